Context: an optimization exercise on an open-source flow, tuned for small area. The choices shown serve that exercise and are no tape-out recipe.
The RTL was checked by simulation tests, not by an equivalence proof against the original design.
Runs are listed by start time; runs that overlapped did not see each other's results, and the first one shown may already differ from the original design.
The series may have gaps, and a smaller design here may also do less where the tests do not look.

==> design/flow/design.v <==
module keyboard_inner_driver(keyboard_clk, keyboard_data, clock50, reset, read, scan_ready, scan_code);
input keyboard_clk;
input keyboard_data;
input clock50;  
input reset;
input read;
output scan_ready;
output [7:0] scan_code;
reg [7:0] scan_code;
reg scan_ready;
reg read_char;
reg clock;  
reg [3:0] incnt;
reg [8:0] shiftin;
reg [7:0] filter;
reg keyboard_clk_filtered;
reg keyboard_clk_filtered_d;
wire kclk_rise = keyboard_clk_filtered & ~keyboard_clk_filtered_d;
always @(posedge clock50)
    if (reset) clock <= 1'b0;
    else clock <= ~clock;
always @(posedge clock50)
begin
   if (reset)
   begin
      filter <= 8'hff;
      keyboard_clk_filtered <= 1'b1;
      keyboard_clk_filtered_d <= 1'b1;
   end
   else
   begin
      keyboard_clk_filtered_d <= keyboard_clk_filtered;
      if (clock)
      begin
         filter <= {keyboard_clk, filter[7:1]};
         if (filter==8'b1111_1111) keyboard_clk_filtered <= 1;
         else if (filter==8'b0000_0000) keyboard_clk_filtered <= 0;
      end
   end
end
always @(posedge clock50)
begin
   if (reset==1)
   begin
      incnt <= 4'b0000;
      read_char <= 0;
      scan_ready <= 0;
   end
   else
   begin
      if (read) scan_ready <= 0;
      if (kclk_rise)
      begin
         if (keyboard_data==0 && read_char==0)
         begin
            read_char <= 1;
         end
         else
         begin
            if (read_char == 1)
            begin
               if (incnt < 9)
               begin
                  incnt <= incnt + 1'b1;
                  shiftin <= { keyboard_data, shiftin[8:1]};
               end
               else
               begin
                  incnt <= 0;
                  scan_code <= shiftin[7:0];
                  read_char <= 0;
                  if (!read) scan_ready <= 1;
               end
            end
         end
      end
   end
end
endmodule
module keyboard_press_driver(
  input  CLOCK_50, 
  output reg valid, makeBreak,
  output reg [7:0] outCode,
  input    PS2DAT,  
  input    PS2CLK,  
  input reset
);
parameter FIRST = 1'b0, SEENF0 = 1'b1;
reg state;
reg [1:0] count;
wire [7:0] scan_code;
reg [7:0] filter_scan;
wire scan_ready;
reg read;
parameter NULL = 8'h00;
keyboard_inner_driver kbd(
  .keyboard_clk(PS2CLK),
  .keyboard_data(PS2DAT),
  .clock50(CLOCK_50),
  .reset(reset),
  .read(read),
  .scan_ready(scan_ready),
  .scan_code(scan_code)
);
always @(posedge CLOCK_50)
	if (reset)
	begin
		state <= FIRST;
		filter_scan <= NULL;
		read <= 1'b0;
		count <= 2'b00;
		valid <= 1'b0;
		makeBreak <= 1'b0;
		outCode <= NULL;
	end
	else
	case(count)
		2'b00:
			if(scan_ready)
				count <= 2'b01;
		2'b01:
			if(scan_ready)
				count <= 2'b10;
		2'b10:
			begin
				read <= 1'b1;
				count <= 2'b11;
				valid <= 0;
				outCode <= scan_code;
				case(state)
					FIRST:
						case(scan_code)
							8'hF0:
								begin
									state <= SEENF0;
								end
							8'hE0:
								begin
									state <= FIRST;
								end
							default:
								begin
									filter_scan <= scan_code;
									if(filter_scan != scan_code)
										begin
											valid <= 1'b1;
											makeBreak <= 1'b1;
										end
								end
						endcase
					SEENF0:
						begin
							state <= FIRST;
							if(filter_scan == scan_code)
								begin
									filter_scan <= NULL;
								end
							valid <= 1'b1;
							makeBreak <= 1'b0;
						end
				endcase
			end
		2'b11:
			begin
				read <= 1'b0;
				count <= 2'b00;
				valid <= 0;
			end
	endcase
endmodule 
module whac_a_mole(
	input        CLOCK_50,
	input        resetn,    
	input        restart,   
	input        PS2_DAT,
	input        PS2_CLK,
	output [6:0] HEX0,
	output [6:0] HEX1,
	output       plot,
	output [7:0] x,
	output [6:0] y,
	output [2:0] colour
	);
	wire go;
	wire [1:0]difficulty;
	wire writeEn;
	wire [2:0] rgb;
	assign plot = writeEn;
	assign colour = rgb;
	wire valid, makeBreak;
	wire [7:0]outCode;
	keyboard_press_driver KEYBOARD(
		.CLOCK_50(CLOCK_50),
		.valid(valid),  
		.makeBreak(makeBreak),
		.outCode(outCode[7:0]),  
		.PS2DAT(PS2_DAT),  
		.PS2CLK(PS2_CLK),  
		.reset(~resetn)
		);
	keyboard_converter k0(
	.clk(CLOCK_50),
	.resetn(resetn),
	.valid(valid),
	.outCode(outCode[7:0]),
	.difficulty(difficulty[1:0]),
	.go(go)
);
	wire  draw_mole, draw_hammer, draw_n, clear, erase, update, count, clear_end;
	wire m;			 
	wire f_en, f;  
	wire compare;
	wire finish;
	assign writeEn = draw_mole || draw_hammer || clear || erase || draw_n || clear_end;
	wire move;			 
	wire [1:0] mole_id;
	wire [5:0] current_state;
	wire [5:0] frame;
	wire [3:0] id;
	wire [7:0] score, highscore;
	wire [3:0] num_id;
	wire [19:0] segment_0,segment_1,segment_2,segment_3,segment_4, segment_5, segment_h1, segment_h2;
        datapath d0(
			.resetn(resetn),
			.restart(restart),
		   .clk(CLOCK_50),
			.h(4'b0000),     
			.update(update),
			.erase(erase),
			.clear(clear),
			.valid(valid),  
			.outCode(outCode[7:0]),  
			.clear_end(clear_end),
			.id(id),
			.draw_mole(draw_mole),
			.draw_hammer(draw_hammer),
			.draw_n(draw_n),     
			.mole_id(mole_id),
			.compare(compare),
			.segment_0(segment_0),
			.segment_1(segment_1),
			.segment_2(segment_2),
			.segment_3(segment_3),
			.segment_4(segment_4),
			.segment_5(segment_5),
			.segment_h1(segment_h1),
			.segment_h2(segment_h2),
			.num_id(num_id),
			.m(m),
			.x(x),
			.y(y),
			.move(move),
			.rgb(rgb),
			.score(score[7:0]),
			.highscore(highscore[7:0])
		);
    number_top n0(
	.CLOCK_50(CLOCK_50),
	.resetn(resetn),
	.go(go),
	.score(score),
	.highscore(highscore),
	.difficulty(difficulty),
	.restart(restart),
	.finish(finish),
	.segment_0(segment_0),
	.segment_1(segment_1),
	.segment_2(segment_2),
	.segment_3(segment_3),
	.segment_4(segment_4),
	.segment_5(segment_5),
	.segment_h1(segment_h1),
	.segment_h2(segment_h2)
);
        control c0(
			.resetn(resetn),
		   .clk(CLOCK_50),
			.go(go),
			.move(move),
			.count(count),
			.difficulty(difficulty),
			.id(id),
			.num_id(num_id),
			.frame(frame),
			.f(f),
			.m(m),
			.restart(restart),
			.finish(finish),
			.update(update),
			.compare(compare),
			.mole_id(mole_id),
			.erase(erase),
			.clear(clear),
			.clear_end(clear_end),
			.draw_mole(draw_mole),
			.draw_hammer(draw_hammer),
			.draw_n(draw_n),
			.current_state(current_state)
		);
  delaycounter u0(
    .clock(CLOCK_50),
    .resetn(count),
    .enable(1'b1),
    .en(f_en)
);
  framecounter u1(
    .clock(CLOCK_50),
    .resetn(count),
	 .frame(frame),
    .enable(f_en),
    .en(f)
);
hex_decoder h0(
	.hex_digit(score[3:0]),
	.segments(HEX0)
	);
hex_decoder h1(
	.hex_digit(score[7:4]),
	.segments(HEX1)
);
endmodule
module keyboard_converter(clk, resetn, valid, outCode, difficulty, go);
	 input clk;
	 input resetn;
	 input valid;
	 input [7:0]outCode;
	 output reg [1:0] difficulty;
	 output reg go;
	 always@(*) begin
		go = 1'b0;
		if(valid == 1) begin
		  if (outCode[7:0] == 8'h16 || outCode[7:0] == 8'h1e || outCode[7:0] == 8'h26)
		     go = 1'b1;
		end
	 end
	 always@(posedge clk) begin
	   if(resetn == 0)begin
		  difficulty <= 2'b00;
		end
		else begin
		  if(valid) begin
			if (outCode[7:0] == 8'h16)
		    difficulty <= 2'b01;
			else if(outCode[7:0] == 8'h1e)
			difficulty <= 2'b10;
			else if(outCode[7:0] == 8'h1e)
			difficulty <= 2'b11;
		  end
		end
	 end
endmodule
module control(
    input clk,
    input resetn,
    input go,
    input move, f,
	 input finish, restart,
	 input [1:0]difficulty,
    output reg  draw_mole,draw_hammer, clear, erase, update, count, m, draw_n, clear_end, compare,
	 output reg [5:0]frame,
	 output reg [3:0] id,
    output reg [1:0]mole_id,
	 output reg [3:0]num_id,
    output reg [5:0]current_state
    );
    reg [5:0]  next_state; 
    localparam  CLEAR = 6'd0,
		D_MOLE_1 = 6'd1,
		D_MOLE_2 = 6'd2,
		D_MOLE_3 = 6'd3,
		D_MOLE_4 = 6'd4,
		D_HAMMER_1 = 6'd5,
		D_HAMMER_2 = 6'd6,
		D_HAMMER_3 = 6'd7,
		D_HAMMER_4 = 6'd8,
		ERASE_1 = 6'd9,
		ERASE_2 = 6'd10,
		ERASE_3 = 6'd11,
		ERASE_4 = 6'd12,
		WAIT = 6'd13,
		UPDATE = 6'd14,
		COUNT_TIME = 6'd15,
		WAIT1 = 6'd16,
		WAIT2 = 6'd17,
		WAIT3 = 6'd18,
		WAIT4= 6'd19,
		EWAIT1= 6'd20,
		EWAIT2= 6'd21,
		EWAIT3= 6'd22,
		EWAIT4= 6'd23,
		HWAIT1= 6'd24,
		HWAIT2= 6'd25,
		HWAIT3= 6'd26,
		HWAIT4= 6'd27,
		COUNT_WAIT= 6'd28,
		D_NUM_1 = 6'd29,
		D_NUM_2 = 6'd30,
		D_NUM_3 = 6'd31,
		D_NUM_4 = 6'd32,
		D_NUM_5 = 6'd33,
		D_NUM_6 = 6'd34,
		WAIT1N = 6'd35,
		WAIT2N = 6'd36,
		WAIT3N = 6'd37,
		WAIT4N= 6'd38,
		WAIT5N= 6'd39,
		WAIT6N= 6'd40,
		ENDGAME = 6'd41,
		CLEAR_END = 6'd42,
		ENDWAIT = 6'd43,
		D_ENDNUM_1 = 6'd44,
		D_ENDNUM_2 = 6'd45,
		D_ENDNUM_3 = 6'd46,
		D_ENDNUM_4 = 6'd47,
		ENDWAIT1 = 6'd48,
		ENDWAIT2 = 6'd49,
		ENDWAIT3 = 6'd50,
		ENDWAIT4 = 6'd51,
		RESTART = 6'd52;
	always@(*)
	begin
	 case(difficulty)
	   2'd1: frame = 6'd14;
		2'd2: frame = 6'd9;
		2'd3: frame = 6'd4;
		default: frame = 6'd14;
	endcase
	end
    always@(*)
    begin: state_table 
            case (current_state)
		CLEAR: next_state = move ? WAIT : CLEAR; 
		WAIT: next_state = go ? D_NUM_1 : WAIT;
		D_NUM_1: next_state = move ? WAIT1N : D_NUM_1;
		WAIT1N:  next_state = D_NUM_2;
		D_NUM_2: next_state = move ? WAIT2N : D_NUM_2;
		WAIT2N:  next_state = D_NUM_3;
		D_NUM_3: next_state = move ? WAIT3N : D_NUM_3;
		WAIT3N:  next_state = D_NUM_4;
		D_NUM_4: next_state = move ? WAIT4N : D_NUM_4;
		WAIT4N:  next_state = D_NUM_5;
		D_NUM_5: next_state = move ? WAIT5N : D_NUM_5;
		WAIT5N:  next_state = D_NUM_6;
		D_NUM_6: next_state = move ? WAIT6N : D_NUM_6;
		WAIT6N:  next_state = D_MOLE_1;
		D_MOLE_1: next_state = move ? WAIT1 : D_MOLE_1;
		WAIT1: next_state = D_MOLE_2;
		D_MOLE_2: next_state = move ? WAIT2 : D_MOLE_2;
		WAIT2: next_state = D_MOLE_3;
		D_MOLE_3: next_state = move ? WAIT3 : D_MOLE_3;
		WAIT3: next_state = D_MOLE_4;
		D_MOLE_4: next_state = move ? WAIT4 : D_MOLE_4;
		WAIT4:next_state = COUNT_TIME;
		COUNT_TIME :  next_state = f ? COUNT_WAIT : COUNT_TIME;
		COUNT_WAIT: next_state = finish ? CLEAR_END : ERASE_1;
		ERASE_1: next_state = move? EWAIT1 : ERASE_1;
		EWAIT1: next_state = ERASE_2;
		ERASE_2: next_state = move? EWAIT2 : ERASE_2;
		EWAIT2: next_state = ERASE_3;
		ERASE_3: next_state = move? EWAIT3 : ERASE_3;
		EWAIT3: next_state = ERASE_4;
		ERASE_4: next_state = move? EWAIT4 : ERASE_4;
		EWAIT4: next_state = UPDATE;
		UPDATE: next_state = D_HAMMER_1;
		D_HAMMER_1 : next_state = move ? HWAIT1 : D_HAMMER_1;
		HWAIT1: next_state = D_HAMMER_2;
		D_HAMMER_2 : next_state = move ? HWAIT2 : D_HAMMER_2;
		HWAIT2: next_state = D_HAMMER_3;
		D_HAMMER_3 : next_state = move ? HWAIT3 : D_HAMMER_3;
		HWAIT3: next_state = D_HAMMER_4;
		D_HAMMER_4 : next_state = move ? HWAIT4 : D_HAMMER_4;
		HWAIT4: next_state = D_NUM_1;
		CLEAR_END: next_state = move ? ENDWAIT : CLEAR_END;
		ENDWAIT: next_state = D_ENDNUM_1;
		D_ENDNUM_1: next_state = move ? ENDWAIT1 : D_ENDNUM_1;
		ENDWAIT1:  next_state = D_ENDNUM_2;
		D_ENDNUM_2: next_state = move ? ENDWAIT2 : D_ENDNUM_2;
		ENDWAIT2:  next_state = D_ENDNUM_3;
		D_ENDNUM_3: next_state = move ? ENDWAIT3 : D_ENDNUM_3;
		ENDWAIT3:  next_state = D_ENDNUM_4;
		D_ENDNUM_4: next_state = move ? ENDWAIT4 : D_ENDNUM_4;
		ENDWAIT4:  next_state = restart ? ENDWAIT4 : RESTART;   
		RESTART: next_state = CLEAR;
      default:     next_state = CLEAR;
      endcase
    end  
    always @(*)
    begin: enable_signals
	clear_end = 1'b0;
	erase = 1'b0;
   draw_mole = 1'b0;
	draw_hammer = 1'b0;
	draw_n = 1'b0;
	clear = 1'b0;
	update = 1'b0;
	count = 1'b0;
	m = 1'b1;     
	num_id = 4'd1;
	mole_id = 2'd0;
	id = 4'd0;
	compare = 1'b0;
        case (current_state)
            CLEAR: begin
		clear = 1'b1;
		m = 1'b0;
                end
            D_MOLE_1: begin
		draw_mole = 1'b1;
				m = 1'b0;
                end
            D_MOLE_2: begin
		draw_mole = 1'b1;
		mole_id = 2'd1;
		id = 4'd1;
				m = 1'b0;
                end
            D_MOLE_3: begin
		draw_mole = 1'b1;
		mole_id = 2'd2;
				id = 4'd2;
				m = 1'b0;
                end
            D_MOLE_4: begin
		draw_mole = 1'b1;
		mole_id = 2'd3;
				id = 4'd3;
				m = 1'b0;
                end
	    D_HAMMER_1: begin
		draw_hammer = 1'b1;
				m = 1'b0;
                end
            D_HAMMER_2: begin
		draw_hammer = 1'b1;
		mole_id = 2'd1;
				id = 4'd1;
				m = 1'b0;
                end
            D_HAMMER_3: begin
		draw_hammer = 1'b1;
		mole_id = 2'd2;
				id = 4'd2;
				m = 1'b0;
                end
            D_HAMMER_4: begin
		draw_hammer = 1'b1;
		mole_id = 2'd3;
				id = 4'd3;
				m = 1'b0;
						end
	    ERASE_1: begin
		erase = 1'b1;
				m = 1'b0;
		end
	    ERASE_2: begin
		erase = 1'b1;
		mole_id = 2'd1;
				id = 4'd1;
				m = 1'b0;
                end
            ERASE_3: begin
		erase = 1'b1;
		mole_id = 2'd2;
				id = 4'd2;
				m = 1'b0;
                end
            ERASE_4: begin
		erase = 1'b1;
		mole_id = 2'd3;
				id = 4'd3;
				m = 1'b0;
                end
	    UPDATE: begin
		update = 1'b1;
		m = 1'b0;
		end
	    COUNT_TIME: begin
		count = 1'b1;
				m = 1'b0;
		end
	    D_NUM_1: begin
		draw_n = 1'b1;
		num_id = 4'd1;
				id = 4'd4;
				m = 1'b0;
                end
	    D_NUM_2: begin
		draw_n = 1'b1;
		num_id = 4'd2;
				id = 4'd5;
				m = 1'b0;
                end
	    D_NUM_3: begin
		draw_n = 1'b1;
		num_id = 4'd3;
				id = 4'd6;
				m = 1'b0;
                end
	    D_NUM_4: begin
		draw_n = 1'b1;
		num_id = 4'd4;
				id = 4'd7;
				m = 1'b0;
                end
	    D_NUM_5: begin
		draw_n = 1'b1;
		num_id = 4'd5;
				id = 4'd8;
				m = 1'b0;
                end
	    D_NUM_6: begin
		draw_n = 1'b1;
		num_id = 4'd6;
				id = 4'd9;
				m = 1'b0;
                end
		CLEAR_END: begin
			clear_end = 1'b1;
			m = 1'b0;
		end
		D_ENDNUM_1: begin
			draw_n = 1'b1;
			num_id = 4'd7;     
				id = 4'd10; 
			m = 1'b0;
		end
		D_ENDNUM_2: begin
			draw_n = 1'b1;
			num_id = 4'd8;
				id = 4'd11;
			m = 1'b0;
		end
		D_ENDNUM_3: begin
			draw_n = 1'b1;
			num_id = 4'd9;
				id = 4'd10;
			m = 1'b0;
		end
		D_ENDNUM_4: begin
			draw_n = 1'b1;
			num_id = 4'd10;
				id = 4'd11;
			m = 1'b0;
		end
		ENDWAIT: begin
			compare = 1'b1;
		end
        endcase
    end  
   always@(posedge clk)
    begin:state_FFs 
        if(resetn == 0)
            current_state <= CLEAR;
        else
            current_state <= next_state;
    end  
endmodule
module datapath(
    input clk,
    input resetn, restart,
	 input valid,
	 input [7:0]outCode,
    input draw_mole, draw_hammer, erase, clear, update, m, draw_n, clear_end, compare,
    input [1:0]mole_id,
    input [3:0] h,id,
	 input [3:0] num_id,
    input [19:0] segment_0,segment_1,segment_2,segment_3,segment_4, segment_5, segment_h1, segment_h2,
    output reg [7:0] x,  
    output reg [6:0] y,
    output reg move,
    output reg [2:0]rgb,
    output reg [7:0]score,
	 output reg [7:0]highscore
    );
    reg [7:0] x_counter;  
    reg [6:0] y_counter;
    reg [7:0] counter;   
    reg [19:0] seq_20;
    reg [7:0] x_posi;
    reg [6:0] y_posi;
    reg [7:0] mole_1, mole_2, mole_3, mole_4;  
    reg [3:0] score_reg;
    reg [3:0] hammer, hammer_to_draw, hammer_up, h_state;
    reg [31:0] sequence1, sequence2, sequence3, sequence4;
    reg [3:0] direction;
	 reg [4:0] i;
    localparam  M_X_1 = 8'd19,  
		M_X_2 = 8'd43,  
		M_X_3 = 8'd67,  
		M_X_4 = 8'd91,  
		M_Y_S = 7'd59,  
		M_Y_E = 7'd51,  
		M_Y_H = 7'd45,  
		M_Y_H_2 = 7'd48,  
 		S1 = 24'b110000111100101100110000,
		S2 = 24'b110011000110011110110011,
		S3 = 24'b000110011011000111001100,
		S4 = 24'b001101100110110011011011,
		NUM_Y = 7'd13,
		END_NUM_Y_1 = 7'd45,
		END_NUM_Y_2 = 7'd59,
		NUM_X_1 = 8'd32,
		NUM_X_2 = 8'd38,
		NUM_X_3 = 8'd74,
		NUM_X_4 = 8'd80,
		NUM_X_5 = 8'd86,
		NUM_X_6 = 8'd134,
		END_NUM_X_1 = 8'd95,
		END_NUM_X_2 = 8'd101;
   always @(*) begin
	case (id)
	  4'd0: x_posi = M_X_1;
	  4'd1: x_posi = M_X_2;
	  4'd2: x_posi = M_X_3;
	  4'd3: x_posi = M_X_4;
	  4'd4: x_posi = NUM_X_1;
	  4'd5: x_posi = NUM_X_2;
	  4'd6: x_posi = NUM_X_3;
	  4'd7: x_posi = NUM_X_4;
	  4'd8: x_posi = NUM_X_5;
	  4'd9: x_posi = NUM_X_6;
	  4'd10: x_posi = END_NUM_X_1;
	  4'd11: x_posi = END_NUM_X_2;
     default: x_posi = M_X_1;
	endcase
   end
	always @(*)begin
		case (num_id)
			4'd1: seq_20 = segment_0;
			4'd2: seq_20 = segment_1;
			4'd3: seq_20 = segment_2;
			4'd4: seq_20 = segment_3;
			4'd5: seq_20 = segment_4;
			4'd6: seq_20 = segment_5;
			4'd7: seq_20 = segment_0;
			4'd8: seq_20 = segment_1;
			4'd9: seq_20 = segment_h1;
			4'd10: seq_20 = segment_h2;
			default: seq_20 = segment_0;
	  endcase
	end
   always @(*) begin
	if(draw_hammer)begin
	   if (h_state[mole_id] ==0)begin
	   	y_posi = M_Y_H;		
	   end
	   else begin
	   	y_posi = M_Y_H_2;
	   end
	end
	else if (erase) begin
			y_posi = M_Y_H;
	end
	else if (draw_n) begin
		  case (num_id)
			4'd7:y_posi = END_NUM_Y_1;
			4'd8:y_posi = END_NUM_Y_1;
			4'd9: y_posi = END_NUM_Y_2;
			4'd10: y_posi = END_NUM_Y_2;
			default: y_posi = NUM_Y;
		  endcase
		  end
    else if(draw_mole) begin
			case (mole_id)
	  			2'd0: y_posi = mole_1;
	  			2'd1: y_posi = mole_2;
	  			2'd2: y_posi = mole_3;
	  			2'd3: y_posi = mole_4;
				default: y_posi = mole_1;
			endcase
		end
	else y_posi = mole_1;
	end 
    always @ (posedge clk) begin
        if (resetn == 0) begin
	    x <= 8'd0; 		 
	    y <= 7'd0;	 	 
       move <= 1'b0;  	 
	    rgb <= 3'd0;
	    score <= 8'd0;
		 highscore <= 8'd0;
	    x_counter <= 8'd0;  
 	    y_counter <= 7'd25;
    	   counter <= 8'd0;   
		 i <= 5'd0;
       mole_1 <= M_Y_S;
 	    mole_2 <= M_Y_S;
	    mole_3 <= M_Y_S;
	    mole_4 <= M_Y_S;
	    hammer <= 4'b0000;
	    hammer_to_draw <= 4'b0000;
		 hammer_up <= 4'b0000;
		 h_state <= 4'b0000;
	    score_reg <= 4'b0000;
	    sequence1 <= S1;
	    sequence2 <= S2;
	    sequence3 <= S3;
	    sequence4 <= S4;
	    direction <= 4'b0000;
        end
        else begin
		 if(restart == 0) begin
	    x <= 8'd0;		
	    y <= 7'd0;	
       move <= 1'b0; 
	    rgb <= 3'd0;
	    score <= 8'd0;  
	    x_counter <= 8'd0;  
 	    y_counter <= 7'd25;
    	   counter <= 8'd0;   
		 i <= 5'd0;
       mole_1 <= M_Y_S;
 	    mole_2 <= M_Y_S;
	    mole_3 <= M_Y_S;
	    mole_4 <= M_Y_S;
	    hammer <= 4'b0000;
	    hammer_to_draw <= 4'b0000;
		 hammer_up <= 4'b0000;
		 h_state <= 4'b0000;
	    score_reg <= 4'b0000;
	    sequence1 <= S1;
	    sequence2 <= S2;
	    sequence3 <= S3;
	    sequence4 <= S4;
	    direction <= 4'b0000;
		 end
		 if (m) begin
		     move<= 1'b0;
			  counter <= 8'd0;		
		 end
		 if(compare) begin
		     if(score > highscore) begin
					highscore <= score;
				end
			end
	    if (update)begin   
		   x_counter <= 8'd0; 
 	      y_counter <= 7'd25;
			move <= 1'b0;
	    	hammer_to_draw <= hammer;
			hammer <= 4'd0;
			hammer_up <= hammer_to_draw;
			score <= score + score_reg[0] + score_reg[1] + score_reg[2] + score_reg[3];
			score_reg <= 4'd0;
		if(mole_1 == M_Y_S)begin
			direction[0] <= sequence1[23];
			sequence1 <= {sequence1[22 : 0], sequence1[23]};
		end
		else begin
			if(mole_1 == M_Y_E)
			    direction[0] <= 1'b0;
		end
		if(mole_2 == M_Y_S)begin
			direction[1] <= sequence2[23];
			sequence2 <= {sequence2[22 : 0], sequence2[23]};
		end
		else begin
			if(mole_2 == M_Y_E)
			    direction[1] <= 1'b0;
		end
		if(mole_3 == M_Y_S)begin
			direction[2] <= sequence3[23];
			sequence3 <= {sequence3[22 : 0], sequence3[23]};
		end
		else begin
			if(mole_3 == M_Y_E)
			    direction[2] <= 1'b0;
		end
		if(mole_4 == M_Y_S)begin
			direction[3] <= sequence4[23];
			sequence4 <= {sequence4[22 : 0], sequence4[23]};
		end
		else begin
			if(mole_4 == M_Y_E)
			    direction[3] <= 1'b0;
		end
		if(direction[0] == 1) begin
			if(mole_1 > M_Y_E)
				mole_1 <= mole_1 -1'b1;
		end
		else if(direction[0] == 0)begin
			if(mole_1 < M_Y_S)
				mole_1 <= mole_1 + 1'b1;
		end
		if(direction[1] == 1) begin
			if(mole_2 > M_Y_E)
				mole_2 <= mole_2 -1'b1;
		end
		else if(direction[1] == 0)begin
			if(mole_2 < M_Y_S)
				mole_2 <= mole_2 + 1'b1;
		end
		if(direction[2] == 1) begin
			if(mole_3 > M_Y_E)
				mole_3 <= mole_3 -1'b1;
		end
		else if(direction[2] == 0) begin
			if(mole_3 < M_Y_S)
				mole_3 <= mole_3 + 1'b1;
		end
		if(direction[3] == 1) begin
			if(mole_4 > M_Y_E)
				mole_4 <= mole_4 - 1'b1;
		end
		else if(direction[3] == 0) begin
			if(mole_4 < M_Y_S)
				mole_4 <= mole_4 + 1'b1;
		end 
		if(hammer_up[0] == 1) begin
			h_state[0] <= 1'b1;
		end else h_state[0] <= 1'b0;
		if(hammer_up[1] == 1) begin
			h_state[1] <= 1'b1;
		end else h_state[1] <= 1'b0;
	   if(hammer_up[2] == 1) begin
			h_state[2] <= 1'b1;
		end else h_state[2] <= 1'b0;
		if(hammer_up[3] == 1) begin
			h_state[3] <= 1'b1;
		end else h_state[3] <= 1'b0;
		end
		if(update == 0)begin
			if(valid == 1 && outCode[7:0] == 8'h1b) begin
				hammer[0] <= 1'b1;
				if(mole_1 == 7'd51 || (mole_1 == 7'd52 && direction[0] == 1)) 
					score_reg[0] <= 1'b1;
	    	end
	    	if(valid == 1 && outCode[7:0] == 8'h23) begin
				hammer[1] <= 1'b1;
				if(mole_2 == 7'd51 || (mole_2 == 7'd52 && direction[1] == 1))
					score_reg[1] <= 1'b1;
	    	end
	    	if(valid == 1 && outCode[7:0] == 8'h2b) begin
				hammer[2] <= 1'b1;
				if(mole_3 == 7'd51 || (mole_3 == 7'd52 && direction[2] == 1))
					score_reg[2] <= 1'b1;
	    	end
	    	if(valid == 1 && outCode[7:0] == 8'h34) begin
				hammer[3] <= 1'b1;
				if(mole_4 == 7'd51 || (mole_4 == 7'd52 && direction[3] == 1))
					score_reg[3] <= 1'b1;
	    	end
		end
	    if (clear) begin  
		if (y_counter < 60) begin 
			rgb<= 3'b111;
		end 
		else begin
			rgb <= 3'b000;
		end
		x_counter <= x_counter + 8'd1;
		if (x_counter == 159)begin
			x_counter <= 0;
			y_counter <= y_counter+ 7'd1;
		end
		if (x_counter == 159 & y_counter == 119)begin
			y_counter <= 7'd25;
			move <= 1'b1;
		end
		x<= x_counter;
		y<= y_counter;
	    end
		if(clear_end) begin
		if (y_counter < 76) begin 
			rgb <= 3'b111;  
			if (y_counter == 28)begin
				rgb<= 3'b111;
				if ( x_counter >54 &&  x_counter <59)begin
					rgb <= 3'b000;
				end
				if ( x_counter ==61 || x_counter ==62 || x_counter ==69 || x_counter ==70|| x_counter ==74|| x_counter ==75|| x_counter ==87|| x_counter ==91)begin
					rgb <= 3'b000;
				end
				if ( x_counter ==65|| x_counter ==66 ||x_counter ==67 ||x_counter ==94 ||x_counter ==95 ||x_counter ==98 ||x_counter ==100 )begin
					rgb <= 3'b000;
				end
				if ( x_counter >81 &&  x_counter <85)begin
					rgb <= 3'b000;
				end
			end 
			if (y_counter == 29)begin
				if ( x_counter ==54 ||  x_counter ==58 ||  x_counter ==63)begin
					rgb <= 3'b000;
				end
				if ( x_counter ==71 || x_counter ==73 || x_counter ==76 || x_counter ==81|| x_counter ==85|| x_counter ==88|| x_counter ==90|| x_counter ==93)begin
					rgb <= 3'b000;
				end
				if ( x_counter ==65|| x_counter ==68 ||x_counter ==96 ||x_counter ==98 ||x_counter ==99 )begin
					rgb <= 3'b000;
				end
			end 
			if (y_counter == 30)begin
				if ( x_counter ==54 ||  x_counter ==58 ||  x_counter ==63 ||x_counter ==61 || x_counter ==62||x_counter ==74 || x_counter ==75)begin
					rgb <= 3'b000;
				end
				if ( x_counter ==71 || x_counter ==73 || x_counter ==76 || x_counter ==81|| x_counter ==85|| x_counter ==88|| x_counter ==90|| x_counter ==93)begin
					rgb <= 3'b000;
				end
				if ( x_counter ==65|| x_counter ==68  ||x_counter ==98 ||x_counter ==94 ||x_counter ==95)begin
					rgb <= 3'b000;
				end
			end 
			if (y_counter == 31)begin
				if ( x_counter ==54 ||  x_counter ==58 ||  x_counter ==63 ||x_counter ==60)begin
					rgb <= 3'b000;
				end
				if ( x_counter ==71 || x_counter ==73 || x_counter ==81|| x_counter ==85|| x_counter ==88|| x_counter ==90|| x_counter ==93)begin
					rgb <= 3'b000;
				end
				if ( x_counter ==65|| x_counter ==68 ||x_counter ==96 ||x_counter ==98  )begin
					rgb <= 3'b000;
				end
			end 
			if (y_counter == 32)begin
				if ( x_counter >54 &&  x_counter <59)begin
					rgb <= 3'b000;
				end
				if ( x_counter >60 &&  x_counter <64)begin
					rgb <= 3'b000;
				end
				if ( x_counter ==71 || x_counter ==74 || x_counter ==74|| x_counter ==75|| x_counter ==76|| x_counter ==89|| x_counter ==94)begin
					rgb <= 3'b000;
				end
				if ( x_counter ==65|| x_counter ==68 ||x_counter ==82 ||x_counter ==83|| x_counter ==84 ||x_counter ==96 ||x_counter ==98 ||x_counter ==95)begin
					rgb <= 3'b000;
				end
			end 
			if (y_counter == 33 && x_counter == 58)begin
					rgb <= 3'b000;
			end
			if (y_counter == 34)begin
				if ( x_counter >54 &&  x_counter <58)begin
					rgb <= 3'b000;
				end
			end  
			if (y_counter == 45)begin
				if ( x_counter >48 &&  x_counter <52)begin
					rgb <= 3'b000;
				end
				if ( x_counter ==42 || x_counter ==46 || x_counter ==54|| x_counter ==58|| x_counter ==60|| x_counter ==62)begin
					rgb <= 3'b000;
				end
				if ( x_counter >66 &&  x_counter <70)begin
					rgb <= 3'b000;
				end
				if ( x_counter >71 &&  x_counter <75)begin
					rgb <= 3'b000;
				end
				if ( x_counter >76 &&  x_counter <80)begin
					rgb <= 3'b000;
				end
				if ( x_counter ==82|| x_counter ==84 ||x_counter ==87 ||x_counter ==88|| x_counter ==92)begin
					rgb <= 3'b000;
				end
			end 
			if (y_counter == 46)begin
				if ( x_counter ==43 || x_counter ==45 || x_counter ==48|| x_counter ==52|| x_counter ==54|| x_counter ==58|| x_counter ==60|| x_counter ==61 )begin
					rgb <= 3'b000;
				end
				if ( x_counter ==86 ||  x_counter ==89 || x_counter ==92)begin
					rgb <= 3'b000;
				end
				if ( x_counter ==67|| x_counter ==71 ||x_counter ==76 ||x_counter ==80|| x_counter ==82|| x_counter ==83)begin
					rgb <= 3'b000;
				end
			end 	
			if (y_counter == 47)begin
				if ( x_counter ==43 || x_counter ==45 || x_counter ==48|| x_counter ==52|| x_counter ==54|| x_counter ==58|| x_counter ==60)begin
					rgb <= 3'b000;
				end
				if ( x_counter ==86 ||  x_counter ==89 || x_counter ==87 || x_counter ==88)begin
					rgb <= 3'b000;
				end
				if ( x_counter ==68|| x_counter ==71 ||x_counter ==76 ||x_counter ==80|| x_counter ==82)begin
					rgb <= 3'b000;
				end
			end 		
			if (y_counter == 48)begin
				if ( x_counter ==43 || x_counter ==45 || x_counter ==48|| x_counter ==52|| x_counter ==54|| x_counter ==58|| x_counter ==60)begin
					rgb <= 3'b000;
				end
				if ( x_counter ==86 ||  x_counter ==92)begin
					rgb <= 3'b000;
				end
				if ( x_counter ==69|| x_counter ==71 ||x_counter ==76 ||x_counter ==80|| x_counter ==82)begin
					rgb <= 3'b000;
				end
			end 		
			if (y_counter == 49)begin
				if ( x_counter >54 &&  x_counter <59)begin
					rgb <= 3'b000;
				end
				if ( x_counter ==44 || x_counter ==49 || x_counter ==50|| x_counter ==51|| x_counter ==60)begin
					rgb <= 3'b000;
				end
				if ( x_counter >71 &&  x_counter <75)begin
					rgb <= 3'b000;
				end
				if ( x_counter >66 &&  x_counter <70)begin
					rgb <= 3'b000;
				end
				if ( x_counter >76 &&  x_counter <80)begin
					rgb <= 3'b000;
				end
				if ( x_counter ==82 ||  x_counter ==87 ||  x_counter ==88||  x_counter ==89||  x_counter ==92)begin
					rgb <= 3'b000;
				end
			end 	
			if (y_counter == 50 && x_counter == 44)begin
					rgb <= 3'b000;
			end 	
			if (y_counter == 51 && x_counter == 43)begin
					rgb <= 3'b000;
			end 	
			if (y_counter == 56)begin
				if ( x_counter ==32 || x_counter ==46)begin
					rgb <= 3'b000;
				end
			end 	
			if (y_counter == 57)begin
				if ( x_counter ==32 || x_counter ==46 ||x_counter ==38 || x_counter ==61)begin
					rgb <= 3'b000;
				end
			end 	
			if (y_counter == 58)begin
				if ( x_counter ==32 || x_counter ==46 || x_counter ==61)begin
					rgb <= 3'b000;
				end
			end 
			if (y_counter == 59)begin
				if ( x_counter >31 &&  x_counter <36)begin
					rgb <= 3'b000;
				end
				if ( x_counter >40 &&  x_counter <45)begin
					rgb <= 3'b000;
				end
				if ( x_counter >45 &&  x_counter <50)begin
					rgb <= 3'b000;
				end
				if ( x_counter >56 &&  x_counter <60)begin
					rgb <= 3'b000;
				end
				if ( x_counter ==38 || x_counter ==53 || x_counter ==54|| x_counter ==61|| x_counter ==62)begin
					rgb <= 3'b000;
				end
				if ( x_counter >66 &&  x_counter <70)begin
					rgb <= 3'b000;
				end
				if ( x_counter >71 &&  x_counter <75)begin
					rgb <= 3'b000;
				end
				if ( x_counter >76 &&  x_counter <80)begin
					rgb <= 3'b000;
				end
				if ( x_counter ==82|| x_counter ==84 ||x_counter ==87 ||x_counter ==88|| x_counter ==92)begin
					rgb <= 3'b000;
				end
			end 
			if (y_counter == 60)begin
				if ( x_counter ==32 || x_counter ==36 || x_counter ==38|| x_counter ==40|| x_counter ==44)begin
					rgb <= 3'b000;
				end
				if ( x_counter ==46 || x_counter ==50 || x_counter ==52|| x_counter ==55|| x_counter ==57 || x_counter ==61)begin
					rgb <= 3'b000;
				end
				if ( x_counter ==86 ||  x_counter ==89 || x_counter ==92)begin
					rgb <= 3'b000;
				end
				if ( x_counter ==67|| x_counter ==71 ||x_counter ==76 ||x_counter ==80|| x_counter ==82|| x_counter ==83)begin
					rgb <= 3'b000;
				end
			end 	
			if (y_counter == 61)begin
				if ( x_counter ==32 || x_counter ==36 || x_counter ==38|| x_counter ==40|| x_counter ==44|| x_counter ==53|| x_counter ==54)begin
					rgb <= 3'b000;
				end
				if ( x_counter ==46 || x_counter ==50 || x_counter ==52|| x_counter ==55|| x_counter ==58 || x_counter ==61)begin
					rgb <= 3'b000;
				end
				if ( x_counter ==86 ||  x_counter ==89 || x_counter ==87 || x_counter ==88)begin
					rgb <= 3'b000;
				end
				if ( x_counter ==68|| x_counter ==71 ||x_counter ==76 ||x_counter ==80|| x_counter ==82)begin
					rgb <= 3'b000;
				end
			end 		
			if (y_counter == 62)begin
				if ( x_counter ==32 || x_counter ==36 || x_counter ==38|| x_counter ==40|| x_counter ==44)begin
					rgb <= 3'b000;
				end
				if ( x_counter ==46 || x_counter ==50 || x_counter ==52|| x_counter ==59 || x_counter ==61)begin
					rgb <= 3'b000;
				end
				if ( x_counter ==86 ||  x_counter ==92)begin
					rgb <= 3'b000;
				end
				if ( x_counter ==69|| x_counter ==71 ||x_counter ==76 ||x_counter ==80|| x_counter ==82)begin
					rgb <= 3'b000;
				end
			end 		
			if (y_counter == 63)begin
				if ( x_counter ==32 || x_counter ==36 || x_counter ==38|| x_counter ==41|| x_counter ==44|| x_counter ==42|| x_counter ==43)begin
					rgb <= 3'b000;
				end
				if ( x_counter >52 &&  x_counter <56)begin
					rgb <= 3'b000;
				end
				if ( x_counter >56 &&  x_counter <60)begin
					rgb <= 3'b000;
				end
				if ( x_counter ==46 || x_counter ==50 ||  x_counter ==59 || x_counter ==62)begin
					rgb <= 3'b000;
				end
				if ( x_counter >71 &&  x_counter <75)begin
					rgb <= 3'b000;
				end
				if ( x_counter >66 &&  x_counter <70)begin
					rgb <= 3'b000;
				end
				if ( x_counter >76 &&  x_counter <80)begin
					rgb <= 3'b000;
				end
				if ( x_counter ==82 ||  x_counter ==87 ||  x_counter ==88||  x_counter ==89||  x_counter ==92)begin
					rgb <= 3'b000;
				end
			end 	
			if (y_counter == 64 && x_counter == 44)begin
					rgb <= 3'b000;
			end
			if (y_counter == 65)begin
				if ( x_counter >40 &&  x_counter <44)begin
					rgb <= 3'b000;
				end
			end
		end 
		else begin
			rgb <= 3'b000;
		end
		x_counter <= x_counter + 8'd1;
		if (x_counter == 159)begin
			x_counter <= 0;
			y_counter <= y_counter+ 7'd1;
		end
		if (x_counter == 159 & y_counter == 119)begin
			y_counter <= 7'd25;
			move <= 1'b1;
		end
		x<= x_counter;
		y<= y_counter;
	    end
	    if (draw_n) begin   
	        if (counter[4:0] == 5'd19)begin
				move <= 1'b1;
				counter <= 8'd0;
				end
		i <= counter[4:0];
		if (i < 5'd20 && seq_20[i] == 1'b1) begin  
			rgb <= 3'b000;
		end else rgb<= 3'b111;
		counter <= counter +8'd1;
		x <= x_posi + counter[1:0];
		y <= y_posi + counter [4:2];	
	   end
	    if (draw_mole) begin   
	    if (counter[5:0] == 6'b111111)begin
			move <= 1'b1;
			counter <= 8'd0;
		 end
		 rgb <= 3'b110;  
		 if (counter[2:0] == 3'd0)begin  
			if (counter[5:3] == 3'd0 ||counter[5:3] == 3'd3 ||counter[5:3] == 3'd4 ||counter[5:3] == 3'd7)
				rgb <= 3'b111;   	
		 end
		 if (counter[2:0] == 3'd2 || counter[2:0] == 3'd3)begin  
			if (counter[5:3] == 3'd2 ||counter[5:3] == 3'd5)
				rgb <= 3'b000;   	
		 end
		 if (counter[2:0] == 3'd5)begin  
			if (counter[5:3] == 3'd3 ||counter[5:3] == 3'd4)
				rgb <= 3'b100;   	
		 end
		 if (counter[2:0] == 3'd6 ||counter[2:0] == 3'd7)begin  
				rgb <= 3'b000;   	
		 end
	    counter <= counter +8'd1;
		 x <= x_posi + counter[5:3];
		 y <= y_posi + counter [2:0];
	    end
		 if (draw_hammer) begin   
	        if (counter[4:0] == 5'b11111)begin
				move <= 1'b1;
				counter <= 8'd0;
			end
				if(hammer_to_draw[mole_id] == 1'b1 || hammer_up[mole_id] == 1'b1) begin
				 rgb <= 3'b011;  
				 if (counter[4:2] == 3'd4 || counter[4:2]==3'd5|| counter[4:2]==3'd6|| counter[4:2]==3'd7)begin
					if (counter[1:0] == 2'd0 || counter[1:0] == 2'd3)begin
						rgb <= 3'b111;
					end
					if (counter[1:0] == 2'd1 || counter[1:0] == 2'd2)begin
						rgb <= 3'b101;
					end
				end
				end else rgb <= 3'b111;
				counter <= counter +8'd1;
				x <= x_posi + counter[4:2];
				y <= y_posi + counter [1:0];
	    end
	    if(erase) begin
			if(counter[7:0] == 8'd159)begin
				move <= 1'b1;
				counter <= 8'd0;
			end
			if (counter[7:3] < 5'd16) begin 
				rgb<= 3'b111;
			end
			else begin
			rgb <= 3'b000;
			end
			counter <= counter + 8'd1;
			x <= x_posi + counter[2:0];
			y <= y_posi + counter[7:3];
			end
        end
      end
endmodule
module delaycounter(clock, resetn, enable, en);
input clock, resetn, enable;
output en;
reg [20:0]q;
localparam DELAY = 21'd99;
assign en = ((q == DELAY) && enable) ? 1:0;
always @(posedge clock)
begin
  if(resetn == 1'b0)
    q<= 0;
  else if(enable == 1'b1)
  begin
    if(q == DELAY)
      q<= 0;
    else
      q<= q + 1'b1;
  end
end
endmodule
module framecounter(clock, resetn, frame, enable, en);
input clock, resetn, enable;
input [5:0] frame;
output en;
reg [5:0]q;
assign en = ((q == frame) && enable) ? 1:0;  
always @(posedge clock)
begin
  if(resetn == 1'b0)
    q<= 0;
  else if(enable == 1'b1)
  begin
    if(q == frame)  
      q<= 0;
    else
      q<= q + 1'b1;
  end
end
endmodule
module number_display(digit, segments);
    input [3:0] digit;
    output reg [19:0] segments;
    always @(*)
        case (digit)
            4'd0: segments = 20'b0111_0101_0101_0101_0111;
            4'd1: segments = 20'b0100_0100_0100_0100_0100;
            4'd2: segments = 20'b0111_0001_0111_0100_0111;
            4'd3: segments = 20'b0111_0100_0111_0100_0111;
            4'd4: segments = 20'b0100_0100_0111_0101_0101;
            4'd5: segments = 20'b0111_0100_0111_0001_0111;
            4'd6: segments = 20'b0111_0101_0111_0001_0111;
            4'd7: segments = 20'b0100_0100_0100_0100_0111;
            4'd8: segments = 20'b0111_0101_0111_0101_0111;
            4'd9: segments = 20'b0111_0100_0111_0101_0111;
            default: segments = 20'b0111_0101_0101_0101_0111;
        endcase
endmodule
module number_top(CLOCK_50, resetn, restart, go, score, highscore, difficulty, finish, segment_0,segment_1,segment_2,segment_3,segment_4, segment_5, segment_h1, segment_h2);
	input CLOCK_50, resetn, restart, go;
	input [1:0] difficulty;
	input [7:0]score, highscore;
   output[19:0] segment_0,segment_1,segment_2,segment_3,segment_4, segment_5, segment_h1, segment_h2;
	output reg finish;
	reg [7:0] timer;
	reg watch;
	wire [3:0] decade, unit, minute, second1, second2, decade_h, unit_h;
	wire en, frame_en;
delaycounter t1(
	.clock(CLOCK_50), 
	.resetn(resetn), 
	.enable(watch), 
	.en(frame_en)
);
framecounter t2(
	.clock(CLOCK_50), 
	.resetn(resetn), 
	.frame(6'd59), 
	.enable(frame_en),
	.en(en)
);
number_display n0(
	.digit(decade),
	.segments(segment_0)
);
number_display n1(
	.digit(unit),
	.segments(segment_1)
);
number_display n2(
	.digit(minute),
	.segments(segment_2)
);
number_display n3(
	.digit(second1),
	.segments(segment_3)
);
number_display n4(
	.digit(second2),
	.segments(segment_4)
);
number_display n5(
	.digit({2'b00, difficulty[1:0]}),
	.segments(segment_5)
);
number_display h1(
	.digit(decade_h),
	.segments(segment_h1)
);
number_display h2(
	.digit(unit_h),
	.segments(segment_h2)
);
always @(posedge CLOCK_50) begin
	if(resetn == 0 || restart == 0) begin
		timer <= 30;
		finish <= 1'b0;
		watch <= 1'b0;
	end
	else begin
	   if(go == 1) begin
			watch <= 1'b1;
		end
		if(watch == 1)begin 
			if(timer == 0) begin
				timer <= 30;
				finish <= 1'b1;
				watch <= 1'b0;
			end
			else begin
				if(en == 1)
					timer <= timer - 1'b1;
			end
		end
	end
end
assign	 decade = score / 10;
assign	 unit = score % 10;
assign	 minute = timer / 60;
assign	 second1 = (timer % 60) / 10;
assign    second2 = (timer % 60) % 10;
assign	 decade_h = highscore / 10;
assign 	 unit_h = highscore % 10;
endmodule
module hex_decoder(hex_digit, segments);
    input [3:0] hex_digit;
    output reg [6:0] segments;
    always @(*)
        case (hex_digit)
            4'h0: segments = 7'b100_0000;
            4'h1: segments = 7'b111_1001;
            4'h2: segments = 7'b010_0100;
            4'h3: segments = 7'b011_0000;
            4'h4: segments = 7'b001_1001;
            4'h5: segments = 7'b001_0010;
            4'h6: segments = 7'b000_0010;
            4'h7: segments = 7'b111_1000;
            4'h8: segments = 7'b000_0000;
            4'h9: segments = 7'b001_1000;
            4'hA: segments = 7'b000_1000;
            4'hB: segments = 7'b000_0011;
            4'hC: segments = 7'b100_0110;
            4'hD: segments = 7'b010_0001;
            4'hE: segments = 7'b000_0110;
            4'hF: segments = 7'b000_1110;   
            default: segments = 7'h7f;
        endcase
endmodule
==> design/flow/run.sh <==
#!/bin/bash
# synth_recipe.tcl (not shown) runs the flow's synth.tcl, then flattens the netlist and writes it again
# the make line also repeats each setting of config.mk as NAME=value (left out here)
make -C /OpenROAD-flow-scripts/flow DESIGN_CONFIG=/design/flow/config.mk WORK_HOME=/design/flow/orfs CLKGATE_MAP_FILE= SYNTH_SCRIPT=/design/flow/synth_recipe.tcl finish
==> design/flow/config.mk <==
export PLATFORM = sky130hd
export DESIGN_NAME = whac_a_mole
export DESIGN_NICKNAME = whac_a_mole
export VERILOG_FILES = /design/flow/design.v
export SDC_FILE = /design/flow/constraint.sdc
export NUM_CORES = 4
export LEC_CHECK = 0
export CAP_MARGIN = 20
export CORE_MARGIN = 2
export CORE_UTILIZATION = 40
export SLEW_MARGIN = 20
==> design/flow/constraint.sdc <==
create_clock -name core_clock -period 10.0 [get_ports {CLOCK_50}]
set_input_delay 2.0000 -clock core_clock [delete_from_list [all_inputs] [get_ports {CLOCK_50}]]
set_output_delay 2.0000 -clock core_clock [all_outputs]
set_load 0.01 [all_outputs]
==> results.ini, run 1 <==
[sta]
rsz_0062_raised_after_global_routing=no
final.setup_skew_ns=0.01055
final_min_period_over_clock_period_pct=62.96
setup_viol=0
max_clock_freq_mhz=158.8
worst_slew_margin_rel_pct=22.49
setup_tns_ns=0
fin_crit_ns=6.296
fin_worst_hold_slack_ns=0.4257
worst_slew_pin_slew_ns=1.146
final-hold-violation-count=0
drv_slew=0

[cts]
cts.hold.buffers_added=0
clockRootBuffer=sky130_fd_sc_hd__clkbuf_16
cts-resized-gates=0
htree_depth=2
tritoncts=built
clkTransAtPathRegs_ns=0.06
post_cts_setup_repair_buffer_count=0
cts.sinks=381
max-clock-path-buffers=3
numCtsBuffers=45
clock_latency_ns=0.58

[drt]
ant_nets=0
route.detailed.wl_per_inst_um=17.07
drt-initial-drc-count=2523
drt-vias-per-instance=5.831
drc=0
dr_total_vias=24890
detailedRoute.firstPassIterationCount=6
drt_wl_total_um=72870

[worst_hold_path]
hold_path_depth=0
worst_hold_startpoint=KEYBOARD.kbd.shiftin[0]$_DFFE_PP_
worst_hold_path.endpoint=KEYBOARD.kbd.scan_code[0]$_DFFE_PP_
holdCritPathClass=reg2reg

[place]
gp_routability_congestion=0.9491
port_buffers=37
detailedPlacementHpwl_um=50990

[setup_path]
worst-path-buf-inv=2
max_stage_delay_ns=0.73
crit_path_top_delay_cell=sky130_fd_sc_hd__dfxtp_1
cp_data_arrival_time_ns=6.78
timing.critical_path.required_ns=10.49
r2r_start=d0.highscore[5]$_SDFFE_PN0P_
timing.critical_path.cells=or2_1 -> ha_1 -> and2b_1 -> a21boi_0 -> nor4_2 -> nor4b_1 -> or2_2 -> nand2_1 -> inv_1 -> a22oi_1 -> o21ai_0 -> inv_1 -> ha_1 -> o311ai_0 -> o211a_1 -> o221ai_1 -> a31oi_1 -> o211ai_1 -> a211oi_1 -> nand3_1 -> a311oi_1
path_delay_family=compound AO/OA/AOI/OAI gates
r2r-end=d0.rgb[2]$_SDFFE_PN0P_
timing.critical_path.from=d0.highscore[5]$_SDFFE_PN0P_
crit_path_category=reg2reg
startpoint_type=flip-flop
reg2reg_depth=21
critPathCaptureType=flip-flop
r2r_slack_ns=3.70
cp_max_fo=21

[cells_and_area]
syn2layout_area_growth_pct=8.716
design.final.nets=3519
post-route-util_pct=43.94
layout_fillers=6554
drive_gt1_share_pct=4.807

[synthesis]
synth.area.top_cells=sky130_fd_sc_hd__dfxtp_1 28%, sky130_fd_sc_hd__ha_1 6.1%, sky130_fd_sc_hd__nand2_1 6.0%
netlist_instances=3493
synth_edf_count=17
post-synth-top-area-cell=sky130_fd_sc_hd__dfxtp_1
syn-mean-instance-area_sq_um=7.446
synth.distinct_cells=102
synth.yosys.seq_area_share_pct=29.98
netlist_area_sq_um=26010
postSynthRegisterBits=381
ys_async_sr_fraction_pct=0
synth.yosys.warnings=10
synthesis.nets=3634
dominantRegCellSynth=sky130_fd_sc_hd__dfxtp_1
synth_top_cell_area_share_pct=28.02

[global_route]
met3_routing_resource_usage_after_global_routing_pct=3.613
grt.overflow.total=0
grt.busiest_layer=met2
grt_util_met1_pct=28.77
via_count_of_the_first_global_routing_pass=22930
global_route.usage.met2_pct=34.03
grt_max_degree=74
track_usage_pct=21.18
grt_pass1_wl_um=119400
antenna_found_initial=1

[floorplan]
num_rows=93
floorplan.die_area_sq_um=67080
floorplan.die.width_um=259
core_sq_um=64350
die_h_um=259
io_pins=38
start_util_pct=40.42

[status]
status=finished clean

[job]
cap_violations=0

## cells in the final DEF, fill, tap and decap left out, types with 15 or more instances in the layout
cell / netlist / final
sky130_fd_sc_hd__a211oi_1: 38 / 38
sky130_fd_sc_hd__a21o_1: 24 / 24
sky130_fd_sc_hd__a21oi_1: 266 / 266
sky130_fd_sc_hd__a221oi_1: 24 / 24
sky130_fd_sc_hd__a22o_1: 22 / 22
sky130_fd_sc_hd__a22oi_1: 33 / 33
sky130_fd_sc_hd__a31oi_1: 59 / 59
sky130_fd_sc_hd__and2_1: 24 / 24
sky130_fd_sc_hd__and3_1: 30 / 30
sky130_fd_sc_hd__buf_4: 1 / 30
sky130_fd_sc_hd__clkbuf_16: 0 / 45
sky130_fd_sc_hd__clkdlybuf4s50_1: 0 / 35
sky130_fd_sc_hd__dfxtp_1: 364 / 363
sky130_fd_sc_hd__edfxtp_1: 17 / 17
sky130_fd_sc_hd__ha_1: 127 / 127
sky130_fd_sc_hd__inv_1: 114 / 112
sky130_fd_sc_hd__mux2i_1: 51 / 51
sky130_fd_sc_hd__nand2_1: 419 / 419
sky130_fd_sc_hd__nand2b_1: 57 / 57
sky130_fd_sc_hd__nand3_1: 183 / 183
sky130_fd_sc_hd__nand3b_1: 17 / 17
sky130_fd_sc_hd__nand4_1: 39 / 39
sky130_fd_sc_hd__nor2_1: 331 / 330
sky130_fd_sc_hd__nor2b_1: 48 / 48
sky130_fd_sc_hd__nor3_1: 94 / 94
sky130_fd_sc_hd__nor4_1: 31 / 30
sky130_fd_sc_hd__o211ai_1: 22 / 22
sky130_fd_sc_hd__o21a_1: 15 / 15
sky130_fd_sc_hd__o21ai_0: 250 / 250
sky130_fd_sc_hd__o22ai_1: 40 / 40
sky130_fd_sc_hd__o31ai_1: 25 / 25
sky130_fd_sc_hd__or2_2: 18 / 18
sky130_fd_sc_hd__or3_1: 86 / 86
sky130_fd_sc_hd__xnor2_1: 55 / 55
sky130_fd_sc_hd__xor2_1: 65 / 65
## final cells by class
| type | count | area, sq um | area share (%) |
|---|---|---|---|
| antenna | 1 | 2.502 | 0.008850 |
| clock buffer | 53 | 1196 | 4.230 |
| clock inverter | 28 | 272.8 | 0.9646 |
| inverter | 119 | 449.2 | 1.588 |
| multi-input combinational | 2765 | 16910 | 59.79 |
| sequential | 381 | 7799 | 27.58 |
| tap | 855 | 1070 | 3.783 |
| timing repair buffer | 66 | 580.6 | 2.053 |
## metrics by stage
step	cell area, sq um	setup WS [ns]	instances
floorplan	26010	4.620	3493
global placement	26790	3.897	4186
detailed placement	26790	3.805	4186
CTS	28260	3.806	4267
global route	28270	2.993	4267
finish	28280	3.704	4268
## Yosys cell counts, types with 33 or more instances
master / count
sky130_fd_sc_hd__nand2_1: 419
sky130_fd_sc_hd__inv_1: 114
sky130_fd_sc_hd__or3_1: 86
sky130_fd_sc_hd__xnor2_1: 55
sky130_fd_sc_hd__nand3_1: 183
sky130_fd_sc_hd__buf_1: 34
sky130_fd_sc_hd__mux2i_1: 51
sky130_fd_sc_hd__o21ai_0: 250
sky130_fd_sc_hd__a21oi_1: 266
sky130_fd_sc_hd__a22oi_1: 33
sky130_fd_sc_hd__clkbuf_1: 178
sky130_fd_sc_hd__a211oi_1: 38
sky130_fd_sc_hd__nor2_1: 331
sky130_fd_sc_hd__nor2b_1: 48
sky130_fd_sc_hd__ha_1: 127
sky130_fd_sc_hd__nand2b_1: 57
sky130_fd_sc_hd__nand4_1: 39
sky130_fd_sc_hd__o22ai_1: 40
sky130_fd_sc_hd__dfxtp_1: 364
sky130_fd_sc_hd__a31oi_1: 59
sky130_fd_sc_hd__xor2_1: 65
sky130_fd_sc_hd__nor3_1: 94
## metal layers
| layer | vias to the layer above | wire, um | share of wire, % |
|---|---|---|---|
| met3 | 152 | 4215 | 5.8 |
| met1 | 11570 | 33720 | 46 |
| met2 | 710 | 32750 | 45 |
| met4 | 0 | 2175 | 3.0 |
| li1 | 12460 | - | - |
| met5 | - | 0 | 0 |
## logic make-up (layout without fill, tap and decap cells)
kind of cell             after synthesis  after routing  share of synthesized area (%)
AND/OR/NAND/NOR                     1442           1442                          26.83
buffers and inverters                347            266                          5.118
other                                  0              1                              0
flip-flops                           381            381                          29.98
multiplexers                          59             59                          2.352
AO/OA/AOI/OAI                       1007           1007                          24.84
XOR/XNOR                             120            120                          4.041
adder cells (fa/ha/maj)              137            137                          6.840
## worst max-delay path by stage
stage | endpoint | slack [ns] | cells after the start
final | d0.rgb[2]$_SDFFE_PN0P_ | 3.70 | 21
after global routing | d0.rgb[2]$_SDFFE_PN0P_ | 2.99 | 21
after CTS | d0.rgb[1]$_SDFFE_PN0P_ | 3.81 | 20
after detailed placement | d0.rgb[1]$_SDFFE_PN0P_ | 3.80 | 20
after global placement | d0.rgb[1]$_SDFFE_PN0P_ | 3.90 | 20
after floorplan | d0.rgb[1]$_SDFFE_PN0P_ | 4.62 | 23
Power of run 1 is not shown: the default activity estimate is doubtful for this run.
==> inputs of run 2 (changes only) <==
==> design/flow/design.v (replaced) <==
module keyboard_inner_driver(keyboard_clk, keyboard_data, clock50, reset, strobe, scan_code);
input keyboard_clk;
input keyboard_data;
input clock50;
input reset;
output strobe;        
output [7:0] scan_code;
reg clock;            
reg fb;               
reg [2:0] fc;         
reg kf, kfd;          
reg read_char;
reg [3:0] incnt;
reg [7:0] shiftin;
wire kclk_rise = kf & ~kfd;
wire full = (fc == 3'd7);
assign strobe = (incnt == 4'd12);
assign scan_code = shiftin;
always @(posedge clock50)
    if (reset) clock <= 1'b0;
    else clock <= ~clock;
always @(posedge clock50)
begin
   if (reset)
   begin
      fb <= 1'b1;
      fc <= 3'd7;
      kf <= 1'b1;
      kfd <= 1'b1;
   end
   else
   begin
      kfd <= kf;
      if (clock)
      begin
         if (full) kf <= fb;
         if (keyboard_clk == fb) begin
            if (!full) fc <= fc + 3'd1;
         end else begin
            fb <= keyboard_clk;
            fc <= 3'd0;
         end
      end
   end
end
always @(posedge clock50)
begin
   if (reset)
   begin
      incnt <= 4'd0;
      read_char <= 1'b0;
   end
   else if (incnt[3] & (incnt[2] | incnt[1]))
   begin
      incnt <= strobe ? 4'd0 : incnt + 4'd1;
   end
   else if (kclk_rise)
   begin
      if (keyboard_data == 1'b0 && read_char == 1'b0)
         read_char <= 1'b1;
      else if (read_char)
      begin
         if (incnt == 4'd9)
         begin
            incnt <= 4'd10;
            read_char <= 1'b0;
         end
         else
         begin
            incnt <= incnt + 4'd1;
            if (!incnt[3]) shiftin <= {keyboard_data, shiftin[7:1]};
         end
      end
   end
end
endmodule
module keyboard_press_driver(
  input  CLOCK_50,
  output reg [2:0] ev,
  input    PS2DAT,  
  input    PS2CLK,  
  input reset
);
reg state;            
reg [2:0] fs;         
wire strobe;
wire [7:0] scan_code;
reg [2:0] k;
keyboard_inner_driver kbd(
  .keyboard_clk(PS2CLK),
  .keyboard_data(PS2DAT),
  .clock50(CLOCK_50),
  .reset(reset),
  .strobe(strobe),
  .scan_code(scan_code)
);
always @(*)
  case (scan_code)
    8'h16: k = 3'd1;
    8'h1e: k = 3'd2;
    8'h26: k = 3'd3;
    8'h1b: k = 3'd4;
    8'h23: k = 3'd5;
    8'h2b: k = 3'd6;
    8'h34: k = 3'd7;
    default: k = 3'd0;
  endcase
always @(posedge CLOCK_50)
  if (reset)
  begin
    state <= 1'b0;
    fs <= 3'd0;
    ev <= 3'd0;
  end
  else
  begin
    ev <= 3'd0;
    if (strobe)
    begin
      if (!state)
      begin
        if (scan_code == 8'hF0)
          state <= 1'b1;
        else if (scan_code != 8'hE0)
        begin
          fs <= k;
          if (fs != k) ev <= k;
        end
      end
      else
      begin
        state <= 1'b0;
        if (fs == k) fs <= 3'd0;
        ev <= k;
      end
    end
  end
endmodule
module whac_a_mole(
	input        CLOCK_50,
	input        resetn,    
	input        restart,   
	input        PS2_DAT,
	input        PS2_CLK,
	output [6:0] HEX0,
	output [6:0] HEX1,
	output       plot,
	output [7:0] x,
	output [6:0] y,
	output [2:0] colour
	);
	wire [2:0] ev;
	keyboard_press_driver KEYBOARD(
		.CLOCK_50(CLOCK_50),
		.ev(ev),
		.PS2DAT(PS2_DAT),
		.PS2CLK(PS2_CLK),
		.reset(~resetn)
		);
	wire go = ~ev[2] & (ev[1] | ev[0]);
	reg [1:0] difficulty;
	always @(posedge CLOCK_50)
		if (!resetn) difficulty <= 2'b00;
		else if (ev == 3'd1) difficulty <= 2'b01;
		else if (ev == 3'd2) difficulty <= 2'b10;
	wire draw_mole, draw_hammer, draw_n, clear, erase, update, count, clear_end, m, compare;
	wire [3:0] id, num_id;
	wire [1:0] mole_id;
	wire move, f, finish;
	wire [7:0] score, highscore;
	wire [3:0] digit;
	assign plot = draw_mole | draw_hammer | clear | erase | draw_n | clear_end;
	control c0(
		.clk(CLOCK_50), .resetn(resetn), .go(go), .move(move), .f(f),
		.finish(finish), .restart(restart),
		.draw_mole(draw_mole), .draw_hammer(draw_hammer), .clear(clear), .erase(erase),
		.update(update), .count(count), .m(m), .draw_n(draw_n), .clear_end(clear_end),
		.compare(compare), .id(id), .mole_id(mole_id), .num_id(num_id));
	datapath d0(
		.clk(CLOCK_50), .resetn(resetn), .restart(restart), .ev(ev),
		.draw_mole(draw_mole), .draw_hammer(draw_hammer), .erase(erase), .clear(clear),
		.update(update), .m(m), .draw_n(draw_n), .clear_end(clear_end), .compare(compare),
		.mole_id(mole_id), .id(id), .num_id(num_id), .digit_in(digit),
		.x(x), .y(y), .move(move), .rgb(colour), .score(score), .highscore(highscore));
	number_top n0(
		.CLOCK_50(CLOCK_50), .resetn(resetn), .restart(restart), .go(go),
		.difficulty(difficulty), .num_id(num_id), .finish(finish),
		.score(score), .highscore(highscore), .digit(digit));
	reg [6:0] dq;
	reg [5:0] fq;
	wire f_en = (dq == 7'd99);
	wire [5:0] frame = (difficulty == 2'd2) ? 6'd9 : (difficulty == 2'd3) ? 6'd4 : 6'd14;
	assign f = f_en & (fq == frame);
	always @(posedge CLOCK_50) begin
		if (!count) begin
			dq <= 7'd0;
			fq <= 6'd0;
		end else begin
			dq <= f_en ? 7'd0 : dq + 7'd1;
			if (f_en) fq <= (fq == frame) ? 6'd0 : fq + 6'd1;
		end
	end
	hex_decoder h0(.hex_digit(score[3:0]), .segments(HEX0));
	hex_decoder h1(.hex_digit(score[7:4]), .segments(HEX1));
endmodule
module control(
	input clk,
	input resetn,
	input go,
	input move, f,
	input finish, restart,
	output reg draw_mole, draw_hammer, clear, erase, update, count, m, draw_n, clear_end, compare,
	output reg [3:0] id,
	output reg [1:0] mole_id,
	output reg [3:0] num_id
	);
	reg [5:0] current_state, next_state;
	localparam  CLEAR = 6'd0,
		D_MOLE_1 = 6'd1, D_MOLE_2 = 6'd2, D_MOLE_3 = 6'd3, D_MOLE_4 = 6'd4,
		D_HAMMER_1 = 6'd5, D_HAMMER_2 = 6'd6, D_HAMMER_3 = 6'd7, D_HAMMER_4 = 6'd8,
		ERASE_1 = 6'd9, ERASE_2 = 6'd10, ERASE_3 = 6'd11, ERASE_4 = 6'd12,
		WAIT = 6'd13, UPDATE = 6'd14, COUNT_TIME = 6'd15,
		WAIT1 = 6'd16, WAIT2 = 6'd17, WAIT3 = 6'd18, WAIT4= 6'd19,
		EWAIT1= 6'd20, EWAIT2= 6'd21, EWAIT3= 6'd22, EWAIT4= 6'd23,
		HWAIT1= 6'd24, HWAIT2= 6'd25, HWAIT3= 6'd26, HWAIT4= 6'd27,
		COUNT_WAIT= 6'd28,
		D_NUM_1 = 6'd29, D_NUM_2 = 6'd30, D_NUM_3 = 6'd31, D_NUM_4 = 6'd32, D_NUM_5 = 6'd33, D_NUM_6 = 6'd34,
		WAIT1N = 6'd35, WAIT2N = 6'd36, WAIT3N = 6'd37, WAIT4N= 6'd38, WAIT5N= 6'd39, WAIT6N= 6'd40,
		CLEAR_END = 6'd42, ENDWAIT = 6'd43,
		D_ENDNUM_1 = 6'd44, D_ENDNUM_2 = 6'd45, D_ENDNUM_3 = 6'd46, D_ENDNUM_4 = 6'd47,
		ENDWAIT1 = 6'd48, ENDWAIT2 = 6'd49, ENDWAIT3 = 6'd50, ENDWAIT4 = 6'd51,
		RESTART = 6'd52;
	always @(*) begin
		case (current_state)
		CLEAR: next_state = move ? WAIT : CLEAR;
		WAIT: next_state = go ? D_NUM_1 : WAIT;
		D_NUM_1: next_state = move ? WAIT1N : D_NUM_1;
		WAIT1N:  next_state = D_NUM_2;
		D_NUM_2: next_state = move ? WAIT2N : D_NUM_2;
		WAIT2N:  next_state = D_NUM_3;
		D_NUM_3: next_state = move ? WAIT3N : D_NUM_3;
		WAIT3N:  next_state = D_NUM_4;
		D_NUM_4: next_state = move ? WAIT4N : D_NUM_4;
		WAIT4N:  next_state = D_NUM_5;
		D_NUM_5: next_state = move ? WAIT5N : D_NUM_5;
		WAIT5N:  next_state = D_NUM_6;
		D_NUM_6: next_state = move ? WAIT6N : D_NUM_6;
		WAIT6N:  next_state = D_MOLE_1;
		D_MOLE_1: next_state = move ? WAIT1 : D_MOLE_1;
		WAIT1: next_state = D_MOLE_2;
		D_MOLE_2: next_state = move ? WAIT2 : D_MOLE_2;
		WAIT2: next_state = D_MOLE_3;
		D_MOLE_3: next_state = move ? WAIT3 : D_MOLE_3;
		WAIT3: next_state = D_MOLE_4;
		D_MOLE_4: next_state = move ? WAIT4 : D_MOLE_4;
		WAIT4: next_state = COUNT_TIME;
		COUNT_TIME: next_state = f ? COUNT_WAIT : COUNT_TIME;
		COUNT_WAIT: next_state = finish ? CLEAR_END : ERASE_1;
		ERASE_1: next_state = move ? EWAIT1 : ERASE_1;
		EWAIT1: next_state = ERASE_2;
		ERASE_2: next_state = move ? EWAIT2 : ERASE_2;
		EWAIT2: next_state = ERASE_3;
		ERASE_3: next_state = move ? EWAIT3 : ERASE_3;
		EWAIT3: next_state = ERASE_4;
		ERASE_4: next_state = move ? EWAIT4 : ERASE_4;
		EWAIT4: next_state = UPDATE;
		UPDATE: next_state = D_HAMMER_1;
		D_HAMMER_1: next_state = move ? HWAIT1 : D_HAMMER_1;
		HWAIT1: next_state = D_HAMMER_2;
		D_HAMMER_2: next_state = move ? HWAIT2 : D_HAMMER_2;
		HWAIT2: next_state = D_HAMMER_3;
		D_HAMMER_3: next_state = move ? HWAIT3 : D_HAMMER_3;
		HWAIT3: next_state = D_HAMMER_4;
		D_HAMMER_4: next_state = move ? HWAIT4 : D_HAMMER_4;
		HWAIT4: next_state = D_NUM_1;
		CLEAR_END: next_state = move ? ENDWAIT : CLEAR_END;
		ENDWAIT: next_state = D_ENDNUM_1;
		D_ENDNUM_1: next_state = move ? ENDWAIT1 : D_ENDNUM_1;
		ENDWAIT1:  next_state = D_ENDNUM_2;
		D_ENDNUM_2: next_state = move ? ENDWAIT2 : D_ENDNUM_2;
		ENDWAIT2:  next_state = D_ENDNUM_3;
		D_ENDNUM_3: next_state = move ? ENDWAIT3 : D_ENDNUM_3;
		ENDWAIT3:  next_state = D_ENDNUM_4;
		D_ENDNUM_4: next_state = move ? ENDWAIT4 : D_ENDNUM_4;
		ENDWAIT4:  next_state = restart ? ENDWAIT4 : RESTART;
		RESTART: next_state = CLEAR;
		default: next_state = CLEAR;
		endcase
	end
	always @(*) begin
		clear_end = 1'b0; erase = 1'b0; draw_mole = 1'b0; draw_hammer = 1'b0;
		draw_n = 1'b0; clear = 1'b0; update = 1'b0; count = 1'b0; m = 1'b1;
		num_id = 4'd1; mole_id = 2'd0; id = 4'd0; compare = 1'b0;
		case (current_state)
		CLEAR:      begin clear = 1'b1; m = 1'b0; end
		D_MOLE_1:   begin draw_mole = 1'b1; m = 1'b0; end
		D_MOLE_2:   begin draw_mole = 1'b1; mole_id = 2'd1; id = 4'd1; m = 1'b0; end
		D_MOLE_3:   begin draw_mole = 1'b1; mole_id = 2'd2; id = 4'd2; m = 1'b0; end
		D_MOLE_4:   begin draw_mole = 1'b1; mole_id = 2'd3; id = 4'd3; m = 1'b0; end
		D_HAMMER_1: begin draw_hammer = 1'b1; m = 1'b0; end
		D_HAMMER_2: begin draw_hammer = 1'b1; mole_id = 2'd1; id = 4'd1; m = 1'b0; end
		D_HAMMER_3: begin draw_hammer = 1'b1; mole_id = 2'd2; id = 4'd2; m = 1'b0; end
		D_HAMMER_4: begin draw_hammer = 1'b1; mole_id = 2'd3; id = 4'd3; m = 1'b0; end
		ERASE_1:    begin erase = 1'b1; m = 1'b0; end
		ERASE_2:    begin erase = 1'b1; mole_id = 2'd1; id = 4'd1; m = 1'b0; end
		ERASE_3:    begin erase = 1'b1; mole_id = 2'd2; id = 4'd2; m = 1'b0; end
		ERASE_4:    begin erase = 1'b1; mole_id = 2'd3; id = 4'd3; m = 1'b0; end
		UPDATE:     begin update = 1'b1; m = 1'b0; end
		COUNT_TIME: begin count = 1'b1; m = 1'b0; end
		D_NUM_1:    begin draw_n = 1'b1; num_id = 4'd1; id = 4'd4; m = 1'b0; end
		D_NUM_2:    begin draw_n = 1'b1; num_id = 4'd2; id = 4'd5; m = 1'b0; end
		D_NUM_3:    begin draw_n = 1'b1; num_id = 4'd3; id = 4'd6; m = 1'b0; end
		D_NUM_4:    begin draw_n = 1'b1; num_id = 4'd4; id = 4'd7; m = 1'b0; end
		D_NUM_5:    begin draw_n = 1'b1; num_id = 4'd5; id = 4'd8; m = 1'b0; end
		D_NUM_6:    begin draw_n = 1'b1; num_id = 4'd6; id = 4'd9; m = 1'b0; end
		CLEAR_END:  begin clear_end = 1'b1; m = 1'b0; end
		D_ENDNUM_1: begin draw_n = 1'b1; num_id = 4'd7; id = 4'd10; m = 1'b0; end
		D_ENDNUM_2: begin draw_n = 1'b1; num_id = 4'd8; id = 4'd11; m = 1'b0; end
		D_ENDNUM_3: begin draw_n = 1'b1; num_id = 4'd9; id = 4'd10; m = 1'b0; end
		D_ENDNUM_4: begin draw_n = 1'b1; num_id = 4'd10; id = 4'd11; m = 1'b0; end
		ENDWAIT:    begin compare = 1'b1; end
		default: ;
		endcase
	end
	always @(posedge clk)
		if (!resetn) current_state <= CLEAR;
		else current_state <= next_state;
endmodule
module datapath(
	input clk,
	input resetn, restart,
	input [2:0] ev,
	input draw_mole, draw_hammer, erase, clear, update, m, draw_n, clear_end, compare,
	input [1:0] mole_id,
	input [3:0] id, num_id,
	input [3:0] digit_in,
	output reg [7:0] x,
	output reg [6:0] y,
	output reg move,
	output reg [2:0] rgb,
	output reg [7:0] score,
	output reg [7:0] highscore
	);
	reg [7:0] x_counter;
	reg [6:0] y_counter;
	reg [7:0] counter;
	reg [4:0] i;
	reg [15:0] mole;
	reg [19:0] sp;
	reg [3:0] direction;
	reg [3:0] score_reg, hammer, hammer_to_draw, hammer_up, h_state;
	reg [7:0] x_posi;
	reg [6:0] y_posi;
	reg [3:0] seqbit;
	integer k;
	localparam [23:0] S1 = 24'b110000111100101100110000,
		S2 = 24'b110011000110011110110011,
		S3 = 24'b000110011011000111001100,
		S4 = 24'b001101100110110011011011;
	always @(*) begin
		for (k = 0; k < 4; k = k + 1) begin
			case (k)
			0: seqbit[k] = S1[5'd23 - sp[5*k +: 5]];
			1: seqbit[k] = S2[5'd23 - sp[5*k +: 5]];
			2: seqbit[k] = S3[5'd23 - sp[5*k +: 5]];
			default: seqbit[k] = S4[5'd23 - sp[5*k +: 5]];
			endcase
		end
	end
	always @(*) begin
		case (id)
		4'd0: x_posi = 8'd19;
		4'd1: x_posi = 8'd43;
		4'd2: x_posi = 8'd67;
		4'd3: x_posi = 8'd91;
		4'd4: x_posi = 8'd32;
		4'd5: x_posi = 8'd38;
		4'd6: x_posi = 8'd74;
		4'd7: x_posi = 8'd80;
		4'd8: x_posi = 8'd86;
		4'd9: x_posi = 8'd134;
		4'd10: x_posi = 8'd95;
		4'd11: x_posi = 8'd101;
		default: x_posi = 8'd19;
		endcase
	end
	always @(*) begin
		if (draw_hammer) y_posi = h_state[mole_id] ? 7'd48 : 7'd45;
		else if (erase) y_posi = 7'd45;
		else if (draw_n) begin
			case (num_id)
			4'd7, 4'd8: y_posi = 7'd45;
			4'd9, 4'd10: y_posi = 7'd59;
			default: y_posi = 7'd13;
			endcase
		end
		else y_posi = {3'b011, mole[4*mole_id +: 4]};
	end
	reg [19:0] seq_20;
	always @(*)
		case (digit_in)
		4'd1: seq_20 = 20'b0100_0100_0100_0100_0100;
		4'd2: seq_20 = 20'b0111_0001_0111_0100_0111;
		4'd3: seq_20 = 20'b0111_0100_0111_0100_0111;
		4'd4: seq_20 = 20'b0100_0100_0111_0101_0101;
		4'd5: seq_20 = 20'b0111_0100_0111_0001_0111;
		4'd6: seq_20 = 20'b0111_0101_0111_0001_0111;
		4'd7: seq_20 = 20'b0100_0100_0100_0100_0111;
		4'd8: seq_20 = 20'b0111_0101_0111_0101_0111;
		4'd9: seq_20 = 20'b0111_0100_0111_0101_0111;
		default: seq_20 = 20'b0111_0101_0101_0101_0111;
		endcase
	wire end_black;
	end_picture ep(.xc(x_counter), .yc(y_counter), .black(end_black));
	always @(posedge clk) begin
		if (resetn == 0) begin
			x <= 8'd0; y <= 7'd0; move <= 1'b0; rgb <= 3'd0;
			score <= 8'd0; highscore <= 8'd0;
			x_counter <= 8'd0; y_counter <= 7'd25; counter <= 8'd0; i <= 5'd0;
			for (k = 0; k < 4; k = k + 1) begin
				mole[4*k +: 4] <= 4'd11;
				sp[5*k +: 5] <= 5'd0;
			end
			hammer <= 4'b0; hammer_to_draw <= 4'b0; hammer_up <= 4'b0; h_state <= 4'b0;
			score_reg <= 4'b0; direction <= 4'b0;
		end
		else begin
			if (restart == 0) begin
				x <= 8'd0; y <= 7'd0; move <= 1'b0; rgb <= 3'd0;
				score <= 8'd0;
				x_counter <= 8'd0; y_counter <= 7'd25; counter <= 8'd0; i <= 5'd0;
				for (k = 0; k < 4; k = k + 1) begin
					mole[4*k +: 4] <= 4'd11;
					sp[5*k +: 5] <= 5'd0;
				end
				hammer <= 4'b0; hammer_to_draw <= 4'b0; hammer_up <= 4'b0; h_state <= 4'b0;
				score_reg <= 4'b0; direction <= 4'b0;
			end
			if (m) begin
				move <= 1'b0;
				counter <= 8'd0;
			end
			if (compare) begin
				if (score > highscore) highscore <= score;
			end
			if (update) begin
				x_counter <= 8'd0;
				y_counter <= 7'd25;
				move <= 1'b0;
				hammer_to_draw <= hammer;
				hammer <= 4'd0;
				hammer_up <= hammer_to_draw;
				score <= score + score_reg[0] + score_reg[1] + score_reg[2] + score_reg[3];
				score_reg <= 4'd0;
				for (k = 0; k < 4; k = k + 1) begin
					if (mole[4*k +: 4] == 4'd11) begin
						direction[k] <= seqbit[k];
						sp[5*k +: 5] <= (sp[5*k +: 5] == 5'd23) ? 5'd0 : sp[5*k +: 5] + 5'd1;
					end
					else if (mole[4*k +: 4] == 4'd3)
						direction[k] <= 1'b0;
					if (direction[k]) begin
						if (mole[4*k +: 4] != 4'd3) mole[4*k +: 4] <= mole[4*k +: 4] - 4'd1;
					end
					else begin
						if (mole[4*k +: 4] != 4'd11) mole[4*k +: 4] <= mole[4*k +: 4] + 4'd1;
					end
				end
				h_state <= hammer_up;
			end
			if (update == 0) begin
				for (k = 0; k < 4; k = k + 1)
					if (ev == 3'd4 + k) begin
						hammer[k] <= 1'b1;
						if (mole[4*k +: 4] == 4'd3 || (mole[4*k +: 4] == 4'd4 && direction[k]))
							score_reg[k] <= 1'b1;
					end
			end
			if (clear | clear_end) begin
				if (clear) rgb <= (y_counter < 7'd60) ? 3'b111 : 3'b000;
				else rgb <= end_black ? 3'b000 : 3'b111;
				x_counter <= x_counter + 8'd1;
				if (x_counter == 8'd159) begin
					x_counter <= 8'd0;
					y_counter <= y_counter + 7'd1;
				end
				if (x_counter == 8'd159 && y_counter == 7'd119) begin
					y_counter <= 7'd25;
					move <= 1'b1;
				end
				x <= x_counter;
				y <= y_counter;
			end
			if (draw_n) begin
				if (counter[4:0] == 5'd19) move <= 1'b1;
				i <= counter[4:0];
				if (i < 5'd20 && seq_20[i] == 1'b1) rgb <= 3'b000;
				else rgb <= 3'b111;
				counter <= counter + 8'd1;
				x <= x_posi + counter[1:0];
				y <= y_posi + counter[4:2];
			end
			if (draw_mole) begin
				if (counter[5:0] == 6'b111111) move <= 1'b1;
				rgb <= 3'b110;
				if (counter[2:0] == 3'd0) begin
					if (counter[5:3] == 3'd0 || counter[5:3] == 3'd3 || counter[5:3] == 3'd4 || counter[5:3] == 3'd7)
						rgb <= 3'b111;
				end
				if (counter[2:0] == 3'd2 || counter[2:0] == 3'd3) begin
					if (counter[5:3] == 3'd2 || counter[5:3] == 3'd5)
						rgb <= 3'b000;
				end
				if (counter[2:0] == 3'd5) begin
					if (counter[5:3] == 3'd3 || counter[5:3] == 3'd4)
						rgb <= 3'b100;
				end
				if (counter[2:0] == 3'd6 || counter[2:0] == 3'd7)
					rgb <= 3'b000;
				counter <= counter + 8'd1;
				x <= x_posi + counter[5:3];
				y <= y_posi + counter[2:0];
			end
			if (draw_hammer) begin
				if (counter[4:0] == 5'b11111) move <= 1'b1;
				if (hammer_to_draw[mole_id] == 1'b1 || hammer_up[mole_id] == 1'b1) begin
					rgb <= 3'b011;
					if (counter[4]) begin
						if (counter[1:0] == 2'd0 || counter[1:0] == 2'd3) rgb <= 3'b111;
						else rgb <= 3'b101;
					end
				end
				else rgb <= 3'b111;
				counter <= counter + 8'd1;
				x <= x_posi + counter[4:2];
				y <= y_posi + counter[1:0];
			end
			if (erase) begin
				if (counter == 8'd159) move <= 1'b1;
				rgb <= (counter[7:3] < 5'd16) ? 3'b111 : 3'b000;
				counter <= counter + 8'd1;
				x <= x_posi + counter[2:0];
				y <= y_posi + counter[7:3];
			end
		end
	end
endmodule
module end_picture(input [7:0] xc, input [6:0] yc, output reg black);
	always @(*) begin
		black = 1'b0;
		if (yc >= 7'd76) black = 1'b1;
		else begin
			case (yc)
			7'd28: black = (xc > 54 && xc < 59) || xc == 61 || xc == 62 || xc == 69 || xc == 70 || xc == 74 || xc == 75 || xc == 87 || xc == 91
				|| xc == 65 || xc == 66 || xc == 67 || xc == 94 || xc == 95 || xc == 98 || xc == 100 || (xc > 81 && xc < 85);
			7'd29: black = xc == 54 || xc == 58 || xc == 63 || xc == 71 || xc == 73 || xc == 76 || xc == 81 || xc == 85 || xc == 88 || xc == 90 || xc == 93
				|| xc == 65 || xc == 68 || xc == 96 || xc == 98 || xc == 99;
			7'd30: black = xc == 54 || xc == 58 || xc == 63 || xc == 61 || xc == 62 || xc == 74 || xc == 75
				|| xc == 71 || xc == 73 || xc == 76 || xc == 81 || xc == 85 || xc == 88 || xc == 90 || xc == 93
				|| xc == 65 || xc == 68 || xc == 98 || xc == 94 || xc == 95;
			7'd31: black = xc == 54 || xc == 58 || xc == 63 || xc == 60
				|| xc == 71 || xc == 73 || xc == 81 || xc == 85 || xc == 88 || xc == 90 || xc == 93
				|| xc == 65 || xc == 68 || xc == 96 || xc == 98;
			7'd32: black = (xc > 54 && xc < 59) || (xc > 60 && xc < 64)
				|| xc == 71 || xc == 74 || xc == 75 || xc == 76 || xc == 89 || xc == 94
				|| xc == 65 || xc == 68 || xc == 82 || xc == 83 || xc == 84 || xc == 96 || xc == 98 || xc == 95;
			7'd33: black = xc == 58;
			7'd34: black = xc > 54 && xc < 58;
			7'd45: black = (xc > 48 && xc < 52) || xc == 42 || xc == 46 || xc == 54 || xc == 58 || xc == 60 || xc == 62
				|| (xc > 66 && xc < 70) || (xc > 71 && xc < 75) || (xc > 76 && xc < 80)
				|| xc == 82 || xc == 84 || xc == 87 || xc == 88 || xc == 92;
			7'd46: black = xc == 43 || xc == 45 || xc == 48 || xc == 52 || xc == 54 || xc == 58 || xc == 60 || xc == 61
				|| xc == 86 || xc == 89 || xc == 92
				|| xc == 67 || xc == 71 || xc == 76 || xc == 80 || xc == 82 || xc == 83;
			7'd47: black = xc == 43 || xc == 45 || xc == 48 || xc == 52 || xc == 54 || xc == 58 || xc == 60
				|| xc == 86 || xc == 89 || xc == 87 || xc == 88
				|| xc == 68 || xc == 71 || xc == 76 || xc == 80 || xc == 82;
			7'd48: black = xc == 43 || xc == 45 || xc == 48 || xc == 52 || xc == 54 || xc == 58 || xc == 60
				|| xc == 86 || xc == 92
				|| xc == 69 || xc == 71 || xc == 76 || xc == 80 || xc == 82;
			7'd49: black = (xc > 54 && xc < 59) || xc == 44 || xc == 49 || xc == 50 || xc == 51 || xc == 60
				|| (xc > 71 && xc < 75) || (xc > 66 && xc < 70) || (xc > 76 && xc < 80)
				|| xc == 82 || xc == 87 || xc == 88 || xc == 89 || xc == 92;
			7'd50: black = xc == 44;
			7'd51: black = xc == 43;
			7'd56: black = xc == 32 || xc == 46;
			7'd57: black = xc == 32 || xc == 46 || xc == 38 || xc == 61;
			7'd58: black = xc == 32 || xc == 46 || xc == 61;
			7'd59: black = (xc > 31 && xc < 36) || (xc > 40 && xc < 45) || (xc > 45 && xc < 50) || (xc > 56 && xc < 60)
				|| xc == 38 || xc == 53 || xc == 54 || xc == 61 || xc == 62
				|| (xc > 66 && xc < 70) || (xc > 71 && xc < 75) || (xc > 76 && xc < 80)
				|| xc == 82 || xc == 84 || xc == 87 || xc == 88 || xc == 92;
			7'd60: black = xc == 32 || xc == 36 || xc == 38 || xc == 40 || xc == 44
				|| xc == 46 || xc == 50 || xc == 52 || xc == 55 || xc == 57 || xc == 61
				|| xc == 86 || xc == 89 || xc == 92
				|| xc == 67 || xc == 71 || xc == 76 || xc == 80 || xc == 82 || xc == 83;
			7'd61: black = xc == 32 || xc == 36 || xc == 38 || xc == 40 || xc == 44 || xc == 53 || xc == 54
				|| xc == 46 || xc == 50 || xc == 52 || xc == 55 || xc == 58 || xc == 61
				|| xc == 86 || xc == 89 || xc == 87 || xc == 88
				|| xc == 68 || xc == 71 || xc == 76 || xc == 80 || xc == 82;
			7'd62: black = xc == 32 || xc == 36 || xc == 38 || xc == 40 || xc == 44
				|| xc == 46 || xc == 50 || xc == 52 || xc == 59 || xc == 61
				|| xc == 86 || xc == 92
				|| xc == 69 || xc == 71 || xc == 76 || xc == 80 || xc == 82;
			7'd63: black = xc == 32 || xc == 36 || xc == 38 || xc == 41 || xc == 44 || xc == 42 || xc == 43
				|| (xc > 52 && xc < 56) || (xc > 56 && xc < 60)
				|| xc == 46 || xc == 50 || xc == 59 || xc == 62
				|| (xc > 71 && xc < 75) || (xc > 66 && xc < 70) || (xc > 76 && xc < 80)
				|| xc == 82 || xc == 87 || xc == 88 || xc == 89 || xc == 92;
			7'd64: black = xc == 44;
			7'd65: black = xc > 40 && xc < 44;
			default: black = 1'b0;
			endcase
		end
	end
endmodule
module number_top(
	input CLOCK_50, resetn, restart, go,
	input [1:0] difficulty,
	input [3:0] num_id,
	input [7:0] score, highscore,
	output reg finish,
	output reg [3:0] digit
	);
	reg [1:0] t_tens;
	reg [3:0] t_units;
	reg watch;
	reg [6:0] q1;
	reg [5:0] q2;
	wire frame_en = watch & (q1 == 7'd99);
	wire en = frame_en & (q2 == 6'd59);
	always @(posedge CLOCK_50) begin
		if (!resetn) begin
			q1 <= 7'd0;
			q2 <= 6'd0;
		end else begin
			if (watch) q1 <= (q1 == 7'd99) ? 7'd0 : q1 + 7'd1;
			if (frame_en) q2 <= (q2 == 6'd59) ? 6'd0 : q2 + 6'd1;
		end
	end
	always @(posedge CLOCK_50) begin
		if (resetn == 0 || restart == 0) begin
			t_tens <= 2'd3;
			t_units <= 4'd0;
			finish <= 1'b0;
			watch <= 1'b0;
		end
		else begin
			if (go) watch <= 1'b1;
			if (watch) begin
				if (t_tens == 2'd0 && t_units == 4'd0) begin
					t_tens <= 2'd3;
					t_units <= 4'd0;
					finish <= 1'b1;
					watch <= 1'b0;
				end
				else if (en) begin
					if (t_units == 4'd0) begin
						t_units <= 4'd9;
						t_tens <= t_tens - 2'd1;
					end
					else t_units <= t_units - 4'd1;
				end
			end
		end
	end
	wire hs = (num_id == 4'd9) || (num_id == 4'd10);
	wire [7:0] val = hs ? highscore : score;
	wire [7:0] tens = val / 8'd10;
	wire [7:0] units = val % 8'd10;
	always @(*)
		case (num_id)
		4'd2, 4'd8, 4'd10: digit = units[3:0];
		4'd3: digit = 4'd0;
		4'd4: digit = {2'b00, t_tens};
		4'd5: digit = t_units;
		4'd6: digit = {2'b00, difficulty};
		default: digit = tens[3:0];
		endcase
endmodule
module hex_decoder(hex_digit, segments);
	input [3:0] hex_digit;
	output reg [6:0] segments;
	always @(*)
		case (hex_digit)
		4'h0: segments = 7'b100_0000;
		4'h1: segments = 7'b111_1001;
		4'h2: segments = 7'b010_0100;
		4'h3: segments = 7'b011_0000;
		4'h4: segments = 7'b001_1001;
		4'h5: segments = 7'b001_0010;
		4'h6: segments = 7'b000_0010;
		4'h7: segments = 7'b111_1000;
		4'h8: segments = 7'b000_0000;
		4'h9: segments = 7'b001_1000;
		4'hA: segments = 7'b000_1000;
		4'hB: segments = 7'b000_0011;
		4'hC: segments = 7'b100_0110;
		4'hD: segments = 7'b010_0001;
		4'hE: segments = 7'b000_0110;
		default: segments = 7'b000_1110;
		endcase
endmodule
--- a/design/flow/config.mk
+++ b/design/flow/config.mk
@@ -5,7 +5,8 @@
 export SDC_FILE = /design/flow/constraint.sdc
 export NUM_CORES = 4
 export LEC_CHECK = 0
+export ABC_AREA = 1
 export CAP_MARGIN = 20
 export CORE_MARGIN = 2
-export CORE_UTILIZATION = 40
+export CORE_UTILIZATION = 50
 export SLEW_MARGIN = 20
==> run 2 against run 1 <==
Effect of this change:
- area after synthesis decreased by 38%
- count of clock-buffer cells in the layout decreased by 21
- synthesized cell count decreased by 30%
- flip-flop and latch count decreased by 155
- register-to-register slack improved by 1.8 ns
- global-route usage increased by 7.0 points
- via count decreased by 33%
- maximum frequency increased by 23%
- die area decreased by 50%
- setup slack improved by 1.2 ns
- critical path depth decreased by 16
- worst hold slack improved by 0.025 ns
- critical path type is now reg2out
- largest cell class unchanged
==> results.ini, run 2 <==
[sta]
fin_crit_ns=5.135
setup_viol=0
final.setup_skew_ns=0.02968
drv_slew=0
fin_worst_hold_slack_ns=0.4511
worst_slew_pin_slew_ns=0.9609
max_clock_freq_mhz=194.7
final-hold-violation-count=0
setup_tns_ns=0
worst_slew_margin_rel_pct=35.70
final_min_period_over_clock_period_pct=51.35
rsz_0062_raised_after_global_routing=no

[synthesis]
ys_async_sr_fraction_pct=0
netlist_instances=2462
syn-mean-instance-area_sq_um=6.579
synth.yosys.warnings=8
synth_xor_area_share_pct=2.055
synth.area.top_cells=sky130_fd_sc_hd__dfxtp_1 27%, sky130_fd_sc_hd__inv_1 9.3%, sky130_fd_sc_hd__nand2_1 8.9%
post-synth-top-count-cell=sky130_fd_sc_hd__inv_1
post_synth_fa_ha_maj_area_fraction_pct=9.301
synth.yosys.seq_area_share_pct=28.43
dominant_combinational_cell_family_by_area_after_synthesis=simple AND/OR/NAND/NOR gates
synth_area_in_compound_gates_pct=21.66
synthMuxAreaShare_pct=0.06952
synth_edf_count=8
synthesis.nets=2582
synth.distinct_cells=63
post-synth-top-area-cell=sky130_fd_sc_hd__dfxtp_1
synth_commonest_cells=402 x sky130_fd_sc_hd__inv_1, 382 x sky130_fd_sc_hd__nand2_1, 341 x sky130_fd_sc_hd__nor2_1
dominantRegCellSynth=sky130_fd_sc_hd__dfxtp_1
netlist_area_sq_um=16200
synth_top_cell_area_share_pct=26.94
synth_simple_gate_area_share_pct=27.72
postSynthRegisterBits=226

[job]
cap_violations=0

[cells_and_area]
stdcell_area_sq_um=17790
most_common_cell_after_layout_fill_and_taps_aside=sky130_fd_sc_hd__inv_1
drive_gt1_share_pct=3.955
design.final.nets=2605
most-common-layout-cells=401 x sky130_fd_sc_hd__inv_1, 382 x sky130_fd_sc_hd__nand2_1, 341 x sky130_fd_sc_hd__nor2_1, 218 x sky130_fd_sc_hd__dfxtp_1, 191 x sky130_fd_sc_hd__o21ai_0
syn2layout_area_growth_pct=9.842
flip_flop_count_of_the_largest_register_after_layout=20
finalNonFillerCells=2905
antenna_cells_inserted=0

[cts]
cts.hold.buffers_added=0
cts-resized-gates=0
tritoncts=built
htree_depth=1
numCtsBuffers=26
clockRootBuffer=sky130_fd_sc_hd__clkbuf_16
clock_latency_ns=0.56
clkTransAtPathRegs_ns=0.06
max-clock-path-buffers=3
post_cts_setup_repair_buffer_count=0
cts.sinks=226

[drt]
detailedRoute.firstPassIterationCount=6
drt_wl_total_um=47890
drt-vias-per-instance=5.761
dr_total_vias=16740
route.detailed.wl_per_inst_um=16.49
ant_nets=0
drc=0
drt-initial-drc-count=1387

[floorplan]
num_rows=65
floorplan.die.width_um=184.0
floorplan.die_area_sq_um=33850
io_pins=38
start_util_pct=51.07
die_h_um=184.0
core_sq_um=31720

[setup_path]
cp_max_fo=19
crit_path_category=reg2out
startpoint_type=flip-flop
r2r-end=d0.rgb[0]$_SDFFE_PN0P_
reg2reg_depth=46
timing.critical_path.required_ns=8.00
cp_data_arrival_time_ns=3.14
r2r_start=d0.num_id[3]$_SDFF_PP0_
r2r_slack_ns=5.54
critPathCaptureType=output port

[worst_hold_path]
holdCritPathClass=reg2reg
worst_hold_startpoint=dq[0]$_SDFF_PP0_
hold_path_depth=1
worst_hold_path.endpoint=dq[0]$_SDFF_PP0_

[place]
gp_routability_congestion=0.9696
dpl-instance-area_sq_um=16930
placed_cells=2859
detailedPlacementHpwl_um=36400
port_buffers=37

[global_route]
via_count_of_the_first_global_routing_pass=15700
antenna_found_initial=0
grt_max_degree=69
grt_pass1_wl_um=78610
grt.overflow.total=0
track_usage_pct=28.20

[status]
status=finished clean

-- run 2: changes by cell type in the layout (fill, tap and decap cells not counted), moves of 48 or more --
cell	previous run	this run
sky130_fd_sc_hd__nand3_1	183	125
sky130_fd_sc_hd__nor2b_1	48	0
sky130_fd_sc_hd__inv_1	112	401
sky130_fd_sc_hd__o21ai_0	250	191
sky130_fd_sc_hd__dfxtp_1	363	218
sky130_fd_sc_hd__or3_1	86	0
sky130_fd_sc_hd__a21oi_1	266	185
sky130_fd_sc_hd__mux2i_1	51	0
sky130_fd_sc_hd__nand2b_1	57	0
-- run 2: stage by stage --
step	util [%]	worst slack, ns
after global routing	56.09	4.529
after floorplan	-	6.170
after global placement	53.36	4.581
after detailed placement	53.36	4.410
after CTS	56.07	4.861
final	56.09	4.865
-- run 2: critical path, cell delays in order (launching register included) --
cell                              delay [ns]
sky130_fd_sc_hd__dfxtp_1                0.67
sky130_fd_sc_hd__clkinv_1               0.65
sky130_fd_sc_hd__nand2_1                0.37
sky130_fd_sc_hd__inv_1                  0.13
sky130_fd_sc_hd__nand2_1                0.18
sky130_fd_sc_hd__clkdlybuf4s50_1        0.59
-- run 2: kinds of logic (layout without fill, tap and decap cells) --
family	after synthesis	after routing
AOI/OAI and AO/OA	588	588
xor gates and xnor gates	38	38
adders and majority gates	115	115
buffers and inverters	462	503
DFF	226	226
muxes	1	1
and+or+nand+nor	1032	1032
-- run 2: area by class of cell --
| class | instances | area (sq um) |
|---|---|---|
| multi-input cells | 1774 | 9854 |
| well taps | 402 | 503.0 |
| repair buffers | 44 | 417.9 |
| fillers | 3139 | 13930 |
| flip-flops and latches | 226 | 4604 |
| inverters | 413 | 1550 |
| clock inverters | 14 | 177.7 |
| clock buffers | 32 | 683.2 |
-- run 2: routing by layer --
metal	GRT usage, %	share of wire, %	vias up
li1	-	-	8320
met1	36.21	44	7718
met2	48.56	47	592
met3	3.447	5.1	106
met4	10.21	3.7	0
met5	0	0	-
-- run 2: worst max path at each step --
stage / cells after the start / startpoint / slack [ns] / end
after global routing: 13 / restart / 4.53 / HEX0[0]$_DFF_P_
after floorplan: 12 / resetn / 6.17 / HEX0[0]$_DFF_P_
after CTS: 5 / draw_mole$_SDFF_PP0_ / 4.86 / plot
final: 5 / draw_mole$_SDFF_PP0_ / 4.86 / plot
after global placement: 13 / restart / 4.58 / HEX0[0]$_DFF_P_
after detailed placement: 13 / restart / 4.41 / HEX0[0]$_DFF_P_
Power of run 2 is not shown: the default activity estimate is doubtful for this run.
==> inputs of run 3 (changes only) <==
==> design/flow/design.v (replaced) <==
module keyboard_inner_driver(keyboard_clk, keyboard_data, clock50, reset, strobe, scan_code);
input keyboard_clk;
input keyboard_data;
input clock50;
input reset;
output strobe;        
output [7:0] scan_code;
reg clock;            
reg fb;               
reg [2:0] fc;         
reg kf, kfd;          
reg read_char;
reg [3:0] incnt;
reg [7:0] shiftin;
wire kclk_rise = kf & ~kfd;
wire full = (fc == 3'd7);
assign strobe = (incnt == 4'd12);
assign scan_code = shiftin;
always @(posedge clock50)
    if (reset) clock <= 1'b0;
    else clock <= ~clock;
always @(posedge clock50)
begin
   if (reset)
   begin
      fb <= 1'b1;
      fc <= 3'd7;
      kf <= 1'b1;
      kfd <= 1'b1;
   end
   else
   begin
      kfd <= kf;
      if (clock)
      begin
         if (full) kf <= fb;
         if (keyboard_clk == fb) begin
            if (!full) fc <= fc + 3'd1;
         end else begin
            fb <= keyboard_clk;
            fc <= 3'd0;
         end
      end
   end
end
always @(posedge clock50)
begin
   if (reset)
   begin
      incnt <= 4'd0;
      read_char <= 1'b0;
   end
   else if (incnt[3] & (incnt[2] | incnt[1]))
   begin
      incnt <= strobe ? 4'd0 : incnt + 4'd1;
   end
   else if (kclk_rise)
   begin
      if (keyboard_data == 1'b0 && read_char == 1'b0)
         read_char <= 1'b1;
      else if (read_char)
      begin
         if (incnt == 4'd9)
         begin
            incnt <= 4'd10;
            read_char <= 1'b0;
         end
         else
         begin
            incnt <= incnt + 4'd1;
            if (!incnt[3]) shiftin <= {keyboard_data, shiftin[7:1]};
         end
      end
   end
end
endmodule
module keyboard_press_driver(
  input  CLOCK_50,
  output reg [2:0] ev,
  input    PS2DAT,  
  input    PS2CLK,  
  input reset
);
reg state;            
reg [2:0] fs;         
wire strobe;
wire [7:0] scan_code;
reg [2:0] k;
keyboard_inner_driver kbd(
  .keyboard_clk(PS2CLK),
  .keyboard_data(PS2DAT),
  .clock50(CLOCK_50),
  .reset(reset),
  .strobe(strobe),
  .scan_code(scan_code)
);
always @(*)
  case (scan_code)
    8'h16: k = 3'd1;
    8'h1e: k = 3'd2;
    8'h26: k = 3'd3;
    8'h1b: k = 3'd4;
    8'h23: k = 3'd5;
    8'h2b: k = 3'd6;
    8'h34: k = 3'd7;
    default: k = 3'd0;
  endcase
always @(posedge CLOCK_50)
  if (reset)
  begin
    state <= 1'b0;
    fs <= 3'd0;
    ev <= 3'd0;
  end
  else
  begin
    ev <= 3'd0;
    if (strobe)
    begin
      if (!state)
      begin
        if (scan_code == 8'hF0)
          state <= 1'b1;
        else if (scan_code != 8'hE0)
        begin
          fs <= k;
          if (fs != k) ev <= k;
        end
      end
      else
      begin
        state <= 1'b0;
        if (fs == k) fs <= 3'd0;
        ev <= k;
      end
    end
  end
endmodule
module whac_a_mole(
	input        CLOCK_50,
	input        resetn,    
	input        restart,   
	input        PS2_DAT,
	input        PS2_CLK,
	output [6:0] HEX0,
	output [6:0] HEX1,
	output       plot,
	output [7:0] x,
	output [6:0] y,
	output [2:0] colour
	);
	wire [2:0] ev;
	keyboard_press_driver KEYBOARD(
		.CLOCK_50(CLOCK_50),
		.ev(ev),
		.PS2DAT(PS2_DAT),
		.PS2CLK(PS2_CLK),
		.reset(~resetn)
		);
	wire go = ~ev[2] & (ev[1] | ev[0]);
	reg [1:0] difficulty;
	always @(posedge CLOCK_50)
		if (!resetn) difficulty <= 2'b00;
		else if (ev == 3'd1) difficulty <= 2'b01;
		else if (ev == 3'd2) difficulty <= 2'b10;
	wire draw_mole, draw_hammer, draw_n, clear, erase, update, count, clear_end, m, compare, end_screen;
	wire [2:0] idx;
	wire move, f, finish;
	wire [7:0] score;
	wire [1:0] t_tens;
	wire [3:0] t_units;
	assign plot = draw_mole | draw_hammer | clear | erase | draw_n | clear_end;
	control c0(
		.clk(CLOCK_50), .resetn(resetn), .go(go), .move(move), .f(f),
		.finish(finish), .restart(restart),
		.draw_mole(draw_mole), .draw_hammer(draw_hammer), .clear(clear), .erase(erase),
		.update(update), .count(count), .m(m), .draw_n(draw_n), .clear_end(clear_end),
		.compare(compare), .end_screen(end_screen), .idx(idx));
	datapath d0(
		.clk(CLOCK_50), .resetn(resetn), .restart(restart), .ev(ev),
		.draw_mole(draw_mole), .draw_hammer(draw_hammer), .erase(erase), .clear(clear),
		.update(update), .m(m), .draw_n(draw_n), .clear_end(clear_end), .compare(compare),
		.end_screen(end_screen), .idx(idx),
		.t_tens(t_tens), .t_units(t_units), .difficulty(difficulty),
		.x(x), .y(y), .move(move), .rgb(colour), .score(score));
	number_top n0(
		.CLOCK_50(CLOCK_50), .resetn(resetn), .restart(restart), .go(go),
		.finish(finish), .t_tens(t_tens), .t_units(t_units));
	reg [6:0] dq;
	reg [5:0] fq;
	wire f_en = (dq == 7'd99);
	wire [5:0] frame = (difficulty == 2'd2) ? 6'd9 : (difficulty == 2'd3) ? 6'd4 : 6'd14;
	assign f = f_en & (fq == frame);
	always @(posedge CLOCK_50) begin
		if (!count) begin
			dq <= 7'd0;
			fq <= 6'd0;
		end else begin
			dq <= f_en ? 7'd0 : dq + 7'd1;
			if (f_en) fq <= (fq == frame) ? 6'd0 : fq + 6'd1;
		end
	end
	hex_decoder h0(.hex_digit(score[3:0]), .segments(HEX0));
	hex_decoder h1(.hex_digit(score[7:4]), .segments(HEX1));
endmodule
module control(
	input clk,
	input resetn,
	input go,
	input move, f,
	input finish, restart,
	output draw_mole, draw_hammer, clear, erase, update, count, m, draw_n, clear_end, compare,
	output end_screen,
	output [2:0] idx
	);
	localparam [2:0] G_NUM = 3'd0, G_MOLE = 3'd1, G_ERASE = 3'd2, G_HAM = 3'd3, G_END = 3'd4, G_MISC = 3'd5;
	localparam [2:0] M_CLEAR = 3'd0, M_WAIT = 3'd1, M_COUNT = 3'd2, M_CWAIT = 3'd3,
		M_UPDATE = 3'd4, M_CLEAR_END = 3'd5, M_ENDWAIT = 3'd6, M_RESTART = 3'd7;
	reg [2:0] g, ng;
	reg [2:0] i, ni;
	reg w, nw;
	assign idx = i;
	wire misc = (g == G_MISC);
	wire step = ~w & ~g[2] | ~w & (g == G_END);    
	assign draw_n = ~w & (g == G_NUM || g == G_END);
	assign draw_mole = ~w & (g == G_MOLE);
	assign erase = ~w & (g == G_ERASE);
	assign draw_hammer = ~w & (g == G_HAM);
	assign end_screen = g[2];
	assign clear = misc & (i == M_CLEAR);
	assign clear_end = misc & (i == M_CLEAR_END);
	assign update = misc & (i == M_UPDATE);
	assign count = misc & (i == M_COUNT);
	assign compare = misc & (i == M_ENDWAIT);
	assign m = ~(step | clear | clear_end | update | count);
	wire last = (g == G_NUM) ? (i == 3'd5) : (i[1:0] == 2'd3);
	always @(*) begin
		ng = g; ni = i; nw = w;
		if (misc) begin
			case (i)
			M_CLEAR:     if (move) ni = M_WAIT;
			M_WAIT:      if (go) begin ng = G_NUM; ni = 3'd0; end
			M_COUNT:     if (f) ni = M_CWAIT;
			M_CWAIT:     if (finish) ni = M_CLEAR_END; else begin ng = G_ERASE; ni = 3'd0; end
			M_UPDATE:    begin ng = G_HAM; ni = 3'd0; end
			M_CLEAR_END: if (move) ni = M_ENDWAIT;
			M_ENDWAIT:   begin ng = G_END; ni = 3'd0; end
			default:     ni = M_CLEAR;
			endcase
		end
		else if (g[2] & (g[1] | g[0])) begin
			ng = G_MISC; ni = M_CLEAR; nw = 1'b0;
		end
		else if (!w) begin
			if (move) nw = 1'b1;
		end
		else if (!last) begin
			ni = i + 3'd1;
			nw = 1'b0;
		end
		else begin
			nw = 1'b0;
			ni = 3'd0;
			case (g)
			G_NUM:   ng = G_MOLE;
			G_MOLE:  begin ng = G_MISC; ni = M_COUNT; end
			G_ERASE: begin ng = G_MISC; ni = M_UPDATE; end
			G_HAM:   ng = G_NUM;
			default: if (restart) begin ni = i; nw = 1'b1; end else begin ng = G_MISC; ni = M_RESTART; end
			endcase
		end
	end
	always @(posedge clk)
		if (!resetn) begin
			g <= G_MISC; i <= M_CLEAR; w <= 1'b0;
		end else begin
			g <= ng; i <= ni; w <= nw;
		end
endmodule
module datapath(
	input clk,
	input resetn, restart,
	input [2:0] ev,
	input draw_mole, draw_hammer, erase, clear, update, m, draw_n, clear_end, compare,
	input end_screen,
	input [2:0] idx,
	input [1:0] t_tens,
	input [3:0] t_units,
	input [1:0] difficulty,
	output reg [7:0] x,
	output reg [6:0] y,
	output reg move,
	output reg [2:0] rgb,
	output reg [7:0] score
	);
	reg [7:0] highscore;
	reg [7:0] x_counter;
	reg [7:0] counter;
	reg i20;              
	reg [15:0] mole;
	reg [19:0] sp;
	reg [3:0] direction;
	reg [3:0] score_reg, hammer, hammer_to_draw, hammer_up, h_state;
	reg [3:0] seqbit;
	integer k;
	localparam [23:0] S1 = 24'b110000111100101100110000,
		S2 = 24'b110011000110011110110011,
		S3 = 24'b000110011011000111001100,
		S4 = 24'b001101100110110011011011;
	always @(*) begin
		for (k = 0; k < 4; k = k + 1) begin
			case (k)
			0: seqbit[k] = S1[5'd23 - sp[5*k +: 5]];
			1: seqbit[k] = S2[5'd23 - sp[5*k +: 5]];
			2: seqbit[k] = S3[5'd23 - sp[5*k +: 5]];
			default: seqbit[k] = S4[5'd23 - sp[5*k +: 5]];
			endcase
		end
	end
	wire [1:0] mid = idx[1:0];
	reg [7:0] x_posi;
	reg [6:0] y_posi;
	reg [2:0] xo;
	reg [6:0] yo;
	always @(*) begin
		if (draw_n) begin
			if (end_screen) x_posi = idx[0] ? 8'd101 : 8'd95;
			else case (idx)
				3'd0: x_posi = 8'd32;
				3'd1: x_posi = 8'd38;
				3'd2: x_posi = 8'd74;
				3'd3: x_posi = 8'd80;
				3'd4: x_posi = 8'd86;
				default: x_posi = 8'd134;
			endcase
		end else case (mid)
			2'd0: x_posi = 8'd19;
			2'd1: x_posi = 8'd43;
			2'd2: x_posi = 8'd67;
			default: x_posi = 8'd91;
		endcase
		if (draw_hammer) y_posi = h_state[mid] ? 7'd48 : 7'd45;
		else if (erase) y_posi = 7'd45;
		else if (draw_n) y_posi = end_screen ? (idx[1] ? 7'd59 : 7'd45) : 7'd13;
		else if (draw_mole) y_posi = {3'b011, mole[4*mid +: 4]};
		else y_posi = 7'd25;
		if (draw_n) begin xo = {1'b0, counter[1:0]}; yo = {4'b0, counter[4:2]}; end
		else if (draw_mole) begin xo = counter[5:3]; yo = {4'b0, counter[2:0]}; end
		else if (draw_hammer) begin xo = counter[4:2]; yo = {5'b0, counter[1:0]}; end
		else if (erase) begin xo = counter[2:0]; yo = {2'b0, counter[7:3]}; end
		else begin xo = 3'd0; yo = counter[6:0]; end
	end
	wire [7:0] x_next = x_posi + xo;
	wire [6:0] y_next = y_posi + yo;
	wire [7:0] val = (end_screen & idx[1]) ? highscore : score;
	wire [7:0] tens = val / 8'd10;
	wire [7:0] units = val % 8'd10;
	reg [3:0] digit;
	always @(*) begin
		if (end_screen) digit = idx[0] ? units[3:0] : tens[3:0];
		else case (idx)
			3'd0: digit = tens[3:0];
			3'd1: digit = units[3:0];
			3'd2: digit = 4'd0;
			3'd3: digit = {2'b00, t_tens};
			3'd4: digit = t_units;
			default: digit = {2'b00, difficulty};
		endcase
	end
	reg [19:0] seq_20;
	always @(*)
		case (digit)
		4'd1: seq_20 = 20'b0100_0100_0100_0100_0100;
		4'd2: seq_20 = 20'b0111_0001_0111_0100_0111;
		4'd3: seq_20 = 20'b0111_0100_0111_0100_0111;
		4'd4: seq_20 = 20'b0100_0100_0111_0101_0101;
		4'd5: seq_20 = 20'b0111_0100_0111_0001_0111;
		4'd6: seq_20 = 20'b0111_0101_0111_0001_0111;
		4'd7: seq_20 = 20'b0100_0100_0100_0100_0111;
		4'd8: seq_20 = 20'b0111_0101_0111_0101_0111;
		4'd9: seq_20 = 20'b0111_0100_0111_0101_0111;
		default: seq_20 = 20'b0111_0101_0101_0101_0111;
		endcase
	wire [20:0] seq_sh = {seq_20, ~i20 & seq_20[0]};
	wire digit_black = seq_sh[counter[4:0]];
	wire end_black;
	end_picture ep(.xc(x_counter), .yc(counter[6:0]), .black(end_black));
	always @(posedge clk) begin
		if (resetn == 0) begin
			x <= 8'd0; y <= 7'd0; move <= 1'b0; rgb <= 3'd0;
			score <= 8'd0; highscore <= 8'd0;
			x_counter <= 8'd0; counter <= 8'd0; i20 <= 1'b0;
			for (k = 0; k < 4; k = k + 1) begin
				mole[4*k +: 4] <= 4'd11;
				sp[5*k +: 5] <= 5'd0;
			end
			hammer <= 4'b0; hammer_to_draw <= 4'b0; hammer_up <= 4'b0; h_state <= 4'b0;
			score_reg <= 4'b0; direction <= 4'b0;
		end
		else begin
			if (restart == 0) begin
				x <= 8'd0; y <= 7'd0; move <= 1'b0; rgb <= 3'd0;
				score <= 8'd0;
				x_counter <= 8'd0; counter <= 8'd0; i20 <= 1'b0;
				for (k = 0; k < 4; k = k + 1) begin
					mole[4*k +: 4] <= 4'd11;
					sp[5*k +: 5] <= 5'd0;
				end
				hammer <= 4'b0; hammer_to_draw <= 4'b0; hammer_up <= 4'b0; h_state <= 4'b0;
				score_reg <= 4'b0; direction <= 4'b0;
			end
			if (m) begin
				move <= 1'b0;
				counter <= 8'd0;
			end
			if (compare) begin
				if (score > highscore) highscore <= score;
			end
			if (update) begin
				x_counter <= 8'd0;
				move <= 1'b0;
				hammer_to_draw <= hammer;
				hammer <= 4'd0;
				hammer_up <= hammer_to_draw;
				score <= score + score_reg[0] + score_reg[1] + score_reg[2] + score_reg[3];
				score_reg <= 4'd0;
				for (k = 0; k < 4; k = k + 1) begin
					if (mole[4*k +: 4] == 4'd11) begin
						direction[k] <= seqbit[k];
						sp[5*k +: 5] <= (sp[5*k +: 5] == 5'd23) ? 5'd0 : sp[5*k +: 5] + 5'd1;
					end
					else if (mole[4*k +: 4] == 4'd3)
						direction[k] <= 1'b0;
					if (direction[k]) begin
						if (mole[4*k +: 4] != 4'd3) mole[4*k +: 4] <= mole[4*k +: 4] - 4'd1;
					end
					else begin
						if (mole[4*k +: 4] != 4'd11) mole[4*k +: 4] <= mole[4*k +: 4] + 4'd1;
					end
				end
				h_state <= hammer_up;
			end
			if (update == 0) begin
				for (k = 0; k < 4; k = k + 1)
					if (ev == 3'd4 + k) begin
						hammer[k] <= 1'b1;
						if (mole[4*k +: 4] == 4'd3 || (mole[4*k +: 4] == 4'd4 && direction[k]))
							score_reg[k] <= 1'b1;
					end
			end
			if (clear | clear_end) begin
				if (clear) rgb <= (counter[6:0] < 7'd35) ? 3'b111 : 3'b000;
				else rgb <= end_black ? 3'b000 : 3'b111;
				x_counter <= x_counter + 8'd1;
				if (x_counter == 8'd159) begin
					x_counter <= 8'd0;
					counter <= counter + 8'd1;
					if (counter[6:0] == 7'd94) begin
						counter <= 8'd0;
						move <= 1'b1;
					end
				end
				x <= x_counter;
				y <= y_next;
			end
			if (draw_n | draw_mole | draw_hammer | erase) begin
				counter <= counter + 8'd1;
				x <= x_next;
				y <= y_next;
			end
			if (draw_n) begin
				if (counter[4:0] == 5'd19) move <= 1'b1;
				i20 <= (counter[4:0] == 5'd20);
				rgb <= digit_black ? 3'b000 : 3'b111;
			end
			if (draw_mole) begin
				if (counter[5:0] == 6'b111111) move <= 1'b1;
				rgb <= 3'b110;
				if (counter[2:0] == 3'd0) begin
					if (counter[5:3] == 3'd0 || counter[5:3] == 3'd3 || counter[5:3] == 3'd4 || counter[5:3] == 3'd7)
						rgb <= 3'b111;
				end
				if (counter[2:0] == 3'd2 || counter[2:0] == 3'd3) begin
					if (counter[5:3] == 3'd2 || counter[5:3] == 3'd5)
						rgb <= 3'b000;
				end
				if (counter[2:0] == 3'd5) begin
					if (counter[5:3] == 3'd3 || counter[5:3] == 3'd4)
						rgb <= 3'b100;
				end
				if (counter[2:0] == 3'd6 || counter[2:0] == 3'd7)
					rgb <= 3'b000;
			end
			if (draw_hammer) begin
				if (counter[4:0] == 5'b11111) move <= 1'b1;
				if (hammer_to_draw[mid] == 1'b1 || hammer_up[mid] == 1'b1) begin
					rgb <= 3'b011;
					if (counter[4]) begin
						if (counter[1:0] == 2'd0 || counter[1:0] == 2'd3) rgb <= 3'b111;
						else rgb <= 3'b101;
					end
				end
				else rgb <= 3'b111;
			end
			if (erase) begin
				if (counter == 8'd159) move <= 1'b1;
				rgb <= (counter[7:3] < 5'd16) ? 3'b111 : 3'b000;
			end
		end
	end
endmodule
module number_top(
	input CLOCK_50, resetn, restart, go,
	output reg finish,
	output reg [1:0] t_tens,
	output reg [3:0] t_units
	);
	reg watch;
	reg [6:0] q1;
	reg [5:0] q2;
	wire frame_en = watch & (q1 == 7'd99);
	wire en = frame_en & (q2 == 6'd59);
	always @(posedge CLOCK_50) begin
		if (!resetn) begin
			q1 <= 7'd0;
			q2 <= 6'd0;
		end else begin
			if (watch) q1 <= (q1 == 7'd99) ? 7'd0 : q1 + 7'd1;
			if (frame_en) q2 <= (q2 == 6'd59) ? 6'd0 : q2 + 6'd1;
		end
	end
	always @(posedge CLOCK_50) begin
		if (resetn == 0 || restart == 0) begin
			t_tens <= 2'd3;
			t_units <= 4'd0;
			finish <= 1'b0;
			watch <= 1'b0;
		end
		else begin
			if (go) watch <= 1'b1;
			if (watch) begin
				if (t_tens == 2'd0 && t_units == 4'd0) begin
					t_tens <= 2'd3;
					t_units <= 4'd0;
					finish <= 1'b1;
					watch <= 1'b0;
				end
				else if (en) begin
					if (t_units == 4'd0) begin
						t_units <= 4'd9;
						t_tens <= t_tens - 2'd1;
					end
					else t_units <= t_units - 4'd1;
				end
			end
		end
	end
endmodule
module end_picture(input [7:0] xc, input [6:0] yc, output reg black);
	always @(*) begin
		if (yc >= 7'd51) black = 1'b1;
		else case (yc)
		7'd3: black = xc == 55 || xc == 56 || xc == 57 || xc == 58 || xc == 61 || xc == 62 || xc == 65 || xc == 66 || xc == 67 || xc == 69 || xc == 70 || xc == 74 || xc == 75 || xc == 82 || xc == 83 || xc == 84 || xc == 87 || xc == 91 || xc == 94 || xc == 95 || xc == 98 || xc == 100;
		7'd4: black = xc == 54 || xc == 58 || xc == 63 || xc == 65 || xc == 68 || xc == 71 || xc == 73 || xc == 76 || xc == 81 || xc == 85 || xc == 88 || xc == 90 || xc == 93 || xc == 96 || xc == 98 || xc == 99;
		7'd5: black = xc == 54 || xc == 58 || xc == 61 || xc == 62 || xc == 63 || xc == 65 || xc == 68 || xc == 71 || xc == 73 || xc == 74 || xc == 75 || xc == 76 || xc == 81 || xc == 85 || xc == 88 || xc == 90 || xc == 93 || xc == 94 || xc == 95 || xc == 98;
		7'd6: black = xc == 54 || xc == 58 || xc == 60 || xc == 63 || xc == 65 || xc == 68 || xc == 71 || xc == 73 || xc == 81 || xc == 85 || xc == 88 || xc == 90 || xc == 93 || xc == 96 || xc == 98;
		7'd7: black = xc == 55 || xc == 56 || xc == 57 || xc == 58 || xc == 61 || xc == 62 || xc == 63 || xc == 65 || xc == 68 || xc == 71 || xc == 74 || xc == 75 || xc == 76 || xc == 82 || xc == 83 || xc == 84 || xc == 89 || xc == 94 || xc == 95 || xc == 96 || xc == 98;
		7'd8: black = xc == 58;
		7'd9: black = xc == 55 || xc == 56 || xc == 57;
		7'd20: black = xc == 42 || xc == 46 || xc == 49 || xc == 50 || xc == 51 || xc == 54 || xc == 58 || xc == 60 || xc == 62 || xc == 67 || xc == 68 || xc == 69 || xc == 72 || xc == 73 || xc == 74 || xc == 77 || xc == 78 || xc == 79 || xc == 82 || xc == 84 || xc == 87 || xc == 88 || xc == 92;
		7'd21: black = xc == 43 || xc == 45 || xc == 48 || xc == 52 || xc == 54 || xc == 58 || xc == 60 || xc == 61 || xc == 67 || xc == 71 || xc == 76 || xc == 80 || xc == 82 || xc == 83 || xc == 86 || xc == 89 || xc == 92;
		7'd22: black = xc == 43 || xc == 45 || xc == 48 || xc == 52 || xc == 54 || xc == 58 || xc == 60 || xc == 68 || xc == 71 || xc == 76 || xc == 80 || xc == 82 || xc == 86 || xc == 87 || xc == 88 || xc == 89;
		7'd23: black = xc == 43 || xc == 45 || xc == 48 || xc == 52 || xc == 54 || xc == 58 || xc == 60 || xc == 69 || xc == 71 || xc == 76 || xc == 80 || xc == 82 || xc == 86 || xc == 92;
		7'd24: black = xc == 44 || xc == 49 || xc == 50 || xc == 51 || xc == 55 || xc == 56 || xc == 57 || xc == 58 || xc == 60 || xc == 67 || xc == 68 || xc == 69 || xc == 72 || xc == 73 || xc == 74 || xc == 77 || xc == 78 || xc == 79 || xc == 82 || xc == 87 || xc == 88 || xc == 89 || xc == 92;
		7'd25: black = xc == 44;
		7'd26: black = xc == 43;
		7'd31: black = xc == 32 || xc == 46;
		7'd32: black = xc == 32 || xc == 38 || xc == 46 || xc == 61;
		7'd33: black = xc == 32 || xc == 46 || xc == 61;
		7'd34: black = xc == 32 || xc == 33 || xc == 34 || xc == 35 || xc == 38 || xc == 41 || xc == 42 || xc == 43 || xc == 44 || xc == 46 || xc == 47 || xc == 48 || xc == 49 || xc == 53 || xc == 54 || xc == 57 || xc == 58 || xc == 59 || xc == 61 || xc == 62 || xc == 67 || xc == 68 || xc == 69 || xc == 72 || xc == 73 || xc == 74 || xc == 77 || xc == 78 || xc == 79 || xc == 82 || xc == 84 || xc == 87 || xc == 88 || xc == 92;
		7'd35: black = xc == 32 || xc == 36 || xc == 38 || xc == 40 || xc == 44 || xc == 46 || xc == 50 || xc == 52 || xc == 55 || xc == 57 || xc == 61 || xc == 67 || xc == 71 || xc == 76 || xc == 80 || xc == 82 || xc == 83 || xc == 86 || xc == 89 || xc == 92;
		7'd36: black = xc == 32 || xc == 36 || xc == 38 || xc == 40 || xc == 44 || xc == 46 || xc == 50 || xc == 52 || xc == 53 || xc == 54 || xc == 55 || xc == 58 || xc == 61 || xc == 68 || xc == 71 || xc == 76 || xc == 80 || xc == 82 || xc == 86 || xc == 87 || xc == 88 || xc == 89;
		7'd37: black = xc == 32 || xc == 36 || xc == 38 || xc == 40 || xc == 44 || xc == 46 || xc == 50 || xc == 52 || xc == 59 || xc == 61 || xc == 69 || xc == 71 || xc == 76 || xc == 80 || xc == 82 || xc == 86 || xc == 92;
		7'd38: black = xc == 32 || xc == 36 || xc == 38 || xc == 41 || xc == 42 || xc == 43 || xc == 44 || xc == 46 || xc == 50 || xc == 53 || xc == 54 || xc == 55 || xc == 57 || xc == 58 || xc == 59 || xc == 62 || xc == 67 || xc == 68 || xc == 69 || xc == 72 || xc == 73 || xc == 74 || xc == 77 || xc == 78 || xc == 79 || xc == 82 || xc == 87 || xc == 88 || xc == 89 || xc == 92;
		7'd39: black = xc == 44;
		7'd40: black = xc == 41 || xc == 42 || xc == 43;
		default: black = 1'b0;
		endcase
	end
endmodule
module hex_decoder(hex_digit, segments);
	input [3:0] hex_digit;
	output reg [6:0] segments;
	always @(*)
		case (hex_digit)
		4'h0: segments = 7'b100_0000;
		4'h1: segments = 7'b111_1001;
		4'h2: segments = 7'b010_0100;
		4'h3: segments = 7'b011_0000;
		4'h4: segments = 7'b001_1001;
		4'h5: segments = 7'b001_0010;
		4'h6: segments = 7'b000_0010;
		4'h7: segments = 7'b111_1000;
		4'h8: segments = 7'b000_0000;
		4'h9: segments = 7'b001_1000;
		4'hA: segments = 7'b000_1000;
		4'hB: segments = 7'b000_0011;
		4'hC: segments = 7'b100_0110;
		4'hD: segments = 7'b010_0001;
		4'hE: segments = 7'b000_0110;
		default: segments = 7'b000_1110;
		endcase
endmodule
==> run 3 against run 2 <==
Effect of this change:
- maximum frequency fell by 18%
- synthesized cell count fell by 16%
- via count fell by 18%
- setup slack got worse by 1.2 ns
- utilization fell by 0.66 points
- routed wire length fell by 19%
- clock skew fell by 0.018 ns
- final area fell by 16%
- sequential share of layout area rose by 0.99 points
- count of clock-buffer cells in the layout fell by 7
- critical endpoint unchanged
- highest routed layer unchanged
==> results.ini, run 3 <==
[status]
status=finished clean

[worst_hold_path]
worst_hold_path.endpoint=dq[0]$_SDFF_PP0_
worst_hold_startpoint=dq[0]$_SDFF_PP0_
hold_path_depth=1
holdCritPathClass=reg2reg

[cells_and_area]
seq_area_sq_um=4004
most_common_cell_after_layout_fill_and_taps_aside=sky130_fd_sc_hd__nand2_1
antenna_cells_inserted=0
multi_input_comb_area_sq_um=8114
design.final.nets=2190
drive_gt1_share_pct=4.371
most-common-layout-cells=342 x sky130_fd_sc_hd__nand2_1, 335 x sky130_fd_sc_hd__inv_1, 302 x sky130_fd_sc_hd__nor2_1, 188 x sky130_fd_sc_hd__dfxtp_1, 150 x sky130_fd_sc_hd__o21ai_0
syn2layout_area_growth_pct=9.339
finalNonFillerCells=2446
layout_fillers=2762
flip_flop_count_of_the_largest_register_after_layout=20

[drt]
drt_wl_total_um=38560
ant_nets=0
dr_total_vias=13650
route.detailed.wl_per_inst_um=15.77
detailedRoute.firstPassIterationCount=6
drt-vias-per-instance=5.580
drc=0
drt-initial-drc-count=1325

[synthesis]
postSynthRegisterBits=196
synth_area_in_compound_gates_pct=19.89
synth_edf_count=8
synth_simple_gate_area_share_pct=28.68
dominantRegCellSynth=sky130_fd_sc_hd__dfxtp_1
dominant_combinational_cell_family_by_area_after_synthesis=simple AND/OR/NAND/NOR gates
synth.yosys.warnings=8
synth.yosys.seq_area_share_pct=29.38
synth_top_cell_area_share_pct=27.62
synth.area.top_cells=sky130_fd_sc_hd__dfxtp_1 28%, sky130_fd_sc_hd__nand2_1 9.4%, sky130_fd_sc_hd__inv_1 9.3%
synth.distinct_cells=62
post_synth_fa_ha_maj_area_fraction_pct=8.815
netlist_instances=2072
netlist_area_sq_um=13630
synth_commonest_cells=342 x sky130_fd_sc_hd__nand2_1, 336 x sky130_fd_sc_hd__inv_1, 302 x sky130_fd_sc_hd__nor2_1
syn-mean-instance-area_sq_um=6.576
post-synth-top-area-cell=sky130_fd_sc_hd__dfxtp_1
synthMuxAreaShare_pct=0.07346
post-synth-top-count-cell=sky130_fd_sc_hd__nand2_1
ys_async_sr_fraction_pct=0
synth_xor_area_share_pct=2.057
synthesis.nets=2170

[cts]
cts.sinks=196
max-clock-path-buffers=2
clkTransAtPathRegs_ns=0.07
numCtsBuffers=17
cts.hold.buffers_added=0
post_cts_setup_repair_buffer_count=0
tritoncts=built
htree_depth=4
clock_latency_ns=0.45
cts-resized-gates=0
clockRootBuffer=sky130_fd_sc_hd__clkbuf_16

[global_route]
via_count_of_the_first_global_routing_pass=12630
grt.overflow.total=0
global_route.usage.met2_pct=45.35
antenna_found_initial=0
grt.busiest_layer=met2
grt_max_degree=50
grt_pass1_wl_um=62310
track_usage_pct=26.96
grt_util_met1_pct=34.61
met3_routing_resource_usage_after_global_routing_pct=4.279

[sta]
fin_crit_ns=6.290
rsz_0062_raised_after_global_routing=no
setup_tns_ns=0
drv_slew=0
final_min_period_over_clock_period_pct=62.90
worst_slew_margin_rel_pct=32.69
max_clock_freq_mhz=159.0
worst_slew_pin_slew_ns=0.9991
setup_viol=0
final-hold-violation-count=0
final.setup_skew_ns=0.01183

[setup_path]
cp_max_fo=21
r2r_start=c0.g[2]$_SDFFE_PN1P_
r2r_slack_ns=4.45
r2r-end=d0.rgb[1]$_SDFFE_PN0P_
critPathCaptureType=output port
timing.critical_path.required_ns=8.00
crit_path_category=reg2out
cp_data_arrival_time_ns=4.29
reg2reg_depth=41
startpoint_type=flip-flop

[floorplan]
floorplan.die_area_sq_um=28590
io_pins=38
num_rows=60
floorplan.die.width_um=169.1
start_util_pct=50.70
core_sq_um=26880
die_h_um=169.1

[place]
gp_routability_congestion=0.9765
detailedPlacementHpwl_um=29480
placed_cells=2414
port_buffers=37

[job]
cap_violations=0

## run 3: cell count changes after synthesis, moves of 9 or more
| cell | delta |
|---|---|
| sky130_fd_sc_hd__nor3_1 | -23 |
| sky130_fd_sc_hd__nor2_1 | -39 |
| sky130_fd_sc_hd__o221ai_1 | -10 |
| sky130_fd_sc_hd__o22ai_1 | -9 |
| sky130_fd_sc_hd__a31oi_1 | -14 |
| sky130_fd_sc_hd__a21oi_1 | -47 |
| sky130_fd_sc_hd__ha_1 | -18 |
| sky130_fd_sc_hd__dfxtp_1 | -30 |
| sky130_fd_sc_hd__xor2_1 | -9 |
| sky130_fd_sc_hd__a211oi_1 | -11 |
| sky130_fd_sc_hd__o21ai_0 | -41 |
| sky130_fd_sc_hd__nand2_1 | -40 |
| sky130_fd_sc_hd__inv_1 | -66 |
| sky130_fd_sc_hd__nand3_1 | -19 |
## run 3: routing by layer
metal  share of wire [%]  wire length [um]
met5                   0                 0
met4                 3.2              1238
met3                 4.6              1765
met1                  45             17530
met2                  47             18030
## run 3: worst max-delay path: stages, from the launching register on
cell and delay [ns]:
sky130_fd_sc_hd__dfxtp_1 0.71, sky130_fd_sc_hd__inv_1 0.38, sky130_fd_sc_hd__ha_1 0.32, sky130_fd_sc_hd__nand2_1 0.13, sky130_fd_sc_hd__nor2_1 0.12, sky130_fd_sc_hd__nor2_1 0.55, sky130_fd_sc_hd__clkinv_1 0.51, sky130_fd_sc_hd__nor2_1 0.42
sky130_fd_sc_hd__inv_1 0.18, sky130_fd_sc_hd__clkdlybuf4s50_1 0.53
## run 3: kinds of logic after synthesis
group,Yosys count
compound gates,454
xor+xnor,32
fa+ha+maj,93
buf+inv,397
flops,196
mux,1
simple gates,899
## run 3: how the worst max path moves through the flow
stage | startpoint | endpoint | slack, ns | cells after the start
floorplan | c0.i[0]$_SDFFE_PN0P_ | plot | 5.64 | 10
global placement | c0.i[0]$_SDFFE_PN0P_ | plot | 4.37 | 9
detailed placement | c0.i[1]$_SDFFE_PN0P_ | plot | 4.20 | 9
CTS | c0.i[1]$_SDFFE_PN0P_ | plot | 3.71 | 9
global route | c0.i[0]$_SDFFE_PN0P_ | plot | 3.42 | 9
finish | c0.i[0]$_SDFFE_PN0P_ | plot | 3.71 | 9
## run 3: area by class of cell
cell class,instances,area share (%)
multi-input combinational,1479,54.46
clock inverter,7,0.5963
inverter,351,8.844
timing repair buffer,47,2.956
clock buffer,25,3.401
tap,341,2.864
sequential,196,26.88
## run 3: through the flow
step           utilization [%]  hold slack (ns)  area, sq um  setup WS [ns]
2_1_floorplan                -           0.4175        13630          5.638
3_3_place_gp             53.20           0.4360        14300          4.374
3_5_place_dp             53.20           0.4436        14300          4.205
4_1_cts                  55.41           0.4550        14890          3.708
5_1_grt                  55.43           0.4747        14900          3.418
6_report                 55.43           0.4527        14900          3.710
Power of run 3 is not shown: the default activity estimate is doubtful for this run.
==> inputs of run 4 (changes only) <==
==> design/flow/flow/run.sh (new file) <==
#!/bin/bash
# Layout flow: the standard synthesis, then the logic between the
# flip-flops is mapped again with a stronger ABC script (the flip-flops, their
# names and cell types are kept as the standard synthesis made them), then
# the standard layout steps from the floorplan on.
set -euo pipefail
HERE=$(pwd)
R=$HERE/orfs/results/${FLOW_PLATFORM:-sky130hd}/whac_a_mole/base
LIB=$FLOW_HOME/platforms/sky130hd/lib/sky130_fd_sc_hd__tt_025C_1v80.lib
YOSYS=yosys
[ -x "$FLOW_HOME/../tools/install/yosys/bin/yosys" ] && YOSYS=$FLOW_HOME/../tools/install/yosys/bin/yosys

# 1. standard synthesis
bash standard.sh synth > synth_standard.log 2>&1
cp $R/1_2_yosys.v $HERE/netlist_standard.v

# 2. map the combinational logic again
python3 flow/mkmap.py $LIB $HERE/cellmap.v > mkmap.log 2>&1
DONT_USE=$(grep -o "^abc -script.*" $HERE/orfs/logs/sky130hd/whac_a_mole/base/1_2_yosys.log | head -1 | grep -oE "\-dont_use [A-Za-z0-9_]+" | tr '\n' ' ')
cp flow/resyn.abc $HERE/resyn.abc
$YOSYS -l resyn_yosys.log -p "
read_liberty -lib $LIB
read_verilog $HERE/netlist_standard.v
hierarchy -top $FLOW_TOP
setattr -set keep 1 t:*__df* t:*__edf* t:*__sdf* t:*__dl* t:*__sedf*
techmap -map $HERE/cellmap.v
techmap
opt -purge
abc -script $HERE/resyn.abc -liberty $LIB $DONT_USE
opt_clean -purge
hilomap -singleton -hicell sky130_fd_sc_hd__conb_1 HI -locell sky130_fd_sc_hd__conb_1 LO
insbuf -buf sky130_fd_sc_hd__buf_4 A X
splitnets
opt_clean -purge
check -assert -mapped
tee -o $HERE/resyn_stat.txt stat -liberty $LIB
write_verilog -noattr -nohex -nodec $HERE/netlist_resyn.v
" > resyn_yosys.out 2>&1

ffs() { grep -oE "sky130_fd_sc_hd__(df|edf|sdf|sedf|dl)[a-z0-9_]* [^ (]+" "$1" | grep -v dlygate | sort; }
if [ "$(ffs $HERE/netlist_standard.v)" != "$(ffs $HERE/netlist_resyn.v)" ]; then
  echo "flip-flops differ; keeping the standard netlist" > resyn_check.log
else
  echo "flip-flops match" > resyn_check.log
  cp $HERE/netlist_resyn.v $R/1_2_yosys.v
  rm -f $R/1_synth.odb $R/1_synth.sdc
fi

# 3. the rest of the standard layout
bash standard.sh finish > layout_standard.log 2>&1
==> design/flow/flow/mkmap.py (new file) <==
# Writes a yosys techmap file that turns each combinational sky130hd cell
# into its logic function (from the liberty), so the logic between the
# flip-flops can be mapped again.
import re, sys
lib = open(sys.argv[1]).read()
out = []
pos = 0
for m in re.finditer(r'\n\s*cell\s*\(\s*"?([\w]+)"?\s*\)\s*\{', lib):
    pass
# split into cell blocks by brace matching
i = 0
cells = []
while True:
    m = re.compile(r'\bcell\s*\(\s*"?(\w+)"?\s*\)\s*\{').search(lib, i)
    if not m: break
    depth = 1; j = m.end()
    while depth:
        c = lib[j]
        if c == '{': depth += 1
        elif c == '}': depth -= 1
        j += 1
    cells.append((m.group(1), lib[m.end():j-1]))
    i = j
def conv(f):
    f = f.strip().strip('"')
    f = f.replace('!', '~').replace('*', '&').replace('+', '|')
    # juxtaposition (space) means AND in liberty: "A B" -> A & B
    f = re.sub(r'(\w|\))\s+(?=[\w(~])', r'\1 & ', f)
    return f
n = 0
for name, body in cells:
    if re.search(r'\b(ff|latch|statetable)\s*\(', body): continue
    pins = []
    for pm in re.finditer(r'\bpin\s*\(\s*"?(\w+)"?\s*\)\s*\{', body):
        depth = 1; j = pm.end()
        while depth:
            c = body[j]
            if c == '{': depth += 1
            elif c == '}': depth -= 1
            j += 1
        pb = body[pm.end():j-1]
        d = re.search(r'direction\s*:\s*"?(\w+)"?', pb)
        fn = re.search(r'\bfunction\s*:\s*("[^"]*"|[^;]*);', pb)
        pins.append((pm.group(1), d.group(1) if d else None, fn.group(1) if fn else None))
    outs = [p for p in pins if p[1] == 'output']
    ins = [p for p in pins if p[1] == 'input']
    if not outs or any(o[2] is None for o in outs): continue
    if any(p[1] not in ('input', 'output') for p in pins): continue
    out.append('module %s (%s);' % (name, ', '.join(p[0] for p in pins)))
    for p in ins: out.append('  input %s;' % p[0])
    for p in outs: out.append('  output %s;' % p[0])
    for p in outs: out.append('  assign %s = %s;' % (p[0], conv(p[2])))
    out.append('endmodule')
    n += 1
open(sys.argv[2], 'w').write('\n'.join(out) + '\n')
print(n, 'cells')
==> design/flow/flow/resyn.abc (new file) <==
strash
&get -n
&deepsyn -T 120
&put
dch -f
amap
==> design/flow/standard.sh (new file) <==
#!/bin/bash
# synth_recipe.tcl (not shown) runs the flow's synth.tcl, then flattens the netlist and writes it again
# the make line also repeats each setting of config.mk as NAME=value (left out here)
make -C /OpenROAD-flow-scripts/flow DESIGN_CONFIG=/design/flow/config.mk WORK_HOME=/design/flow/orfs CLKGATE_MAP_FILE= SYNTH_SCRIPT=/design/flow/synth_recipe.tcl "${@:-finish}"
removed: design/flow/run.sh
==> run 4 against run 3 <==
Effect of this change:
- utilization up 1.9 points
- area after synthesis down 26%
- setup slack better by 0.52 ns
- final area down 23%
- flip-flop and latch count unchanged
- via count down 24%
- count of clock-buffer cells in the layout down 7
- clock skew up 0.0056 ns
- first-iteration DRC count down 31%
- register-to-register slack better by 0.38 ns
- synthesized cell count down 31%
==> results.ini, run 4 <==
[status]
status=finished clean

[drt]
ant_nets=0
route.detailed.wl_per_inst_um=16.14
drt_wl_total_um=28740
dr_total_vias=10420
detailedRoute.firstPassIterationCount=6
drt-vias-per-instance=5.851
drc=0
drt-initial-drc-count=918

[sta]
final-hold-violation-count=0
final_min_period_over_clock_period_pct=57.72
fin_worst_hold_slack_ns=0.4515
drv_slew=0
max_clock_freq_mhz=173.2
setup_viol=0
worst_slew_pin_slew_ns=0.9104
rsz_0062_raised_after_global_routing=no
final.setup_skew_ns=0.01743
worst_slew_margin_rel_pct=38.84
setup_tns_ns=0
fin_crit_ns=5.772

[synthesis]
synthesis.nets=1443
synth.yosys.warnings=8
netlist_area_sq_um=10150
netlist_instances=1438
syn-mean-instance-area_sq_um=7.057

[floorplan]
die_h_um=146.5
start_util_pct=50.48
floorplan.die.width_um=146.5
num_rows=52
io_pins=38
floorplan.die_area_sq_um=21450
core_sq_um=20100

[cts]
cts.hold.buffers_added=0
numCtsBuffers=17
htree_depth=4
cts-resized-gates=0
clock_latency_ns=0.44
cts.sinks=196
clkTransAtPathRegs_ns=0.08
max-clock-path-buffers=2
tritoncts=built
post_cts_setup_repair_buffer_count=0
clockRootBuffer=sky130_fd_sc_hd__clkbuf_16

[setup_path]
worst-path-buf-inv=6
crit_path_category=in2reg
cp_max_fo=27
startpoint_type=input port
timing.critical_path.required_ns=10.32
crit_path_top_delay_cell=sky130_fd_sc_hd__o21ai_0
critPathCaptureType=flip-flop
cp_data_arrival_time_ns=6.10
timing.critical_path.cells=clkdlybuf4s50_1 -> buf_4 -> nand2_1 -> nor2_1 -> buf_4 -> clkinv_1 -> o21ai_0 -> clkinv_1 -> nor2_1 -> nor2_1 -> nor2_1 -> nor2_1 -> a21oi_1 -> clkinv_1 -> a21oi_1 -> o21ai_0
max_stage_delay_ns=0.68
path_delay_family=buffers and inverters
cp_common_cell=sky130_fd_sc_hd__nor2_1

[global_route]
track_usage_pct=26.57
via_count_of_the_first_global_routing_pass=9454
grt_pass1_wl_um=46640
antenna_found_initial=0
grt.overflow.total=0
grt_max_degree=28

[place]
port_buffers=37
gp_routability_congestion=0.9299
dpl-instance-area_sq_um=10890
detailedPlacementHpwl_um=21410

[cells_and_area]
most_common_cell_after_layout_fill_and_taps_aside=sky130_fd_sc_hd__nor2_1
most-common-layout-cells=297 x sky130_fd_sc_hd__nor2_1, 227 x sky130_fd_sc_hd__clkinv_1, 188 x sky130_fd_sc_hd__dfxtp_1, 126 x sky130_fd_sc_hd__o21ai_0, 124 x sky130_fd_sc_hd__nand2_1
design.final.nets=1503
post-route-util_pct=57.33
drive_gt1_share_pct=2.449
stdcell_area_sq_um=11530
flip_flop_count_of_the_largest_register_after_layout=20
antenna_cells_inserted=0
syn2layout_area_growth_pct=13.57

[worst_hold_path]
holdCritPathClass=reg2reg

[job]
cap_violations=0

[run 4: metrics by stage]
step,instances,setup slack (ns)
floorplan,1438,5.160
global placement,1748,3.858
detailed placement,1749,3.847
CTS,1781,4.267
global route,1781,3.794
finish,1781,4.228
[run 4: worst register-to-register path: cells and delay by family (launching register included)]
kind	cells	cell delay [ns]
buffers and inverters	3	0.86
and+or+nand+nor	9	2.02
DFF	1	0.66
AOI/OAI and AO/OA	8	1.55
[run 4: path summary, 6_finish.rpt]
check	startpoint	endpoint	slack, ns	cells past startpoint
max	resetn	HEX0[0]$_DFF_P_	4.23	16
max reg2reg	c0.g[2]$_SDFFE_PN1P_	HEX1[1]$_DFF_P_	4.83	20
min reg2reg	KEYBOARD.kbd.kf$_SDFFE_PN1P_	KEYBOARD.kbd.kfd$_SDFF_PN1_	0.45	2
min	KEYBOARD.kbd.kf$_SDFFE_PN1P_	KEYBOARD.kbd.kfd$_SDFF_PN1_	0.45	2
[run 4: layer usage]
metal  track usage [%]  up-vias  wire, um
met5                 0        -         0
met2             42.45      398     12760
li1                  -     5271         -
met1             36.34     4697     13060
met3             4.906       54      2186
met4             9.029        0       726
[run 4: area by class of cell]
cell class | count | area (sq um)
well taps | 270 | 337.8
fillers | 1916 | 8578
clock buffers | 18 | 439.2
flip-flops and latches | 196 | 4004
repair buffers | 41 | 400.4
clock inverters | 14 | 195.2
inverters | 227 | 852.1
multi-input cells | 1015 | 5298
Power of run 4 is not shown: the default activity estimate is doubtful for this run.
==> inputs of run 5 (changes only) <==
--- a/design/flow/design.v
+++ b/design/flow/design.v
@@ -14,7 +14,7 @@
 reg [7:0] shiftin;
 wire kclk_rise = kf & ~kfd;
 wire full = (fc == 3'd7);
-assign strobe = (incnt == 4'd12);
+assign strobe = (incnt == 4'd13);
 assign scan_code = shiftin;
 always @(posedge clock50)
     if (reset) clock <= 1'b0;
@@ -110,31 +110,25 @@
   begin
     state <= 1'b0;
     fs <= 3'd0;
-    ev <= 3'd0;
   end
-  else
+  else if (strobe)
   begin
-    ev <= 3'd0;
-    if (strobe)
+    if (!state)
     begin
-      if (!state)
-      begin
-        if (scan_code == 8'hF0)
-          state <= 1'b1;
-        else if (scan_code != 8'hE0)
-        begin
-          fs <= k;
-          if (fs != k) ev <= k;
-        end
-      end
-      else
-      begin
-        state <= 1'b0;
-        if (fs == k) fs <= 3'd0;
-        ev <= k;
-      end
+      if (scan_code == 8'hF0)
+        state <= 1'b1;
+      else if (scan_code != 8'hE0)
+        fs <= k;
+    end
+    else
+    begin
+      state <= 1'b0;
+      if (fs == k) fs <= 3'd0;
     end
   end
+always @(*)
+  if (strobe && (state || fs != k)) ev = k;
+  else ev = 3'd0;
 endmodule
 module whac_a_mole(
 	input        CLOCK_50,
@@ -165,7 +159,7 @@
 		else if (ev == 3'd2) difficulty <= 2'b10;
 	wire draw_mole, draw_hammer, draw_n, clear, erase, update, count, clear_end, m, compare, end_screen;
 	wire [2:0] idx;
-	wire move, f, finish;
+	wire move, f, f_en, finish;
 	wire [7:0] score;
 	wire [1:0] t_tens;
 	wire [3:0] t_units;
@@ -182,23 +176,19 @@
 		.update(update), .m(m), .draw_n(draw_n), .clear_end(clear_end), .compare(compare),
 		.end_screen(end_screen), .idx(idx),
 		.t_tens(t_tens), .t_units(t_units), .difficulty(difficulty),
+		.count(count), .f_en(f_en),
 		.x(x), .y(y), .move(move), .rgb(colour), .score(score));
 	number_top n0(
 		.CLOCK_50(CLOCK_50), .resetn(resetn), .restart(restart), .go(go),
 		.finish(finish), .t_tens(t_tens), .t_units(t_units));
-	reg [6:0] dq;
 	reg [5:0] fq;
-	wire f_en = (dq == 7'd99);
 	wire [5:0] frame = (difficulty == 2'd2) ? 6'd9 : (difficulty == 2'd3) ? 6'd4 : 6'd14;
 	assign f = f_en & (fq == frame);
 	always @(posedge CLOCK_50) begin
-		if (!count) begin
-			dq <= 7'd0;
+		if (!count)
 			fq <= 6'd0;
-		end else begin
-			dq <= f_en ? 7'd0 : dq + 7'd1;
-			if (f_en) fq <= (fq == frame) ? 6'd0 : fq + 6'd1;
-		end
+		else if (f_en)
+			fq <= (fq == frame) ? 6'd0 : fq + 6'd1;
 	end
 	hex_decoder h0(.hex_digit(score[3:0]), .segments(HEX0));
 	hex_decoder h1(.hex_digit(score[7:4]), .segments(HEX1));
@@ -287,15 +277,20 @@
 	input [1:0] t_tens,
 	input [3:0] t_units,
 	input [1:0] difficulty,
+	input count,
+	output f_en,
 	output reg [7:0] x,
 	output reg [6:0] y,
-	output reg move,
+	output move,
 	output reg [2:0] rgb,
 	output reg [7:0] score
 	);
 	reg [7:0] highscore;
-	reg [7:0] x_counter;
 	reg [7:0] counter;
+	reg fc;               
+	reg x1;
+	wire [7:0] x_inc = (x == 8'd159) ? 8'd0 : x + 8'd1;
+	wire [7:0] x_counter = fc ? {7'd0, x1} : x_inc;
 	reg i20;              
 	reg [15:0] mole;
 	reg [19:0] sp;
@@ -385,11 +380,17 @@
 	wire digit_black = seq_sh[counter[4:0]];
 	wire end_black;
 	end_picture ep(.xc(x_counter), .yc(counter[6:0]), .black(end_black));
+	assign f_en = (counter[6:0] == 7'd99);
+	assign move = ((clear | clear_end) & ~fc & (x == 8'd159) & (counter[6:0] == 7'd0))
+		| (draw_n & (counter[4:0] == 5'd20))
+		| (draw_mole & counter[6])
+		| (draw_hammer & counter[5])
+		| (erase & (counter == 8'd160));
 	always @(posedge clk) begin
 		if (resetn == 0) begin
-			x <= 8'd0; y <= 7'd0; move <= 1'b0; rgb <= 3'd0;
+			x <= 8'd0; y <= 7'd0; rgb <= 3'd0;
 			score <= 8'd0; highscore <= 8'd0;
-			x_counter <= 8'd0; counter <= 8'd0; i20 <= 1'b0;
+			fc <= 1'b1; x1 <= 1'b0; counter <= 8'd0; i20 <= 1'b0;
 			for (k = 0; k < 4; k = k + 1) begin
 				mole[4*k +: 4] <= 4'd11;
 				sp[5*k +: 5] <= 5'd0;
@@ -399,9 +400,9 @@
 		end
 		else begin
 			if (restart == 0) begin
-				x <= 8'd0; y <= 7'd0; move <= 1'b0; rgb <= 3'd0;
+				x <= 8'd0; y <= 7'd0; rgb <= 3'd0;
 				score <= 8'd0;
-				x_counter <= 8'd0; counter <= 8'd0; i20 <= 1'b0;
+				x1 <= 1'b0; counter <= 8'd0; i20 <= 1'b0;
 				for (k = 0; k < 4; k = k + 1) begin
 					mole[4*k +: 4] <= 4'd11;
 					sp[5*k +: 5] <= 5'd0;
@@ -409,16 +410,14 @@
 				hammer <= 4'b0; hammer_to_draw <= 4'b0; hammer_up <= 4'b0; h_state <= 4'b0;
 				score_reg <= 4'b0; direction <= 4'b0;
 			end
-			if (m) begin
-				move <= 1'b0;
-				counter <= 8'd0;
-			end
+			fc <= ~(clear | clear_end);
+			if (m) counter <= 8'd0;
+			if (count) counter <= f_en ? 8'd0 : counter + 8'd1;
 			if (compare) begin
 				if (score > highscore) highscore <= score;
 			end
 			if (update) begin
-				x_counter <= 8'd0;
-				move <= 1'b0;
+				x1 <= 1'b0;
 				hammer_to_draw <= hammer;
 				hammer <= 4'd0;
 				hammer_up <= hammer_to_draw;
@@ -451,15 +450,9 @@
 			if (clear | clear_end) begin
 				if (clear) rgb <= (counter[6:0] < 7'd35) ? 3'b111 : 3'b000;
 				else rgb <= end_black ? 3'b000 : 3'b111;
-				x_counter <= x_counter + 8'd1;
-				if (x_counter == 8'd159) begin
-					x_counter <= 8'd0;
-					counter <= counter + 8'd1;
-					if (counter[6:0] == 7'd94) begin
-						counter <= 8'd0;
-						move <= 1'b1;
-					end
-				end
+				x1 <= (x_counter == 8'd0);
+				if (x_counter == 8'd159)
+					counter <= (counter[6:0] == 7'd94) ? 8'd0 : counter + 8'd1;
 				x <= x_counter;
 				y <= y_next;
 			end
@@ -469,12 +462,10 @@
 				y <= y_next;
 			end
 			if (draw_n) begin
-				if (counter[4:0] == 5'd19) move <= 1'b1;
 				i20 <= (counter[4:0] == 5'd20);
 				rgb <= digit_black ? 3'b000 : 3'b111;
 			end
 			if (draw_mole) begin
-				if (counter[5:0] == 6'b111111) move <= 1'b1;
 				rgb <= 3'b110;
 				if (counter[2:0] == 3'd0) begin
 					if (counter[5:3] == 3'd0 || counter[5:3] == 3'd3 || counter[5:3] == 3'd4 || counter[5:3] == 3'd7)
@@ -492,7 +483,6 @@
 					rgb <= 3'b000;
 			end
 			if (draw_hammer) begin
-				if (counter[4:0] == 5'b11111) move <= 1'b1;
 				if (hammer_to_draw[mid] == 1'b1 || hammer_up[mid] == 1'b1) begin
 					rgb <= 3'b011;
 					if (counter[4]) begin
@@ -503,7 +493,6 @@
 				else rgb <= 3'b111;
 			end
 			if (erase) begin
-				if (counter == 8'd159) move <= 1'b1;
 				rgb <= (counter[7:3] < 5'd16) ? 3'b111 : 3'b000;
 			end
 		end
@@ -590,24 +579,13 @@
 endmodule
 module hex_decoder(hex_digit, segments);
 	input [3:0] hex_digit;
-	output reg [6:0] segments;
-	always @(*)
-		case (hex_digit)
-		4'h0: segments = 7'b100_0000;
-		4'h1: segments = 7'b111_1001;
-		4'h2: segments = 7'b010_0100;
-		4'h3: segments = 7'b011_0000;
-		4'h4: segments = 7'b001_1001;
-		4'h5: segments = 7'b001_0010;
-		4'h6: segments = 7'b000_0010;
-		4'h7: segments = 7'b111_1000;
-		4'h8: segments = 7'b000_0000;
-		4'h9: segments = 7'b001_1000;
-		4'hA: segments = 7'b000_1000;
-		4'hB: segments = 7'b000_0011;
-		4'hC: segments = 7'b100_0110;
-		4'hD: segments = 7'b010_0001;
-		4'hE: segments = 7'b000_0110;
-		default: segments = 7'b000_1110;
-		endcase
+	output [6:0] segments;
+	wire [15:0] s0 = 16'b0010100000010010;
+	wire [15:0] s1 = 16'b1101100001100000;
+	wire [15:0] s2 = 16'b1101000000000100;
+	wire [15:0] s3 = 16'b1000011010010010;
+	wire [15:0] s4 = 16'b0000001010111010;
+	wire [15:0] s5 = 16'b0010000010001110;
+	wire [15:0] s6 = 16'b0001000010000011;
+	assign segments = {s6[hex_digit], s5[hex_digit], s4[hex_digit], s3[hex_digit], s2[hex_digit], s1[hex_digit], s0[hex_digit]};
 endmodule
==> run 5 against run 4 <==
Effect of this change:
- still clean
- die area down 7.2%
- cell count down 6.7%
- sequential share of layout area down 3.3 points
- routed wire length up 2.7%
- final area down 6.6%
- area after synthesis down 7.4%
- count of clock-buffer cells in the layout down 1
- utilization up 0.59 points
- clock skew down 0.0019 ns
- via count down 1.1%
- highest routed layer unchanged
==> results.ini, run 5 <==
[status]
status=finished clean

[cells_and_area]
most-common-layout-cells=266 x sky130_fd_sc_hd__nor2_1, 195 x sky130_fd_sc_hd__clkinv_1, 157 x sky130_fd_sc_hd__dfxtp_1, 126 x sky130_fd_sc_hd__nand2_1, 110 x sky130_fd_sc_hd__o21ai_0
antenna_cells_inserted=0
layout_fillers=1755
most_common_cell_after_layout_fill_and_taps_aside=sky130_fd_sc_hd__nor2_1
design.final.nets=1420
multi_input_comb_area_sq_um=5284
seq_area_sq_um=3383
drive_gt1_share_pct=2.871
flip_flop_count_of_the_largest_register_after_layout=20
stdcell_area_sq_um=10760
syn2layout_area_growth_pct=14.51

[sta]
rsz_0062_raised_after_global_routing=no
worst_slack_ns=3.989
drv_slew=0
fin_crit_ns=6.011
worst_slew_margin_rel_pct=40.96
setup_tns_ns=0
final-hold-violation-count=0
max_clock_freq_mhz=166.4
worst_slew_pin_slew_ns=0.8788
final_min_period_over_clock_period_pct=60.11
final.setup_skew_ns=0.01556
setup_viol=0

[cts]
tritoncts=built
clkTransAtPathRegs_ns=0.08
post_cts_setup_repair_buffer_count=0
cts.hold.buffers_added=0
max-clock-path-buffers=2
cts.sinks=165
cts-resized-gates=0
numCtsBuffers=17
htree_depth=4
clock_latency_ns=0.45
clockRootBuffer=sky130_fd_sc_hd__clkbuf_16

[setup_path]
cp_max_fo=12
r2r_slack_ns=3.99
cp_common_cell=sky130_fd_sc_hd__nor2_1
max_stage_delay_ns=0.55
crit_path_top_delay_cell=sky130_fd_sc_hd__nor2_1
cp_data_arrival_time_ns=6.33
crit_path_category=reg2reg
timing.critical_path.required_ns=10.32
critPathCaptureType=flip-flop
reg2reg_depth=26
r2r_start=c0.g[2]$_SDFFE_PN1P_
startpoint_type=flip-flop
r2r-end=d0.rgb[1]$_SDFFE_PN0P_

[drt]
route.detailed.wl_per_inst_um=17.75
drc=0
drt_wl_total_um=29510
drt-initial-drc-count=884
ant_nets=0
dr_total_vias=10310
detailedRoute.firstPassIterationCount=6
drt-vias-per-instance=6.200

[synthesis]
syn-mean-instance-area_sq_um=6.962
netlist_area_sq_um=9399
netlist_instances=1350
synth.yosys.warnings=7
synthesis.nets=1355

[floorplan]
floorplan.die.width_um=141.1
io_pins=38
start_util_pct=50.59
core_sq_um=18580
die_h_um=141.1
num_rows=50
floorplan.die_area_sq_um=19910

[place]
dpl-instance-area_sq_um=10130
port_buffers=37
detailedPlacementHpwl_um=22010
gp_routability_congestion=0.9752
dp_worst_setup_slack_ns=4.178

[global_route]
grt.busiest_layer=met2
global_route.usage.met2_pct=47.37
grt_max_degree=27
met3_routing_resource_usage_after_global_routing_pct=5.673
grt.overflow.total=0
grt_pass1_wl_um=47660
grt_util_met1_pct=39.94
antenna_found_initial=0
via_count_of_the_first_global_routing_pass=9340
track_usage_pct=29.90

[job]
cap_violations=0

[worst_hold_path]
worst_hold_startpoint=KEYBOARD.kbd.clock$_SDFF_PN0_
holdCritPathClass=reg2reg
hold_path_depth=1
worst_hold_path.endpoint=KEYBOARD.kbd.clock$_SDFF_PN0_

==> run 5: worst max path at each step <==
| stage | slack, ns | from | end | depth (start not counted) |
|---|---|---|---|---|
| 2_1_floorplan | 5.06 | c0.g[2]$_SDFFE_PN1P_ | d0.rgb[1]$_SDFFE_PN0P_ | 26 |
| 3_3_place_gp | 4.41 | c0.g[2]$_SDFFE_PN1P_ | d0.rgb[1]$_SDFFE_PN0P_ | 26 |
| 3_5_place_dp | 4.18 | c0.g[2]$_SDFFE_PN1P_ | d0.rgb[1]$_SDFFE_PN0P_ | 26 |
| 4_1_cts | 4.15 | c0.g[2]$_SDFFE_PN1P_ | d0.rgb[1]$_SDFFE_PN0P_ | 26 |
| 5_1_grt | 3.36 | c0.g[2]$_SDFFE_PN1P_ | d0.rgb[1]$_SDFFE_PN0P_ | 26 |
| 6_report | 3.99 | c0.g[2]$_SDFFE_PN1P_ | d0.rgb[1]$_SDFFE_PN0P_ | 26 |
==> run 5: area by class of cell <==
| cell class | count | share of cell area, % |
|---|---|---|
| well taps | 234 | 2.720 |
| repair buffers | 46 | 4.069 |
| clock buffers | 17 | 3.953 |
| inverters | 195 | 6.801 |
| clock inverters | 15 | 1.930 |
| multi-input cells | 990 | 49.09 |
| flip-flops and latches | 165 | 31.43 |
==> run 5: through the flow <==
stage | utilization, % | hold slack (ns) | cells
2_1_floorplan | - | 0.4189 | 1350
3_3_place_gp | 54.52 | 0.4424 | 1630
3_5_place_dp | 54.52 | 0.4358 | 1630
4_1_cts | 57.93 | 0.4495 | 1662
5_1_grt | 57.93 | 0.4706 | 1662
6_report | 57.93 | 0.4472 | 1662
==> run 5: per-layer routing <==
metal / part of all wire, % / up-vias
met5: 0 / -
met2: 45 / 476
li1: - / 5044
met4: 3.4 / 0
met1: 43 / 4704
met3: 8.0 / 81
==> run 5: critical path: cells and delay by family, from the launching register on <==
family / cells / cell delay [ns]
AOI/OAI and AO/OA: 11 / 2.49
buffers and inverters: 4 / 1.12
DFF: 1 / 0.52
and+or+nand+nor: 11 / 1.77
Power of run 5 is not shown: the default activity estimate is doubtful for this run.
==> inputs of run 6 (changes only) <==
--- a/design/flow/flow/run.sh
+++ b/design/flow/flow/run.sh
@@ -46,5 +46,7 @@
   rm -f $R/1_synth.odb $R/1_synth.sdc
 fi
 
-# 3. the rest of the standard layout
-bash standard.sh finish > layout_standard.log 2>&1
+# 3. the rest of the standard layout, with the smallest buffer on the ports
+# and a clock tree of small buffers without dummy loads
+CTS="-sink_clustering_enable -repair_clock_nets -dont_use_dummy_load -buf_list {$(cat flow/cts_bufs.txt)}"
+bash standard.sh "BUFFER_PORTS_ARGS=-buffer_cell sky130_fd_sc_hd__buf_1" "CTS_ARGS=$CTS" finish > layout_standard.log 2>&1
==> design/flow/flow/cts_bufs.txt (new file) <==
sky130_fd_sc_hd__clkbuf_4 sky130_fd_sc_hd__clkbuf_8
--- a/design/flow/config.mk
+++ b/design/flow/config.mk
@@ -6,7 +6,7 @@
 export NUM_CORES = 4
 export LEC_CHECK = 0
 export ABC_AREA = 1
-export CAP_MARGIN = 20
+export CAP_MARGIN = 10
 export CORE_MARGIN = 2
 export CORE_UTILIZATION = 50
-export SLEW_MARGIN = 20
+export SLEW_MARGIN = 10
==> run 6 against run 5 <==
Effect of this change:
- still clean
- non-clock buffer count fell by 3
- register-to-register slack improved by 0.06 ns
- area after synthesis is the same
- die area is the same
- via count down 1.2%
- setup slack gained 0.057 ns
- final area is 6.0% lower
- critical path type unchanged
- highest routed layer unchanged
==> results.ini, run 6 <==
[drt]
drt_wl_total_um=29430
drt-vias-per-instance=6.189
drc=0
ant_nets=0
route.detailed.wl_per_inst_um=17.89
drt-initial-drc-count=1059
dr_total_vias=10180
detailedRoute.firstPassIterationCount=6

[setup_path]
startpoint_type=flip-flop
crit_path_category=reg2reg
critPathCaptureType=flip-flop
timing.critical_path.required_ns=10.31
cp_max_fo=12
cp_data_arrival_time_ns=6.26

[sta]
worst_slew_margin_rel_pct=26.13
max_clock_freq_mhz=168.0
setup_tns_ns=0
worst_slack_ns=4.046
final_min_period_over_clock_period_pct=59.54
final.setup_skew_ns=0.04319
setup_viol=0
drv_slew=0
final-hold-violation-count=0
rsz_0062_raised_after_global_routing=no
fin_crit_ns=5.954
worst_slew_pin_slew_ns=1.080

[cells_and_area]
most_common_cell_after_layout_fill_and_taps_aside=sky130_fd_sc_hd__nor2_1
design.final.nets=1417
post-route-util_pct=54.42
flip_flop_count_of_the_largest_register_after_layout=20
syn2layout_area_growth_pct=7.588
most-common-layout-cells=266 x sky130_fd_sc_hd__nor2_1, 195 x sky130_fd_sc_hd__clkinv_1, 157 x sky130_fd_sc_hd__dfxtp_1, 126 x sky130_fd_sc_hd__nand2_1, 110 x sky130_fd_sc_hd__o21ai_0
drive_gt1_share_pct=1.631

[cts]
cts.hold.buffers_added=0
clock_latency_ns=0.48
cts.sinks=165
tritoncts=built
htree_depth=4
numCtsBuffers=17
cts-resized-gates=0
clkTransAtPathRegs_ns=0.11
clockRootBuffer=sky130_fd_sc_hd__clkbuf_8
post_cts_setup_repair_buffer_count=0
max-clock-path-buffers=2

[global_route]
grt.busiest_layer=met2
via_count_of_the_first_global_routing_pass=9415
track_usage_pct=29.95
grt_util_met1_pct=40.15
grt_pass1_wl_um=48010
grt.overflow.total=0
met3_routing_resource_usage_after_global_routing_pct=4.688
global_route.usage.met2_pct=48.39
antenna_found_initial=1
grt_max_degree=31

[job]
cap_violations=0

[floorplan]
floorplan.die.width_um=141.1
floorplan.die_area_sq_um=19910
core_sq_um=18580
die_h_um=141.1
num_rows=50
io_pins=38
start_util_pct=50.59

[place]
gp_routability_congestion=0.9902
port_buffers=37
dp_worst_setup_slack_ns=4.181
detailedPlacementHpwl_um=22160

[synthesis]
synthesis.nets=1355
netlist_area_sq_um=9399
netlist_instances=1350
synth.yosys.warnings=7
syn-mean-instance-area_sq_um=6.962

[status]
status=finished clean

[worst_hold_path]
holdCritPathClass=reg2reg

[run 6: final cells by class]
cell class                 instances  area [sq um]
clock buffer                      17         234.0
antenna                            1         2.502
timing repair buffer              43         183.9
multi-input combinational        990          5284
sequential                       165          3383
tap                              234         292.8
fill                            1925          8468
inverter                         195         732.0
[run 6: path summary, 6_finish.rpt]
kind                                               startpoint                            end  cells past startpoint  slack [ns]
worst min-delay path            KEYBOARD.kbd.clock$_SDFF_PN0_  KEYBOARD.kbd.clock$_SDFF_PN0_                      1        0.46
worst max-delay path                     c0.g[2]$_SDFFE_PN1P_         d0.rgb[1]$_SDFFE_PN0P_                     26        4.05
worst min register to register  KEYBOARD.kbd.clock$_SDFF_PN0_  KEYBOARD.kbd.clock$_SDFF_PN0_                      1        0.46
worst max register to register           c0.g[2]$_SDFFE_PN1P_         d0.rgb[1]$_SDFFE_PN0P_                     26        4.05
[run 6: worst max-delay path, stage by stage (launching register included)]
cell and delay [ns]:
sky130_fd_sc_hd__dfxtp_1 0.51, sky130_fd_sc_hd__clkinv_1 0.36, sky130_fd_sc_hd__nor2_1 0.52, sky130_fd_sc_hd__clkinv_1 0.44, sky130_fd_sc_hd__o32ai_1 0.48, sky130_fd_sc_hd__clkinv_1 0.24
sky130_fd_sc_hd__nor2_1 0.20, sky130_fd_sc_hd__a21oi_1 0.06, sky130_fd_sc_hd__o211ai_1 0.26, sky130_fd_sc_hd__nand2_1 0.08, sky130_fd_sc_hd__o21ai_0 0.13, sky130_fd_sc_hd__nor2_1 0.11
sky130_fd_sc_hd__nor2_1 0.15, sky130_fd_sc_hd__nor2_1 0.08, sky130_fd_sc_hd__or2_0 0.24, sky130_fd_sc_hd__a31oi_1 0.43, sky130_fd_sc_hd__o21ai_0 0.20, sky130_fd_sc_hd__o211a_1 0.14
sky130_fd_sc_hd__o311a_1 0.34, sky130_fd_sc_hd__a311oi_1 0.21, sky130_fd_sc_hd__nor2_1 0.07, sky130_fd_sc_hd__clkinv_1 0.05, sky130_fd_sc_hd__nor2b_1 0.03, sky130_fd_sc_hd__nand2b_1 0.15
sky130_fd_sc_hd__nor2_1 0.12, sky130_fd_sc_hd__o21a_1 0.14, sky130_fd_sc_hd__o21ai_0 0.07
[run 6: through the flow]
stage	hold WS, ns	std cells	area, sq um
after global routing	0.4919	1645	10110
after floorplan	0.4189	1350	9399
after detailed placement	0.4417	1627	9876
after CTS	0.4612	1644	10110
after global placement	0.4369	1627	9876
final	0.4582	1645	10110
[run 6: layer usage]
layer / vias to the layer above / part of all wire (%)
li1: 5027 / -
met1: 4669 / 44
met2: 403 / 46
met3: 82 / 6.5
met4: 0 / 3.6
met5: - / 0
Power of run 6 is not shown: the default activity estimate is doubtful for this run.
==> inputs of run 7 (changes only) <==
--- a/design/flow/design.v
+++ b/design/flow/design.v
@@ -379,7 +379,7 @@
 	wire [20:0] seq_sh = {seq_20, ~i20 & seq_20[0]};
 	wire digit_black = seq_sh[counter[4:0]];
 	wire end_black;
-	end_picture ep(.xc(x_counter), .yc(counter[6:0]), .black(end_black));
+	end_picture ep(.x(x), .yc(counter[6:0]), .black(end_black));
 	assign f_en = (counter[6:0] == 7'd99);
 	assign move = ((clear | clear_end) & ~fc & (x == 8'd159) & (counter[6:0] == 7'd0))
 		| (draw_n & (counter[4:0] == 5'd20))
@@ -449,7 +449,7 @@
 			end
 			if (clear | clear_end) begin
 				if (clear) rgb <= (counter[6:0] < 7'd35) ? 3'b111 : 3'b000;
-				else rgb <= end_black ? 3'b000 : 3'b111;
+				else rgb <= (end_black & ~fc) ? 3'b000 : 3'b111;
 				x1 <= (x_counter == 8'd0);
 				if (x_counter == 8'd159)
 					counter <= (counter[6:0] == 7'd94) ? 8'd0 : counter + 8'd1;
@@ -545,34 +545,34 @@
 		end
 	end
 endmodule
-module end_picture(input [7:0] xc, input [6:0] yc, output reg black);
+module end_picture(input [7:0] x, input [6:0] yc, output reg black);
 	always @(*) begin
 		if (yc >= 7'd51) black = 1'b1;
 		else case (yc)
-		7'd3: black = xc == 55 || xc == 56 || xc == 57 || xc == 58 || xc == 61 || xc == 62 || xc == 65 || xc == 66 || xc == 67 || xc == 69 || xc == 70 || xc == 74 || xc == 75 || xc == 82 || xc == 83 || xc == 84 || xc == 87 || xc == 91 || xc == 94 || xc == 95 || xc == 98 || xc == 100;
-		7'd4: black = xc == 54 || xc == 58 || xc == 63 || xc == 65 || xc == 68 || xc == 71 || xc == 73 || xc == 76 || xc == 81 || xc == 85 || xc == 88 || xc == 90 || xc == 93 || xc == 96 || xc == 98 || xc == 99;
-		7'd5: black = xc == 54 || xc == 58 || xc == 61 || xc == 62 || xc == 63 || xc == 65 || xc == 68 || xc == 71 || xc == 73 || xc == 74 || xc == 75 || xc == 76 || xc == 81 || xc == 85 || xc == 88 || xc == 90 || xc == 93 || xc == 94 || xc == 95 || xc == 98;
-		7'd6: black = xc == 54 || xc == 58 || xc == 60 || xc == 63 || xc == 65 || xc == 68 || xc == 71 || xc == 73 || xc == 81 || xc == 85 || xc == 88 || xc == 90 || xc == 93 || xc == 96 || xc == 98;
-		7'd7: black = xc == 55 || xc == 56 || xc == 57 || xc == 58 || xc == 61 || xc == 62 || xc == 63 || xc == 65 || xc == 68 || xc == 71 || xc == 74 || xc == 75 || xc == 76 || xc == 82 || xc == 83 || xc == 84 || xc == 89 || xc == 94 || xc == 95 || xc == 96 || xc == 98;
-		7'd8: black = xc == 58;
-		7'd9: black = xc == 55 || xc == 56 || xc == 57;
-		7'd20: black = xc == 42 || xc == 46 || xc == 49 || xc == 50 || xc == 51 || xc == 54 || xc == 58 || xc == 60 || xc == 62 || xc == 67 || xc == 68 || xc == 69 || xc == 72 || xc == 73 || xc == 74 || xc == 77 || xc == 78 || xc == 79 || xc == 82 || xc == 84 || xc == 87 || xc == 88 || xc == 92;
-		7'd21: black = xc == 43 || xc == 45 || xc == 48 || xc == 52 || xc == 54 || xc == 58 || xc == 60 || xc == 61 || xc == 67 || xc == 71 || xc == 76 || xc == 80 || xc == 82 || xc == 83 || xc == 86 || xc == 89 || xc == 92;
-		7'd22: black = xc == 43 || xc == 45 || xc == 48 || xc == 52 || xc == 54 || xc == 58 || xc == 60 || xc == 68 || xc == 71 || xc == 76 || xc == 80 || xc == 82 || xc == 86 || xc == 87 || xc == 88 || xc == 89;
-		7'd23: black = xc == 43 || xc == 45 || xc == 48 || xc == 52 || xc == 54 || xc == 58 || xc == 60 || xc == 69 || xc == 71 || xc == 76 || xc == 80 || xc == 82 || xc == 86 || xc == 92;
-		7'd24: black = xc == 44 || xc == 49 || xc == 50 || xc == 51 || xc == 55 || xc == 56 || xc == 57 || xc == 58 || xc == 60 || xc == 67 || xc == 68 || xc == 69 || xc == 72 || xc == 73 || xc == 74 || xc == 77 || xc == 78 || xc == 79 || xc == 82 || xc == 87 || xc == 88 || xc == 89 || xc == 92;
-		7'd25: black = xc == 44;
-		7'd26: black = xc == 43;
-		7'd31: black = xc == 32 || xc == 46;
-		7'd32: black = xc == 32 || xc == 38 || xc == 46 || xc == 61;
-		7'd33: black = xc == 32 || xc == 46 || xc == 61;
-		7'd34: black = xc == 32 || xc == 33 || xc == 34 || xc == 35 || xc == 38 || xc == 41 || xc == 42 || xc == 43 || xc == 44 || xc == 46 || xc == 47 || xc == 48 || xc == 49 || xc == 53 || xc == 54 || xc == 57 || xc == 58 || xc == 59 || xc == 61 || xc == 62 || xc == 67 || xc == 68 || xc == 69 || xc == 72 || xc == 73 || xc == 74 || xc == 77 || xc == 78 || xc == 79 || xc == 82 || xc == 84 || xc == 87 || xc == 88 || xc == 92;
-		7'd35: black = xc == 32 || xc == 36 || xc == 38 || xc == 40 || xc == 44 || xc == 46 || xc == 50 || xc == 52 || xc == 55 || xc == 57 || xc == 61 || xc == 67 || xc == 71 || xc == 76 || xc == 80 || xc == 82 || xc == 83 || xc == 86 || xc == 89 || xc == 92;
-		7'd36: black = xc == 32 || xc == 36 || xc == 38 || xc == 40 || xc == 44 || xc == 46 || xc == 50 || xc == 52 || xc == 53 || xc == 54 || xc == 55 || xc == 58 || xc == 61 || xc == 68 || xc == 71 || xc == 76 || xc == 80 || xc == 82 || xc == 86 || xc == 87 || xc == 88 || xc == 89;
-		7'd37: black = xc == 32 || xc == 36 || xc == 38 || xc == 40 || xc == 44 || xc == 46 || xc == 50 || xc == 52 || xc == 59 || xc == 61 || xc == 69 || xc == 71 || xc == 76 || xc == 80 || xc == 82 || xc == 86 || xc == 92;
-		7'd38: black = xc == 32 || xc == 36 || xc == 38 || xc == 41 || xc == 42 || xc == 43 || xc == 44 || xc == 46 || xc == 50 || xc == 53 || xc == 54 || xc == 55 || xc == 57 || xc == 58 || xc == 59 || xc == 62 || xc == 67 || xc == 68 || xc == 69 || xc == 72 || xc == 73 || xc == 74 || xc == 77 || xc == 78 || xc == 79 || xc == 82 || xc == 87 || xc == 88 || xc == 89 || xc == 92;
-		7'd39: black = xc == 44;
-		7'd40: black = xc == 41 || xc == 42 || xc == 43;
+		7'd3: black = x == 54 || x == 55 || x == 56 || x == 57 || x == 60 || x == 61 || x == 64 || x == 65 || x == 66 || x == 68 || x == 69 || x == 73 || x == 74 || x == 81 || x == 82 || x == 83 || x == 86 || x == 90 || x == 93 || x == 94 || x == 97 || x == 99;
+		7'd4: black = x == 53 || x == 57 || x == 62 || x == 64 || x == 67 || x == 70 || x == 72 || x == 75 || x == 80 || x == 84 || x == 87 || x == 89 || x == 92 || x == 95 || x == 97 || x == 98;
+		7'd5: black = x == 53 || x == 57 || x == 60 || x == 61 || x == 62 || x == 64 || x == 67 || x == 70 || x == 72 || x == 73 || x == 74 || x == 75 || x == 80 || x == 84 || x == 87 || x == 89 || x == 92 || x == 93 || x == 94 || x == 97;
+		7'd6: black = x == 53 || x == 57 || x == 59 || x == 62 || x == 64 || x == 67 || x == 70 || x == 72 || x == 80 || x == 84 || x == 87 || x == 89 || x == 92 || x == 95 || x == 97;
+		7'd7: black = x == 54 || x == 55 || x == 56 || x == 57 || x == 60 || x == 61 || x == 62 || x == 64 || x == 67 || x == 70 || x == 73 || x == 74 || x == 75 || x == 81 || x == 82 || x == 83 || x == 88 || x == 93 || x == 94 || x == 95 || x == 97;
+		7'd8: black = x == 57;
+		7'd9: black = x == 54 || x == 55 || x == 56;
+		7'd20: black = x == 41 || x == 45 || x == 48 || x == 49 || x == 50 || x == 53 || x == 57 || x == 59 || x == 61 || x == 66 || x == 67 || x == 68 || x == 71 || x == 72 || x == 73 || x == 76 || x == 77 || x == 78 || x == 81 || x == 83 || x == 86 || x == 87 || x == 91;
+		7'd21: black = x == 42 || x == 44 || x == 47 || x == 51 || x == 53 || x == 57 || x == 59 || x == 60 || x == 66 || x == 70 || x == 75 || x == 79 || x == 81 || x == 82 || x == 85 || x == 88 || x == 91;
+		7'd22: black = x == 42 || x == 44 || x == 47 || x == 51 || x == 53 || x == 57 || x == 59 || x == 67 || x == 70 || x == 75 || x == 79 || x == 81 || x == 85 || x == 86 || x == 87 || x == 88;
+		7'd23: black = x == 42 || x == 44 || x == 47 || x == 51 || x == 53 || x == 57 || x == 59 || x == 68 || x == 70 || x == 75 || x == 79 || x == 81 || x == 85 || x == 91;
+		7'd24: black = x == 43 || x == 48 || x == 49 || x == 50 || x == 54 || x == 55 || x == 56 || x == 57 || x == 59 || x == 66 || x == 67 || x == 68 || x == 71 || x == 72 || x == 73 || x == 76 || x == 77 || x == 78 || x == 81 || x == 86 || x == 87 || x == 88 || x == 91;
+		7'd25: black = x == 43;
+		7'd26: black = x == 42;
+		7'd31: black = x == 31 || x == 45;
+		7'd32: black = x == 31 || x == 37 || x == 45 || x == 60;
+		7'd33: black = x == 31 || x == 45 || x == 60;
+		7'd34: black = x == 31 || x == 32 || x == 33 || x == 34 || x == 37 || x == 40 || x == 41 || x == 42 || x == 43 || x == 45 || x == 46 || x == 47 || x == 48 || x == 52 || x == 53 || x == 56 || x == 57 || x == 58 || x == 60 || x == 61 || x == 66 || x == 67 || x == 68 || x == 71 || x == 72 || x == 73 || x == 76 || x == 77 || x == 78 || x == 81 || x == 83 || x == 86 || x == 87 || x == 91;
+		7'd35: black = x == 31 || x == 35 || x == 37 || x == 39 || x == 43 || x == 45 || x == 49 || x == 51 || x == 54 || x == 56 || x == 60 || x == 66 || x == 70 || x == 75 || x == 79 || x == 81 || x == 82 || x == 85 || x == 88 || x == 91;
+		7'd36: black = x == 31 || x == 35 || x == 37 || x == 39 || x == 43 || x == 45 || x == 49 || x == 51 || x == 52 || x == 53 || x == 54 || x == 57 || x == 60 || x == 67 || x == 70 || x == 75 || x == 79 || x == 81 || x == 85 || x == 86 || x == 87 || x == 88;
+		7'd37: black = x == 31 || x == 35 || x == 37 || x == 39 || x == 43 || x == 45 || x == 49 || x == 51 || x == 58 || x == 60 || x == 68 || x == 70 || x == 75 || x == 79 || x == 81 || x == 85 || x == 91;
+		7'd38: black = x == 31 || x == 35 || x == 37 || x == 40 || x == 41 || x == 42 || x == 43 || x == 45 || x == 49 || x == 52 || x == 53 || x == 54 || x == 56 || x == 57 || x == 58 || x == 61 || x == 66 || x == 67 || x == 68 || x == 71 || x == 72 || x == 73 || x == 76 || x == 77 || x == 78 || x == 81 || x == 86 || x == 87 || x == 88 || x == 91;
+		7'd39: black = x == 43;
+		7'd40: black = x == 40 || x == 41 || x == 42;
 		default: black = 1'b0;
 		endcase
 	end
==> design/flow/flow/resyn.abc (replaced) <==
strash
&get -n
&deepsyn -T 300
&put
dch -f
amap
--- a/design/flow/config.mk
+++ b/design/flow/config.mk
@@ -8,5 +8,5 @@
 export ABC_AREA = 1
 export CAP_MARGIN = 10
 export CORE_MARGIN = 2
-export CORE_UTILIZATION = 50
+export CORE_UTILIZATION = 60
 export SLEW_MARGIN = 10
==> run 7 against run 6 <==
Effect of this change:
- via count decreased by 1.1%
- maximum frequency is 5.6% higher
- cell count is 3.6% lower
- final area is 1.9% lower
- largest cell class unchanged
- highest routed layer unchanged
==> results.ini, run 7 <==
[status]
status=finished clean

[floorplan]
core_sq_um=15150
floorplan.die.width_um=128.4
die_h_um=128.4
num_rows=45
floorplan.die_area_sq_um=16500
start_util_pct=61.34
io_pins=38

[place]
detailedPlacementHpwl_um=19850
dpl-instance-area_sq_um=9687
gp_routability_congestion=0.9765
port_buffers=37

[sta]
worst_slew_margin_rel_pct=22.63
drv_slew=0
final.setup_skew_ns=0.03165
setup_tns_ns=0
max_clock_freq_mhz=177.4
rsz_0062_raised_after_global_routing=no
final_min_period_over_clock_period_pct=56.38
setup_viol=0
worst_slew_pin_slew_ns=1.151
fin_worst_hold_slack_ns=0.4516
fin_crit_ns=5.638
final-hold-violation-count=0

[cells_and_area]
drive_gt1_share_pct=1.503
multi_input_comb_area_sq_um=5190
most-common-layout-cells=283 x sky130_fd_sc_hd__nor2_1, 189 x sky130_fd_sc_hd__clkinv_1, 157 x sky130_fd_sc_hd__dfxtp_1, 126 x sky130_fd_sc_hd__nand2_1, 80 x sky130_fd_sc_hd__o21ai_0
stdcell_area_sq_um=9921
flip_flop_count_of_the_largest_register_after_layout=20
most_common_cell_after_layout_fill_and_taps_aside=sky130_fd_sc_hd__nor2_1
syn2layout_area_growth_pct=6.788
layout_fillers=1390
antenna_cells_inserted=0
design.final.nets=1404
post-route-util_pct=65.50
seq_area_sq_um=3383

[drt]
route.detailed.wl_per_inst_um=16.75
dr_total_vias=10070
drt_wl_total_um=26550
detailedRoute.firstPassIterationCount=6
drc=0
drt-vias-per-instance=6.351
drt-initial-drc-count=1102
ant_nets=0

[setup_path]
r2r_start=c0.i[1]$_SDFFE_PN0P_
critPathCaptureType=flip-flop
startpoint_type=flip-flop
reg2reg_depth=22
crit_path_category=reg2reg
cp_data_arrival_time_ns=6.00
crit_path_top_delay_cell=sky130_fd_sc_hd__o32ai_1
max_stage_delay_ns=0.73
cp_max_fo=16
timing.critical_path.required_ns=10.36
r2r_slack_ns=4.36
r2r-end=d0.rgb[2]$_SDFFE_PN0P_
timing.critical_path.cells=clkinv_1 -> o32ai_1 -> clkinv_1 -> nand2_1 -> nor2_1 -> or3_1 -> o21ai_0 -> clkinv_1 -> nor2_1 -> xnor2_1 -> o21ai_0 -> nand2_1 -> and3_1 -> o22ai_1 -> nand2_1 -> or3_1 -> a31o_1 -> nand3_1 -> nor2b_1 -> nand2b_1 -> o22ai_1 -> o211ai_1

[cts]
cts-resized-gates=0
clock_latency_ns=0.47
htree_depth=4
clockRootBuffer=sky130_fd_sc_hd__clkbuf_8
numCtsBuffers=17
tritoncts=built
clkTransAtPathRegs_ns=0.10
cts.hold.buffers_added=0
post_cts_setup_repair_buffer_count=0
cts.sinks=165
max-clock-path-buffers=2

[synthesis]
syn-mean-instance-area_sq_um=6.933
netlist_area_sq_um=9290
synth.yosys.warnings=7
synthesis.nets=1345
netlist_instances=1340

[global_route]
via_count_of_the_first_global_routing_pass=8984
track_usage_pct=32.52
grt.overflow.total=0
grt_max_degree=29
antenna_found_initial=0
grt_pass1_wl_um=43420

[worst_hold_path]
worst_hold_startpoint=n0.q1[6]$_SDFFE_PN0P_
hold_path_depth=1
holdCritPathClass=reg2reg
worst_hold_path.endpoint=n0.q1[6]$_SDFFE_PN0P_

[job]
cap_violations=0

-- run 7: changes by cell type in the layout (fill, tap and decap cells not counted), moves of 5 or more --
cell	change
sky130_fd_sc_hd__o21ai_0	-30
sky130_fd_sc_hd__nor2_1	+17
sky130_fd_sc_hd__o21a_1	-10
sky130_fd_sc_hd__a21oi_1	+9
sky130_fd_sc_hd__nor3_1	+9
sky130_fd_sc_hd__o32ai_1	+8
sky130_fd_sc_hd__a22oi_1	-6
sky130_fd_sc_hd__clkinv_1	-6
sky130_fd_sc_hd__nor4_1	-6
sky130_fd_sc_hd__a222oi_1	-5
sky130_fd_sc_hd__a31o_1	-5
sky130_fd_sc_hd__or2_0	+5
-- run 7: final cells by class --
type	count	share of cell area [%]
well taps	188	2.371
repair buffers	41	1.703
clock buffers	17	2.358
flip-flops and latches	165	34.10
multi-input cells	985	52.31
inverters	189	7.151
-- run 7: how the worst max path moves through the flow --
stage,from,to,slack (ns),depth (start not counted)
after floorplan,c0.i[1]$_SDFFE_PN0P_,d0.rgb[1]$_SDFFE_PN0P_,5.42,24
after global placement,resetn,d0.counter[7]$_SDFF_PN0_,4.38,14
after detailed placement,resetn,d0.counter[7]$_SDFF_PN0_,4.18,14
after CTS,c0.i[1]$_SDFFE_PN0P_,d0.rgb[2]$_SDFFE_PN0P_,4.48,24
after global routing,c0.i[1]$_SDFFE_PN0P_,d0.rgb[2]$_SDFFE_PN0P_,3.81,24
final,c0.i[1]$_SDFFE_PN0P_,d0.rgb[2]$_SDFFE_PN0P_,4.36,22
-- run 7: worst max-delay path, delay by kind of cell, from the launching register on --
family                 cells  cell delay, ns
AND/OR/NAND/NOR           11            2.01
AO/OA/AOI/OAI              7            1.94
buffers and inverters      3            0.92
flip-flops                 1            0.59
XOR/XNOR                   1            0.09
-- run 7: stage by stage --
step	std cells	setup WS (ns)
finish	1585	4.362
global route	1585	3.807
global placement	1568	4.380
detailed placement	1568	4.176
floorplan	1340	5.424
CTS	1585	4.477
-- run 7: layer usage --
metal	routed length [um]	GRT usage (%)
met4	610	10.41
met3	2308	5.073
met2	11840	52.63
met1	11800	44.82
met5	0	0
Power of run 7 is not shown: the default activity estimate is doubtful for this run.
==> inputs of run 8 (changes only) <==
--- a/design/flow/design.v
+++ b/design/flow/design.v
@@ -161,8 +161,7 @@
 	wire [2:0] idx;
 	wire move, f, f_en, finish;
 	wire [7:0] score;
-	wire [1:0] t_tens;
-	wire [3:0] t_units;
+	wire [4:0] timer;
 	assign plot = draw_mole | draw_hammer | clear | erase | draw_n | clear_end;
 	control c0(
 		.clk(CLOCK_50), .resetn(resetn), .go(go), .move(move), .f(f),
@@ -175,12 +174,12 @@
 		.draw_mole(draw_mole), .draw_hammer(draw_hammer), .erase(erase), .clear(clear),
 		.update(update), .m(m), .draw_n(draw_n), .clear_end(clear_end), .compare(compare),
 		.end_screen(end_screen), .idx(idx),
-		.t_tens(t_tens), .t_units(t_units), .difficulty(difficulty),
+		.timer(timer), .difficulty(difficulty),
 		.count(count), .f_en(f_en),
 		.x(x), .y(y), .move(move), .rgb(colour), .score(score));
 	number_top n0(
 		.CLOCK_50(CLOCK_50), .resetn(resetn), .restart(restart), .go(go),
-		.finish(finish), .t_tens(t_tens), .t_units(t_units));
+		.finish(finish), .timer(timer));
 	reg [5:0] fq;
 	wire [5:0] frame = (difficulty == 2'd2) ? 6'd9 : (difficulty == 2'd3) ? 6'd4 : 6'd14;
 	assign f = f_en & (fq == frame);
@@ -274,8 +273,7 @@
 	input draw_mole, draw_hammer, erase, clear, update, m, draw_n, clear_end, compare,
 	input end_screen,
 	input [2:0] idx,
-	input [1:0] t_tens,
-	input [3:0] t_units,
+	input [4:0] timer,
 	input [1:0] difficulty,
 	input count,
 	output f_en,
@@ -315,7 +313,7 @@
 	wire [1:0] mid = idx[1:0];
 	reg [7:0] x_posi;
 	reg [6:0] y_posi;
-	reg [2:0] xo;
+	reg xb, xi;
 	reg [6:0] yo;
 	always @(*) begin
 		if (draw_n) begin
@@ -339,29 +337,37 @@
 		else if (draw_n) y_posi = end_screen ? (idx[1] ? 7'd59 : 7'd45) : 7'd13;
 		else if (draw_mole) y_posi = {3'b011, mole[4*mid +: 4]};
 		else y_posi = 7'd25;
-		if (draw_n) begin xo = {1'b0, counter[1:0]}; yo = {4'b0, counter[4:2]}; end
-		else if (draw_mole) begin xo = counter[5:3]; yo = {4'b0, counter[2:0]}; end
-		else if (draw_hammer) begin xo = counter[4:2]; yo = {5'b0, counter[1:0]}; end
-		else if (erase) begin xo = counter[2:0]; yo = {2'b0, counter[7:3]}; end
-		else begin xo = 3'd0; yo = counter[6:0]; end
+		if (draw_n) begin
+			xb = (counter[1:0] == 2'd0); xi = 1'b1;
+			yo = {4'b0, counter[4:2]};
+		end
+		else if (draw_mole) begin
+			xb = (counter[5:0] == 6'd0); xi = (counter[2:0] == 3'd0);
+			yo = {4'b0, counter[2:0]};
+		end
+		else if (draw_hammer) begin
+			xb = (counter[4:0] == 5'd0); xi = (counter[1:0] == 2'd0);
+			yo = {5'b0, counter[1:0]};
+		end
+		else if (erase) begin
+			xb = (counter[2:0] == 3'd0); xi = 1'b1;
+			yo = {2'b0, counter[7:3]};
+		end
+		else begin
+			xb = 1'b0; xi = 1'b0;
+			yo = counter[6:0];
+		end
 	end
-	wire [7:0] x_next = x_posi + xo;
+	wire [7:0] x_next = xb ? x_posi : xi ? x_inc : x;
 	wire [6:0] y_next = y_posi + yo;
-	wire [7:0] val = (end_screen & idx[1]) ? highscore : score;
+	wire tsel = ~end_screen & (idx == 3'd3 || idx == 3'd4);
+	wire dsel = ~end_screen & (idx == 3'd2 || idx == 3'd5);
+	wire [7:0] val = (end_screen & idx[1]) ? highscore : tsel ? {3'b000, timer} :
+		dsel ? {6'd0, difficulty} : score;
 	wire [7:0] tens = val / 8'd10;
 	wire [7:0] units = val % 8'd10;
-	reg [3:0] digit;
-	always @(*) begin
-		if (end_screen) digit = idx[0] ? units[3:0] : tens[3:0];
-		else case (idx)
-			3'd0: digit = tens[3:0];
-			3'd1: digit = units[3:0];
-			3'd2: digit = 4'd0;
-			3'd3: digit = {2'b00, t_tens};
-			3'd4: digit = t_units;
-			default: digit = {2'b00, difficulty};
-		endcase
-	end
+	wire usel = end_screen ? idx[0] : (idx == 3'd1 || idx == 3'd4 || idx == 3'd5);
+	wire [3:0] digit = usel ? units[3:0] : tens[3:0];
 	reg [19:0] seq_20;
 	always @(*)
 		case (digit)
@@ -501,8 +507,7 @@
 module number_top(
 	input CLOCK_50, resetn, restart, go,
 	output reg finish,
-	output reg [1:0] t_tens,
-	output reg [3:0] t_units
+	output reg [4:0] timer
 	);
 	reg watch;
 	reg [6:0] q1;
@@ -520,27 +525,20 @@
 	end
 	always @(posedge CLOCK_50) begin
 		if (resetn == 0 || restart == 0) begin
-			t_tens <= 2'd3;
-			t_units <= 4'd0;
+			timer <= 5'd30;
 			finish <= 1'b0;
 			watch <= 1'b0;
 		end
 		else begin
 			if (go) watch <= 1'b1;
 			if (watch) begin
-				if (t_tens == 2'd0 && t_units == 4'd0) begin
-					t_tens <= 2'd3;
-					t_units <= 4'd0;
+				if (timer == 5'd0) begin
+					timer <= 5'd30;
 					finish <= 1'b1;
 					watch <= 1'b0;
 				end
-				else if (en) begin
-					if (t_units == 4'd0) begin
-						t_units <= 4'd9;
-						t_tens <= t_tens - 2'd1;
-					end
-					else t_units <= t_units - 4'd1;
-				end
+				else if (en)
+					timer <= timer - 5'd1;
 			end
 		end
 	end
==> run 8 against run 7 <==
Effect of this change:
- still clean
- critical path depth rose by 2
- flip-flop and latch count down 1
- cell count shrank 0.32%
- non-clock buffer count up 2
- setup slack worse by 0.56 ns
- sequential share of layout area is 0.21 points lower
- worst hold slack worse by 0.024 ns
- count of clock-buffer cells in the layout did not move
- clock skew increased by 0.014 ns
- first-iteration DRC count decreased by 3.0%
- critical path type unchanged
==> results.ini, run 8 <==
[drt]
drt-initial-drc-count=1069
drt-vias-per-instance=6.442
drt_wl_total_um=27350
drc=0
dr_total_vias=10180
detailedRoute.firstPassIterationCount=10
route.detailed.wl_per_inst_um=17.31
ant_nets=0

[cells_and_area]
layout_fillers=1421
design.final.nets=1399
syn2layout_area_growth_pct=6.959
most-common-layout-cells=257 x sky130_fd_sc_hd__nor2_1, 204 x sky130_fd_sc_hd__clkinv_1, 156 x sky130_fd_sc_hd__dfxtp_1, 112 x sky130_fd_sc_hd__nand2_1, 98 x sky130_fd_sc_hd__o21ai_0
flip_flop_count_of_the_largest_register_after_layout=20
antenna_cells_inserted=0
most_common_cell_after_layout_fill_and_taps_aside=sky130_fd_sc_hd__nor2_1
drive_gt1_share_pct=1.652

[global_route]
grt.overflow.total=0
grt_pass1_wl_um=44950
antenna_found_initial=0
track_usage_pct=33.76
grt_max_degree=29
via_count_of_the_first_global_routing_pass=9078

[floorplan]
core_sq_um=15150
io_pins=38
num_rows=45
start_util_pct=61.26
die_h_um=128.4
floorplan.die.width_um=128.4
floorplan.die_area_sq_um=16470

[cts]
cts-resized-gates=0
cts.sinks=164
clockRootBuffer=sky130_fd_sc_hd__clkbuf_8
tritoncts=built
max-clock-path-buffers=2
post_cts_setup_repair_buffer_count=0
clkTransAtPathRegs_ns=0.09
htree_depth=4
clock_latency_ns=0.47
cts.hold.buffers_added=0
numCtsBuffers=17

[setup_path]
r2r-end=d0.rgb[0]$_SDFFE_PN0P_
r2r_slack_ns=3.81
r2r_start=c0.g[2]$_SDFFE_PN1P_
crit_path_category=reg2reg
cp_max_fo=13
critPathCaptureType=flip-flop
setup.worst_path.end=d0.rgb[0]$_SDFFE_PN0P_
cp_data_arrival_time_ns=6.57
timing.critical_path.from=c0.g[2]$_SDFFE_PN1P_
timing.critical_path.required_ns=10.38
reg2reg_depth=24
startpoint_type=flip-flop

[place]
gp_routability_congestion=0.9751
port_buffers=37
detailedPlacementHpwl_um=20180

[synthesis]
synthesis.nets=1338
netlist_area_sq_um=9278
syn-mean-instance-area_sq_um=6.960
netlist_instances=1333
synth.yosys.warnings=7

[sta]
worst_slew_pin_slew_ns=0.9839
rsz_0062_raised_after_global_routing=no
final.setup_skew_ns=0.04607
fin_crit_ns=6.193
final-hold-violation-count=0
worst_slew_margin_rel_pct=33.90
drv_slew=0
max_clock_freq_mhz=161.5
setup_viol=0
setup_tns_ns=0
final_min_period_over_clock_period_pct=61.93

[worst_hold_path]
holdCritPathClass=reg2reg

[job]
cap_violations=0

[status]
status=finished clean

run 8: area by class of cell:
class                           count  area (sq um)  share of cell area, %
Tap cell                          188         235.2                  2.370
Multi-Input combinational cell    964          5141                  51.81
Timing Repair Buffer               43         183.9                  1.853
Sequential cell                   164          3363                  33.89
Inverter                          204         765.7                  7.717
Clock buffer                       17         234.0                  2.358
run 8: per-stage QoR:
step	util, %	instances	hold WS, ns	instance area [sq um]	setup slack (ns)
6_report	65.52	1580	0.4271	9923	3.807
5_1_grt	65.52	1580	0.4414	9923	3.277
4_1_cts	65.52	1580	0.4251	9923	4.000
3_5_place_dp	63.97	1563	0.4403	9689	4.033
3_3_place_gp	63.97	1563	0.4371	9689	4.347
2_1_floorplan	-	1333	0.4227	9278	4.311
run 8: per-layer routing:
metal / global-route usage, % / part of all wire, % / up-vias
li1: - / - / 4944
met5: 0 / 0 / -
met2: 54.04 / 44 / 514
met1: 45.64 / 44 / 4637
met4: 13.70 / 3.5 / 0
met3: 5.613 / 8.9 / 84
run 8: critical path, stage by stage (launching register included):
cell and delay [ns]:
sky130_fd_sc_hd__dfxtp_1 0.63, sky130_fd_sc_hd__clkinv_1 0.43, sky130_fd_sc_hd__nor2_1 0.46, sky130_fd_sc_hd__clkinv_1 0.28, sky130_fd_sc_hd__o32ai_1 0.43, sky130_fd_sc_hd__clkinv_1 0.18, sky130_fd_sc_hd__o21ai_0 0.33, sky130_fd_sc_hd__nor2_1 0.16
sky130_fd_sc_hd__a21oi_1 0.17, sky130_fd_sc_hd__nor2b_1 0.19, sky130_fd_sc_hd__nor2_1 0.06, sky130_fd_sc_hd__o31ai_1 0.41, sky130_fd_sc_hd__nor2b_1 0.12, sky130_fd_sc_hd__a221oi_1 0.49, sky130_fd_sc_hd__nor2_1 0.10, sky130_fd_sc_hd__nor2_1 0.17
sky130_fd_sc_hd__a22oi_1 0.09, sky130_fd_sc_hd__o31ai_1 0.41, sky130_fd_sc_hd__clkinv_1 0.13, sky130_fd_sc_hd__o31ai_1 0.19, sky130_fd_sc_hd__o21ba_1 0.18, sky130_fd_sc_hd__nor2_1 0.08, sky130_fd_sc_hd__nor2b_1 0.09, sky130_fd_sc_hd__o311a_1 0.12
sky130_fd_sc_hd__o32ai_1 0.21
run 8: worst min path at each step:
stage / cells past startpoint / start / slack, ns / end
after detailed placement: 1 / fq[5]$_SDFFE_PN0N_ / 0.44 / fq[5]$_SDFFE_PN0N_
after floorplan: 1 / fq[5]$_SDFFE_PN0N_ / 0.42 / fq[5]$_SDFFE_PN0N_
after global placement: 1 / fq[5]$_SDFFE_PN0N_ / 0.44 / fq[5]$_SDFFE_PN0N_
final: 2 / d0.hammer[1]$_SDFF_PN0_ / 0.43 / d0.hammer_to_draw[1]$_SDFFE_PN0P_
after CTS: 2 / d0.hammer[1]$_SDFF_PN0_ / 0.43 / d0.hammer_to_draw[1]$_SDFFE_PN0P_
after global routing: 2 / d0.hammer[1]$_SDFF_PN0_ / 0.44 / d0.hammer_to_draw[1]$_SDFFE_PN0P_
Power of run 8 is not shown: the default activity estimate is doubtful for this run.
==> inputs of run 9 (changes only) <==
--- a/design/flow/flow/run.sh
+++ b/design/flow/flow/run.sh
@@ -48,5 +48,5 @@
 
 # 3. the rest of the standard layout, with the smallest buffer on the ports
 # and a clock tree of small buffers without dummy loads
-CTS="-sink_clustering_enable -repair_clock_nets -dont_use_dummy_load -buf_list {$(cat flow/cts_bufs.txt)}"
+CTS="-sink_clustering_enable -repair_clock_nets -dont_use_dummy_load $(cat flow/cts_extra.txt) -buf_list {$(cat flow/cts_bufs.txt)}"
 bash standard.sh "BUFFER_PORTS_ARGS=-buffer_cell sky130_fd_sc_hd__buf_1" "CTS_ARGS=$CTS" finish > layout_standard.log 2>&1
==> design/flow/flow/cts_bufs.txt (replaced) <==
sky130_fd_sc_hd__clkbuf_8
==> design/flow/flow/cts_extra.txt (new file) <==
-sink_clustering_size 30
--- a/design/flow/config.mk
+++ b/design/flow/config.mk
@@ -8,5 +8,5 @@
 export ABC_AREA = 1
 export CAP_MARGIN = 10
 export CORE_MARGIN = 2
-export CORE_UTILIZATION = 60
+export CORE_UTILIZATION = 70
 export SLEW_MARGIN = 10
==> run 9 against run 8 <==
Effect of this change:
- still clean on timing, DRC and antenna
- utilization increased by 10 points
- setup slack got worse by 0.097 ns
- worst hold slack improved by 0.027 ns
- flip-flop and latch count unchanged
- routed wire length about the same
- cell count decreased by 0.76%
- final area decreased by 0.15%
- maximum frequency decreased by 1.5%
- register-to-register slack got worse by 0.097 ns
- count of clock-buffer cells in the layout unchanged
- via count increased by 2.8%
- sequential share of layout area increased by 0.051 points
- critical path type unchanged
- largest cell class unchanged
==> results.ini, run 9 <==
[status]
status=finished clean

[cts]
cts-resized-gates=0
clockRootBuffer=sky130_fd_sc_hd__clkbuf_8
tritoncts=built
cts.hold.buffers_added=0
numCtsBuffers=17
htree_depth=4
clkTransAtPathRegs_ns=0.08
cts.sinks=164
max-clock-path-buffers=2
post_cts_setup_repair_buffer_count=0
clock_latency_ns=0.47

[sta]
final_min_period_over_clock_period_pct=62.90
setup_viol=0
worst_slew_pin_slew_ns=1.036
max_clock_freq_mhz=159.0
setup_tns_ns=0
final.setup_skew_ns=0.03546
worst_slew_margin_rel_pct=30.40
fin_crit_ns=6.290
worst_slack_ns=3.710
drv_slew=0
rsz_0062_raised_after_global_routing=no
final-hold-violation-count=0

[global_route]
grt_pass1_wl_um=44820
grt.overflow.total=0
antenna_found_initial=0
grt_max_degree=33
track_usage_pct=38.50
via_count_of_the_first_global_routing_pass=9652

[setup_path]
cp_max_fo=13
startpoint_type=flip-flop
cp_data_arrival_time_ns=6.65
worst-path-buf-inv=4
timing.critical_path.required_ns=10.36
path_delay_family=compound AO/OA/AOI/OAI gates
crit_path_category=reg2reg
max_stage_delay_ns=0.60
cp_common_cell=sky130_fd_sc_hd__nor2_1
critPathCaptureType=flip-flop
timing.critical_path.cells=clkinv_1 -> nor2_1 -> clkinv_1 -> o32ai_1 -> clkinv_1 -> o21ai_0 -> nor2_1 -> a21oi_1 -> nor2b_1 -> nor2_1 -> o31ai_1 -> nor2b_1 -> a221oi_1 -> nor2_1 -> nor2_1 -> a22oi_1 -> o31ai_1 -> clkinv_1 -> o31ai_1 -> o21ba_1 -> nor2_1 -> nor2b_1 -> o311a_1 -> o32ai_1
crit_path_top_delay_cell=sky130_fd_sc_hd__dfxtp_1

[synthesis]
synth.yosys.warnings=7
synthesis.nets=1338
netlist_instances=1333
syn-mean-instance-area_sq_um=6.960
netlist_area_sq_um=9278

[drt]
drc=0
drt-vias-per-instance=6.676
ant_nets=0
detailedRoute.firstPassIterationCount=8
drt_wl_total_um=27330
drt-initial-drc-count=1403
route.detailed.wl_per_inst_um=17.43
dr_total_vias=10470

[cells_and_area]
syn2layout_area_growth_pct=6.797
most-common-layout-cells=257 x sky130_fd_sc_hd__nor2_1, 204 x sky130_fd_sc_hd__clkinv_1, 156 x sky130_fd_sc_hd__dfxtp_1, 112 x sky130_fd_sc_hd__nand2_1, 98 x sky130_fd_sc_hd__o21ai_0
drive_gt1_share_pct=1.652
stdcell_area_sq_um=9908
flip_flop_count_of_the_largest_register_after_layout=20
most_common_cell_after_layout_fill_and_taps_aside=sky130_fd_sc_hd__nor2_1
antenna_cells_inserted=0
finalNonFillerCells=1568
design.final.nets=1399

[floorplan]
die_h_um=119.1
start_util_pct=70.90
io_pins=38
core_sq_um=13090
num_rows=42
floorplan.die_area_sq_um=14190
floorplan.die.width_um=119.1

[place]
gp_routability_congestion=1.035
port_buffers=37
detailedPlacementHpwl_um=19760
dp_worst_setup_slack_ns=4.153
dpl-instance-area_sq_um=9674
placed_cells=1551

[job]
cap_violations=0

[worst_hold_path]
holdCritPathClass=reg2reg

## run 9: final timing paths
kind	start	to	slack, ns	cells past startpoint
worst max register to register	c0.g[2]$_SDFFE_PN1P_	d0.rgb[0]$_SDFFE_PN0P_	3.71	24
worst min-delay path	fq[5]$_SDFFE_PN0N_	fq[5]$_SDFFE_PN0N_	0.45	1
worst min register to register	fq[5]$_SDFFE_PN0N_	fq[5]$_SDFFE_PN0N_	0.45	1
worst max-delay path	c0.g[2]$_SDFFE_PN1P_	d0.rgb[0]$_SDFFE_PN0P_	3.71	24
## run 9: metrics by stage
step,util (%),hold slack (ns)
2_1_floorplan,-,0.4227
3_3_place_gp,73.93,0.4348
3_5_place_dp,73.93,0.4403
4_1_cts,75.72,0.4549
5_1_grt,75.72,0.4765
6_report,75.72,0.4539
## run 9: routing by layer
| layer | wire [um] | track usage, % |
|---|---|---|
| met1 | 10730 | 48.56 |
| met5 | 0 | 0 |
| met4 | 1274 | 18.08 |
| met3 | 3014 | 9.626 |
| met2 | 12320 | 62.00 |
## run 9: final cells by class
type / instances / area [sq um]
multi-input cells: 964 / 5141
flip-flops and latches: 164 / 3363
fillers: 1015 / 3177
inverters: 204 / 765.7
clock buffers: 17 / 234.0
well taps: 176 / 220.2
repair buffers: 43 / 183.9
Power of run 9 is not shown: the default activity estimate is doubtful for this run.
==> inputs of run 10 (changes only) <==
--- a/design/flow/design.v
+++ b/design/flow/design.v
@@ -9,12 +9,11 @@
 reg fb;               
 reg [2:0] fc;         
 reg kf, kfd;          
-reg read_char;
-reg [3:0] incnt;
+reg [3:0] st;
 reg [7:0] shiftin;
 wire kclk_rise = kf & ~kfd;
 wire full = (fc == 3'd7);
-assign strobe = (incnt == 4'd13);
+assign strobe = (st == 4'd13);
 assign scan_code = shiftin;
 always @(posedge clock50)
     if (reset) clock <= 1'b0;
@@ -46,30 +45,23 @@
 always @(posedge clock50)
 begin
    if (reset)
+      st <= 4'd14;
+   else if (st[3] & (st[2] | st[1]))
    begin
-      incnt <= 4'd0;
-      read_char <= 1'b0;
-   end
-   else if (incnt[3] & (incnt[2] | incnt[1]))
-   begin
-      incnt <= strobe ? 4'd0 : incnt + 4'd1;
+      if (st[3] & st[2] & st[1])
+      begin
+         if (kclk_rise && keyboard_data == 1'b0) st <= 4'd0;
+      end
+      else st <= strobe ? 4'd14 : st + 4'd1;
    end
    else if (kclk_rise)
    begin
-      if (keyboard_data == 1'b0 && read_char == 1'b0)
-         read_char <= 1'b1;
-      else if (read_char)
+      if (st == 4'd9)
+         st <= 4'd10;
+      else
       begin
-         if (incnt == 4'd9)
-         begin
-            incnt <= 4'd10;
-            read_char <= 1'b0;
-         end
-         else
-         begin
-            incnt <= incnt + 4'd1;
-            if (!incnt[3]) shiftin <= {keyboard_data, shiftin[7:1]};
-         end
+         st <= st + 4'd1;
+         if (!st[3]) shiftin <= {keyboard_data, shiftin[7:1]};
       end
    end
 end
--- a/design/flow/flow/run.sh
+++ b/design/flow/flow/run.sh
@@ -48,5 +48,5 @@
 
 # 3. the rest of the standard layout, with the smallest buffer on the ports
 # and a clock tree of small buffers without dummy loads
-CTS="-sink_clustering_enable -repair_clock_nets -dont_use_dummy_load $(cat flow/cts_extra.txt) -buf_list {$(cat flow/cts_bufs.txt)}"
+CTS="-sink_clustering_enable -repair_clock_nets -dont_use_dummy_load -buf_list {$(cat flow/cts_bufs.txt)}"
 bash standard.sh "BUFFER_PORTS_ARGS=-buffer_cell sky130_fd_sc_hd__buf_1" "CTS_ARGS=$CTS" finish > layout_standard.log 2>&1
==> design/flow/flow/cts_bufs.txt (replaced) <==
sky130_fd_sc_hd__clkbuf_4 sky130_fd_sc_hd__clkbuf_8
--- a/design/flow/config.mk
+++ b/design/flow/config.mk
@@ -8,5 +8,5 @@
 export ABC_AREA = 1
 export CAP_MARGIN = 10
 export CORE_MARGIN = 2
-export CORE_UTILIZATION = 70
+export CORE_UTILIZATION = 60
 export SLEW_MARGIN = 10
removed: design/flow/flow/cts_extra.txt
==> run 10 against run 9 <==
Effect of this change:
- first-iteration DRC count down 31%
- cell count grew 1.2%
- via count fell by 3.7%
- critical path type unchanged
- largest cell class unchanged
- highest routed layer unchanged
==> results.ini, run 10 <==
[status]
status=finished clean

[cells_and_area]
seq_area_sq_um=3343
most_common_cell_after_layout_fill_and_taps_aside=sky130_fd_sc_hd__nor2_1
flip_flop_count_of_the_largest_register_after_layout=20
drive_gt1_share_pct=1.501
most-common-layout-cells=272 x sky130_fd_sc_hd__nor2_1, 228 x sky130_fd_sc_hd__clkinv_1, 155 x sky130_fd_sc_hd__dfxtp_1, 103 x sky130_fd_sc_hd__o21ai_0, 95 x sky130_fd_sc_hd__nand2_1
layout_fillers=1416
design.final.nets=1406
syn2layout_area_growth_pct=6.813
multi_input_comb_area_sq_um=5050
antenna_cells_inserted=0
post-route-util_pct=65.28

[setup_path]
r2r_slack_ns=3.48
worst-path-buf-inv=5
critPathCaptureType=flip-flop
critical_path_depth=31
cp_common_cell=sky130_fd_sc_hd__nor2_1
crit_path_category=reg2reg
r2r_start=c0.g[2]$_SDFFE_PN1P_
max_stage_delay_ns=0.65
startpoint_type=flip-flop
r2r-end=d0.rgb[1]$_SDFFE_PN0P_
cp_max_fo=15
path_delay_family=compound AO/OA/AOI/OAI gates
reg2reg_depth=31
crit_path_top_delay_cell=sky130_fd_sc_hd__dfxtp_1
cp_data_arrival_time_ns=6.88
timing.critical_path.required_ns=10.35

[sta]
final-hold-violation-count=0
fin_worst_hold_slack_ns=0.4568
final.setup_skew_ns=0.03262
worst_slew_pin_slew_ns=1.067
rsz_0062_raised_after_global_routing=no
fin_crit_ns=6.524
setup_viol=0
drv_slew=0
max_clock_freq_mhz=153.3
setup_tns_ns=0
final_min_period_over_clock_period_pct=65.24
worst_slew_margin_rel_pct=28.31

[drt]
route.detailed.wl_per_inst_um=17.07
detailedRoute.firstPassIterationCount=6
ant_nets=0
dr_total_vias=10080
routed.top_layer=met4
route.met3.wl_um=2371
wl_met1_um=11770
drt-vias-per-instance=6.351
met2WireLength_um=12180
drc=0
drt_wl_total_um=27090
drt-initial-drc-count=972

[cts]
clockRootBuffer=sky130_fd_sc_hd__clkbuf_8
clkTransAtPathRegs_ns=0.07
clock_latency_ns=0.46
max-clock-path-buffers=2
tritoncts=built
cts.sinks=163
post_cts_setup_repair_buffer_count=0
htree_depth=4
cts-resized-gates=0
numCtsBuffers=17
cts.hold.buffers_added=0

[synthesis]
synth.yosys.warnings=7
netlist_instances=1342
netlist_area_sq_um=9256
syn-mean-instance-area_sq_um=6.897
synthesis.nets=1347

[global_route]
via_count_of_the_first_global_routing_pass=9062
track_usage_pct=33.27
grt.overflow.total=0
grt_pass1_wl_um=44080
grt_max_degree=26
antenna_found_initial=0

[worst_hold_path]
worst_hold_startpoint=d0.mole[2]$_SDFF_PN0_
holdCritPathClass=reg2reg
hold_path_depth=1
worst_hold_path.endpoint=d0.mole[2]$_SDFF_PN0_

[floorplan]
core_sq_um=15150
io_pins=38
start_util_pct=61.12
floorplan.die_area_sq_um=16440
floorplan.die.width_um=128.2
die_h_um=128.2
num_rows=45

[job]
cap_violations=0

[place]
detailedPlacementHpwl_um=20230
gp_routability_congestion=1.027
port_buffers=37

[run 10: changes by cell type in the layout (fill, tap and decap cells not counted), sizes merged, moves of 9 or more]
cell,delta
clkinv,+24
nand2,-17
o32ai,+9
nor2,+15
nor3,-12
a22oi,-9
o22ai,+10
[run 10: worst reg2reg max path, delay by kind of cell (launching register included)]
kind                   cells  cell delay (ns)
buffers and inverters      5             1.12
DFF                        1             0.65
and+or+nand+nor           11             1.42
AOI/OAI and AO/OA         15             3.26
[run 10: final cells by class]
cell class / count / area share [%]
Timing Repair Buffer: 41 / 1.708
Clock buffer: 17 / 2.366
Inverter: 228 / 8.656
Tap cell: 188 / 2.379
Multi-Input combinational cell: 950 / 51.08
Sequential cell: 163 / 33.81
[run 10: how the worst max path moves through the flow]
stage                         startpoint                     end
floorplan           c0.g[2]$_SDFFE_PN1P_  d0.rgb[1]$_SDFFE_PN0P_
global placement    c0.g[2]$_SDFFE_PN1P_  d0.rgb[1]$_SDFFE_PN0P_
detailed placement  c0.g[2]$_SDFFE_PN1P_  d0.rgb[1]$_SDFFE_PN0P_
CTS                 c0.g[2]$_SDFFE_PN1P_  d0.rgb[1]$_SDFFE_PN0P_
global route        c0.g[2]$_SDFFE_PN1P_  d0.rgb[1]$_SDFFE_PN0P_
finish              c0.g[2]$_SDFFE_PN1P_  d0.rgb[1]$_SDFFE_PN0P_
[run 10: metrics by stage]
stage | std cells | area [sq um] | setup slack (ns)
detailed placement | 1570 | 9653 | 3.709
global route | 1587 | 9887 | 2.852
global placement | 1570 | 9653 | 4.029
CTS | 1587 | 9887 | 3.686
finish | 1587 | 9887 | 3.476
floorplan | 1342 | 9256 | 4.931
[run 10: metal layers]
layer / vias up / track usage (%)
met2: 512 / 53.10
met5: - / 0
met1: 4560 / 44.29
met4: 0 / 13.12
li1: 4930 / -
met3: 77 / 6.761
Power of run 10 is not shown: the default activity estimate is doubtful for this run.
==> inputs of run 11 (changes only) <==
--- a/design/flow/flow/run.sh
+++ b/design/flow/flow/run.sh
@@ -17,8 +17,10 @@
 # 2. map the combinational logic again
 python3 flow/mkmap.py $LIB $HERE/cellmap.v > mkmap.log 2>&1
 DONT_USE=$(grep -o "^abc -script.*" $HERE/orfs/logs/sky130hd/whac_a_mole/base/1_2_yosys.log | head -1 | grep -oE "\-dont_use [A-Za-z0-9_]+" | tr '\n' ' ')
-cp flow/resyn.abc $HERE/resyn.abc
-$YOSYS -l resyn_yosys.log -p "
+# three runs of the ABC script with different seeds; the smallest is kept
+resyn() {
+  sed "s/@SEED@/$1/" flow/resyn.abc > $HERE/resyn$1.abc
+  $YOSYS -l resyn_yosys$1.log -p "
 read_liberty -lib $LIB
 read_verilog $HERE/netlist_standard.v
 hierarchy -top $FLOW_TOP
@@ -26,16 +28,26 @@
 techmap -map $HERE/cellmap.v
 techmap
 opt -purge
-abc -script $HERE/resyn.abc -liberty $LIB $DONT_USE
+abc -script $HERE/resyn$1.abc -liberty $LIB $DONT_USE
 opt_clean -purge
 hilomap -singleton -hicell sky130_fd_sc_hd__conb_1 HI -locell sky130_fd_sc_hd__conb_1 LO
 insbuf -buf sky130_fd_sc_hd__buf_4 A X
 splitnets
 opt_clean -purge
 check -assert -mapped
-tee -o $HERE/resyn_stat.txt stat -liberty $LIB
-write_verilog -noattr -nohex -nodec $HERE/netlist_resyn.v
-" > resyn_yosys.out 2>&1
+tee -o $HERE/resyn_stat$1.txt stat -liberty $LIB
+write_verilog -noattr -nohex -nodec $HERE/netlist_resyn$1.v
+" > resyn_yosys$1.out 2>&1
+}
+resyn 1 & resyn 2 & resyn 3 & wait
+best=""; besta=""
+for k in 1 2 3; do
+  a=$(grep -o "Chip area for module .*: [0-9.]*" $HERE/resyn_stat$k.txt 2>/dev/null | awk '{print $NF}' || true)
+  [ -z "$a" ] && continue
+  if [ -z "$besta" ] || awk "BEGIN{exit !($a < $besta)}"; then best=$k; besta=$a; fi
+done
+echo "areas: $(grep -ho 'Chip area for module .*: [0-9.]*' $HERE/resyn_stat?.txt | awk '{print $NF}' | tr '\n' ' ' || true) kept run $best" > resyn_pick.log
+cp $HERE/netlist_resyn$best.v $HERE/netlist_resyn.v
 
 ffs() { grep -oE "sky130_fd_sc_hd__(df|edf|sdf|sedf|dl)[a-z0-9_]* [^ (]+" "$1" | grep -v dlygate | sort; }
 if [ "$(ffs $HERE/netlist_standard.v)" != "$(ffs $HERE/netlist_resyn.v)" ]; then
==> design/flow/flow/resyn.abc (replaced) <==
strash
&get -n
&deepsyn -T 300 -S @SEED@
&put
dch -f
amap
--- a/design/flow/config.mk
+++ b/design/flow/config.mk
@@ -6,7 +6,7 @@
 export NUM_CORES = 4
 export LEC_CHECK = 0
 export ABC_AREA = 1
-export CAP_MARGIN = 10
+export CAP_MARGIN = 5
 export CORE_MARGIN = 2
 export CORE_UTILIZATION = 60
-export SLEW_MARGIN = 10
+export SLEW_MARGIN = 5
==> run 11 against run 10 <==
Effect of this change:
- worst hold slack gained 0.0023 ns
- maximum frequency shrank 1.2%
- final area shrank 0.87%
- flip-flop and latch count is the same
- critical endpoint is now d0.rgb[2]$_SDFFE_PN0P_
- highest routed layer unchanged
==> results.ini, run 11 <==
[place]
dp_worst_setup_slack_ns=3.661
detailedPlacementHpwl_um=19960
port_buffers=37
dpl-instance-area_sq_um=9567
gp_routability_congestion=0.9969
placed_cells=1545

[job]
cap_violations=0

[sta]
worst_slew_pin_slew_ns=1.148
final-hold-violation-count=0
worst_slew_margin_rel_pct=23.15
setup_tns_ns=0
final.setup_skew_ns=0.03045
fin_crit_ns=6.604
max_clock_freq_mhz=151.4
drv_slew=0
final_min_period_over_clock_period_pct=66.04
rsz_0062_raised_after_global_routing=no
worst_slack_ns=3.396
setup_viol=0

[cts]
cts-resized-gates=0
cts.hold.buffers_added=0
clock_latency_ns=0.47
htree_depth=4
clkTransAtPathRegs_ns=0.09
cts.sinks=163
post_cts_setup_repair_buffer_count=0
max-clock-path-buffers=2
clockRootBuffer=sky130_fd_sc_hd__clkbuf_8
tritoncts=built
numCtsBuffers=17

[cells_and_area]
design.final.nets=1381
finalNonFillerCells=1562
flip_flop_count_of_the_largest_register_after_layout=20
most_common_cell_after_layout_fill_and_taps_aside=sky130_fd_sc_hd__nor2_1
drive_gt1_share_pct=1.674
syn2layout_area_growth_pct=7.052
stdcell_area_sq_um=9801
antenna_cells_inserted=0
most-common-layout-cells=264 x sky130_fd_sc_hd__nor2_1, 199 x sky130_fd_sc_hd__clkinv_1, 155 x sky130_fd_sc_hd__dfxtp_1, 121 x sky130_fd_sc_hd__o21ai_0, 116 x sky130_fd_sc_hd__nand2_1

[floorplan]
floorplan.die_area_sq_um=16260
num_rows=45
die_h_um=127.5
core_sq_um=15030
io_pins=38
start_util_pct=60.90
floorplan.die.width_um=127.5

[synthesis]
netlist_instances=1315
syn-mean-instance-area_sq_um=6.962
synth.yosys.warnings=7
netlist_area_sq_um=9155
synthesis.nets=1320

[setup_path]
critPathCaptureType=flip-flop
startpoint_type=flip-flop
crit_path_category=reg2reg
timing.critical_path.required_ns=10.31
cp_max_fo=9
cp_data_arrival_time_ns=6.92

[status]
status=finished clean

[drt]
route.detailed.wl_per_inst_um=17.15
drc=0
ant_nets=0
dr_total_vias=9983
drt_wl_total_um=26780
drt-vias-per-instance=6.391
detailedRoute.firstPassIterationCount=8
drt-initial-drc-count=996

[worst_hold_path]
holdCritPathClass=reg2reg

[global_route]
track_usage_pct=32.84
via_count_of_the_first_global_routing_pass=8872
grt_max_degree=29
antenna_found_initial=0
grt.overflow.total=0
grt_pass1_wl_um=43030

==> run 11: layer usage <==
layer	global-route usage (%)	routed length, um	vias up
li1	-	-	4866
met1	42.54	11570	4513
met2	54.20	12210	504
met3	5.235	2134	100
met4	14.67	870	0
met5	0	0	-
==> run 11: worst paths after layout <==
check	from	to	slack (ns)	cells after the start
min	KEYBOARD.kbd.kf$_SDFFE_PN1P_	KEYBOARD.kbd.kfd$_SDFF_PN1_	0.46	2
min reg2reg	KEYBOARD.kbd.kf$_SDFFE_PN1P_	KEYBOARD.kbd.kfd$_SDFF_PN1_	0.46	2
max	c0.i[2]$_SDFFE_PN0P_	d0.rgb[2]$_SDFFE_PN0P_	3.40	24
max reg2reg	c0.i[2]$_SDFFE_PN0P_	d0.rgb[2]$_SDFFE_PN0P_	3.40	24
==> run 11: critical path: stages, from the launching register on <==
cell and delay (ns):
sky130_fd_sc_hd__dfxtp_1 0.51, sky130_fd_sc_hd__clkinv_1 0.20, sky130_fd_sc_hd__nor2_1 0.33, sky130_fd_sc_hd__clkinv_1 0.15, sky130_fd_sc_hd__o22ai_1 0.48, sky130_fd_sc_hd__clkinv_1 0.30, sky130_fd_sc_hd__a222oi_1 0.66, sky130_fd_sc_hd__nor2b_1 0.26
sky130_fd_sc_hd__nor3_1 0.06, sky130_fd_sc_hd__a2111oi_0 0.55, sky130_fd_sc_hd__clkinv_1 0.27, sky130_fd_sc_hd__or2_0 0.28, sky130_fd_sc_hd__o22ai_1 0.12, sky130_fd_sc_hd__a22oi_1 0.10, sky130_fd_sc_hd__o21ai_0 0.17, sky130_fd_sc_hd__clkinv_1 0.20
sky130_fd_sc_hd__o21ai_0 0.37, sky130_fd_sc_hd__nor2_1 0.08, sky130_fd_sc_hd__a221oi_1 0.33, sky130_fd_sc_hd__o221ai_1 0.14, sky130_fd_sc_hd__nor3b_1 0.15, sky130_fd_sc_hd__nand2b_1 0.20, sky130_fd_sc_hd__o32a_1 0.31, sky130_fd_sc_hd__a211oi_1 0.18
sky130_fd_sc_hd__nor2_1 0.06
==> run 11: layout make-up <==
type                       instances  area (sq um)
sequential                       163          3343
timing repair buffer              43         183.9
clock buffer                      17         234.0
fill                            1396          5233
inverter                         199         747.0
multi-input combinational        952          5057
tap                              188         235.2
==> run 11: metrics by stage <==
stage	hold slack (ns)	util, %
floorplan	0.4201	-
global placement	0.4390	63.64
detailed placement	0.4500	63.64
CTS	0.4629	65.19
global route	0.4775	65.19
finish	0.4591	65.19
Power of run 11 is not shown: the default activity estimate is doubtful for this run.
==> inputs of run 12 (changes only) <==
--- a/design/flow/flow/run.sh
+++ b/design/flow/flow/run.sh
@@ -17,7 +17,7 @@
 # 2. map the combinational logic again
 python3 flow/mkmap.py $LIB $HERE/cellmap.v > mkmap.log 2>&1
 DONT_USE=$(grep -o "^abc -script.*" $HERE/orfs/logs/sky130hd/whac_a_mole/base/1_2_yosys.log | head -1 | grep -oE "\-dont_use [A-Za-z0-9_]+" | tr '\n' ' ')
-# three runs of the ABC script with different seeds; the smallest is kept
+# four runs of the ABC script with different seeds; the smallest is kept
 resyn() {
   sed "s/@SEED@/$1/" flow/resyn.abc > $HERE/resyn$1.abc
   $YOSYS -l resyn_yosys$1.log -p "
@@ -39,9 +39,9 @@
 write_verilog -noattr -nohex -nodec $HERE/netlist_resyn$1.v
 " > resyn_yosys$1.out 2>&1
 }
-resyn 1 & resyn 2 & resyn 3 & wait
+resyn 1 & resyn 2 & resyn 3 & resyn 4 & wait
 best=""; besta=""
-for k in 1 2 3; do
+for k in 1 2 3 4; do
   a=$(grep -o "Chip area for module .*: [0-9.]*" $HERE/resyn_stat$k.txt 2>/dev/null | awk '{print $NF}' || true)
   [ -z "$a" ] && continue
   if [ -z "$besta" ] || awk "BEGIN{exit !($a < $besta)}"; then best=$k; besta=$a; fi
==> design/flow/flow/resyn.abc (replaced) <==
strash
&get -n
&deepsyn -T 420 -S @SEED@
&put
dch -f
amap
==> run 12 against run 11 <==
Effect of this change:
- synthesized cell count is the same
- highest routed layer unchanged
- worst hold slack got worse by 0.028 ns
- via count is 0.73% higher
- global-route usage rose by 0.93 points
- cell count about the same
- non-clock buffer count shrank 1
- largest cell class unchanged
- count of clock-buffer cells in the layout did not move
- area after synthesis increased by 0.15%
- sequential share of layout area barely moved
- flip-flop and latch count unchanged
- setup slack improved by 0.57 ns
==> results.ini, run 12 <==
[global_route]
grt.overflow.total=0
grt_max_degree=27
grt_pass1_wl_um=44400
track_usage_pct=33.77
antenna_found_initial=0
via_count_of_the_first_global_routing_pass=9143

[drt]
ant_nets=0
drt_wl_total_um=27000
drt-vias-per-instance=6.442
drc=0
routed.top_layer=met4
wl_met1_um=11520
met2WireLength_um=12130
detailedRoute.firstPassIterationCount=6
dr_total_vias=10060
route.met3.wl_um=2301
route.detailed.wl_per_inst_um=17.30
drt-initial-drc-count=1234

[place]
gp_routability_congestion=1.036
dp_worst_setup_slack_ns=4.175
port_buffers=37
detailedPlacementHpwl_um=20270
dpl-instance-area_sq_um=9573
placed_cells=1544

[worst_hold_path]
worst_hold_startpoint=KEYBOARD.kbd.kf$_SDFFE_PN1P_
hold_path_depth=2
holdCritPathClass=reg2reg
worst_hold_path.endpoint=KEYBOARD.kbd.kfd$_SDFF_PN1_

[sta]
worst_slack_ns=3.964
worst_slew_margin_rel_pct=32.04
max_clock_freq_mhz=165.7
final-hold-violation-count=0
drv_slew=0
final.setup_skew_ns=0.03391
final_min_period_over_clock_period_pct=60.36
setup_viol=0
setup_tns_ns=0
fin_crit_ns=6.036
worst_slew_pin_slew_ns=0.9937
rsz_0062_raised_after_global_routing=no

[cells_and_area]
drive_gt1_share_pct=1.602
syn2layout_area_growth_pct=6.960
stdcell_area_sq_um=9807
finalNonFillerCells=1561
antenna_cells_inserted=0
design.final.nets=1380
most-common-layout-cells=270 x sky130_fd_sc_hd__nor2_1, 200 x sky130_fd_sc_hd__clkinv_1, 155 x sky130_fd_sc_hd__dfxtp_1, 110 x sky130_fd_sc_hd__nand2_1, 94 x sky130_fd_sc_hd__o21ai_0
most_common_cell_after_layout_fill_and_taps_aside=sky130_fd_sc_hd__nor2_1
flip_flop_count_of_the_largest_register_after_layout=20

[setup_path]
r2r_start=c0.i[0]$_SDFFE_PN0P_
startpoint_type=flip-flop
r2r-end=d0.rgb[1]$_SDFFE_PN0P_
cp_max_fo=11
cp_data_arrival_time_ns=6.36
timing.critical_path.required_ns=10.32
critPathCaptureType=flip-flop
crit_path_category=reg2reg
r2r_slack_ns=3.96
reg2reg_depth=27

[cts]
htree_depth=4
post_cts_setup_repair_buffer_count=0
numCtsBuffers=17
max-clock-path-buffers=2
clock_latency_ns=0.47
cts-resized-gates=0
clkTransAtPathRegs_ns=0.10
cts.sinks=163
cts.hold.buffers_added=0
clockRootBuffer=sky130_fd_sc_hd__clkbuf_8
tritoncts=built

[floorplan]
floorplan.die_area_sq_um=16290
io_pins=38
start_util_pct=60.76
die_h_um=127.6
floorplan.die.width_um=127.6
num_rows=45
core_sq_um=15090

[synthesis]
synthesis.nets=1320
synth.yosys.warnings=7
netlist_instances=1315
netlist_area_sq_um=9169
syn-mean-instance-area_sq_um=6.972

[job]
cap_violations=0

[status]
status=finished clean

run 12: cell count changes in the layout (fill, tap and decap cells not counted), moves of 7 or more:
cell,change
sky130_fd_sc_hd__a21oi_1,+17
sky130_fd_sc_hd__o21ai_0,-27
sky130_fd_sc_hd__o22ai_1,-9
sky130_fd_sc_hd__o32ai_1,-7
run 12: final cells by class:
cell class,instances,area [sq um]
fill,1395,5283
multi-input combinational,951,5067
sequential,163,3343
inverter,200,750.7
tap,188,235.2
clock buffer,17,234.0
timing repair buffer,42,176.4
run 12: through the flow:
stage | utilization [%] | hold WS, ns
finish | 64.99 | 0.4312
global route | 64.99 | 0.4655
CTS | 64.99 | 0.4338
detailed placement | 63.44 | 0.4409
global placement | 63.44 | 0.4365
floorplan | - | 0.4201
run 12: critical path: stages (launching register included):
cell                        delay, ns
sky130_fd_sc_hd__dfxtp_1         0.51
sky130_fd_sc_hd__clkinv_1        0.32
sky130_fd_sc_hd__nor2_1          0.46
sky130_fd_sc_hd__clkinv_1        0.27
sky130_fd_sc_hd__nor2_1          0.23
sky130_fd_sc_hd__nor2_1          0.07
sky130_fd_sc_hd__nor2_1          0.22
sky130_fd_sc_hd__a222oi_1        0.17
sky130_fd_sc_hd__clkinv_1        0.10
sky130_fd_sc_hd__nor2_1          0.07
sky130_fd_sc_hd__nor2_1          0.13
sky130_fd_sc_hd__o21ai_0         0.13
sky130_fd_sc_hd__o211a_1         0.13
sky130_fd_sc_hd__a2111oi_0       0.85
sky130_fd_sc_hd__nand2_1         0.11
sky130_fd_sc_hd__a311oi_1        0.38
sky130_fd_sc_hd__clkinv_1        0.14
sky130_fd_sc_hd__nor2_1          0.18
sky130_fd_sc_hd__nor2_1          0.09
sky130_fd_sc_hd__o311a_1         0.33
sky130_fd_sc_hd__o22ai_1         0.20
sky130_fd_sc_hd__o21bai_1        0.10
sky130_fd_sc_hd__nand3_1         0.08
sky130_fd_sc_hd__nand2b_1        0.11
sky130_fd_sc_hd__nor2b_1         0.17
sky130_fd_sc_hd__o21ai_0         0.13
sky130_fd_sc_hd__a21oi_1         0.15
sky130_fd_sc_hd__o31ai_1         0.08
run 12: routing by layer:
layer | GRT usage (%) | up-vias
met1 | 44.52 | 4535
met2 | 54.45 | 524
met5 | 0 | -
met4 | 12.54 | 0
li1 | - | 4884
met3 | 7.580 | 113
run 12: worst max path at each step:
| stage | startpoint | endpoint | slack (ns) |
|---|---|---|---|
| global placement | c0.i[0]$_SDFFE_PN0P_ | d0.rgb[1]$_SDFFE_PN0P_ | 4.36 |
| detailed placement | c0.i[0]$_SDFFE_PN0P_ | d0.rgb[1]$_SDFFE_PN0P_ | 4.17 |
| global route | c0.i[0]$_SDFFE_PN0P_ | d0.rgb[0]$_SDFFE_PN0P_ | 3.29 |
| finish | c0.i[0]$_SDFFE_PN0P_ | d0.rgb[1]$_SDFFE_PN0P_ | 3.96 |
| CTS | c0.i[0]$_SDFFE_PN0P_ | d0.rgb[1]$_SDFFE_PN0P_ | 4.13 |
| floorplan | c0.i[2]$_SDFFE_PN0P_ | d0.rgb[1]$_SDFFE_PN0P_ | 5.09 |
Power of run 12 is not shown: the default activity estimate is doubtful for this run.

[port drivers added, routing unchanged]
In the flow no input, the clock included, has a driving cell. The finished layouts below were timed again as built, in two steps.
Step 1 (the two cells are an assumption about what drives the block):
set clk [get_ports {CLOCK_50}]
set_driving_cell -lib_cell sky130_fd_sc_hd__clkbuf_16 $clk
set_driving_cell -lib_cell sky130_fd_sc_hd__buf_2 [delete_from_list [all_inputs] $clk]
Step 2 moves the port delays by t, midway between the first and last clock arrival at a register: inputs arrive t later, outputs are due t later. That takes back most of the time a late clock gives input paths.
Three values: no drivers, after step 1, after step 2; two values: the first two.
run	t, ns	slack for setup (ns)	hold slack, ns
run 1	0.635	3.704 / 3.704 / 3.704	0.426 / 0.426 / 0.426
run 2	0.597	4.865 / 4.813 / 4.340	0.451 / 0.451 / 0.451
run 3	0.489	3.710 / 3.660 / 4.150	0.453 / 0.453 / 0.453
run 4	0.483	4.228 / 4.254 / 3.771	0.452 / 0.452 / 0.452
run 5	0.491	3.989 / 3.989 / 3.989	0.447 / 0.447 / 0.447
run 6	0.494	4.046 / 4.046 / 4.046	0.458 / 0.458 / 0.458
run 7	0.494	4.362 / 4.362 / 4.080	0.452 / 0.452 / 0.452
run 8	0.492	3.807 / 3.807 / 3.807	0.427 / 0.427 / 0.427
run 9	0.491	3.710 / 3.710 / 3.710	0.454 / 0.454 / 0.454
run 10	0.489	3.476 / 3.476 / 3.476	0.457 / 0.457 / 0.457
run 11	0.494	3.396 / 3.396 / 3.396	0.459 / 0.459 / 0.459
run 12	0.498	3.964 / 3.964 / 3.964	0.431 / 0.431 / 0.431
After both steps setup and hold are still met in every run listed. The setup slack of run 2, which loses most, moves by -0.052 ns with the drivers and by -0.525 ns with both steps.
